Context: an optimization exercise on an open-source flow, tuned for small area. The choices shown serve that exercise and are no tape-out recipe. At most, simulation tests tie the RTL to the original design; equivalence was not proved. Order is by start time. A run may have started before the one above it ended, and the first run may already hold edits. Not every run is shown, and edits may drop behaviour that the tests do not exercise. The RTL of run 1 was laid out without a check of its function. Power and IR drop assume default switching activity.

## flow/config.mk

```make
export PLATFORM = sky130hd
export DESIGN_NAME = sauria_sa_top
export DESIGN_NICKNAME = sauria_sa_top
export VERILOG_FILES = /design/flow/design.v
export SDC_FILE = /design/flow/constraint.sdc
export NUM_CORES = 4
export LEC_CHECK = 0
export CAP_MARGIN = 20
export CORE_MARGIN = 2
export CORE_UTILIZATION = 40
export PLACE_DENSITY = 0.6
export SLEW_MARGIN = 20
```

## flow/constraint.sdc

```tcl
create_clock -name core_clock -period 8.0 [get_ports {i_clk}]
set_input_delay 1.6000 -clock core_clock [delete_from_list [all_inputs] [get_ports {i_clk}]]
set_output_delay 1.6000 -clock core_clock [all_outputs]
set_load 0.01 [all_outputs]
```

## flow/design.v

```verilog
module FA 
(
  input logic   A,
  input logic   B,
  input logic   Cin, 
  output logic  S,
  output logic  Co
);
  assign S = A ^ B ^ Cin;
  assign Co = (Cin & A) | (Cin & B) |(A & B);
endmodule 
module HA
(
  input logic   A,
  input logic   B,
  output logic  S,
  output logic  Co
);
  assign S = A ^ B;
  assign Co = A & B;
endmodule
module mul_8x8_signed_bw
#(
  parameter MAC_IN_WIDTH = 8,                            
  parameter MAC_OUT_WIDTH = MAC_IN_WIDTH*2,              
  parameter N_LEVELS = 5,                                
  parameter N_PP = MAC_IN_WIDTH,                         
  parameter N_BIT_APPR = 8,                              
  parameter N_BIT_RES = MAC_OUT_WIDTH-4,                 
  parameter N_BIT_RES_MIN = MAC_OUT_WIDTH - N_BIT_RES,  
  parameter [N_LEVELS*32-1:0] n_rows = {32'd2,32'd3,32'd4,32'd6,32'd8},     
  parameter [(N_LEVELS-1)*32-1:0] col_start = {32'd2,32'd3,32'd4,32'd6},    
  parameter [(N_LEVELS-1)*32-1:0] col_end = {32'd13,32'd12,32'd11,32'd9}    
)(
	input logic 				i_clk,
  input logic         i_en_ff,
	input logic					i_rstn,
  input logic [MAC_IN_WIDTH-1 : 0]          a,
  input logic [MAC_IN_WIDTH-1 : 0]          b,
  input logic [N_BIT_RES-1 : 0]             res_mask,    
  input logic [N_BIT_APPR-1 : 0]            appr_mask,   
  output logic [MAC_OUT_WIDTH-1 : 0]        res
);
  logic [N_LEVELS-1:0][N_PP-1:0][MAC_OUT_WIDTH-1:0] q;
  logic [N_PP-1:0][MAC_IN_WIDTH-1:0] p;  
  logic [N_PP-1:0][MAC_OUT_WIDTH-1:0] p_shifted;
  for (genvar i = 0; i < MAC_IN_WIDTH; i++)
  begin : row_creation
    if (i < MAC_IN_WIDTH -1)
    begin : first_rows
      for (genvar j = 0; j < MAC_IN_WIDTH; j++)
      begin : column_creation
        if (j < MAC_IN_WIDTH -1)
          assign p[i][j] = a[j] & b[i];
        else
          assign p[i][j] = ~(a[j] & b[i]);
      end
    end
    else
    begin : last_row
      for (genvar j = 0; j < MAC_IN_WIDTH; j++)
      begin : column_creation
        if (j < MAC_IN_WIDTH -1)
          assign p[i][j] = ~(a[j] & b[i]);
        else
          assign p[i][j] = (a[j] & b[i]);
      end
    end
  end
  for (genvar i = 0; i < n_rows[(0)*32 +: 32]; i++)
  begin : shift_left_rows
    for (genvar j = 0; j < MAC_IN_WIDTH; j++)
    begin : shift_left_el
      if (((j+i) >= (N_BIT_RES_MIN)) && ((j+i) < N_BIT_APPR) && i!=0)     
        assign p_shifted[i][j+i] = p[i][j] & res_mask[j+i-N_BIT_RES_MIN] & appr_mask[j+i];
      else if (((j+i) >= (N_BIT_RES_MIN)) && ((j+i) < N_BIT_APPR) && i==0)     
        assign p_shifted[i][j+i] = ((~(appr_mask[j+i]) | p[i][j]) & res_mask[j+i-N_BIT_RES_MIN]);
      else if (j+i < N_BIT_RES_MIN && ((j!=3 && j!=2) || i!=0))
        assign p_shifted[i][j+i] = p[i][j] & appr_mask[j+i]; 
      else if (j+i < N_BIT_RES_MIN && (j==3 || j==2) && i==0)
        assign p_shifted[i][j+i] = (~(appr_mask[j+i])|p[i][j]); 
      else if (j+i >= N_BIT_APPR)  
      begin : apply_res_mask
        assign p_shifted[i][j+i] = p[i][j] & res_mask[j+i-N_BIT_RES_MIN];
      end
    end
  end
  assign p_shifted[0][MAC_IN_WIDTH] = 1 & res_mask[MAC_IN_WIDTH-N_BIT_RES_MIN];  
  assign p_shifted [N_PP-1][MAC_OUT_WIDTH-1] = 1 & res_mask[N_BIT_RES-1];  
  for (genvar i = 0; i < n_rows[(0)*32 +: 32]; i++)
  begin : rows_level_0
    for (genvar j = 0; j < MAC_OUT_WIDTH; j++)
    begin : columns_level_0
      if (j <= MAC_IN_WIDTH)
      begin : copy_unchanged
        assign q[0][i][j] = p_shifted[i][j];
      end
      else if ( j < MAC_OUT_WIDTH -1)
      begin : raise_columns
        if (i+j-(MAC_IN_WIDTH-1) <= (MAC_IN_WIDTH-1) )    
          assign q[0][i][j] = p_shifted[i+j-(MAC_IN_WIDTH-1)][j];
      end
      else  
      begin : raise_last_column
        if (i==0)
          assign q[0][i][j] = p_shifted[(MAC_IN_WIDTH-1)][j];   
      end
    end
  end
  for (genvar level = 0; level < N_LEVELS-1; level++) 
  begin
    for (genvar i = 0; i < n_rows[(level+1)*32 +: 32]; i++)  
    begin : rows_iteration_right_side
      for (genvar j = 0; j < col_start[(level)*32 +: 32]; j++)
      begin : dots_rside
        if (j >= i)    
          assign q[level+1][i][j] = q[level][i][j];
      end
    end
    for (genvar j = col_end[(level)*32 +: 32]+1; j < MAC_OUT_WIDTH; j++)
    begin : dots_lside
      for (genvar i = 0; i < MAC_OUT_WIDTH-1-j ; i++)
      begin : rows_iteration_left_side
        if (j != col_end[(level)*32 +: 32]+1)
          assign q[level+1][i][j] = q[level][i][j];
        else
          assign q[level+1][i+1][j] = q[level][i][j];  
      end
    end
    assign q[level+1][0][MAC_OUT_WIDTH-1] = q[level][0][MAC_OUT_WIDTH-1];
    for (genvar i = 0; i < n_rows[(level)*32 +: 32]; i++)
    begin : rows_selection_ha_fa
      if(i%3 == 0 && i+1 < n_rows[(level)*32 +: 32] && i+2 < n_rows[(0)*32 +: 32])   
      begin : ha_right  
        HA ha_li_right (
                          .A      (q[level][i][col_start[(level)*32 +: 32]+(i/3)]), 
                          .B      (q[level][i+1][col_start[(level)*32 +: 32]+(i/3)]),
                          .S      (q[level+1][i-i/3][col_start[(level)*32 +: 32]+(i/3)]),
                          .Co     (q[level+1][i+1-i/3][col_start[(level)*32 +: 32]+(i/3)+1]) 
        ); 
      end
      if(i%3 == 0 && i+2< n_rows[(level)*32 +: 32])   
      begin : fa_central_rows
        for (genvar j = col_start[(level)*32 +: 32]; j<= col_end[(level)*32 +: 32];j++)
        begin : fa_central_cols
          if ( j >= col_start[(level)*32 +: 32]+(i/3)+1 && j <= col_end[(level)*32 +: 32]-(i/3) ) 
          begin 
            if (j == col_end[(level)*32 +: 32]-(i/3))
            begin : fa_left_side  
              FA fa_li_left (
                                .A      (q[level][i][j]),
                                .B      (q[level][i+1][j]),
                                .Cin    (q[level][i+2][j]),
                                .S      (q[level+1][i-i/3][j]),
                                .Co     (q[level+1][i-i/3][j+1])
              );
            end
            else   
            begin : all_fas_central
              FA fa_li_right (
                                .A      (q[level][i][j]),
                                .B      (q[level][i+1][j]),
                                .Cin    (q[level][i+2][j]),
                                .S      (q[level+1][i-i/3][j]),
                                .Co     (q[level+1][i+1-i/3][j+1])
              );
            end
          end
        end
      end
      if (level!=3) 
      begin
        for (genvar j=col_start[(level)*32 +: 32]; j< col_start[(level)*32 +: 32]+3-level;j++)         
        begin : central_dots_right
          if (i >= 3*(j-col_start[(level)*32 +: 32])+2 && i <= j-col_start[(level)*32 +: 32]+ n_rows[(level)*32 +: 32]-2+level)    
            assign q[level+1][i-(j-col_start[(level)*32 +: 32]+1)][j] = q[level][i][j]; 
        end
      end
      if (level == 0 || level == 1)
      begin : central_dots_left
        for (genvar j = col_end[(level)*32 +: 32]-1+level; j<col_end[(level)*32 +: 32]+1; j++) 
        begin : central_dots_left_cols
          if (i >= 3 + 3*(col_end[(level)*32 +: 32]-j) && i <= 3*(col_end[(level)*32 +: 32]-j)+n_rows[(level)*32 +: 32]-3)  
            assign q[level+1][i-2*(col_end[(level)*32 +: 32]-j)][j] = q[level][i][j];  
        end
      end 
    end   
    if (level == 3)
      assign q[level+1][1][col_start[(level)*32 +: 32]] = q[level][2][col_start[(level)*32 +: 32]];
    if (level == 2)    
    begin : level2_central_dots
      for(genvar j = col_start[(level)*32 +: 32]+1; j<col_end[(level)*32 +: 32]+1;j++)
      begin : central_dots_l2l3
        assign q[level+1][2][j] = q[level][3][j];
      end
    end 
  end  
  logic [MAC_OUT_WIDTH-1:0] res_tmp_1;
  logic [MAC_OUT_WIDTH-1:0] res_tmp_2;
  logic sign_res;
  assign res_tmp_2[0] = q[N_LEVELS-1][0][0];
  assign q[N_LEVELS-1][1][MAC_OUT_WIDTH-1] = 0;   
  assign res_tmp_1[MAC_OUT_WIDTH-1:1] = q[N_LEVELS-1][0][MAC_OUT_WIDTH-1:1] + q[N_LEVELS-1][1][MAC_OUT_WIDTH-1:1];
  assign res_tmp_2 [MAC_OUT_WIDTH-N_BIT_RES-1:1] = res_tmp_1 [MAC_OUT_WIDTH-N_BIT_RES-1:1];
  assign sign_res = (a[MAC_IN_WIDTH-1] ^ b[MAC_IN_WIDTH-1]);
  assign res_tmp_2 [MAC_OUT_WIDTH-1 : MAC_OUT_WIDTH-N_BIT_RES] = (sign_res == 0) ? (res_mask & res_tmp_1[MAC_OUT_WIDTH-1 : MAC_OUT_WIDTH-N_BIT_RES]) :
                                                            (~(res_mask) | res_tmp_1[MAC_OUT_WIDTH-1 : MAC_OUT_WIDTH-N_BIT_RES] );
  assign res = (a!='0 && b!='0) ? res_tmp_2 : '0;  
endmodule
module multiplier_generic #(
    parameter MUL_TYPE = 0,
    parameter STAGES = 0,
    parameter SIGNED = 0,
    parameter M_APPROX = 0,
    parameter MM_APPROX = 0,
    parameter IA_W = 16,
    parameter IB_W = 16,
    parameter MULT_RES_MASK_W = 12,
    parameter MULT_APPR_MASK_W = 8,
    localparam MUL_W = IA_W+IB_W
)(
	input logic 				i_clk,
    input logic                 i_en_ff,
	input logic					i_rstn,
    input  logic [IA_W-1:0]   	i_a,
	input  logic [IB_W-1:0]		i_b,
    input logic [MULT_RES_MASK_W-1:0]   i_mult_res_mask,
    input logic [MULT_APPR_MASK_W-1:0]  i_mult_appr_mask,
	output logic [MUL_W-1:0]  	o_prod
);
generate
    if (MUL_TYPE == 10) begin
        mul_8x8_signed_bw multiplier_i
                (.i_clk		(i_clk),
                .i_rstn		(i_rstn),
                .i_en_ff    (i_en_ff),
                .a		    (i_a),
                .b		    (i_b),
                .res_mask   (i_mult_res_mask),
                .appr_mask  (i_mult_appr_mask),
                .res		(o_prod));              
    end
endgenerate
endmodule
module adder_ideal #(
    parameter IP_W = 16,
    parameter OC_W = 16
)(
    input  logic [IP_W-1:0]   	i_p,	     
	input  logic [OC_W-1:0]		i_c,	     
    input  logic                i_carry,     
	output logic [OC_W-1:0]     o_c 	         
);
logic signed                carry;
logic signed [IP_W-1:0]     p;
logic signed [OC_W-1:0]     c, sum;
assign carry = i_carry;
assign p = i_p;
assign c = i_c;
assign sum = p + c + carry;
assign o_c = sum;
endmodule
module adder_generic #(
    parameter ADD_TYPE = 0,
    parameter A_APPROX = 0,
    parameter AA_APPROX = 0,
    parameter IP_W = 16,
    parameter OC_W = 16
)(
    input  logic [IP_W-1:0]   	i_p,
    input  logic [OC_W-1:0]		i_c,
    input  logic                i_carry,
	output logic [OC_W-1:0]  	o_c 	 
);
generate
    if (ADD_TYPE == 0) begin
        adder_ideal #(
                .IP_W(IP_W),
                .OC_W(OC_W)
            ) adder_i
                (.i_p		(i_p),
                .i_c		(i_c),
                .i_carry    (i_carry),
                .o_c		(o_c));
    end
endgenerate
endmodule
module zero_det_neg #(
    parameter IA_W = 16,
    parameter IB_W = 16,
    parameter TH_W = 2
)(
    input  logic [IA_W-1:0]   	i_a,	 
	input  logic [IB_W-1:0]		i_b,	 
	input  logic [TH_W-1:0]		i_thres,         
	output  logic               o_zero_det 	     
);
logic exact_zero_det, neg_det_a, neg_det_b, neg_det;
localparam dec_bits = 2**TH_W -1;
logic [dec_bits-1:0] thres_dec;
logic [IA_W-1:1] a_neg_inputs_p, a_neg_inputs_n;     
logic [IB_W-1:1] b_neg_inputs_p, b_neg_inputs_n;
localparam a_exp_bit_max = 14;
localparam a_exp_bit_min = 10;
localparam b_exp_bit_max = 14;
localparam b_exp_bit_min = 10;
logic [a_exp_bit_max:a_exp_bit_min+1] a_exp_inputs;      
logic [b_exp_bit_max:b_exp_bit_min+1] b_exp_inputs;
always_comb begin
    if ((i_a == 0) || (i_b == 0)) begin
        exact_zero_det = 1;
    end else begin
        exact_zero_det = 0;
    end
end
    always_comb begin
        for (integer b=0; b<dec_bits; b=b+1) begin
            if (b<i_thres) begin
                thres_dec[b] = 1;
            end else begin
                thres_dec[b] = 0;
            end
        end
    end
        always_comb begin
            if (i_thres==0) begin
                a_neg_inputs_p = '1;
                a_neg_inputs_n = '0;
                b_neg_inputs_p = '1;
                b_neg_inputs_n = '0;
            end else begin
                for (integer ba=1; ba<IA_W; ba=ba+1) begin
                    if(ba<dec_bits) begin
                        if (thres_dec[ba]) begin
                            a_neg_inputs_p[ba] = 0;            
                            a_neg_inputs_n[ba] = 1;            
                        end else begin
                            a_neg_inputs_p[ba] = i_a[ba];
                            a_neg_inputs_n[ba] = i_a[ba];
                        end
                    end else begin
                        a_neg_inputs_p[ba] = i_a[ba];
                        a_neg_inputs_n[ba] = i_a[ba];
                    end
                end
                for (integer bb=1; bb<IB_W; bb=bb+1) begin
                    if(bb<dec_bits) begin
                        if (thres_dec[bb]) begin
                            b_neg_inputs_p[bb] = 0;            
                            b_neg_inputs_n[bb] = 1;            
                        end else begin
                            b_neg_inputs_p[bb] = i_b[bb];
                            b_neg_inputs_n[bb] = i_b[bb];
                        end
                    end else begin
                        b_neg_inputs_p[bb] = i_b[bb];
                        b_neg_inputs_n[bb] = i_b[bb];
                    end
                end
            end
            neg_det_a = (a_neg_inputs_p=='0) || (a_neg_inputs_n=='1);
            neg_det_b = (b_neg_inputs_p=='0) || (b_neg_inputs_n=='1);
            neg_det = neg_det_a & neg_det_b;
        end
    assign o_zero_det = exact_zero_det | neg_det;
endmodule
module sa_processing_element #(
    parameter ARITHMETIC = 0,
	parameter MUL_TYPE = 0,         
	parameter M_APPROX = 0,
	parameter MM_APPROX = 0,
	parameter ADD_TYPE = 0,         
	parameter A_APPROX = 0,       	
	parameter AA_APPROX = 0,  
    parameter IA_W = 16,
    parameter IB_W = 16,
    parameter OC_W = 48,
    parameter TH_W = 2,
    parameter MULT_RES_MASK_W = 12,
    parameter MULT_APPR_MASK_W = 8, 
	parameter STAGES_MUL = 2,
    parameter INTERMEDIATE_PIPELINE_STAGE = 1,
    parameter ZERO_GATING_MULT = 1,
    parameter ZERO_GATING_ADD = 1,
    parameter ZD_LOOKAHEAD = 1,
    parameter EXTRA_CSREG = 0
)(
	input logic 				i_clk,
	input logic					i_rstn,
    input  logic [IA_W-1:0]   	i_a,	 
	input  logic [IB_W-1:0]		i_b,	 
	input  logic [OC_W-1:0] 	i_c,	 
    input logic                 i_reg_clear,     
	input logic					i_cell_en,       
	input logic					i_cell_sc_en,    
    input logic					i_pipeline_en,   
    input logic					i_cswitch,       
    input logic					i_cscan_en,      
    input logic [TH_W-1:0]      i_thres,         
    input logic [MULT_RES_MASK_W-1:0]   i_mult_res_mask,      
    input logic [MULT_APPR_MASK_W-1:0]  i_mult_appr_mask,     
	output  logic               o_cswitch, 	 
    output  logic               o_cell_en, 	 
	output  logic [IA_W-1:0]  	o_a, 	 
    output  logic [IB_W-1:0]  	o_b, 	 
	output  logic [OC_W-1:0]  	o_c 	 
);
localparam ZERO_DETECTOR = ZERO_GATING_MULT | ZERO_GATING_ADD;
localparam MUL_W = (ARITHMETIC == 0)? (IA_W + IB_W) : OC_W;
logic pipeline_ff_en;
logic [IA_W-1:0] a_q;
logic [IB_W-1:0] b_q;
logic            cswitch_q;
logic            cell_en_q;
logic            cswitch_q_ext;
logic               mul_mux_sel;
logic [MUL_W-1:0]   mul_d, mul_q, mul_q_zd;
logic [OC_W-1:0]    mac_d, mac_q, mac_q_mux, mac_q_zd;
logic                   zero_det_d, zero_det_q0, zero_det_q1;
logic                   zd_lookahead;
logic                   acc_read_en;
logic [STAGES_MUL:0]    zero_det_q_shim;     
logic [IA_W-1:0]        a_zd_q;
logic [IB_W-1:0]        b_zd_q;
logic [OC_W-1:0]        mhold_q;
logic [OC_W-1:0]        mac_sc_d, mac_sc_q;
logic                   sc_reg_en;
assign pipeline_ff_en = i_cell_en & i_pipeline_en;
generate
    if (ARITHMETIC == 0) begin
        multiplier_generic #(
                .MUL_TYPE(MUL_TYPE),
                .M_APPROX(M_APPROX),
                .MM_APPROX(MM_APPROX),
                .SIGNED(1'b1),
                .STAGES(STAGES_MUL),
                .IA_W(IA_W),
                .IB_W(IB_W),
                .MULT_RES_MASK_W(MULT_RES_MASK_W),
                .MULT_APPR_MASK_W(MULT_APPR_MASK_W)
            ) multiplier_i
                (.i_clk		(i_clk),
                .i_rstn		(i_rstn && (!i_reg_clear)),
                .i_en_ff    (pipeline_ff_en),
                .i_a		(a_zd_q),
                .i_b		(b_zd_q),
                .i_mult_res_mask    (i_mult_res_mask),
                .i_mult_appr_mask   (i_mult_appr_mask),
                .o_prod		(mul_d));
        adder_generic #(
                .ADD_TYPE(ADD_TYPE),
                .A_APPROX(A_APPROX),
                .AA_APPROX(AA_APPROX),
                .IP_W(MUL_W),
                .OC_W(OC_W)
            ) adder_i
                (.i_p		(mul_q_zd),
                .i_c		(mac_q_zd),
                .i_carry    (1'b0),
                .o_c		(mac_d));
    end
endgenerate
generate
    if(EXTRA_CSREG == 1) begin
        always_ff @(posedge i_clk or negedge i_rstn) begin : prop_reg
            if(~i_rstn) begin
                cswitch_q_ext <= 0;
            end else begin
                if (i_reg_clear) begin
                    cswitch_q_ext <= 0;
                end else if(pipeline_ff_en) begin
                    cswitch_q_ext <= i_cswitch;
                end
            end
        end
    end else begin
        assign cswitch_q_ext = i_cswitch;
    end
endgenerate
generate
    if(ZERO_DETECTOR == 1) begin
        zero_det_neg #(
            .IA_W(IA_W),
            .IB_W(IB_W),
            .TH_W(TH_W)
        ) zero_det_neg_i
        (.i_a		    (i_a),
            .i_b		    (i_b),
            .i_thres	    (i_thres),
            .o_zero_det		(zero_det_d));
        always_ff @(posedge i_clk or negedge i_rstn) begin : zd_reg0
            if(~i_rstn) begin
                zero_det_q0 <= 0;
            end else begin
                if (i_reg_clear) begin
                    zero_det_q0 <= 0;
                end else if(pipeline_ff_en) begin
                    zero_det_q0 <= zero_det_d;
                end
            end
        end
    end
endgenerate
generate
    if(ZERO_GATING_MULT == 1) begin
        always_ff @(posedge i_clk or negedge i_rstn) begin : sil_reg
            if(~i_rstn) begin
                a_zd_q <= 0;
                b_zd_q <= 0;
            end else begin
                if (i_reg_clear) begin
                    a_zd_q <= 0;
                    b_zd_q <= 0;
                end else if ((pipeline_ff_en) && !(zero_det_d)) begin
                    a_zd_q <= i_a;
                    b_zd_q <= i_b;
                end
            end
        end
    end else begin
        assign a_zd_q = i_a;
        assign b_zd_q = i_b;
    end
endgenerate
genvar k;
generate
    if(ZERO_DETECTOR == 1) begin
        if (STAGES_MUL>0) begin
            for (k=1; k<STAGES_MUL+1; k=k+1) begin
                always_ff @(posedge i_clk or negedge i_rstn) begin : buff_reg
                    if(~i_rstn) begin
                        zero_det_q_shim[k] <= 0;
                    end else begin
                        if (i_reg_clear) begin
                            zero_det_q_shim[k] <= 0;
                        end else if(pipeline_ff_en) begin
                            if (k==1) begin
                                zero_det_q_shim[1] <= zero_det_q0;
                            end else begin
                                zero_det_q_shim[k] <= zero_det_q_shim[k-1];
                            end
                        end
                    end
                end
            end
        end else begin
            assign zero_det_q_shim[0] = zero_det_q0;
        end
    end
endgenerate
generate
    if(INTERMEDIATE_PIPELINE_STAGE == 1) begin
        if (ARITHMETIC == 0) begin
            always_ff @(posedge i_clk or negedge i_rstn) begin : mul_reg
                if(~i_rstn) begin
                    mul_q <= 0;
                end else begin
                    if (i_reg_clear) begin
                        mul_q <= 0;
                    end else if(pipeline_ff_en) begin
                        mul_q <= mul_d;
                    end
                end
            end
        end
        if(ZERO_DETECTOR == 1) begin
            always_ff @(posedge i_clk or negedge i_rstn) begin : zd_reg1
                if(~i_rstn) begin
                    zero_det_q1 <= 0;
                end else begin
                    if (i_reg_clear) begin
                        zero_det_q1 <= 0;
                    end else if(pipeline_ff_en) begin
                        zero_det_q1 <= zero_det_q_shim[STAGES_MUL];
                    end
                end
            end
        end
    end else begin
        assign mul_q = mul_d;
        assign zero_det_q1 = zero_det_q_shim[STAGES_MUL];
    end
endgenerate
generate
    if(ZERO_DETECTOR == 1) begin
        assign mul_mux_sel = zero_det_q1 && cswitch_q_ext;
        if (ARITHMETIC == 0) begin
            assign mul_q_zd = (mul_mux_sel) ? 0 : mul_q;
        end
        assign acc_read_en = pipeline_ff_en & (cswitch_q_ext | (~zero_det_q1));
    end else begin
        assign mul_q_zd = mul_q;
        assign acc_read_en = pipeline_ff_en;
    end
endgenerate
generate
    if(ZERO_GATING_ADD == 1) begin
        if(ZD_LOOKAHEAD == 1) begin
            if(INTERMEDIATE_PIPELINE_STAGE == 1) begin
                assign zd_lookahead = zero_det_q_shim[STAGES_MUL];
            end else begin
                if (STAGES_MUL>0) begin
                    assign zd_lookahead = zero_det_q_shim[STAGES_MUL-1];
                end else begin
                    assign zd_lookahead = zero_det_d;
                end
            end
        end else begin
            assign zd_lookahead = 1;
        end
        always_ff @(posedge i_clk or negedge i_rstn) begin : mhold_reg
            if(~i_rstn) begin
                mhold_q <= 0;
            end else begin
                if (i_reg_clear) begin
                    mhold_q <= 0;
                end else if(zd_lookahead) begin
                    mhold_q <= mac_q_zd;
                end
            end
        end
        assign mac_q_zd = (zero_det_q1 && (!cswitch_q_ext)) ? mhold_q : mac_q_mux;
    end else begin
        assign mac_q_zd = mac_q_mux;
    end
endgenerate
always_ff @(posedge i_clk or negedge i_rstn) begin : acc_reg
	if(~i_rstn) begin
		mac_q <= 0;
	end else begin
        if (i_reg_clear) begin
            mac_q <= 0;
        end else if(acc_read_en) begin
		    mac_q <= mac_d;
        end
	end
end
assign mac_q_mux = (cswitch_q_ext) ? mac_sc_q : mac_q;
assign sc_reg_en = (i_cscan_en | cswitch_q_ext ) & i_pipeline_en;
assign mac_sc_d = (cswitch_q_ext) ? mac_q : i_c;
always_ff @(posedge i_clk or negedge i_rstn) begin : sc_reg
	if(~i_rstn) begin
		mac_sc_q <= 0;
	end else begin
        if (i_reg_clear) begin
            mac_sc_q <= 0;
        end else if(sc_reg_en) begin
		    mac_sc_q <= mac_sc_d;
        end
	end
end
always_ff @(posedge i_clk or negedge i_rstn) begin : prop_reg
	if(~i_rstn) begin
		a_q <= 0;
		b_q <= 0;
        cswitch_q <= 0;
	end else begin
        if (i_reg_clear) begin
            a_q <= 0;
            b_q <= 0;
            cswitch_q <= 0;
        end else if(pipeline_ff_en) begin
		    a_q <= i_a;
		    b_q <= i_b;
            cswitch_q <= i_cswitch;
        end
	end
end
always_ff @(posedge i_clk or negedge i_rstn) begin : cell_en_reg
	if(~i_rstn) begin
		cell_en_q <= 0;
	end else begin
        if (i_reg_clear) begin
            cell_en_q <= 0;
        end else if(i_cell_sc_en) begin
		    cell_en_q <= i_cell_en;
        end
	end
end
assign o_a = a_q;
assign o_b = b_q;
assign o_c = mac_sc_q;
assign o_cswitch = cswitch_q;
assign o_cell_en = cell_en_q;
endmodule
module sa_array #(
    parameter ARITHMETIC = 0,
	parameter MUL_TYPE = 0,         
	parameter M_APPROX = 0,
	parameter MM_APPROX = 0,
	parameter ADD_TYPE = 0,         
	parameter A_APPROX = 0,       	
	parameter AA_APPROX = 0,  
    parameter X = 3,
    parameter Y = 3,
    parameter IA_W = 16,
    parameter IB_W = 16,
    parameter OC_W = 48,
    parameter TH_W = 2,
    parameter MULT_RES_MASK_W = 12,
    parameter MULT_APPR_MASK_W = 8,
	parameter STAGES_MUL = 2,
    parameter INTERMEDIATE_PIPELINE_STAGE = 1,
    parameter ZERO_GATING_MULT = 1,
    parameter ZERO_GATING_ADD = 1,
    parameter ZD_LOOKAHEAD = 1,
    parameter EXTRA_CSREG = 0
)(
	input logic 				        i_clk,
	input logic					        i_rstn,
    input  logic [0:Y-1][IA_W-1:0]      i_a_arr,	         
	input  logic [0:X-1][IB_W-1:0]	    i_b_arr,	         
	input  logic [0:Y-1][OC_W-1:0] 	    i_c_arr,	         
    input logic                         i_reg_clear,         
    input logic					        i_pipeline_en,       
    input logic	[0:X-1]				    i_cswitch_arr,       
    input logic					        i_cscan_en,          
    input logic [TH_W-1:0]              i_thres,             
    input logic [MULT_RES_MASK_W-1:0]   i_mult_res_mask,      
    input logic [MULT_APPR_MASK_W-1:0]  i_mult_appr_mask,     
	output  logic [0:Y-1][OC_W-1:0]  	o_c_arr              
);
logic [0:Y-1][0:X][IA_W-1:0]   	mat_A;
logic [0:Y][0:X-1][IB_W-1:0]	mat_B;
logic [0:Y-1][0:X][OC_W-1:0]	mat_C;
logic [0:Y][0:X-1]              mat_cswitch;
logic [0:Y][0:X-1]              mat_cell_en;
genvar jj;
    generate
        for (jj=0; jj < Y; jj++) begin : y_ios
            assign mat_A[jj][0] = i_a_arr[jj];       
            assign mat_C[jj][X] = i_c_arr[jj];       
            assign o_c_arr[jj] = mat_C[jj][0];       
        end
    endgenerate
genvar ii;
    generate
        for (ii=0; ii < X; ii++) begin : x_ios
            assign mat_B[0][ii] = i_b_arr[ii];                   
            assign mat_cswitch[0][ii] = i_cswitch_arr[ii];       
        end
    endgenerate
genvar i,j;
    generate
        for (j=0; j < Y; j++) begin : y_axis
			for (i=0; i < X; i++) begin : x_axis
                sa_processing_element #(
                    .ARITHMETIC(ARITHMETIC),
                    .MUL_TYPE(MUL_TYPE),
                    .M_APPROX(M_APPROX),
                    .MM_APPROX(MM_APPROX),
                    .ADD_TYPE(ADD_TYPE),
                    .A_APPROX(A_APPROX),
                    .AA_APPROX(AA_APPROX),
                    .IA_W(IA_W),
                    .IB_W(IB_W),
                    .OC_W(OC_W),
                    .TH_W(TH_W),
                    .MULT_RES_MASK_W(MULT_RES_MASK_W),
                    .MULT_APPR_MASK_W(MULT_APPR_MASK_W),
                    .STAGES_MUL(STAGES_MUL),
                    .INTERMEDIATE_PIPELINE_STAGE(INTERMEDIATE_PIPELINE_STAGE),
                    .ZERO_GATING_MULT(ZERO_GATING_MULT),
                    .ZERO_GATING_ADD(ZERO_GATING_ADD),
                    .ZD_LOOKAHEAD(ZD_LOOKAHEAD),
                    .EXTRA_CSREG(EXTRA_CSREG)
                ) sa_processing_element_i (
                    .i_clk		    (i_clk),
                    .i_rstn		    (i_rstn),
                    .i_a		    (mat_A[j][i]),          
                    .i_b		    (mat_B[j][i]),
                    .i_c		    (mat_C[j][i+1]),         
                    .i_thres        (i_thres),
                    .i_mult_res_mask    (i_mult_res_mask),
                    .i_mult_appr_mask   (i_mult_appr_mask), 
                    .i_reg_clear    (i_reg_clear),
                    .i_cell_en		(1'b1),                  
                    .i_cell_sc_en   (1'b1),                  
                    .i_pipeline_en	(i_pipeline_en),
                    .i_cswitch		(mat_cswitch[j][i]),
                    .i_cscan_en		(i_cscan_en),
                    .o_cswitch		(mat_cswitch[j+1][i]),   
                    .o_cell_en		(),                      
                    .o_a		    (mat_A[j][i+1]),         
                    .o_b		    (mat_B[j+1][i]),         
                    .o_c		    (mat_C[j][i]));          
            end
        end
    endgenerate
endmodule
module sauria_sa_top #(
    parameter X = 4,
    parameter Y = 4,
    parameter IA_W = 8,
    parameter IB_W = 8,
    parameter OC_W = 32,
    parameter TH_W = 2,
    parameter MULT_RES_MASK_W = 12,
    parameter MULT_APPR_MASK_W = 8
)(
    input  logic                        i_clk,
    input  logic                        i_rstn,
    input  logic [Y*IA_W-1:0]           i_a_arr,         
    input  logic [X*IB_W-1:0]           i_b_arr,         
    input  logic [Y*OC_W-1:0]           i_c_arr,         
    input  logic                        i_reg_clear,
    input  logic                        i_pipeline_en,
    input  logic [X-1:0]                i_cswitch_arr,   
    input  logic                        i_cscan_en,
    input  logic [TH_W-1:0]             i_thres,
    input  logic [MULT_RES_MASK_W-1:0]  i_mult_res_mask,
    input  logic [MULT_APPR_MASK_W-1:0] i_mult_appr_mask,
    output logic [Y*OC_W-1:0]           o_c_arr          
);
logic [0:Y-1][IA_W-1:0] a_arr;
logic [0:X-1][IB_W-1:0] b_arr;
logic [0:Y-1][OC_W-1:0] c_arr, oc_arr;
logic [0:X-1]           cswitch_arr;
genvar j, i;
generate
    for (j = 0; j < Y; j++) begin : rows
        assign a_arr[j] = i_a_arr[j*IA_W +: IA_W];
        assign c_arr[j] = i_c_arr[j*OC_W +: OC_W];
        assign o_c_arr[j*OC_W +: OC_W] = oc_arr[j];
    end
    for (i = 0; i < X; i++) begin : cols
        assign b_arr[i] = i_b_arr[i*IB_W +: IB_W];
        assign cswitch_arr[i] = i_cswitch_arr[i];
    end
endgenerate
sa_array #(
    .ARITHMETIC(0),
    .MUL_TYPE(10),
    .M_APPROX(0),
    .MM_APPROX(0),
    .ADD_TYPE(0),
    .A_APPROX(0),
    .AA_APPROX(0),
    .X(X),
    .Y(Y),
    .IA_W(IA_W),
    .IB_W(IB_W),
    .OC_W(OC_W),
    .TH_W(TH_W),
    .MULT_RES_MASK_W(MULT_RES_MASK_W),
    .MULT_APPR_MASK_W(MULT_APPR_MASK_W),
    .STAGES_MUL(0),
    .INTERMEDIATE_PIPELINE_STAGE(1),
    .ZERO_GATING_MULT(1),
    .ZERO_GATING_ADD(0),
    .ZD_LOOKAHEAD(1),
    .EXTRA_CSREG(1)
) sa_array_i (
    .i_clk            (i_clk),
    .i_rstn           (i_rstn),
    .i_a_arr          (a_arr),
    .i_b_arr          (b_arr),
    .i_c_arr          (c_arr),
    .i_reg_clear      (i_reg_clear),
    .i_pipeline_en    (i_pipeline_en),
    .i_cswitch_arr    (cswitch_arr),
    .i_cscan_en       (i_cscan_en),
    .i_thres          (i_thres),
    .i_mult_res_mask  (i_mult_res_mask),
    .i_mult_appr_mask (i_mult_appr_mask),
    .o_c_arr          (oc_arr)
);
endmodule
```

## flow/run.sh

```bash
#!/bin/bash
# synth_recipe.tcl (not shown) runs the flow's synth.tcl, then flattens the netlist and writes it again
# the make line also repeats each setting of config.mk as NAME=value (left out here)
make -C /OpenROAD-flow-scripts/flow DESIGN_CONFIG=/design/flow/config.mk WORK_HOME=/design/flow/orfs CLKGATE_MAP_FILE= SYNTH_SCRIPT=/design/flow/synth_recipe.tcl finish
```

==> results of run 1 <==
## cell type report
| cell class | count | area (um^2) |
|---|---|---|
| multi-input combinational | 11930 | 88120 |
| timing repair buffer | 511 | 4933 |
| antenna | 46 | 115.1 |
| clock inverter | 84 | 960.9 |
| sequential | 1776 | 44500 |
| tap | 4620 | 5781 |
| fill | 34540 | 197300 |
| clock buffer | 304 | 6276 |
| inverter | 1023 | 3841 |
## state kept, by name, indices dropped and copies added, names as in the netlist, named ones only
signal / flops
sa_array_i.y_axis.x_axis.sa_processing_element_i.mac_sc_q: 512
sa_array_i.y_axis.x_axis.sa_processing_element_i.a_q: 96
sa_array_i.y_axis.x_axis.sa_processing_element_i.b_zd_q: 128
sa_array_i.y_axis.x_axis.sa_processing_element_i.mul_q: 256
sa_array_i.y_axis.x_axis.sa_processing_element_i.zero_det_q1: 16
sa_array_i.y_axis.x_axis.sa_processing_element_i.a_zd_q: 128
sa_array_i.y_axis.x_axis.sa_processing_element_i.zero_det_q0: 16
sa_array_i.y_axis.x_axis.sa_processing_element_i.mac_q: 512
sa_array_i.y_axis.x_axis.sa_processing_element_i.b_q: 96
## cells by family after synthesis
group,share of synthesized area
simple gates,0.1593
mux,0.1062
xor+xnor,0.03744
fa+ha+maj,0.1578
compound gates,0.1619
flops,0.3151
buf+inv,0.06224
## stage by stage
| step | util | hold WS (ns) | setup slack [ns] |
|---|---|---|---|
| CTS | 0.4387 | 0.4764 | 2.049 |
| floorplan | - | 0.4418 | 1.781 |
| global route | 0.4391 | 0.4965 | 1.676 |
| detailed placement | 0.4182 | 0.4629 | 1.075 |
| finish | 0.4392 | 0.4687 | 1.961 |
| global placement | 0.4181 | 0.4542 | 1.095 |
## path summary, 6_finish.rpt
| check | startpoint | endpoint | cells past startpoint |
|---|---|---|---|
| max | i_mult_res_mask[3] | flip-flop | 19 |
| min | flip-flop | flip-flop | 2 |
| max reg2reg | flip-flop | flip-flop | 17 |
| min reg2reg | flip-flop | flip-flop | 2 |
| max in group asynchronous | i_rstn | async pin | 3 |
| min in group asynchronous | i_rstn | async pin | 1 |
## metal layers
metal / track usage / part of all wire
met1: 0.3304 / 0.44
met2: 0.3919 / 0.46
met3: 0.03189 / 0.054
met5: 0 / 0.00025
met4: 0.09451 / 0.040
## critical path, stage by stage
cell	delay (ns)
buf_2	0.45
and2_4	0.58
buf_12	0.33
and3_1	0.21
fa_1	0.41
inv_1	0.08
fa_1	0.44
fa_1	0.41
fa_1	0.36
inv_1	0.07
ha_1	0.28
and2_1	0.21
a31oi_1	0.14
o21ai_1	0.12
o41ai_1	0.51
o21ai_1	0.17
xor2_1	0.16
mux2i_1	0.14
o21ai_1	0.08
## Yosys cell counts, types with 104 or more instances
cell type  count  area share
clkbuf_1     885       0.024
inv_1       1005       0.027
buf_1        108      0.0029
nand2b_1     104      0.0046
and2_1       300       0.013
a21oi_1      892       0.032
and3_1       555       0.025
xnor2_1      303       0.019
buf_4        136      0.0072
mux2i_1      933       0.066
nor2_1       689       0.018
a21o_1       285       0.015
xor2_1       300       0.019
o31ai_1      568       0.030
fa_1         592       0.084
nand2_1     2322       0.062
nand3_1      330       0.012
o21ai_0      595       0.021
ha_1         832       0.074
mux2_2       501       0.040
a31oi_1      131      0.0058
nor3_1       192      0.0068
o21ai_1      381       0.014
dfrtp_1     1776        0.32
## power breakdown
group,internal (mW),switching (mW)
clock network,5.89,4.28
logic,1.16,2.05
registers,9.26,0.469
total,16.3,6.80
## layout by cell type (no fill, tap or decap), types with 62 or more instances in the layout
| cell type | instances |
|---|---|
| o21a_1 | 78 |
| clkbuf_16 | 216 |
| a22o_1 | 73 |
| mux2_2 | 501 |
| fa_1 | 592 |
| o21ai_0 | 595 |
| and2_1 | 296 |
| nor4_1 | 81 |
| nor2b_1 | 101 |
| a32o_1 | 62 |
| a31oi_1 | 131 |
| ha_1 | 832 |
| a21boi_0 | 87 |
| xnor2_1 | 303 |
| a21o_1 | 285 |
| nand2_1 | 2320 |
| and3_1 | 555 |
| dfrtp_1 | 1760 |
| o31ai_1 | 568 |
| xor2_1 | 300 |
| inv_1 | 1003 |
| nand2b_1 | 103 |
| buf_4 | 146 |
| o21bai_1 | 65 |
| mux2i_1 | 933 |
| nand3_1 | 330 |
| nor3_1 | 190 |
| o21ai_1 | 381 |
| nor2_1 | 672 |
| a21oi_1 | 875 |
| clkdlybuf4s50_1 | 326 |
==> out/qor.yml, run 1 <==
outcome:
  outcome: "timing/DRC/antenna clean"
floorplan:
  fp.dieW_um: 597.8
  row_count: 218
  fp.dieH_um: 597.8
  core_mm2: 0.3519
  fp.dieArea_mm2: 0.3574
  boundaryPins: 351
  initial_core_util: 0.4008
critical_path:
  cp.required_ns: 8.78
  r2r_setup_slack_ns: 2.96
  path_class: "in -> reg"
  crit_arrival_ns: 6.81
  cp-start-kind: "primary input"
  worstPathMaxFanout: 47
  endpoint_kind: "flip-flop"
sta:
  hold_viol_final: 0
  fin_tns_setup_ns: 0
  fin_crit_sh: 0.7549
  timing.final.crit_period_ns: 6.039
  fmax_mhz: 165.6
  setup_viol: 0
  worst_pin_slew_ns: 1.169
  slew_headroom: 0.2207
  rsz0062_at_grt: "no"
  finClkSkew_ns: 0.07946
  slew_viol_final: 0
power:
  p_per_area_mw_per_mm2: 149.6
  p_total_mw: 23.11
  peakVddDrop_mv: 0.1900
  leakage_nw: 72.46
clock_network:
  numClockSinks: 1776
  post_cts_buffers: 0
  clockBufferDepth: 4
  post_cts_resized: 0
  cts-hold-fix-buffers: 0
  root_buffer: "clkbuf_16"
  tritoncts: "built"
  path_clk_slew_ns: 0.06
  htreeDepth: 4
  cts_buffers: 215
  clock_latency_ns: 0.94
global_routing:
  grt_max_degree: 166
  grt_pass1_vias: 111600
  antenna_found_initial: 62
  globalRouteTotalUtil: 0.2429
  grt_overflow: 0
  grt_pass1_wl_um: 685100
placed_design:
  hpwl_um: 316200
  gp_congestion: 0.9119
  dpl_cell_area_mm2: 0.1471
  dp.cells: 19850
  numPortBuffers: 350
synthesis:
  netlist_instances: 15890
  synth_warnings: 2
  synthArstFlopShare: 1.000
  seq_area_frac_synth: 0.3151
  synth_edf_count: 0
  synth_area_mm2: 0.1410
  syn_area_per_cell_um2: 8.876
  ys_seq_elements: 1776
  synth_ff_type: "dfrtp_1"
  synth_cell_type_count: 101
final_layout:
  stdcell_area_mm2: 0.1545
  drive_gt1_frac: 0.07457
  nets: 17100
  layoutNonFillerInstCount: 20290
  area_growth_pct: 9.562
detailed_routing:
  wirelength_um: 440100
  drcViolationCount: 0
  antenna_left: 0
  drtIter0Drc: 9332
  wire_per_inst_um: 21.69
  firstDrtPassIters: 8
  via_per_inst: 5.633
  vias: 114300
flow_run:
  drv_cap: 0
hold_path:
  min_path_type: "reg -> reg"
==> inputs of run 2 (changes only) <==
==> flow/design.v (replaced) <==
module FA 
(
  input logic   A,
  input logic   B,
  input logic   Cin, 
  output logic  S,
  output logic  Co
);
  assign S = A ^ B ^ Cin;
  assign Co = (Cin & A) | (Cin & B) |(A & B);
endmodule 
module HA
(
  input logic   A,
  input logic   B,
  output logic  S,
  output logic  Co
);
  assign S = A ^ B;
  assign Co = A & B;
endmodule
module mul_8x8_signed_bw (
  input  logic [7:0]  a,
  input  logic [7:0]  b,
  input  logic [11:0] R,    
  input  logic [7:0]  P,    
  output logic [15:0] s,
  output logic [15:0] c
);
  logic pp_0_0;
  assign pp_0_0 = (a[0] & b[0]) & P[0];
  logic pp_0_1;
  assign pp_0_1 = (a[1] & b[0]) & P[1];
  logic pp_0_2;
  assign pp_0_2 = ~P[2] | (a[2] & b[0]);
  logic pp_0_3;
  assign pp_0_3 = ~P[3] | (a[3] & b[0]);
  logic pp_0_4;
  assign pp_0_4 = (~P[4] | (a[4] & b[0])) & R[0];
  logic pp_0_5;
  assign pp_0_5 = (~P[5] | (a[5] & b[0])) & R[1];
  logic pp_0_6;
  assign pp_0_6 = (~P[6] | (a[6] & b[0])) & R[2];
  logic pp_0_7;
  assign pp_0_7 = (~P[7] | ~(a[7] & b[0])) & R[3];
  logic pp_1_0;
  assign pp_1_0 = (a[0] & b[1]) & P[1];
  logic pp_1_1;
  assign pp_1_1 = (a[1] & b[1]) & P[2];
  logic pp_1_2;
  assign pp_1_2 = (a[2] & b[1]) & P[3];
  logic pp_1_3;
  assign pp_1_3 = (a[3] & b[1]) & R[0] & P[4];
  logic pp_1_4;
  assign pp_1_4 = (a[4] & b[1]) & R[1] & P[5];
  logic pp_1_5;
  assign pp_1_5 = (a[5] & b[1]) & R[2] & P[6];
  logic pp_1_6;
  assign pp_1_6 = (a[6] & b[1]) & R[3] & P[7];
  logic pp_1_7;
  assign pp_1_7 = ~(a[7] & b[1]) & R[4];
  logic pp_2_0;
  assign pp_2_0 = (a[0] & b[2]) & P[2];
  logic pp_2_1;
  assign pp_2_1 = (a[1] & b[2]) & P[3];
  logic pp_2_2;
  assign pp_2_2 = (a[2] & b[2]) & R[0] & P[4];
  logic pp_2_3;
  assign pp_2_3 = (a[3] & b[2]) & R[1] & P[5];
  logic pp_2_4;
  assign pp_2_4 = (a[4] & b[2]) & R[2] & P[6];
  logic pp_2_5;
  assign pp_2_5 = (a[5] & b[2]) & R[3] & P[7];
  logic pp_2_6;
  assign pp_2_6 = (a[6] & b[2]) & R[4];
  logic pp_2_7;
  assign pp_2_7 = ~(a[7] & b[2]) & R[5];
  logic pp_3_0;
  assign pp_3_0 = (a[0] & b[3]) & P[3];
  logic pp_3_1;
  assign pp_3_1 = (a[1] & b[3]) & R[0] & P[4];
  logic pp_3_2;
  assign pp_3_2 = (a[2] & b[3]) & R[1] & P[5];
  logic pp_3_3;
  assign pp_3_3 = (a[3] & b[3]) & R[2] & P[6];
  logic pp_3_4;
  assign pp_3_4 = (a[4] & b[3]) & R[3] & P[7];
  logic pp_3_5;
  assign pp_3_5 = (a[5] & b[3]) & R[4];
  logic pp_3_6;
  assign pp_3_6 = (a[6] & b[3]) & R[5];
  logic pp_3_7;
  assign pp_3_7 = ~(a[7] & b[3]) & R[6];
  logic pp_4_0;
  assign pp_4_0 = (a[0] & b[4]) & R[0] & P[4];
  logic pp_4_1;
  assign pp_4_1 = (a[1] & b[4]) & R[1] & P[5];
  logic pp_4_2;
  assign pp_4_2 = (a[2] & b[4]) & R[2] & P[6];
  logic pp_4_3;
  assign pp_4_3 = (a[3] & b[4]) & R[3] & P[7];
  logic pp_4_4;
  assign pp_4_4 = (a[4] & b[4]) & R[4];
  logic pp_4_5;
  assign pp_4_5 = (a[5] & b[4]) & R[5];
  logic pp_4_6;
  assign pp_4_6 = (a[6] & b[4]) & R[6];
  logic pp_4_7;
  assign pp_4_7 = ~(a[7] & b[4]) & R[7];
  logic pp_5_0;
  assign pp_5_0 = (a[0] & b[5]) & R[1] & P[5];
  logic pp_5_1;
  assign pp_5_1 = (a[1] & b[5]) & R[2] & P[6];
  logic pp_5_2;
  assign pp_5_2 = (a[2] & b[5]) & R[3] & P[7];
  logic pp_5_3;
  assign pp_5_3 = (a[3] & b[5]) & R[4];
  logic pp_5_4;
  assign pp_5_4 = (a[4] & b[5]) & R[5];
  logic pp_5_5;
  assign pp_5_5 = (a[5] & b[5]) & R[6];
  logic pp_5_6;
  assign pp_5_6 = (a[6] & b[5]) & R[7];
  logic pp_5_7;
  assign pp_5_7 = ~(a[7] & b[5]) & R[8];
  logic pp_6_0;
  assign pp_6_0 = (a[0] & b[6]) & R[2] & P[6];
  logic pp_6_1;
  assign pp_6_1 = (a[1] & b[6]) & R[3] & P[7];
  logic pp_6_2;
  assign pp_6_2 = (a[2] & b[6]) & R[4];
  logic pp_6_3;
  assign pp_6_3 = (a[3] & b[6]) & R[5];
  logic pp_6_4;
  assign pp_6_4 = (a[4] & b[6]) & R[6];
  logic pp_6_5;
  assign pp_6_5 = (a[5] & b[6]) & R[7];
  logic pp_6_6;
  assign pp_6_6 = (a[6] & b[6]) & R[8];
  logic pp_6_7;
  assign pp_6_7 = ~(a[7] & b[6]) & R[9];
  logic pp_7_0;
  assign pp_7_0 = ~(a[0] & b[7]) & R[3] & P[7];
  logic pp_7_1;
  assign pp_7_1 = ~(a[1] & b[7]) & R[4];
  logic pp_7_2;
  assign pp_7_2 = ~(a[2] & b[7]) & R[5];
  logic pp_7_3;
  assign pp_7_3 = ~(a[3] & b[7]) & R[6];
  logic pp_7_4;
  assign pp_7_4 = ~(a[4] & b[7]) & R[7];
  logic pp_7_5;
  assign pp_7_5 = ~(a[5] & b[7]) & R[8];
  logic pp_7_6;
  assign pp_7_6 = ~(a[6] & b[7]) & R[9];
  logic pp_7_7;
  assign pp_7_7 = (a[7] & b[7]) & R[10];
  logic fs0, fc0;
  logic fs1, fc1;
  logic fs2, fc2;
  logic fs3, fc3;
  logic fs4, fc4;
  logic fs5, fc5;
  logic fs6, fc6;
  logic fs7, fc7;
  logic fs8, fc8;
  logic fs9, fc9;
  logic fs10, fc10;
  logic fs11, fc11;
  logic fs12, fc12;
  logic fs13, fc13;
  logic fs14, fc14;
  logic fs15, fc15;
  logic fs16, fc16;
  logic fs17, fc17;
  logic fs18, fc18;
  logic fs19, fc19;
  logic fs20, fc20;
  logic fs21, fc21;
  logic fs22, fc22;
  logic fs23, fc23;
  logic fs24, fc24;
  logic fs25, fc25;
  logic fs26, fc26;
  logic fs27, fc27;
  logic fs28, fc28;
  logic fs29, fc29;
  logic fs30, fc30;
  logic fs31, fc31;
  logic fs32, fc32;
  logic fs33, fc33;
  logic fs34, fc34;
  logic fs35, fc35;
  logic fs36, fc36;
  logic fs37, fc37;
  logic fs38, fc38;
  logic fs39, fc39;
  logic fs40, fc40;
  logic fs41, fc41;
  HA ha0 (.A(pp_0_6), .B(pp_1_5), .S(fs0), .Co(fc0));
  FA fa1 (.A(pp_0_7), .B(pp_1_6), .Cin(pp_2_5), .S(fs1), .Co(fc1));
  HA ha2 (.A(pp_3_4), .B(pp_4_3), .S(fs2), .Co(fc2));
  FA fa3 (.A(pp_1_7), .B(pp_2_6), .Cin(pp_3_5), .S(fs3), .Co(fc3));
  FA fa4 (.A(pp_4_4), .B(pp_5_3), .Cin(pp_6_2), .S(fs4), .Co(fc4));
  FA fa5 (.A(pp_2_7), .B(pp_3_6), .Cin(pp_4_5), .S(fs5), .Co(fc5));
  HA ha6 (.A(pp_0_4), .B(pp_1_3), .S(fs6), .Co(fc6));
  FA fa7 (.A(pp_0_5), .B(pp_1_4), .Cin(pp_2_3), .S(fs7), .Co(fc7));
  HA ha8 (.A(pp_3_2), .B(pp_4_1), .S(fs8), .Co(fc8));
  FA fa9 (.A(fs0), .B(pp_2_4), .Cin(pp_3_3), .S(fs9), .Co(fc9));
  FA fa10 (.A(pp_4_2), .B(pp_5_1), .Cin(pp_6_0), .S(fs10), .Co(fc10));
  FA fa11 (.A(fc0), .B(fs1), .Cin(fs2), .S(fs11), .Co(fc11));
  FA fa12 (.A(pp_5_2), .B(pp_6_1), .Cin(pp_7_0), .S(fs12), .Co(fc12));
  FA fa13 (.A(fc1), .B(fc2), .Cin(fs3), .S(fs13), .Co(fc13));
  FA fa14 (.A(fs4), .B(pp_7_1), .Cin(R[4]), .S(fs14), .Co(fc14));
  FA fa15 (.A(fc3), .B(fc4), .Cin(fs5), .S(fs15), .Co(fc15));
  FA fa16 (.A(pp_5_4), .B(pp_6_3), .Cin(pp_7_2), .S(fs16), .Co(fc16));
  FA fa17 (.A(fc5), .B(pp_3_7), .Cin(pp_4_6), .S(fs17), .Co(fc17));
  FA fa18 (.A(pp_5_5), .B(pp_6_4), .Cin(pp_7_3), .S(fs18), .Co(fc18));
  FA fa19 (.A(pp_4_7), .B(pp_5_6), .Cin(pp_6_5), .S(fs19), .Co(fc19));
  HA ha20 (.A(pp_0_3), .B(pp_1_2), .S(fs20), .Co(fc20));
  FA fa21 (.A(fs6), .B(pp_2_2), .Cin(pp_3_1), .S(fs21), .Co(fc21));
  FA fa22 (.A(fc6), .B(fs7), .Cin(fs8), .S(fs22), .Co(fc22));
  FA fa23 (.A(fc7), .B(fc8), .Cin(fs9), .S(fs23), .Co(fc23));
  FA fa24 (.A(fc9), .B(fc10), .Cin(fs11), .S(fs24), .Co(fc24));
  FA fa25 (.A(fc11), .B(fc12), .Cin(fs13), .S(fs25), .Co(fc25));
  FA fa26 (.A(fc13), .B(fc14), .Cin(fs15), .S(fs26), .Co(fc26));
  FA fa27 (.A(fc15), .B(fc16), .Cin(fs17), .S(fs27), .Co(fc27));
  FA fa28 (.A(fc17), .B(fc18), .Cin(fs19), .S(fs28), .Co(fc28));
  FA fa29 (.A(fc19), .B(pp_5_7), .Cin(pp_6_6), .S(fs29), .Co(fc29));
  HA ha30 (.A(pp_0_2), .B(pp_1_1), .S(fs30), .Co(fc30));
  FA fa31 (.A(fs20), .B(pp_2_1), .Cin(pp_3_0), .S(fs31), .Co(fc31));
  FA fa32 (.A(fc20), .B(fs21), .Cin(pp_4_0), .S(fs32), .Co(fc32));
  FA fa33 (.A(fc21), .B(fs22), .Cin(pp_5_0), .S(fs33), .Co(fc33));
  FA fa34 (.A(fc22), .B(fs23), .Cin(fs10), .S(fs34), .Co(fc34));
  FA fa35 (.A(fc23), .B(fs24), .Cin(fs12), .S(fs35), .Co(fc35));
  FA fa36 (.A(fc24), .B(fs25), .Cin(fs14), .S(fs36), .Co(fc36));
  FA fa37 (.A(fc25), .B(fs26), .Cin(fs16), .S(fs37), .Co(fc37));
  FA fa38 (.A(fc26), .B(fs27), .Cin(fs18), .S(fs38), .Co(fc38));
  FA fa39 (.A(fc27), .B(fs28), .Cin(pp_7_4), .S(fs39), .Co(fc39));
  FA fa40 (.A(fc28), .B(fs29), .Cin(pp_7_5), .S(fs40), .Co(fc40));
  FA fa41 (.A(fc29), .B(pp_6_7), .Cin(pp_7_6), .S(fs41), .Co(fc41));
  assign s[0] = pp_0_0;
  assign c[0] = 1'b0;
  assign s[1] = pp_0_1;
  assign c[1] = pp_1_0;
  assign s[2] = fs30;
  assign c[2] = pp_2_0;
  assign s[3] = fc30;
  assign c[3] = fs31;
  assign s[4] = fc31;
  assign c[4] = fs32;
  assign s[5] = fc32;
  assign c[5] = fs33;
  assign s[6] = fc33;
  assign c[6] = fs34;
  assign s[7] = fc34;
  assign c[7] = fs35;
  assign s[8] = fc35;
  assign c[8] = fs36;
  assign s[9] = fc36;
  assign c[9] = fs37;
  assign s[10] = fc37;
  assign c[10] = fs38;
  assign s[11] = fc38;
  assign c[11] = fs39;
  assign s[12] = fc39;
  assign c[12] = fs40;
  assign s[13] = fc40;
  assign c[13] = fs41;
  assign s[14] = fc41;
  assign c[14] = pp_7_7;
  assign s[15] = R[11];
  assign c[15] = 1'b0;
endmodule
module multiplier_generic (
    input  logic [7:0]  i_a,
    input  logic [7:0]  i_b,
    input  logic [11:0] i_mult_res_mask,
    input  logic [7:0]  i_mult_appr_mask,
    output logic [15:0] o_prod
);
logic [15:0] s, c, t;
logic        sign_res;
mul_8x8_signed_bw tree_i (
    .a (i_a),
    .b (i_b),
    .R (i_mult_res_mask),
    .P (i_mult_appr_mask),
    .s (s),
    .c (c)
);
adder_ideal #(.W(16)) cpa_i (.i_p(s), .i_c(c), .o_c(t));
assign sign_res = i_a[7] ^ i_b[7];
assign o_prod[3:0]  = t[3:0];
assign o_prod[15:4] = (i_mult_res_mask & t[15:4]) | (~i_mult_res_mask & {12{sign_res}});
endmodule
module adder_ideal #(
    parameter W = 16
)(
    input  logic [W-1:0] i_p,
    input  logic [W-1:0] i_c,
    output logic [W-1:0] o_c
);
assign o_c = i_p + i_c;
endmodule
module adder_generic (
    input  logic [15:0] i_p,
    input  logic [31:0] i_c,
    output logic [31:0] o_c
);
assign o_c = i_c + {{16{i_p[15]}}, i_p};
endmodule
module zero_det_neg (
    input  logic [7:0] i_a,
    input  logic [7:0] i_b,
    input  logic [1:0] i_thres,
    output logic       o_zero_det
);
logic a_s3, a_s2, a_s1, b_s3, b_s2, b_s1, neg_det;
assign a_s3 = (i_a[7:3] == 5'b00000) | (i_a[7:3] == 5'b11111);
assign a_s2 = a_s3 & (i_a[2] == i_a[3]);
assign a_s1 = a_s2 & (i_a[1] == i_a[2]);
assign b_s3 = (i_b[7:3] == 5'b00000) | (i_b[7:3] == 5'b11111);
assign b_s2 = b_s3 & (i_b[2] == i_b[3]);
assign b_s1 = b_s2 & (i_b[1] == i_b[2]);
always_comb begin
    case (i_thres)
        2'd1:    neg_det = a_s1 & b_s1;
        2'd2:    neg_det = a_s2 & b_s2;
        2'd3:    neg_det = a_s3 & b_s3;
        default: neg_det = 1'b0;
    endcase
end
assign o_zero_det = (i_a == 8'd0) | (i_b == 8'd0) | neg_det;
endmodule
module sa_processing_element #(
    parameter PRIM_A  = 0,   
    parameter PRIM_B  = 0,   
    parameter PRIM_C  = 0,   
    parameter TRUE_SC = 0    
)(
    input  logic        i_clk,
    input  logic        i_rstn,
    input  logic        i_z,
    input  logic        i_clear,
    input  logic        i_en,
    input  logic        i_cscan_en,
    input  logic [7:0]  i_a,
    input  logic [7:0]  i_b,
    input  logic        i_cswitch,
    input  logic [31:0] i_c,
    input  logic [11:0] i_mult_res_mask,
    input  logic [7:0]  i_mult_appr_mask,
    input  logic [1:0]  i_thres,
    output logic [7:0]  o_a,
    output logic [7:0]  o_b,
    output logic        o_cswitch,
    output logic [31:0] o_c
);
logic [7:0]  a_q, b_q;
logic        cswitch_q;
logic [31:0] mac_q, mac_sc_q;
logic [15:0] mul_q;
logic        nz, ld_a, ld_b, hold;
logic        zero_det, ld_mul, add_en, cswitch_eff;
logic        sel_sc, sel_mac, sc_mac, sc_in, sc_hold;
logic [15:0] prod, addend;
logic [31:0] acc_in, mac_d, sc_d;
assign nz   = ~i_z;
assign ld_a = i_en & ((PRIM_A != 0) | nz);
assign ld_b = i_en & ((PRIM_B != 0) | nz);
assign hold = ~i_en & nz;
always_ff @(posedge i_clk) begin
    a_q       <= ({8{ld_a}} & i_a) | ({8{hold}} & a_q);
    b_q       <= ({8{ld_b}} & i_b) | ({8{hold}} & b_q);
    cswitch_q <= (ld_b & i_cswitch) | (hold & cswitch_q);
end
zero_det_neg zero_det_neg_i (
    .i_a        (a_q),
    .i_b        (b_q),
    .i_thres    (i_thres),
    .o_zero_det (zero_det)
);
multiplier_generic multiplier_i (
    .i_a              (a_q),
    .i_b              (b_q),
    .i_mult_res_mask  (i_mult_res_mask),
    .i_mult_appr_mask (i_mult_appr_mask),
    .o_prod           (prod)
);
assign ld_mul = i_en & nz & ~zero_det;
always_ff @(posedge i_clk) begin
    mul_q <= ({16{ld_mul}} & prod) | ({16{hold}} & mul_q);
end
assign cswitch_eff = cswitch_q & nz;
assign add_en      = i_en & nz;
assign addend      = {16{add_en}} & mul_q;
assign sel_sc  = i_en & cswitch_eff;
assign sel_mac = nz & ~sel_sc;
assign acc_in  = ({32{sel_sc}} & mac_sc_q) | ({32{sel_mac}} & mac_q);
adder_generic adder_i (
    .i_p (addend),
    .i_c (acc_in),
    .o_c (mac_d)
);
always_ff @(posedge i_clk) begin
    mac_q <= mac_d;
end
assign sc_mac  = i_en & cswitch_eff;
assign sc_in   = i_en & ~cswitch_eff & i_cscan_en & ((PRIM_C != 0) | nz);
assign sc_hold = nz & ~(i_en & (cswitch_eff | i_cscan_en));
assign sc_d    = ({32{sc_mac}} & mac_q) | ({32{sc_in}} & i_c) | ({32{sc_hold}} & mac_sc_q);
generate
    if (TRUE_SC != 0) begin : g_true_sc
        always_ff @(posedge i_clk or negedge i_rstn) begin
            if (~i_rstn) begin
                mac_sc_q <= '0;
            end else begin
                mac_sc_q <= {32{~i_clear}} & sc_d;
            end
        end
    end else begin : g_raw_sc
        always_ff @(posedge i_clk) begin
            mac_sc_q <= sc_d;
        end
    end
endgenerate
assign o_a       = a_q;
assign o_b       = b_q;
assign o_cswitch = cswitch_q;
assign o_c       = mac_sc_q;
endmodule
module sa_array #(
    parameter X = 4,
    parameter Y = 4
)(
    input  logic                 i_clk,
    input  logic                 i_rstn,
    input  logic [0:Y-1][7:0]    i_a_arr,
    input  logic [0:X-1][7:0]    i_b_arr,
    input  logic [0:Y-1][31:0]   i_c_arr,
    input  logic                 i_reg_clear,
    input  logic                 i_pipeline_en,
    input  logic [0:X-1]         i_cswitch_arr,
    input  logic                 i_cscan_en,
    input  logic [1:0]           i_thres,
    input  logic [11:0]          i_mult_res_mask,
    input  logic [7:0]           i_mult_appr_mask,
    output logic [0:Y-1][31:0]   o_c_arr
);
logic z_q;
always_ff @(posedge i_clk or negedge i_rstn) begin
    if (~i_rstn) begin
        z_q <= 1'b1;
    end else begin
        z_q <= i_reg_clear;
    end
end
logic [1:0]  thres_q;
always_ff @(posedge i_clk) begin
    if (i_pipeline_en) begin
        thres_q <= i_thres;
    end
end
logic [0:Y-1][0:X][7:0]    mat_a;
logic [0:Y][0:X-1][7:0]    mat_b;
logic [0:Y-1][0:X][31:0]   mat_c;
logic [0:Y][0:X-1]         mat_cswitch;
genvar i, j;
generate
    for (j = 0; j < Y; j++) begin : y_ios
        assign mat_a[j][0] = i_a_arr[j];
        assign mat_c[j][X] = i_c_arr[j];
        assign o_c_arr[j]  = mat_c[j][0];
    end
    for (i = 0; i < X; i++) begin : x_ios
        assign mat_b[0][i]       = i_b_arr[i];
        assign mat_cswitch[0][i] = i_cswitch_arr[i];
    end
    for (j = 0; j < Y; j++) begin : y_axis
        for (i = 0; i < X; i++) begin : x_axis
            sa_processing_element #(
                .PRIM_A  (i == 0),
                .PRIM_B  (j == 0),
                .PRIM_C  (i == X-1),
                .TRUE_SC (i == 0)
            ) sa_processing_element_i (
                .i_clk            (i_clk),
                .i_rstn           (i_rstn),
                .i_z              (z_q),
                .i_clear          (i_reg_clear),
                .i_en             (i_pipeline_en),
                .i_cscan_en       (i_cscan_en),
                .i_a              (mat_a[j][i]),
                .i_b              (mat_b[j][i]),
                .i_cswitch        (mat_cswitch[j][i]),
                .i_c              (mat_c[j][i+1]),
                .i_mult_res_mask  (i_mult_res_mask),
                .i_mult_appr_mask (i_mult_appr_mask),
                .i_thres          (thres_q),
                .o_a              (mat_a[j][i+1]),
                .o_b              (mat_b[j+1][i]),
                .o_cswitch        (mat_cswitch[j+1][i]),
                .o_c              (mat_c[j][i])
            );
        end
    end
endgenerate
endmodule
module sauria_sa_top #(
    parameter X = 4,
    parameter Y = 4,
    parameter IA_W = 8,
    parameter IB_W = 8,
    parameter OC_W = 32,
    parameter TH_W = 2,
    parameter MULT_RES_MASK_W = 12,
    parameter MULT_APPR_MASK_W = 8
)(
    input  logic                        i_clk,
    input  logic                        i_rstn,
    input  logic [Y*IA_W-1:0]           i_a_arr,         
    input  logic [X*IB_W-1:0]           i_b_arr,         
    input  logic [Y*OC_W-1:0]           i_c_arr,         
    input  logic                        i_reg_clear,
    input  logic                        i_pipeline_en,
    input  logic [X-1:0]                i_cswitch_arr,   
    input  logic                        i_cscan_en,
    input  logic [TH_W-1:0]             i_thres,
    input  logic [MULT_RES_MASK_W-1:0]  i_mult_res_mask,
    input  logic [MULT_APPR_MASK_W-1:0] i_mult_appr_mask,
    output logic [Y*OC_W-1:0]           o_c_arr          
);
logic [0:Y-1][IA_W-1:0] a_arr;
logic [0:X-1][IB_W-1:0] b_arr;
logic [0:Y-1][OC_W-1:0] c_arr, oc_arr;
logic [0:X-1]           cswitch_arr;
genvar j, i;
generate
    for (j = 0; j < Y; j++) begin : rows
        assign a_arr[j] = i_a_arr[j*IA_W +: IA_W];
        assign c_arr[j] = i_c_arr[j*OC_W +: OC_W];
        assign o_c_arr[j*OC_W +: OC_W] = oc_arr[j];
    end
    for (i = 0; i < X; i++) begin : cols
        assign b_arr[i] = i_b_arr[i*IB_W +: IB_W];
        assign cswitch_arr[i] = i_cswitch_arr[i];
    end
endgenerate
sa_array #(
    .X(X),
    .Y(Y)
) sa_array_i (
    .i_clk            (i_clk),
    .i_rstn           (i_rstn),
    .i_a_arr          (a_arr),
    .i_b_arr          (b_arr),
    .i_c_arr          (c_arr),
    .i_reg_clear      (i_reg_clear),
    .i_pipeline_en    (i_pipeline_en),
    .i_cswitch_arr    (cswitch_arr),
    .i_cscan_en       (i_cscan_en),
    .i_thres          (i_thres),
    .i_mult_res_mask  (i_mult_res_mask),
    .i_mult_appr_mask (i_mult_appr_mask),
    .o_c_arr          (oc_arr)
);
endmodule
==> run 2 against run 1 <==
  * Still clean on timing, DRC and antenna
  * Flip-flop and latch count is 221 lower
  * Clock-buffer cell count is 31 lower
  * Synthesized cell count is 12% lower
  * Routed wire length is 15% lower
  * Sequential share of layout area is 3.9 points lower
  * Combinational power is 12% lower
  * Clock skew is 0.012 ns higher
  * Utilization is 0.41 points higher
  * Register-to-register slack worse by 0.20 ns
  * Highest routed layer unchanged
==> out/qor.yml, run 2 <==
critical_path:
  path_class: "in -> reg"
  slowest_stage: "and2_4"
  path_delay_family: "adder cells"
  crit_arrival_ns: 6.96  # +0.15 ns
  cp.depth: 16  # -3
  cp.required_ns: 8.77  # about the same
  cp_num_buf_inv: 2  # -2
  worstPathMaxFanout: 51  # +8.5%
  max_stage_delay_ns: 0.64  # +0.06 ns
  path_common_cell: "fa_1"
  worst-r2r-cell-count: 13  # -4
  endpoint_kind: "flip-flop"
  cp-start-kind: "primary input"
  path_cells: "buf_2 > and2_4 > buf_4 > and3_1 > fa_1 > fa_1 > fa_1 > fa_1 > ha_1 > or3_1 > o21ai_0 > a21oi_1 > a31oi_1 > o21ai_0 > or3_1 > nand3_1"
global_routing:
  grt_max_degree: 150  # -9.6%
  grt_pass1_vias: 94220  # -16%
  antenna_found_initial: 28  # -55%
  grt_overflow: 0  # unchanged
  grt_pass1_wl_um: 570700  # -17%
  globalRouteTotalUtil: 0.2460  # +0.003169
sta:
  slew_viol_final: 0  # unchanged
  hold_viol_final: 0  # unchanged
  finClkSkew_ns: 0.09140  # +0.01194 ns
  rsz0062_at_grt: "no"
  timing.final.crit_period_ns: 6.190  # +0.1502 ns
  fin_crit_sh: 0.7737  # +0.01877
  worst_pin_slew_ns: 1.117  # -0.05239 ns
  fmax_mhz: 161.6  # -2.4%
  setup_viol: 0  # unchanged
  fin_tns_setup_ns: 0  # unchanged
  slew_headroom: 0.2510  # +0.03033
clock_network:
  clockBufferDepth: 4  # unchanged
  numClockSinks: 1555  # -12%
  root_buffer: "clkbuf_16"
  tritoncts: "built"
  cts_buffers: 190  # -12%
  post_cts_buffers: 0  # unchanged
  clock_latency_ns: 0.91  # -0.03 ns
  htreeDepth: 4  # unchanged
  cts-hold-fix-buffers: 0  # unchanged
  path_clk_slew_ns: 0.06  # about the same
  post_cts_resized: 0  # unchanged
final_layout:
  layout_common_cells: "nand2_1, dfxtp_1, inv_1, ha_1, a21oi_1"
  area_growth_pct: 10.19
  layout_commonest_cell: "nand2_1"
  nets: 15270  # -11%
  drive_gt1_frac: 0.04590  # -0.02866
  top_regs: "sa_array_i.y_axis.x_axis.sa_processing_element_i.mac_q: 512 flops, sa_array_i.y_axis.x_axis.sa_processing_element_i.mac_sc_q: 512 flops, sa_array_i.y_axis.x_axis.sa_processing_element_i.mul_q: 256 flops"
detailed_routing:
  drtIter0Drc: 9503  # +1.8%
  vias: 99360  # -13%
  firstDrtPassIters: 10  # +2
  drcViolationCount: 0  # unchanged
  wirelength_um: 372100  # -15%
  via_per_inst: 5.672  # +0.69%
  antenna_left: 0  # unchanged
  wire_per_inst_um: 21.24  # -2.1%
synthesis:
  syn_area_per_cell_um2: 8.337  # -6.1%
  ys_top_cells_by_count: "nand2_1, dfxtp_1, inv_1"
  synth_edf_count: 2  # +2
  synth_area_leaders: "dfxtp_1, fa_1, ha_1"
  netlist_instances: 13920  # -12%
  synth_ff_type: "dfxtp_1"
  synth.top_cell.area_share: 0.2457  # -0.06936
  synth_area_mm2: 0.1160  # -18%
  yosysMostFrequentCell: "nand2_1"
  seq_area_frac_synth: 0.2741  # -0.04100
  post-synth-top-area-cell: "dfxtp_1"
  ys_seq_elements: 1555  # -12%
  synth_warnings: 8  # +6
  synth_cell_type_count: 100  # -0.99%
  synthArstFlopShare: 0.08296  # -0.9170
floorplan:
  fp.dieW_um: 542.5  # -9.2%
  fp.dieArea_mm2: 0.2943  # -18%
  core_mm2: 0.2884  # -18%
  fp.dieH_um: 542.5  # -9.2%
  initial_core_util: 0.4023  # +0.001402
  row_count: 197  # -9.6%
  boundaryPins: 351  # unchanged
placed_design:
  numPortBuffers: 350  # unchanged
  hpwl_um: 268600  # -15%
  gp_congestion: 0.9083  # -0.39%
power:
  p_total_mw: 20.05  # -13%
  peakVddDrop_mv: 0.1876  # -1.3%
  p_per_area_mw_per_mm2: 156.8  # +4.9%
  leakage_nw: 60.73  # -16%
outcome:
  outcome: "timing/DRC/antenna clean"
flow_run:
  drv_cap: 0  # unchanged
hold_path:
  min_path_type: "reg -> reg"
  min_path_cells: 2  # unchanged
==> run 2: cell types whose count changed in the layout (fill, tap and decap cells not counted), sizes merged, moves of 159 or more <==
cell    before   now
o21ai      977   761
dfrtp     1776   128
mux2i      933   332
a222oi       0   256
o31ai      571    41
dfxtp        0  1424
xnor2      303   462
a21oi      894   724
nand2     2322  1783
mux2       501     0
a22o        73   321
a22oi        9   270
==> run 2: worst min-delay path: cells and delay by family (launching register included) <==
family	cells	cell delay (ns)
AO/OA/AOI/OAI	1	0.05
flip-flops	1	0.31
AND/OR/NAND/NOR	1	0.05
==> run 2: per-stage QoR <==
stage          worst slack, ns  std cells  instance area [um^2]    util  hold WS (ns)
5_1_grt                  1.644      17520                127800  0.4432        0.4077
6_report                 1.810      17520                127800  0.4432        0.3665
4_1_cts                  1.901      17510                127800  0.4431        0.3740
3_3_place_gp             1.032      17160                121500  0.4213        0.4156
2_1_floorplan            1.234      13920                116000       -        0.4073
3_5_place_dp             1.004      17160                121500  0.4213        0.4248
==> run 2: cells by family (layout without fill, tap and decap cells) <==
group / Yosys count / after routing / synth area share
XOR/XNOR: 670 / 670 / 0.05059
AO/OA/AOI/OAI: 3429 / 3429 / 0.2023
adder cells (fa/ha/maj): 1472 / 1472 / 0.1971
buffers and inverters: 2202 / 2011 / 0.07540
AND/OR/NAND/NOR: 4255 / 4255 / 0.1719
flip-flops: 1555 / 1555 / 0.2741
other: 0 / 13 / 0
multiplexers: 332 / 332 / 0.02865
==> run 2: area by class of cell <==
class / instances / area (um^2)
fill: 28600 / 160600
multi-input combinational: 10160 / 75750
sequential: 1555 / 31800
clock buffer: 273 / 5502
timing repair buffer: 529 / 4927
tap: 3781 / 4731
inverter: 1140 / 4288
clock inverter: 69 / 793.3
antenna: 13 / 32.53
==> run 2: final timing paths <==
kind / to / slack (ns) / start
setup reg to reg: flip-flop / 2.76 / sa_array_i.z_q
max in group asynchronous: async pin / 5.92 / i_rstn
hold / removal: flip-flop / 0.37 / flip-flop
hold reg to reg: flip-flop / 0.37 / flip-flop
setup / recovery: flip-flop / 1.81 / i_mult_res_mask[3]
min in group asynchronous: async pin / 0.75 / i_rstn
==> run 2: per-layer routing <==
| layer | wire, um | global-route usage | vias up |
|---|---|---|---|
| li1 | - | - | 47720 |
| met1 | 170300 | 0.3484 | 47980 |
| met4 | 12140 | 0.07609 | 10 |
| met5 | 48 | 0 | - |
| met3 | 24910 | 0.03077 | 587 |
| met2 | 164600 | 0.3878 | 3063 |
==> run 2: power by group <==
part | internal [mW] | switching, mW | total, mW | leakage, nW
combinational | 1.10 | 1.71 | 2.81 | 44.3
clock | 5.20 | 3.60 | 8.80 | 3.07
sequential | 8.02 | 0.415 | 8.44 | 13.4
==> inputs of run 3 (changes only) <==
--- a/flow/design.v
+++ b/flow/design.v
@@ -26,2 +26,4 @@
   input  logic [7:0]  P,    
+  input  logic [7:4]  RP,   
+  input  logic [7:4]  RnP,  
   output logic [15:0] s,
@@ -38,9 +40,9 @@
   logic pp_0_4;
-  assign pp_0_4 = (~P[4] | (a[4] & b[0])) & R[0];
+  assign pp_0_4 = RnP[4] | ((a[4] & b[0]) & R[0]);
   logic pp_0_5;
-  assign pp_0_5 = (~P[5] | (a[5] & b[0])) & R[1];
+  assign pp_0_5 = RnP[5] | ((a[5] & b[0]) & R[1]);
   logic pp_0_6;
-  assign pp_0_6 = (~P[6] | (a[6] & b[0])) & R[2];
+  assign pp_0_6 = RnP[6] | ((a[6] & b[0]) & R[2]);
   logic pp_0_7;
-  assign pp_0_7 = (~P[7] | ~(a[7] & b[0])) & R[3];
+  assign pp_0_7 = RnP[7] | (~(a[7] & b[0]) & R[3]);
   logic pp_1_0;
@@ -52,9 +54,9 @@
   logic pp_1_3;
-  assign pp_1_3 = (a[3] & b[1]) & R[0] & P[4];
+  assign pp_1_3 = (a[3] & b[1]) & RP[4];
   logic pp_1_4;
-  assign pp_1_4 = (a[4] & b[1]) & R[1] & P[5];
+  assign pp_1_4 = (a[4] & b[1]) & RP[5];
   logic pp_1_5;
-  assign pp_1_5 = (a[5] & b[1]) & R[2] & P[6];
+  assign pp_1_5 = (a[5] & b[1]) & RP[6];
   logic pp_1_6;
-  assign pp_1_6 = (a[6] & b[1]) & R[3] & P[7];
+  assign pp_1_6 = (a[6] & b[1]) & RP[7];
   logic pp_1_7;
@@ -66,9 +68,9 @@
   logic pp_2_2;
-  assign pp_2_2 = (a[2] & b[2]) & R[0] & P[4];
+  assign pp_2_2 = (a[2] & b[2]) & RP[4];
   logic pp_2_3;
-  assign pp_2_3 = (a[3] & b[2]) & R[1] & P[5];
+  assign pp_2_3 = (a[3] & b[2]) & RP[5];
   logic pp_2_4;
-  assign pp_2_4 = (a[4] & b[2]) & R[2] & P[6];
+  assign pp_2_4 = (a[4] & b[2]) & RP[6];
   logic pp_2_5;
-  assign pp_2_5 = (a[5] & b[2]) & R[3] & P[7];
+  assign pp_2_5 = (a[5] & b[2]) & RP[7];
   logic pp_2_6;
@@ -80,9 +82,9 @@
   logic pp_3_1;
-  assign pp_3_1 = (a[1] & b[3]) & R[0] & P[4];
+  assign pp_3_1 = (a[1] & b[3]) & RP[4];
   logic pp_3_2;
-  assign pp_3_2 = (a[2] & b[3]) & R[1] & P[5];
+  assign pp_3_2 = (a[2] & b[3]) & RP[5];
   logic pp_3_3;
-  assign pp_3_3 = (a[3] & b[3]) & R[2] & P[6];
+  assign pp_3_3 = (a[3] & b[3]) & RP[6];
   logic pp_3_4;
-  assign pp_3_4 = (a[4] & b[3]) & R[3] & P[7];
+  assign pp_3_4 = (a[4] & b[3]) & RP[7];
   logic pp_3_5;
@@ -94,9 +96,9 @@
   logic pp_4_0;
-  assign pp_4_0 = (a[0] & b[4]) & R[0] & P[4];
+  assign pp_4_0 = (a[0] & b[4]) & RP[4];
   logic pp_4_1;
-  assign pp_4_1 = (a[1] & b[4]) & R[1] & P[5];
+  assign pp_4_1 = (a[1] & b[4]) & RP[5];
   logic pp_4_2;
-  assign pp_4_2 = (a[2] & b[4]) & R[2] & P[6];
+  assign pp_4_2 = (a[2] & b[4]) & RP[6];
   logic pp_4_3;
-  assign pp_4_3 = (a[3] & b[4]) & R[3] & P[7];
+  assign pp_4_3 = (a[3] & b[4]) & RP[7];
   logic pp_4_4;
@@ -110,7 +112,7 @@
   logic pp_5_0;
-  assign pp_5_0 = (a[0] & b[5]) & R[1] & P[5];
+  assign pp_5_0 = (a[0] & b[5]) & RP[5];
   logic pp_5_1;
-  assign pp_5_1 = (a[1] & b[5]) & R[2] & P[6];
+  assign pp_5_1 = (a[1] & b[5]) & RP[6];
   logic pp_5_2;
-  assign pp_5_2 = (a[2] & b[5]) & R[3] & P[7];
+  assign pp_5_2 = (a[2] & b[5]) & RP[7];
   logic pp_5_3;
@@ -126,5 +128,5 @@
   logic pp_6_0;
-  assign pp_6_0 = (a[0] & b[6]) & R[2] & P[6];
+  assign pp_6_0 = (a[0] & b[6]) & RP[6];
   logic pp_6_1;
-  assign pp_6_1 = (a[1] & b[6]) & R[3] & P[7];
+  assign pp_6_1 = (a[1] & b[6]) & RP[7];
   logic pp_6_2;
@@ -142,3 +144,3 @@
   logic pp_7_0;
-  assign pp_7_0 = ~(a[0] & b[7]) & R[3] & P[7];
+  assign pp_7_0 = ~(a[0] & b[7]) & RP[7];
   logic pp_7_1;
@@ -279,2 +281,4 @@
     input  logic [7:0]  i_mult_appr_mask,
+    input  logic [7:4]  i_rp,        
+    input  logic [7:4]  i_rnp,       
     output logic [15:0] o_prod
@@ -288,2 +292,4 @@
     .P (i_mult_appr_mask),
+    .RP  (i_rp),
+    .RnP (i_rnp),
     .s (s),
@@ -291,3 +297,3 @@
 );
-adder_ideal #(.W(16)) cpa_i (.i_p(s), .i_c(c), .o_c(t));
+adder_ideal #(.W(16), .BLK(8)) cpa_i (.i_p(s), .i_c(c), .i_ci(1'b0), .o_c(t), .o_co());
 assign sign_res = i_a[7] ^ i_b[7];
@@ -297,3 +303,4 @@
 module adder_ideal #(
-    parameter W = 16
+    parameter W   = 16,
+    parameter BLK = 5
 )(
@@ -301,7 +308,40 @@
     input  logic [W-1:0] i_c,
-    output logic [W-1:0] o_c
-);
-assign o_c = i_p + i_c;
+    input  logic         i_ci,
+    output logic [W-1:0] o_c,
+    output logic         o_co
+);
+localparam NB = (W + BLK - 1) / BLK;
+logic [NB:0] bc;     
+assign bc[0] = i_ci;
+genvar k, n;
+generate
+    for (n = 0; n < NB; n++) begin : blk
+        localparam LO = n * BLK;
+        localparam HI = ((n + 1) * BLK < W) ? (n + 1) * BLK : W;
+        if (n == 0) begin : first
+            logic [HI-LO:0] cy;
+            assign cy[0] = bc[0];
+            for (k = LO; k < HI; k++) begin : bits
+                FA fa_i (.A(i_p[k]), .B(i_c[k]), .Cin(cy[k-LO]), .S(o_c[k]), .Co(cy[k-LO+1]));
+            end
+            assign bc[1] = cy[HI-LO];
+        end else begin : sel
+            logic [HI-LO:0] cy0, cy1;
+            logic [HI-LO-1:0] s0, s1;
+            assign cy0[0] = 1'b0;
+            assign cy1[0] = 1'b1;
+            for (k = LO; k < HI; k++) begin : bits
+                FA fa0_i (.A(i_p[k]), .B(i_c[k]), .Cin(cy0[k-LO]), .S(s0[k-LO]), .Co(cy0[k-LO+1]));
+                FA fa1_i (.A(i_p[k]), .B(i_c[k]), .Cin(cy1[k-LO]), .S(s1[k-LO]), .Co(cy1[k-LO+1]));
+            end
+            assign o_c[HI-1:LO] = bc[n] ? s1 : s0;
+            assign bc[n+1] = bc[n] ? cy1[HI-LO] : cy0[HI-LO];
+        end
+    end
+endgenerate
+assign o_co = bc[NB];
 endmodule
-module adder_generic (
+module adder_generic #(
+    parameter BLK = 8
+)(
     input  logic [15:0] i_p,
@@ -310,3 +350,23 @@
 );
-assign o_c = i_c + {{16{i_p[15]}}, i_p};
+logic        c16, inc, dec;
+logic [16:0] all1, all0;
+adder_ideal #(.W(16), .BLK(BLK)) lo_i (
+    .i_p  (i_p),
+    .i_c  (i_c[15:0]),
+    .i_ci (1'b0),
+    .o_c  (o_c[15:0]),
+    .o_co (c16)
+);
+assign inc = c16 & ~i_p[15];
+assign dec = ~c16 & i_p[15];
+assign all1[0] = 1'b1;
+assign all0[0] = 1'b1;
+genvar k;
+generate
+    for (k = 0; k < 16; k++) begin : hi
+        assign all1[k+1] = all1[k] & i_c[16+k];
+        assign all0[k+1] = all0[k] & ~i_c[16+k];
+        assign o_c[16+k] = i_c[16+k] ^ ((inc & all1[k]) | (dec & all0[k]));
+    end
+endgenerate
 endmodule
@@ -353,2 +413,4 @@
     input  logic [7:0]  i_mult_appr_mask,
+    input  logic [7:4]  i_rp,
+    input  logic [7:4]  i_rnp,
     input  logic [1:0]  i_thres,
@@ -388,2 +450,4 @@
     .i_mult_appr_mask (i_mult_appr_mask),
+    .i_rp             (i_rp),
+    .i_rnp            (i_rnp),
     .o_prod           (prod)
@@ -464,2 +528,5 @@
 end
+logic [7:4] rp, rnp;
+assign rp  = i_mult_res_mask[3:0] & i_mult_appr_mask[7:4];
+assign rnp = i_mult_res_mask[3:0] & ~i_mult_appr_mask[7:4];
 logic [0:Y-1][0:X][7:0]    mat_a;
@@ -499,2 +566,4 @@
                 .i_mult_appr_mask (i_mult_appr_mask),
+                .i_rp             (rp),
+                .i_rnp            (rnp),
                 .i_thres          (thres_q),
==> flow/flow/run.sh (new file) <==
#!/bin/bash
# The standard layout (standard.sh, standard synthesis unchanged),
# with the smallest buffer on the ports, yosys/abc buffers removed instead of
# an early timing repair on the unplaced netlist, and a clock tree of
# mid-size buffers without dummy loads. make's full output goes to
# standard.log.
set -euo pipefail
bash standard.sh finish \
  "REMOVE_ABC_BUFFERS=1" \
  "BUFFER_PORTS_ARGS=-buffer_cell sky130_fd_sc_hd__buf_1" \
  "CTS_ARGS=-sink_clustering_enable -repair_clock_nets -dont_use_dummy_load -buf_list sky130_fd_sc_hd__clkbuf_8 -sink_clustering_size 20 -sink_clustering_max_diameter 50" \
  > standard.log 2>&1
==> flow/standard.sh (new file) <==
#!/bin/bash
# synth_recipe.tcl (not shown) runs the flow's synth.tcl, then flattens the netlist and writes it again
# the make line also repeats each setting of config.mk as NAME=value (left out here)
make -C /OpenROAD-flow-scripts/flow DESIGN_CONFIG=/design/flow/config.mk WORK_HOME=/design/flow/orfs CLKGATE_MAP_FILE= SYNTH_SCRIPT=/design/flow/synth_recipe.tcl "${@:-finish}"
removed: flow/run.sh
==> run 3 against run 2 <==
  * Still clean on timing, DRC and antenna
  * Worst setup slack worse by 1.5 ns
  * Clock skew is 0.055 ns higher
  * Total power is 19% lower
  * Critical path depth is 11 higher
  * Fmax is 20% lower
  * Combinational power is 4% lower
  * Synthesized area is 6.7% lower
  * Critical path type unchanged
==> out/qor.yml, run 3 <==
synthesis:
  synth_cell_type_count: 97  # -3.0%
  syn_area_per_cell_um2: 8.731  # +4.7%
  ys_seq_elements: 1555  # unchanged
  ys_top_cells_by_count: "nand2_1, dfxtp_1, inv_1"
  netlist_instances: 12390  # -11%
  synth_ff_type: "dfxtp_1"
  synth.top_cell.area_share: 0.2634  # +0.01769
  seq_area_frac_synth: 0.2938  # +0.01973
  synth_edf_count: 2  # unchanged
  synth_area_leaders: "dfxtp_1, fa_1, ha_1"
  post-synth-top-area-cell: "dfxtp_1"
  synthArstFlopShare: 0.08296  # unchanged
  yosysMostFrequentCell: "nand2_1"
  synth_area_mm2: 0.1082  # -6.7%
  synth_warnings: 8  # unchanged
final_layout:
  layout_commonest_cell: "nand2_1"
  area_growth_pct: 7.372
  nets: 13760  # -9.9%
  drive_gt1_frac: 0.07953  # +0.03363
  layout_common_cells: "nand2_1, dfxtp_1, inv_1, fa_1, and3_1"
  top_regs: "sa_array_i.y_axis.x_axis.sa_processing_element_i.mac_q: 512 flops, sa_array_i.y_axis.x_axis.sa_processing_element_i.mac_sc_q: 512 flops, sa_array_i.y_axis.x_axis.sa_processing_element_i.mul_q: 256 flops"
  layoutNonFillerInstCount: 15830  # -9.7%
power:
  p_int_mw: 11.19  # -22%
  peakVddDrop_mv: 0.1626  # -13%
  p_sw_frac: 0.3095  # +0.02387
  clkPwrFrac: 0.312  # -0.127
  p_sw_mw: 5.016  # -12%
  p_per_area_mw_per_mm2: 139.5  # -11%
  combPwrFrac: 0.167  # +0.027
  leakage_nw: 52.66  # -13%
  seqPwrFrac: 0.520  # +0.099
sta:
  fin_crit_sh: 0.9616  # +0.1879
  fmax_mhz: 130.0  # -20%
  worst_pin_slew_ns: 1.092  # -0.02419 ns
  final.setup.worst_slack_ns: 0.3073  # -1.503 ns
  timing.final.crit_period_ns: 7.693  # +1.503 ns
  slew_headroom: 0.2718  # +0.02073
  setup_viol: 0  # unchanged
  rsz0062_at_grt: "yes"
  finClkSkew_ns: 0.1466  # +0.05515 ns
  slew_viol_final: 0  # unchanged
  hold_viol_final: 0  # unchanged
detailed_routing:
  antenna_left: 0  # unchanged
  wirelength_um: 350000  # -5.9%
  firstDrtPassIters: 11  # +1
  drtIter0Drc: 8785  # -7.6%
  drcViolationCount: 0  # unchanged
  via_per_inst: 5.646  # -0.45%
  wire_per_inst_um: 22.12  # +4.1%
  vias: 89360  # -10%
critical_path:
  cp.required_ns: 8.90  # +0.13 ns
  path_delay_family: "adder cells"
  path_class: "in -> reg"
  crit_arrival_ns: 8.59  # +1.63 ns
  slowest_stage: "or3b_2"
  endpoint_kind: "flip-flop"
  path_common_cell: "fa_1"
  max_stage_delay_ns: 0.52  # -0.12 ns
  worstPathMaxFanout: 6  # -88%
  r2r_setup_slack_ns: 0.31  # -2.45 ns
  cp-start-kind: "primary input"
  cp_num_buf_inv: 5  # +3
clock_network:
  htreeDepth: 4  # unchanged
  path_clk_slew_ns: 0.06  # about the same
  numClockSinks: 1555  # unchanged
  cts_buffers: 199  # +4.7%
  clockBufferDepth: 3  # -1
  tritoncts: "built"
  cts-hold-fix-buffers: 0  # unchanged
  root_buffer: "clkbuf_8"
  clock_latency_ns: 1.04  # +0.13 ns
global_routing:
  globalRouteTotalUtil: 0.2489  # +0.002887
  grt_overflow: 0  # unchanged
  antenna_found_initial: 15  # -46%
  grt_pass1_vias: 85550  # -9.2%
  grt_pass1_wl_um: 533500  # -6.5%
  grt_max_degree: 144  # -4.0%
hold_path:
  min_path_type: "reg -> reg"
floorplan:
  fp.dieH_um: 524.1  # -3.4%
  core_mm2: 0.2686  # -6.9%
  fp.dieArea_mm2: 0.2747  # -6.7%
  fp.dieW_um: 524.1  # -3.4%
  row_count: 190  # -3.6%
  boundaryPins: 351  # unchanged
  initial_core_util: 0.4028  # +0.0005848
placed_design:
  numPortBuffers: 350  # unchanged
  hpwl_um: 251400  # -6.4%
  gp_congestion: 0.9087  # about the same
  dp.cells: 15610  # -9.0%
  pre_cts_slack_ns: -1.073  # -2.077 ns
outcome:
  outcome: "timing/DRC/antenna clean"
flow_run:
  drv_cap: 0  # unchanged
run 3: cell types whose count changed in the layout (fill, tap and decap cells not counted), moves of 192 or more:
cell,change
buf_1,+327
a21oi_1,-259
clkbuf_16,-192
clkdlybuf4s50_1,-330
o21ai_0,-355
buf_4,+230
nand2_1,-255
ha_1,-386
a21o_1,-248
run 3: power by group through the flow:
stage	Combinational (mW)	Clock (mW)	Sequential, mW
after global placement	2.65	0	8.59
final	2.71	5.06	8.43
after global routing	2.99	5.49	8.45
after CTS	2.68	5.21	8.42
after floorplan	1.61	0	8.40
after detailed placement	2.66	0	8.59
run 3: timing repair:
item / in CTS / in global routing
pin swaps: 1 / 28
gates resized for setup: 2 / 83
setup endpoints to repair: 4 / 111
setup buffers: 0 / 13
cloned: 0 / 2
run 3: kinds of logic after synthesis:
logic type / count (synthesis) / synth area share
AOI/OAI and AO/OA: 2559 / 0.1715
muxes: 385 / 0.03567
and+or+nand+nor: 3760 / 0.1690
DFF: 1555 / 0.2938
buffers and inverters: 2329 / 0.08674
adders and majority gates: 1264 / 0.1994
xor gates and xnor gates: 542 / 0.04387
run 3: worst register-to-register path, cell delays in order (launching register included):
cell and delay (ns):
dfstp_4 0.73, buf_4 0.17, and3b_2 0.23, o21ai_0 0.17, ha_1 0.20, fa_1 0.18
inv_1 0.06, fa_1 0.45, fa_1 0.47, fa_2 0.41, fa_1 0.46, fa_1 0.48
fa_2 0.44, mux2i_1 0.15, o41a_1 0.41, o21ai_2 0.18, a31oi_1 0.13, o21bai_1 0.21
a21o_1 0.14, ha_1 0.18, or3b_4 0.39, or4_4 0.55, or4_4 0.56, o31ai_2 0.25
xnor2_1 0.09
run 3: per-layer routing:
metal  global-route usage  share of wire  routed length (um)
met2               0.3920           0.45              156300
met4              0.08913          0.039               13480
met3              0.03918          0.068               23940
met5                    0        0.00020                  69
met1               0.3446           0.45              156200
run 3: cell type report:
class / count / area (um^2)
inverter: 1216 / 4572
timing repair buffer: 792 / 5094
multi-input combinational: 8510 / 67540
sequential: 1555 / 31800
tap: 3552 / 4444
antenna: 2 / 5.005
fill: 26790 / 152400
clock buffer: 199 / 2739
run 3: path summary, 6_finish.rpt:
check,startpoint,endpoint,cells after the start
hold / removal,flip-flop,flip-flop,2
setup reg to reg,sa_array_i.z_q,flip-flop,24
max in group asynchronous,i_rstn,async pin,2
setup / recovery,i_pipeline_en,flip-flop,27
min in group asynchronous,i_rstn,async pin,1
hold reg to reg,flip-flop,flip-flop,2
run 3: metrics by stage:
stage / hold WS, ns / power (mW) / cell area [um^2] / TNS [ns] / utilization
final: 0.3759 / 16.20 / 116200 / 0 / 0.4325
after global routing: 0.4024 / 16.93 / 116200 / -0.1550 / 0.4325
after CTS: 0.3629 / 16.31 / 115700 / 0 / 0.4308
after detailed placement: 0.4204 / 11.25 / 113000 / -135.42 / 0.4206
after global placement: 0.4202 / 11.24 / 113000 / -111.32 / 0.4206
after floorplan: 0.4060 / 10.01 / 103400 / - / -
==> inputs of run 4 (changes only) <==
==> flow/run.sh (new file) <==
#!/bin/bash
# synth_recipe.tcl (not shown) runs the flow's synth.tcl, then flattens the netlist and writes it again
# the make line also repeats each setting of config.mk as NAME=value (left out here)
make -C /OpenROAD-flow-scripts/flow DESIGN_CONFIG=/design/flow/config.mk WORK_HOME=/design/flow/orfs CLKGATE_MAP_FILE= SYNTH_SCRIPT=/design/flow/synth_recipe.tcl finish
--- a/flow/config.mk
+++ b/flow/config.mk
@@ -9,4 +9,7 @@
 export CORE_MARGIN = 2
-export CORE_UTILIZATION = 40
-export PLACE_DENSITY = 0.6
+export CORE_UTILIZATION = 50
+export CTS_BUF_LIST = sky130_fd_sc_hd__clkbuf_8
+export CTS_CLUSTER_DIAMETER = 40
+export CTS_CLUSTER_SIZE = 16
+export PLACE_DENSITY = 0.65
 export SLEW_MARGIN = 20
removed: flow/flow/run.sh
removed: flow/standard.sh
==> run 4 against run 3 <==
  * Total power up 27%
  * Highest routed layer unchanged
  * Routed wire length grew 3.0%
  * Global-route usage up 7.0 points
  * Via count increased by 4.4%
  * Critical path type is now reg -> reg
  * Flip-flop and latch count unchanged
  * Fmax up 2.9%
  * Clock-buffer cell count up 145
  * Clock skew fell by 0.058 ns
  * Still clean on timing, DRC and antenna
  * First-iteration DRC count up 16%
==> out/qor.yml, run 4 <==
synthesis:
  synthXorXnorAreaFrac: 0.04387  # unchanged
  synth.top_cell.area_share: 0.2634  # unchanged
  post-synth-top-area-cell: "dfxtp_1"
  synth_cell_type_count: 97  # unchanged
  yosysMostFrequentCell: "nand2_1"
  netlist_instances: 12390  # unchanged
  synth_warnings: 8  # unchanged
  synth_area_mm2: 0.1082  # unchanged
  yosys.area_share.simple: 0.1690  # unchanged
  synth_top_family_by_area: "adder cells"
  synth_area_leaders: "dfxtp_1, fa_1, ha_1"
  synth-compound-area-share: 0.1715  # unchanged
  synth.area.mux_share: 0.03567  # unchanged
  synth_edf_count: 2  # unchanged
  yosys.area_share.adder: 0.1994  # unchanged
  syn_area_per_cell_um2: 8.731  # unchanged
  synthArstFlopShare: 0.08296  # unchanged
  ys_seq_elements: 1555  # unchanged
  seq_area_frac_synth: 0.2938  # unchanged
  synth_ff_type: "dfxtp_1"
  ys_top_cells_by_count: "nand2_1, dfxtp_1, inv_1"
critical_path:
  crit_arrival_ns: 8.39  # -0.20 ns
  slowest_stage: "dfstp_4"
  r2r-start: "sa_array_i.z_q"
  cp.required_ns: 8.91  # about the same
  worstPathMaxFanout: 28  # +22
  cp-start-kind: "flip-flop"
  endpoint_kind: "flip-flop"
  max_stage_delay_ns: 0.96  # +0.44 ns
  path_common_cell: "fa_2"
  path_class: "reg -> reg"
  r2r_setup_slack_ns: 0.53  # +0.22 ns
  worst-r2r-cell-count: 25  # +4.2%
sta:
  worst_pin_slew_ns: 1.209  # +0.1165 ns
  fmax_mhz: 133.8  # +2.9%
  fin_tns_setup_ns: 0  # unchanged
  timing.final.crit_period_ns: 7.474  # -0.2187 ns
  rsz0062_at_grt: "no"
  final.setup.worst_slack_ns: 0.5261  # +0.2187 ns
  slew_headroom: 0.1932  # -0.07854
  slew_viol_final: 0  # unchanged
  hold_viol_final: 0  # unchanged
  fin_crit_sh: 0.9342  # -0.02734
  setup_viol: 0  # unchanged
  whs_ns: 0.4195  # +0.04356 ns
  finClkSkew_ns: 0.08812  # -0.05843 ns
final_layout:
  fillers: 19120  # -29%
  area_growth_pct: 12.23
  post-route-util: 0.5654  # +0.1328
  top_regs: "sa_array_i.y_axis.x_axis.sa_processing_element_i.mac_q: 512 flops, sa_array_i.y_axis.x_axis.sa_processing_element_i.mac_sc_q: 512 flops, sa_array_i.y_axis.x_axis.sa_processing_element_i.mul_q: 256 flops"
  layout_commonest_cell: "nand2_1"
  nets: 13800  # +0.27%
  layout_common_cells: "nand2_1, dfxtp_1, inv_1, fa_1, and3_1"
  drive_gt1_frac: 0.1063  # +0.02674
outcome:
  outcome: "timing/DRC/antenna clean"
hold_path:
  min_path_type: "reg -> reg"
  min_path_cells: 2  # unchanged
detailed_routing:
  firstDrtPassIters: 9  # -2
  wirelength_um: 360400  # +3.0%
  drtIter0Drc: 10230  # +16%
  wire_per_inst_um: 23.42  # +5.9%
  via_per_inst: 6.060  # +7.3%
  vias: 93260  # +4.4%
  drcViolationCount: 0  # unchanged
  antenna_left: 0  # unchanged
clock_network:
  root_buffer: "clkbuf_8"
  cts_buffers: 305  # +53%
  clockBufferDepth: 4  # +1
  clock_latency_ns: 1.08  # +0.04 ns
  htreeDepth: 5  # +1
  numClockSinks: 1555  # unchanged
  path_clk_slew_ns: 0.08  # +0.02 ns
  tritoncts: "built"
  post_cts_resized: 0  # -2
  cts-hold-fix-buffers: 0  # unchanged
  post_cts_buffers: 0  # unchanged
flow_run:
  drv_cap: 0  # unchanged
floorplan:
  row_count: 170  # -11%
  initial_core_util: 0.5037  # +0.1009
  core_mm2: 0.2148  # -20%
  fp.dieArea_mm2: 0.2202  # -20%
  fp.dieH_um: 469.2  # -10%
  fp.dieW_um: 469.2  # -10%
  boundaryPins: 351  # unchanged
placed_design:
  hpwl_um: 257900  # +2.6%
  pre_cts_slack_ns: -0.2936  # +0.7794 ns
  gp_congestion: 0.9313  # +2.5%
  numPortBuffers: 350  # unchanged
global_routing:
  grt_pass1_vias: 91310  # +6.7%
  antenna_found_initial: 29  # +14
  grt_overflow: 0  # unchanged
  grt_max_degree: 162  # +13%
  globalRouteTotalUtil: 0.3184  # +0.06952
  grt_pass1_wl_um: 550300  # +3.1%
power:
  p_total_mw: 20.63  # +27%
  leakage_nw: 55.45  # +5.3%
  peakVddDrop_mv: 0.2110  # +30%
  p_per_area_mw_per_mm2: 169.8  # +22%
-- run 4: cell counts after synthesis --
Identical to the previous run, type by type.
-- run 4: report_power, final --
group,total (mW),switching [mW],leakage (nW),internal [mW]
combinational,2.84,1.76,38.5,1.08
clock,9.34,4.03,3.60,5.31
sequential,8.44,0.451,13.4,7.99
total,20.6,6.25,55.5,14.4
-- run 4: cells by family (layout without fill, tap and decap cells) --
| kind of cell | after synthesis | in the layout |
|---|---|---|
| AND/OR/NAND/NOR | 3760 | 3760 |
| AO/OA/AOI/OAI | 2559 | 2559 |
| buffers and inverters | 2329 | 2478 |
| flip-flops | 1555 | 1555 |
| adder cells (fa/ha/maj) | 1264 | 1264 |
| XOR/XNOR | 542 | 542 |
| multiplexers | 385 | 385 |
| other | 0 | 8 |
-- run 4: per-layer routing --
layer | wire [um] | track usage | share of wire
met2 | 151100 | 0.4636 | 0.42
met1 | 156200 | 0.4470 | 0.43
met5 | 77 | 0 | 0.00021
met4 | 16890 | 0.1438 | 0.047
met3 | 36210 | 0.07506 | 0.10
-- run 4: stage by stage --
step	std cells	instance area [um^2]
2_1_floorplan	12390	109300
3_5_place_dp	14840	114400
4_1_cts	15380	121400
6_report	15390	121500
5_1_grt	15390	121400
3_3_place_gp	14840	114400
-- run 4: how the worst max path moves through the flow --
stage              startpoint   endpoint  slack, ns
5_1_grt        sa_array_i.z_q  flip-flop       0.20
6_report       sa_array_i.z_q  flip-flop       0.53
3_3_place_gp    i_pipeline_en  flip-flop      -0.15
3_5_place_dp    i_pipeline_en  flip-flop      -0.29
4_1_cts        sa_array_i.z_q  flip-flop       0.55
2_1_floorplan   i_pipeline_en  flip-flop      -0.19
-- run 4: worst max-delay path, delay by kind of cell, from the launching register on --
kind,cells,cell delay [ns]
buffers and inverters,2,0.34
XOR/XNOR,1,0.17
flip-flops,1,0.96
AO/OA/AOI/OAI,8,1.38
multiplexers,1,0.25
AND/OR/NAND/NOR,4,1.26
adder cells (fa/ha/maj),9,2.94
-- run 4: layout make-up --
class,count,area (um^2),share of cell area
Clock buffer,344,4735,0.03898
Sequential cell,1555,31800,0.2618
Clock inverter,195,2270,0.01869
Timing Repair Buffer,723,6538,0.05383
Multi-Input combinational cell,8510,67970,0.5596
Inverter,1216,4572,0.03764
Antenna cell,8,20.02,0.0001648
Tap cell,2838,3551,0.02924
==> inputs of run 5 (changes only) <==
--- a/flow/design.v
+++ b/flow/design.v
@@ -346,19 +346,22 @@
 )(
-    input  logic [15:0] i_p,
-    input  logic [31:0] i_c,
-    output logic [31:0] o_c
+    input  logic [15:0] i_p,       
+    input  logic [15:0] i_c_lo,    
+    output logic [15:0] o_lo,      
+    output logic        o_ps,      
+    output logic        o_pc,
+    input  logic [15:0] i_hi,      
+    input  logic        i_ps,      
+    input  logic        i_pc,
+    output logic [15:0] o_hi       
 );
-logic        c16, inc, dec;
-logic [16:0] all1, all0;
 adder_ideal #(.W(16), .BLK(BLK)) lo_i (
     .i_p  (i_p),
-    .i_c  (i_c[15:0]),
+    .i_c  (i_c_lo),
     .i_ci (1'b0),
-    .o_c  (o_c[15:0]),
-    .o_co (c16)
+    .o_c  (o_lo),
+    .o_co (o_pc)
 );
-assign inc = c16 & ~i_p[15];
-assign dec = ~c16 & i_p[15];
-assign all1[0] = 1'b1;
-assign all0[0] = 1'b1;
+assign o_ps = i_p[15];
+logic [16:0] tg;
+assign tg[0] = i_ps ^ i_pc;
 genvar k;
@@ -366,5 +369,4 @@
     for (k = 0; k < 16; k++) begin : hi
-        assign all1[k+1] = all1[k] & i_c[16+k];
-        assign all0[k+1] = all0[k] & ~i_c[16+k];
-        assign o_c[16+k] = i_c[16+k] ^ ((inc & all1[k]) | (dec & all0[k]));
+        assign tg[k+1]  = tg[k] & (i_hi[k] ^ i_ps);
+        assign o_hi[k]  = i_hi[k] ^ tg[k];
     end
@@ -423,2 +425,4 @@
 logic        cswitch_q;
+logic [15:0] mac_lo_q, mac_hi_q, mac_hi;
+logic        mac_ps_q, mac_pc_q, ps_d, pc_d;
 logic [31:0] mac_q, mac_sc_q;
@@ -429,3 +433,4 @@
 logic [15:0] prod, addend;
-logic [31:0] acc_in, mac_d, sc_d;
+logic [31:0] acc_in, sc_d;
+logic [15:0] lo_d;
 assign nz   = ~i_z;
@@ -461,2 +466,3 @@
 assign addend      = {16{add_en}} & mul_q;
+assign mac_q   = {mac_hi, mac_lo_q};
 assign sel_sc  = i_en & cswitch_eff;
@@ -465,8 +471,17 @@
 adder_generic adder_i (
-    .i_p (addend),
-    .i_c (acc_in),
-    .o_c (mac_d)
+    .i_p    (addend),
+    .i_c_lo (acc_in[15:0]),
+    .o_lo   (lo_d),
+    .o_ps   (ps_d),
+    .o_pc   (pc_d),
+    .i_hi   (mac_hi_q),
+    .i_ps   (mac_ps_q),
+    .i_pc   (mac_pc_q),
+    .o_hi   (mac_hi)
 );
 always_ff @(posedge i_clk) begin
-    mac_q <= mac_d;
+    mac_lo_q <= lo_d;
+    mac_hi_q <= acc_in[31:16];
+    mac_ps_q <= ps_d;
+    mac_pc_q <= pc_d;
 end
==> flow/flow/run.sh (new file) <==
#!/bin/bash
# The standard layout (standard.sh, standard synthesis unchanged),
# with the smallest buffer on the ports, yosys/abc buffers removed instead of
# an early timing repair on the unplaced netlist, and a clock tree of
# mid-size buffers without dummy loads. make's full output goes to
# standard.log.
set -euo pipefail
bash standard.sh finish \
  "REMOVE_ABC_BUFFERS=1" \
  "BUFFER_PORTS_ARGS=-buffer_cell sky130_fd_sc_hd__buf_1" \
  "CTS_ARGS=-sink_clustering_enable -repair_clock_nets -dont_use_dummy_load -buf_list sky130_fd_sc_hd__clkbuf_8 -sink_clustering_size 20 -sink_clustering_max_diameter 50" \
  > standard.log 2>&1
==> flow/standard.sh (new file) <==
#!/bin/bash
# synth_recipe.tcl (not shown) runs the flow's synth.tcl, then flattens the netlist and writes it again
# the make line also repeats each setting of config.mk as NAME=value (left out here)
make -C /OpenROAD-flow-scripts/flow DESIGN_CONFIG=/design/flow/config.mk WORK_HOME=/design/flow/orfs CLKGATE_MAP_FILE= SYNTH_SCRIPT=/design/flow/synth_recipe.tcl "${@:-finish}"
--- a/flow/config.mk
+++ b/flow/config.mk
@@ -9,7 +9,4 @@
 export CORE_MARGIN = 2
-export CORE_UTILIZATION = 50
-export CTS_BUF_LIST = sky130_fd_sc_hd__clkbuf_8
-export CTS_CLUSTER_DIAMETER = 40
-export CTS_CLUSTER_SIZE = 16
-export PLACE_DENSITY = 0.65
+export CORE_UTILIZATION = 40
+export PLACE_DENSITY = 0.6
 export SLEW_MARGIN = 20
removed: flow/run.sh
==> run 5 against run 4 <==
  * Utilization shrank 14 points
  * Synthesized area down 1.3%
  * Sequential share of layout area is 2.4 points higher
  * Critical path type unchanged
  * Global-route usage is 6.5 points lower
  * Largest power group is now registers
  * Still clean on timing, DRC and antenna
  * Combinational power decreased by about 10%
  * Final cell count up 0.45%
  * Clock power is 43% lower
  * Hold slack worse by 0.030 ns
  * Critical path depth is 5 lower
  * Non-clock buffer count down 132
  * Total power down 20%
==> out/qor.yml, run 5 <==
clock_network:
  tritoncts: "built"
  htreeDepth: 4  # -1
  numClockSinks: 1587  # +2.1%
  clockBufferDepth: 4  # unchanged
  post_cts_resized: 0  # unchanged
  root_buffer: "clkbuf_8"
  cts_buffers: 216  # -29%
  path_clk_slew_ns: 0.10  # +0.02 ns
  cts-hold-fix-buffers: 0  # unchanged
  post_cts_buffers: 0  # unchanged
  clock_latency_ns: 1.05  # -0.03 ns
critical_path:
  cp_num_buf_inv: 4  # +2
  worstPathMaxFanout: 56  # +100%
  path_cells: "nor2b_4 > buf_12 > buf_12 > and2_2 > buf_4 > o21ai_0 > ha_1 > fa_1 > inv_1 > fa_1 > fa_1 > fa_1 > fa_1 > fa_1 > fa_1 > mux2i_1 > o41a_1 > o21ai_0 > o211ai_1 > xnor2_1"
  cp-start-kind: "flip-flop"
  cp.required_ns: 8.85  # -0.06 ns
  path_delay_family: "adder cells"
  max_stage_delay_ns: 0.88  # -0.08 ns
  path_common_cell: "fa_1"
  crit_arrival_ns: 7.77  # -0.62 ns
  endpoint_kind: "flip-flop"
  path_class: "reg -> reg"
  slowest_stage: "dfstp_4"
floorplan:
  fp.dieW_um: 520.8  # +11%
  fp.dieArea_mm2: 0.2712  # +23%
  row_count: 189  # +11%
  core_mm2: 0.2653  # +24%
  initial_core_util: 0.4026  # -0.1011
  boundaryPins: 351  # unchanged
  fp.dieH_um: 520.8  # +11%
synthesis:
  synthArstFlopShare: 0.08129  # -0.001673
  seq_area_frac_synth: 0.3036  # +0.009817
  synth.top_cell.area_share: 0.2729  # +0.009422
  ys_top_cells_by_count: "dfxtp_1, nand2_1, inv_1"
  netlist_instances: 12170  # -1.8%
  syn_area_per_cell_um2: 8.777  # +0.53%
  yosysMostFrequentCell: "dfxtp_1"
  synth_warnings: 8  # unchanged
  synth_area_leaders: "dfxtp_1, fa_1, ha_1"
  synth_edf_count: 2  # unchanged
  post-synth-top-area-cell: "dfxtp_1"
  synth_ff_type: "dfxtp_1"
  synth_area_mm2: 0.1068  # -1.3%
  synth_cell_type_count: 81  # -16%
  ys_seq_elements: 1587  # +2.1%
power:
  leakage_nw: 49.48  # -11%
  peakVddDrop_mv: 0.1270  # -40%
  p_per_area_mw_per_mm2: 145.3  # -14%
sta:
  timing.final.crit_period_ns: 6.926  # -0.5482 ns
  final.setup.worst_slack_ns: 1.074  # +0.5482 ns
  finClkSkew_ns: 0.1480  # +0.05984 ns
  slew_headroom: 0.2657  # +0.07246
  rsz0062_at_grt: "no"
  setup_viol: 0  # unchanged
  slew_viol_final: 0  # unchanged
  worst_pin_slew_ns: 1.099  # -0.1100 ns
  fin_crit_sh: 0.8657  # -0.06852
  fmax_mhz: 144.4  # +7.9%
  hold_viol_final: 0  # unchanged
detailed_routing:
  wirelength_um: 353300  # -2.0%
  vias: 89470  # -4.1%
  drcViolationCount: 0  # unchanged
  drtIter0Drc: 9152  # -11%
  wire_per_inst_um: 22.86  # -2.4%
  firstDrtPassIters: 10  # +1
  antenna_left: 0  # unchanged
  via_per_inst: 5.788  # -4.5%
placed_design:
  numPortBuffers: 350  # unchanged
  hpwl_um: 252400  # -2.1%
  dp.cells: 15230  # +2.6%
  dpl_cell_area_mm2: 0.1104  # -3.5%
  gp_congestion: 0.9043  # -2.9%
  pre_cts_slack_ns: 0.2097  # +0.5032 ns
final_layout:
  largest_register_ffs: 512
  area_growth_pct: 6.166
  layout_commonest_cell: "dfxtp_1"
  nets: 13370  # -3.1%
  layoutNonFillerInstCount: 15460  # +0.45%
  layout_common_cells: "dfxtp_1, nand2_1, inv_1, fa_1, o21ai_0"
  largest_register: "sa_array_i.y_axis.x_axis.sa_processing_element_i.mac_sc_q"
  drive_gt1_frac: 0.05473  # -0.05154
  stdcell_area_mm2: 0.1134  # -6.6%
global_routing:
  met3_usage: 0.03811  # -0.03695
  grt_overflow: 0  # unchanged
  grt_pass1_vias: 87810  # -3.8%
  use_met1: 0.3458  # -0.1012
  grt_max_degree: 99  # -39%
  top_usage_layer: "met2"
  antenna_found_initial: 23  # -21%
  grt_pass1_wl_um: 540100  # -1.9%
  use_met2: 0.3973  # -0.06631
  globalRouteTotalUtil: 0.2535  # -0.06490
hold_path:
  min_path_type: "reg -> reg"
outcome:
  outcome: "timing/DRC/antenna clean"
flow_run:
  drv_cap: 0  # unchanged
[run 5: cell types whose count changed after synthesis, moves of 46 or more]
cell / previous run / this run
a21oi_1: 459 / 315
a222oi_1: 224 / 167
a22o_1: 288 / 334
a31o_2: 54 / 3
and4b_1: 75 / 17
buf_2: 85 / 33
inv_1: 1214 / 1106
mux2i_1: 380 / 294
nand2_1: 1527 / 1394
nand3_1: 374 / 320
o21ai_0: 367 / 673
xor2_1: 182 / 240
[run 5: where the power goes]
| group | switching [mW] | internal (mW) |
|---|---|---|
| clock network | 2.99 | 2.37 |
| logic | 1.59 | 0.969 |
| registers | 0.440 | 8.13 |
| total | 5.02 | 11.5 |
[run 5: stage by stage]
| step | util | total power [mW] | hold WS, ns | TNS, ns |
|---|---|---|---|---|
| 6_report | 0.4274 | 16.48 | 0.3900 | 0 |
| 3_3_place_gp | 0.4160 | 11.17 | 0.4187 | 0 |
| 4_1_cts | 0.4273 | 16.61 | 0.3803 | 0 |
| 3_5_place_dp | 0.4161 | 11.24 | 0.4210 | 0 |
| 2_1_floorplan | - | 10.08 | 0.4071 | -6408.13 |
| 5_1_grt | 0.4274 | 17.22 | 0.3817 | 0 |
[run 5: layer usage]
metal	vias to the layer above	routed length [um]
li1	40840	-
met1	44290	152300
met2	3588	158000
met4	22	16590
met5	-	124
met3	726	26300
[run 5: logic make-up (layout without fill, tap and decap cells)]
family	after synthesis	count (layout)	synth area share
AOI/OAI and AO/OA	2666	2666	0.1754
xor gates and xnor gates	590	590	0.04837
adders and majority gates	1232	1232	0.1983
buffers and inverters	2173	1915	0.08127
DFF	1587	1587	0.3036
muxes	332	332	0.03155
other	0	12	0
and+or+nand+nor	3591	3591	0.1614
[run 5: final timing paths]
path | from | endpoint | slack, ns | cells after the start
worst min register to register | flip-flop | flip-flop | 0.39 | 2
worst max-delay path | sa_array_i.z_q | flip-flop | 1.07 | 20
worst max register to register | sa_array_i.z_q | flip-flop | 1.07 | 20
worst min-delay path | flip-flop | flip-flop | 0.39 | 2
min in group asynchronous | i_rstn | async pin | 0.50 | 1
max in group asynchronous | i_rstn | async pin | 5.60 | 3
[run 5: cell type report]
type / instances / area, um^2
diodes: 12 / 30.03
well taps: 3533 / 4420
fillers: 26080 / 151900
clock buffers: 216 / 2973
multi-input cells: 8411 / 65900
inverters: 1108 / 4164
flip-flops and latches: 1587 / 32440
repair buffers: 591 / 3480
[run 5: worst min-delay path, cell delays in order (launching register included)]
cell and delay [ns]:
dfxtp_1 0.31, nand2_1 0.06, a21oi_1 0.05
==> inputs of run 6 (changes only) <==
--- a/flow/design.v
+++ b/flow/design.v
@@ -304,3 +304,3 @@
     parameter W   = 16,
-    parameter BLK = 5
+    parameter BLK = 8
 )(
@@ -327,13 +327,13 @@
             assign bc[1] = cy[HI-LO];
-        end else begin : sel
-            logic [HI-LO:0] cy0, cy1;
-            logic [HI-LO-1:0] s0, s1;
-            assign cy0[0] = 1'b0;
-            assign cy1[0] = 1'b1;
+        end else begin : inc
+            logic [HI-LO:0] cy, all1;
+            logic [HI-LO-1:0] s;
+            assign cy[0] = 1'b0;
+            assign all1[0] = 1'b1;
             for (k = LO; k < HI; k++) begin : bits
-                FA fa0_i (.A(i_p[k]), .B(i_c[k]), .Cin(cy0[k-LO]), .S(s0[k-LO]), .Co(cy0[k-LO+1]));
-                FA fa1_i (.A(i_p[k]), .B(i_c[k]), .Cin(cy1[k-LO]), .S(s1[k-LO]), .Co(cy1[k-LO+1]));
+                FA fa_i (.A(i_p[k]), .B(i_c[k]), .Cin(cy[k-LO]), .S(s[k-LO]), .Co(cy[k-LO+1]));
+                assign all1[k-LO+1] = all1[k-LO] & s[k-LO];
+                assign o_c[k] = s[k-LO] ^ (bc[n] & all1[k-LO]);
             end
-            assign o_c[HI-1:LO] = bc[n] ? s1 : s0;
-            assign bc[n+1] = bc[n] ? cy1[HI-LO] : cy0[HI-LO];
+            assign bc[n+1] = cy[HI-LO] | (bc[n] & all1[HI-LO]);
         end
==> run 6 against run 5 <==
  * Still clean on timing, DRC and antenna
  * Clock-buffer cell count down 24
  * Largest power group unchanged
  * Register-to-register slack better by 0.48 ns
  * Flip-flop and latch count stayed put
==> out/qor.yml, run 6 <==
critical_path:
  cp_num_buf_inv: 7  # +3
  crit_arrival_ns: 7.62  # -0.15 ns
  path_class: "in -> reg"
  cp.required_ns: 8.83  # -0.02 ns
  slowest_stage: "fa_1"
  path_common_cell: "fa_1"
  path_cells: "clkbuf_4 > and2_2 > buf_12 > nand3_1 > fa_1 > inv_1 > fa_1 > inv_1 > fa_1 > inv_1 > fa_1 > ha_1 > fa_1 > fa_1 > inv_1 > fa_1 > fa_1 > fa_1 > inv_1 > fa_1 > nor4bb_1 > xnor2_1 > mux2i_1 > o21ai_0"
  cp-start-kind: "primary input"
  cp.depth: 24  # +20%
  worst-r2r-cell-count: 18  # -10%
  path_delay_family: "adder cells"
  endpoint_kind: "flip-flop"
  worstPathMaxFanout: 41  # -27%
  max_stage_delay_ns: 0.55  # -0.33 ns
placed_design:
  numPortBuffers: 350  # unchanged
  gp_congestion: 0.9255  # +2.3%
  hpwl_um: 249900  # -0.99%
  dp.cells: 14390  # -5.5%
  pre_cts_slack_ns: 0.2724  # +0.06278 ns
synthesis:
  yosysMostFrequentCell: "dfxtp_1"
  synth_cell_type_count: 76  # -6.2%
  ys_top_cells_by_count: "dfxtp_1, nand2_1, inv_1"
  ys_seq_elements: 1587  # unchanged
  netlist_instances: 11460  # -5.9%
  synthArstFlopShare: 0.08129  # unchanged
  synth.top_cell.area_share: 0.2800  # +0.007153
  syn_area_per_cell_um2: 9.086  # +3.5%
  post-synth-top-area-cell: "dfxtp_1"
  synth_ff_type: "dfxtp_1"
  seq_area_frac_synth: 0.3116  # +0.007960
  synth_edf_count: 2  # unchanged
  synth_area_mm2: 0.1041  # -2.6%
  synth_area_leaders: "dfxtp_1, fa_1, nand2_1"
  synth_warnings: 8  # unchanged
detailed_routing:
  drcViolationCount: 0  # unchanged
  wire_per_inst_um: 23.63  # +3.4%
  antenna_left: 0  # unchanged
  firstDrtPassIters: 13  # +3
  vias: 84320  # -5.8%
  via_per_inst: 5.776  # -0.21%
  drtIter0Drc: 9135  # -0.19%
  wirelength_um: 345000  # -2.4%
power:
  clkPwrFrac: 0.311  # -0.014
  combPwrFrac: 0.157  # +0.002
  seqPwrFrac: 0.531  # +0.011
  p_total_mw: 16.05  # -2.6%
  peakVddDrop_mv: 0.1444  # +14%
  p_sw_frac: 0.3040  # -0.0003757
  p_sw_mw: 4.878  # -2.8%
  p_per_area_mw_per_mm2: 145.6  # +0.17%
  p_int_mw: 11.17  # -2.6%
  leakage_nw: 47.07  # -4.9%
floorplan:
  row_count: 187  # -1.1%
  initial_core_util: 0.4015  # -0.001078
  core_mm2: 0.2592  # -2.3%
  fp.dieArea_mm2: 0.2643  # -2.5%
  fp.dieH_um: 514.1  # -1.3%
  fp.dieW_um: 514.1  # -1.3%
  boundaryPins: 351  # unchanged
global_routing:
  grt_overflow: 0  # unchanged
  grt_pass1_vias: 83780  # -4.6%
  grt_pass1_wl_um: 522800  # -3.2%
  antenna_found_initial: 35  # +52%
  globalRouteTotalUtil: 0.2559  # +0.002345
  grt_max_degree: 176  # +78%
final_layout:
  largest_register: "sa_array_i.y_axis.x_axis.sa_processing_element_i.mac_sc_q"
  layout_commonest_cell: "dfxtp_1"
  post-route-util: 0.4252  # -0.002252
  drive_gt1_frac: 0.05180  # -0.002932
  nets: 12640  # -5.5%
  layout_common_cells: "dfxtp_1, nand2_1, inv_1, fa_1, o21ai_0"
  largest_register_ffs: 512  # unchanged
  area_growth_pct: 5.889
  layoutNonFillerInstCount: 14600  # -5.6%
sta:
  timing.final.crit_period_ns: 6.786  # -0.1398 ns
  whs_ns: 0.4146  # +0.02460 ns
  slew_headroom: 0.2135  # -0.05221
  hold_viol_final: 0  # unchanged
  finClkSkew_ns: 0.1502  # +0.002240 ns
  setup_viol: 0  # unchanged
  fin_crit_sh: 0.8483  # -0.01747
  final.setup.worst_slack_ns: 1.214  # +0.1398 ns
  rsz0062_at_grt: "no"
  worst_pin_slew_ns: 1.180  # +0.08098 ns
  slew_viol_final: 0  # unchanged
  fmax_mhz: 147.4  # +2.1%
clock_network:
  clockBufferDepth: 3  # -1
  htreeDepth: 4  # unchanged
  cts-hold-fix-buffers: 0  # unchanged
  numClockSinks: 1587  # unchanged
  post_cts_resized: 0  # unchanged
  cts_buffers: 192  # -11%
  root_buffer: "clkbuf_8"
  post_cts_buffers: 0  # unchanged
  tritoncts: "built"
  path_clk_slew_ns: 0.09  # about the same
  clock_latency_ns: 1.05  # about the same
flow_run:
  drv_cap: 0  # unchanged
outcome:
  outcome: "timing/DRC/antenna clean"
hold_path:
  min_path_cells: 2  # unchanged
  min_path_type: "reg -> reg"
## run 6: layout make-up
| cell class | instances | area (um^2) |
|---|---|---|
| Antenna cell | 19 | 47.55 |
| Clock buffer | 192 | 2643 |
| Fill cell | 25420 | 149000 |
| Inverter | 1092 | 4104 |
| Multi-Input combinational cell | 7728 | 63290 |
| Sequential cell | 1587 | 32440 |
| Tap cell | 3402 | 4257 |
| Timing Repair Buffer | 579 | 3445 |
## run 6: per-layer routing
| layer | global-route usage | wire (um) |
|---|---|---|
| met5 | 0 | 102 |
| met4 | 0.08991 | 11900 |
| met3 | 0.04500 | 27880 |
| met2 | 0.4066 | 157200 |
| met1 | 0.3492 | 147900 |
## run 6: cell families after synthesis
family	share of synthesized area
xor+xnor	0.04762
simple gates	0.1639
mux	0.03185
compound gates	0.1444
buf+inv	0.08212
fa+ha+maj	0.2185
flops	0.3116
## run 6: worst paths after layout
check / startpoint / endpoint / slack (ns)
max: i_mult_res_mask[3] / flip-flop / 1.21
min: flip-flop / flip-flop / 0.41
max reg2reg: sa_array_i.z_q / flip-flop / 1.55
min reg2reg: flip-flop / flip-flop / 0.41
max in group asynchronous: i_rstn / async pin / 5.98
min in group asynchronous: i_rstn / async pin / 0.52
## run 6: worst register-to-register path, delay by kind of cell, from the launching register on
kind,cells,cell delay [ns]
buffers and inverters,4,0.73
and+or+nand+nor,5,1.35
DFF,1,1.10
adders and majority gates,7,2.71
AOI/OAI and AO/OA,2,0.56
## run 6: power by group through the flow
stage          clock [mW]  combinational, mW  sequential, mW
2_1_floorplan           0               1.51            8.50
3_3_place_gp            0               2.45            8.68
3_5_place_dp            0               2.50            8.68
4_1_cts              5.13               2.51            8.51
5_1_grt              5.43               2.78            8.54
6_report             5.00               2.52            8.53
## run 6: stage by stage
stage          area [um^2]  TNS (ns)
2_1_floorplan        99650  -5916.50
3_3_place_gp        107500         0
3_5_place_dp        107500         0
4_1_cts             110100         0
5_1_grt             110200         0
6_report            110200         0
==> inputs of run 7 (changes only) <==
--- a/flow/design.v
+++ b/flow/design.v
@@ -487,5 +487,7 @@
 end
-assign sc_mac  = i_en & cswitch_eff;
-assign sc_in   = i_en & ~cswitch_eff & i_cscan_en & ((PRIM_C != 0) | nz);
-assign sc_hold = nz & ~(i_en & (cswitch_eff | i_cscan_en));
+logic sc_keep;
+assign sc_keep = (TRUE_SC == 0) | ~i_clear;
+assign sc_mac  = sc_keep & i_en & cswitch_eff;
+assign sc_in   = sc_keep & i_en & ~cswitch_eff & i_cscan_en & ((PRIM_C != 0) | nz);
+assign sc_hold = sc_keep & nz & ~(i_en & (cswitch_eff | i_cscan_en));
 assign sc_d    = ({32{sc_mac}} & mac_q) | ({32{sc_in}} & i_c) | ({32{sc_hold}} & mac_sc_q);
@@ -497,3 +499,3 @@
             end else begin
-                mac_sc_q <= {32{~i_clear}} & sc_d;
+                mac_sc_q <= sc_d;
             end
--- a/flow/config.mk
+++ b/flow/config.mk
@@ -9,4 +9,4 @@
 export CORE_MARGIN = 2
-export CORE_UTILIZATION = 40
-export PLACE_DENSITY = 0.6
+export CORE_UTILIZATION = 48
+export PLACE_DENSITY = 0.62
 export SLEW_MARGIN = 20
==> run 7 against run 6 <==
  * Clock skew shrank 0.032 ns
  * Total power fell by 0.54%
  * Utilization increased by 8.2 points
  * Synthesized cell count decreased by 1.6%
  * Hold slack better by 0.020 ns
  * Synthesized area decreased by 0.62%
  * Clock power decreased by 0.8%
  * Largest power group unchanged
  * Critical path depth fell by 6
  * First-iteration DRC count down 2.6%
  * Design area decreased by 1.4%
  * Register-to-register slack got worse by 0.08 ns
  * Fmax fell by 0.45%
==> out/qor.yml, run 7 <==
outcome:
  outcome: "timing/DRC/antenna clean"
final_layout:
  layout_commonest_cell: "dfxtp_1"
  largest_register_ffs: 512  # unchanged
  post-route-util: 0.5067  # +0.08152
  layout_common_cells: "dfxtp_1, nand2_1, inv_1, fa_1, o21ai_0"
  nets: 12450  # -1.5%
  largest_register: "sa_array_i.y_axis.x_axis.sa_processing_element_i.mac_sc_q"
  stdcell_area_mm2: 0.1086  # -1.4%
  area_growth_pct: 5.017
  fillers: 20110  # -21%
  drive_gt1_frac: 0.05187  # +0.00007188
detailed_routing:
  wirelength_um: 327000  # -5.2%
  vias: 82720  # -1.9%
  firstDrtPassIters: 12  # -1
  drtIter0Drc: 8893  # -2.6%
  antenna_left: 0  # unchanged
  wire_per_inst_um: 23.61  # -0.11%
  drcViolationCount: 0  # unchanged
  via_per_inst: 5.972  # +3.4%
global_routing:
  grt_pass1_wl_um: 497900  # -4.8%
  antenna_found_initial: 35  # unchanged
  grt_pass1_vias: 81490  # -2.7%
  grt_overflow: 0  # unchanged
  globalRouteTotalUtil: 0.2933  # +0.03739
  grt_max_degree: 180  # +2.3%
power:
  seqPwrFrac: 0.534  # +0.003
  p_sw_frac: 0.3013  # -0.002666
  leakage_nw: 47.71  # +1.4%
  p_per_area_mw_per_mm2: 146.9  # +0.91%
  clkPwrFrac: 0.311  # about the same
  p_sw_mw: 4.809  # -1.4%
  p_total_mw: 15.96  # -0.54%
  combPwrFrac: 0.156  # about the same
  peakVddDrop_mv: 0.1593  # +10%
  p_int_mw: 11.15  # -0.16%
sta:
  rsz0062_at_grt: "no"
  slew_viol_final: 0  # unchanged
  slew_headroom: 0.2229  # +0.009456
  setup_viol: 0  # unchanged
  finClkSkew_ns: 0.1180  # -0.03217 ns
  timing.final.crit_period_ns: 6.816  # +0.03038 ns
  fmax_mhz: 146.7  # -0.45%
  worst_pin_slew_ns: 1.163  # -0.01700 ns
  hold_viol_final: 0  # unchanged
  whs_ns: 0.4347  # +0.02011 ns
  fin_crit_sh: 0.8520  # +0.003798
critical_path:
  endpoint_kind: "flip-flop"
  r2r_setup_slack_ns: 1.47  # -0.08 ns
  crit_arrival_ns: 7.63  # about the same
  cp.required_ns: 8.81  # -0.02 ns
  r2r-start: "sa_array_i.z_q"
  worstPathMaxFanout: 26  # -37%
  cp-startpoint: "i_mult_res_mask[4]"
  cp-start-kind: "primary input"
  path_class: "in -> reg"
  worst-r2r-cell-count: 19  # +1
synthesis:
  syn_area_per_cell_um2: 9.174  # +0.97%
  synth_edf_count: 2  # unchanged
  synth_warnings: 8  # unchanged
  ys_top_cells_by_count: "dfxtp_1, nand2_1, inv_1"
  post-synth-top-area-cell: "dfxtp_1"
  netlist_instances: 11280  # -1.6%
  yosysMostFrequentCell: "dfxtp_1"
  synth_area_mm2: 0.1035  # -0.62%
  synthArstFlopShare: 0.08129  # unchanged
  synth_cell_type_count: 74  # -2.6%
  ys_seq_elements: 1587  # unchanged
  synth.top_cell.area_share: 0.2818  # +0.001744
  synth_ff_type: "dfxtp_1"
  seq_area_frac_synth: 0.3135  # +0.001941
  synth_area_leaders: "dfxtp_1, fa_1, nand2_1"
floorplan:
  initial_core_util: 0.4825  # +0.08097
  fp.dieArea_mm2: 0.2193  # -17%
  core_mm2: 0.2144  # -17%
  fp.dieH_um: 468.3  # -8.9%
  row_count: 170  # -9.1%
  fp.dieW_um: 468.3  # -8.9%
  boundaryPins: 351  # unchanged
clock_network:
  numClockSinks: 1587  # unchanged
  htreeDepth: 4  # unchanged
  tritoncts: "built"
  post_cts_buffers: 0  # unchanged
  clockBufferDepth: 3  # unchanged
  cts_buffers: 191  # -0.52%
  clock_latency_ns: 0.99  # -0.06 ns
  root_buffer: "clkbuf_8"
  path_clk_slew_ns: 0.10  # about the same
  post_cts_resized: 0  # unchanged
  cts-hold-fix-buffers: 0  # unchanged
hold_path:
  min_path_type: "reg -> reg"
placed_design:
  dpl_cell_area_mm2: 0.1059  # -1.4%
  hpwl_um: 233400  # -6.6%
  numPortBuffers: 350  # unchanged
  gp_congestion: 0.9201  # -0.58%
flow_run:
  drv_cap: 0  # unchanged
-- run 7: final cells by class --
type,count,area (um^2),share of cell area
Multi-Input combinational cell,7481,62370,0.5741
Sequential cell,1587,32440,0.2986
Inverter,1182,4439,0.04086
Tap cell,2838,3551,0.03268
Timing Repair Buffer,548,3152,0.02901
Clock buffer,191,2629,0.02420
Antenna cell,23,57.56,0.0005298
-- run 7: through the flow --
stage	std cells	worst slack, ns	TNS (ns)
after floorplan	10250	-6.829	-6017.98
after global placement	13630	0.3011	0
after detailed placement	13640	0.2567	0
after CTS	13830	1.313	0
after global routing	13840	0.9317	0
final	13850	1.184	0
-- run 7: power groups by stage --
stage	clock (mW)	sequential (mW)	combinational, mW
after floorplan	0	8.50	1.51
after global placement	0	8.67	2.39
after detailed placement	0	8.68	2.45
after CTS	5.09	8.50	2.46
after global routing	5.38	8.53	2.74
final	4.96	8.52	2.48
-- run 7: worst min-delay path by stage --
stage	from	endpoint	slack, ns	cells after the start
final	flip-flop	flip-flop	0.43	2
after global routing	flip-flop	flip-flop	0.46	2
after CTS	flip-flop	flip-flop	0.42	2
after detailed placement	flip-flop	flip-flop	0.43	2
after global placement	flip-flop	flip-flop	0.43	2
after floorplan	flip-flop	flip-flop	0.42	2
-- run 7: kinds of logic after synthesis --
group,after synthesis,synth area share
AND/OR/NAND/NOR,3158,0.1558
buffers and inverters,2209,0.08524
AO/OA/AOI/OAI,2190,0.1448
flip-flops,1587,0.3135
adder cells (fa/ha/maj),1232,0.2198
XOR/XNOR,569,0.04817
multiplexers,332,0.03256
-- run 7: per-layer routing --
| metal | GRT usage | wire (um) | vias to the layer above |
|---|---|---|---|
| li1 | - | - | 37220 |
| met1 | 0.4067 | 140800 | 41570 |
| met2 | 0.4599 | 147400 | 3307 |
| met3 | 0.04913 | 26040 | 615 |
| met4 | 0.1076 | 12590 | 10 |
| met5 | 0 | 59 | - |
-- run 7: worst max-delay path: stages --
cell	delay, ns
clkbuf_4	0.25
buf_4	0.36
a21boi_0	0.35
fa_1	0.48
fa_1	0.51
fa_1	0.43
fa_1	0.52
ha_1	0.17
fa_1	0.22
fa_1	0.18
inv_1	0.06
fa_1	0.44
fa_1	0.46
fa_1	0.52
nor4_1	0.53
a21oi_1	0.18
nor3_1	0.24
o21ai_0	0.10
==> inputs of run 8 (changes only) <==
--- a/flow/design.v
+++ b/flow/design.v
@@ -297,3 +297,3 @@
 );
-adder_ideal #(.W(16), .BLK(8)) cpa_i (.i_p(s), .i_c(c), .i_ci(1'b0), .o_c(t), .o_co());
+adder_ideal #(.W(16), .BLK(10)) cpa_i (.i_p(s), .i_c(c), .i_ci(1'b0), .o_c(t), .o_co());
 assign sign_res = i_a[7] ^ i_b[7];
@@ -344,3 +344,3 @@
 module adder_generic #(
-    parameter BLK = 8
+    parameter BLK = 10
 )(
==> run 8 against run 7 <==
  * Sequential power about the same
  * Clock-buffer cell count stayed put
  * Clock power about the same
  * Routed wire length fell by 1.9%
  * Design area is 0.51% lower
  * Global-route usage shrank 0.41 points
  * Hold slack worse by 0.038 ns
  * Still clean
==> out/qor.yml, run 8 <==
synthesis:
  yosysMostFrequentCell: "dfxtp_1"
  ys_top_cells_by_count: "dfxtp_1, inv_1, nand2_1"
  synth_cell_type_count: 78  # +5.4%
  yosys.area_share.adder: 0.2210  # +0.001208
  synth_area_mm2: 0.1029  # -0.55%
  synthXorXnorAreaFrac: 0.04137  # -0.006801
  syn_area_per_cell_um2: 9.267  # +1.0%
  seq_area_frac_synth: 0.3153  # +0.001723
  synth-compound-area-share: 0.1558  # +0.01099
  synth_top_family_by_area: "adder cells"
  ys_seq_elements: 1587  # unchanged
  post-synth-top-area-cell: "dfxtp_1"
  synth_ff_type: "dfxtp_1"
  netlist_instances: 11100  # -1.5%
  synth.top_cell.area_share: 0.2833  # +0.001549
  yosys.area_share.simple: 0.1462  # -0.009675
  synth.area.mux_share: 0.02943  # -0.003129
  synth_warnings: 8  # unchanged
  synth_edf_count: 2  # unchanged
  synth_area_leaders: "dfxtp_1, fa_1, inv_1"
  synthArstFlopShare: 0.08129  # unchanged
final_layout:
  area_growth_pct: 5.054  # about the same
  largest_register_ffs: 512  # unchanged
  layout_common_cells: "dfxtp_1, inv_1, nand2_1, fa_1, and3_1"
  post-route-util: 0.5086  # +0.001906
  largest_register: "sa_array_i.y_axis.x_axis.sa_processing_element_i.mac_sc_q"
  nets: 12280  # -1.3%
  layout_commonest_cell: "dfxtp_1"
  regArea_mm2: 0.03244  # unchanged
  multiInputGateArea_mm2: 0.06123  # -1.8%
  drive_gt1_frac: 0.05201  # +0.0001392
  fillers: 19740  # -1.8%
clock_network:
  numClockSinks: 1587  # unchanged
  cts_buffers: 191  # unchanged
  path_clk_slew_ns: 0.09  # about the same
  root_buffer: "clkbuf_8"
  post_cts_buffers: 0  # unchanged
  clock_latency_ns: 1.02  # +0.03 ns
  cts-hold-fix-buffers: 0  # unchanged
  post_cts_resized: 0  # unchanged
  tritoncts: "built"
  htreeDepth: 4  # unchanged
  clockBufferDepth: 3  # unchanged
critical_path:
  cp-start-kind: "flip-flop"
  worst-r2r-cell-count: 20  # +1
  cp.required_ns: 8.89  # +0.08 ns
  path_class: "reg -> reg"
  r2r_setup_slack_ns: 0.88  # -0.59 ns
  crit_arrival_ns: 8.01  # +0.38 ns
  r2r-start: "sa_array_i.z_q"
  worstPathMaxFanout: 25  # -3.8%
  endpoint_kind: "flip-flop"
detailed_routing:
  antenna_left: 0  # unchanged
  wire_per_inst_um: 23.47  # -0.59%
  top_layer: "met5"
  drcViolationCount: 0  # unchanged
  wl_met3_um: 25500  # -2.1%
  drtIter0Drc: 8723  # -1.9%
  via_per_inst: 5.970  # about the same
  firstDrtPassIters: 15  # +3
  wirelength_um: 320600  # -1.9%
  wl_met2_um: 146500  # -0.62%
  met1Wirelength_um: 134700  # -4.3%
  vias: 81560  # -1.4%
global_routing:
  grt_pass1_vias: 80620  # -1.1%
  antenna_found_initial: 22  # -37%
  globalRouteTotalUtil: 0.2891  # -0.004137
  grt_max_degree: 106  # -41%
  grt_overflow: 0  # unchanged
  grt_pass1_wl_um: 489600  # -1.7%
floorplan:
  initial_core_util: 0.4842  # +0.001643
  fp.dieH_um: 467.0  # -0.27%
  fp.dieW_um: 467.0  # -0.27%
  core_mm2: 0.2125  # -0.88%
  boundaryPins: 351  # unchanged
  row_count: 169  # -0.59%
  fp.dieArea_mm2: 0.2181  # -0.54%
sta:
  slew_headroom: 0.3031  # +0.08021
  fmax_mhz: 140.5  # -4.2%
  fin_crit_sh: 0.8894  # +0.03733
  hold_viol_final: 0  # unchanged
  worst_pin_slew_ns: 1.045  # -0.1175 ns
  timing.final.crit_period_ns: 7.115  # +0.2987 ns
  fin_tns_setup_ns: 0  # unchanged
  rsz0062_at_grt: "no"
  slew_viol_final: 0  # unchanged
  setup_viol: 0  # unchanged
  finClkSkew_ns: 0.1109  # -0.007160 ns
placed_design:
  numPortBuffers: 350  # unchanged
  gp_congestion: 0.8962  # -2.6%
  hpwl_um: 227500  # -2.5%
power:
  leakage_nw: 47.22  # -1.0%
  peakVddDrop_mv: 0.2061  # +29%
  p_per_area_mw_per_mm2: 146.4  # -0.34%
outcome:
  outcome: "timing/DRC/antenna clean"
hold_path:
  min_path_type: "reg -> reg"
  min_path_cells: 2  # unchanged
flow_run:
  drv_cap: 0  # unchanged
[run 8: metrics by stage]
stage | setup WS (ns) | power (mW) | cells | hold slack, ns | area, um^2
2_1_floorplan | -7.991 | 9.930 | 10070 | 0.4167 | 98450
3_3_place_gp | 0.001430 | 10.95 | 13460 | 0.4385 | 105400
4_1_cts | 0.9032 | 15.93 | 13650 | 0.4046 | 108000
3_5_place_dp | -0.06803 | 11.02 | 13460 | 0.4409 | 105400
5_1_grt | 0.5571 | 16.52 | 13650 | 0.4097 | 108100
6_report | 0.8850 | 15.82 | 13660 | 0.3962 | 108100
[run 8: report_power, final]
group | switching (mW) | internal, mW | leakage (nW) | total (mW)
registers | 0.401 | 8.13 | 13.6 | 8.53
clock network | 2.85 | 2.09 | 1.37 | 4.94
logic | 1.45 | 0.900 | 32.2 | 2.35
total | 4.70 | 11.1 | 47.2 | 15.8
[run 8: worst max-delay path by stage]
| stage | start | end | slack, ns | cells after the start |
|---|---|---|---|---|
| after CTS | sa_array_i.z_q | flip-flop | 0.90 | 20 |
| after global placement | i_pipeline_en | flip-flop | 0.001 | 21 |
| final | sa_array_i.z_q | flip-flop | 0.88 | 20 |
| after global routing | sa_array_i.z_q | flip-flop | 0.56 | 20 |
| after floorplan | sa_array_i.z_q | flip-flop | -7.99 | 18 |
| after detailed placement | i_pipeline_en | flip-flop | -0.07 | 21 |
[run 8: kinds of logic after synthesis]
| family | Yosys count |
|---|---|
| buffers and inverters | 2340 |
| and+or+nand+nor | 2911 |
| adders and majority gates | 1232 |
| muxes | 301 |
| AOI/OAI and AO/OA | 2246 |
| DFF | 1587 |
| xor gates and xnor gates | 486 |
[run 8: routing by layer]
metal  vias to the layer above  track usage
met2                      3217       0.4570
met3                       634      0.04866
li1                      36830            -
met5                         -            0
met4                         6       0.1184
met1                     40880       0.3930
[run 8: final cells by class]
| class | instances | area share |
|---|---|---|
| flip-flops and latches | 1587 | 0.3001 |
| clock buffers | 191 | 0.02432 |
| diodes | 17 | 0.0003936 |
| inverters | 1311 | 0.04557 |
| repair buffers | 560 | 0.03046 |
| well taps | 2821 | 0.03266 |
| multi-input cells | 7176 | 0.5665 |
[run 8: critical path: stages (launching register included)]
cell and delay, ns:
dfstp_4 1.03, nor2b_4 0.34, buf_12 0.27, and2_2 0.22, buf_4 0.20, o21ai_0 0.19
ha_1 0.22, fa_1 0.18, inv_1 0.05, fa_1 0.45, fa_1 0.46, fa_1 0.47
fa_1 0.47, fa_1 0.48, fa_1 0.47, fa_1 0.43, inv_1 0.09, fa_1 0.26
nand4_1 0.17, or3_1 0.38, xor2_1 0.15
==> inputs of run 9 (changes only) <==
--- a/flow/design.v
+++ b/flow/design.v
@@ -297,3 +297,3 @@
 );
-adder_ideal #(.W(16), .BLK(10)) cpa_i (.i_p(s), .i_c(c), .i_ci(1'b0), .o_c(t), .o_co());
+adder_ideal #(.W(16), .BLK(8)) cpa_i (.i_p(s), .i_c(c), .i_ci(1'b0), .o_c(t), .o_co());
 assign sign_res = i_a[7] ^ i_b[7];
@@ -344,3 +344,3 @@
 module adder_generic #(
-    parameter BLK = 10
+    parameter BLK = 8
 )(
--- a/flow/config.mk
+++ b/flow/config.mk
@@ -9,4 +9,4 @@
 export CORE_MARGIN = 2
-export CORE_UTILIZATION = 48
-export PLACE_DENSITY = 0.62
+export CORE_UTILIZATION = 52
+export PLACE_DENSITY = 0.66
 export SLEW_MARGIN = 20
==> run 9 against run 8 <==
  * Design area is essentially flat
  * Total power fell by 0.96%
  * Sequential power is essentially flat
  * Synthesized area increased by 0.55%
  * Critical path type is now in -> reg
  * Worst setup slack gained 0.41 ns
  * Non-clock buffer count shrank 18
  * Largest power group unchanged
==> out/qor.yml, run 9 <==
synthesis:
  synthArstFlopShare: 0.08129  # unchanged
  seq_area_frac_synth: 0.3135  # -0.001723
  synth.area.mux_share: 0.03256  # +0.003129
  post-synth-top-area-cell: "dfxtp_1"
  ys_top_cells_by_count: "dfxtp_1, nand2_1, inv_1"
  synth_ff_type: "dfxtp_1"
  synthXorXnorAreaFrac: 0.04817  # +0.006801
  ys_seq_elements: 1587  # unchanged
  synth_area_leaders: "dfxtp_1, fa_1, nand2_1"
  synth-compound-area-share: 0.1448  # -0.01099
  synth_warnings: 8  # unchanged
  netlist_instances: 11280  # +1.6%
  synth_top_family_by_area: "adder cells"
  synth_area_mm2: 0.1035  # +0.55%
  synth_cell_type_count: 74  # -5.1%
  yosys.area_share.adder: 0.2198  # -0.001208
  yosysMostFrequentCell: "dfxtp_1"
  synth.top_cell.area_share: 0.2818  # -0.001549
  synth_edf_count: 2  # unchanged
  yosys.area_share.simple: 0.1558  # +0.009675
  syn_area_per_cell_um2: 9.174  # -1.0%
clock_network:
  clockBufferDepth: 3  # unchanged
  clock_latency_ns: 1.01  # about the same
  cts_buffers: 173  # -9.4%
  post_cts_buffers: 0  # unchanged
  root_buffer: "clkbuf_8"
  tritoncts: "built"
  path_clk_slew_ns: 0.09  # about the same
  post_cts_resized: 0  # unchanged
  numClockSinks: 1587  # unchanged
  cts-hold-fix-buffers: 0  # unchanged
  htreeDepth: 4  # unchanged
power:
  peakVddDrop_mv: 0.1670  # -19%
  leakage_nw: 47.53  # +0.67%
  p_per_area_mw_per_mm2: 145.1  # -0.92%
final_layout:
  layout_commonest_cell: "dfxtp_1"
  largest_register_ffs: 512  # unchanged
  drive_gt1_frac: 0.04961  # -0.002397
  largest_register: "sa_array_i.y_axis.x_axis.sa_processing_element_i.mac_sc_q"
  nets: 12420  # +1.1%
  layout_common_cells: "dfxtp_1, nand2_1, inv_1, fa_1, o21ai_0"
  area_growth_pct: 4.441
  layoutNonFillerInstCount: 13620  # -0.34%
floorplan:
  fp.dieArea_mm2: 0.2025  # -7.1%
  fp.dieH_um: 450.0  # -3.6%
  initial_core_util: 0.5240  # +0.03987
  core_mm2: 0.1974  # -7.1%
  fp.dieW_um: 450.0  # -3.6%
  boundaryPins: 351  # unchanged
  row_count: 163  # -3.6%
global_routing:
  antenna_found_initial: 18  # -18%
  grt_pass1_vias: 82680  # +2.6%
  met3_usage: 0.05839  # +0.009726
  globalRouteTotalUtil: 0.3150  # +0.02591
  grt_max_degree: 154  # +45%
  grt_pass1_wl_um: 497700  # +1.7%
  use_met1: 0.4229  # +0.02994
  use_met2: 0.4983  # +0.04124
  top_usage_layer: "met2"
  grt_overflow: 0  # unchanged
detailed_routing:
  wire_per_inst_um: 23.83  # +1.5%
  drtIter0Drc: 9015  # +3.3%
  drcViolationCount: 0  # unchanged
  firstDrtPassIters: 14  # -1
  vias: 83110  # +1.9%
  via_per_inst: 6.104  # +2.2%
  antenna_left: 0  # unchanged
  wirelength_um: 324500  # +1.2%
sta:
  rsz0062_at_grt: "no"
  fmax_mhz: 149.1  # +6.1%
  worst_pin_slew_ns: 1.234  # +0.1883 ns
  hold_viol_final: 0  # unchanged
  fin_crit_sh: 0.8382  # -0.05122
  final.setup.worst_slack_ns: 1.295  # +0.4098 ns
  whs_ns: 0.4156  # +0.01937 ns
  timing.final.crit_period_ns: 6.705  # -0.4098 ns
  slew_headroom: 0.1776  # -0.1255
  finClkSkew_ns: 0.1096  # -0.001295 ns
  setup_viol: 0  # unchanged
  slew_viol_final: 0  # unchanged
critical_path:
  cp_num_buf_inv: 3  # -1
  path_delay_family: "adder cells"
  cp-startpoint: "i_mult_res_mask[4]"
  worstPathMaxFanout: 32  # +28%
  cp.required_ns: 8.81  # -0.08 ns
  crit_arrival_ns: 7.51  # -0.50 ns
  endpoint_kind: "flip-flop"
  cp-start-kind: "primary input"
  path_class: "in -> reg"
  slowest_stage: "nor4_1"
  path_common_cell: "fa_1"
  max_stage_delay_ns: 0.56  # -0.47 ns
  path_cells: "clkbuf_4 > buf_4 > a21boi_0 > fa_1 > fa_1 > fa_1 > fa_1 > ha_1 > fa_1 > fa_1 > inv_1 > fa_1 > fa_1 > fa_1 > nor4_1 > a21oi_1 > nor3_1 > o21ai_0"
placed_design:
  hpwl_um: 232400  # +2.1%
  gp_congestion: 0.9456  # +5.5%
  pre_cts_slack_ns: 0.3130  # +0.3810 ns
  dp.cells: 13430  # -0.17%
  numPortBuffers: 350  # unchanged
hold_path:
  min_path_type: "reg -> reg"
flow_run:
  drv_cap: 0  # unchanged
outcome:
  outcome: "timing/DRC/antenna clean"
[run 9: changes by cell type in the layout (fill, tap and decap cells not counted), moves of 32 or more]
cell | previous run | this run
o21ai_1 | 169 | 27
nand2_1 | 1014 | 1222
a22o_1 | 375 | 185
xnor2_1 | 288 | 243
a21boi_0 | 192 | 224
inv_1 | 1306 | 1181
o21ai_0 | 500 | 855
xor2_1 | 198 | 326
nor2_1 | 360 | 300
a21oi_1 | 220 | 124
[run 9: area by class of cell]
cell class / instances / area, um^2
multi-input combinational: 7481 / 62380
timing repair buffer: 542 / 3077
tap: 2640 / 3303
inverter: 1182 / 4439
sequential: 1587 / 32440
fill: 18040 / 89370
antenna: 11 / 27.53
clock buffer: 173 / 2381
[run 9: path summary, 6_finish.rpt]
kind / end / slack, ns / cells past startpoint
worst max-delay path: flip-flop / 1.29 / 18
worst min register to register: flip-flop / 0.42 / 2
max in group asynchronous: async pin / 5.91 / 2
min in group asynchronous: async pin / 0.70 / 1
worst max register to register: flip-flop / 1.68 / 17
worst min-delay path: flip-flop / 0.42 / 2
[run 9: power breakdown]
part           switching [mW]  total [mW]  internal, mW
Clock                    2.78        4.69          1.91
Combinational            1.53        2.46         0.928
Sequential              0.402        8.52          8.12
Total                    4.72        15.7          11.0
[run 9: cells by family (layout without fill, tap and decap cells)]
kind of cell	Yosys count	in the layout
simple gates	3158	3158
flops	1587	1587
mux	332	332
fa+ha+maj	1232	1232
xor+xnor	569	569
buf+inv	2209	1897
other cells	0	11
compound gates	2190	2190
[run 9: stage by stage]
| stage | TNS [ns] | total power, mW | instance area (um^2) | util |
|---|---|---|---|---|
| after global placement | 0 | 11.03 | 105600 | 0.5350 |
| after floorplan | -6017.98 | 10.01 | 99070 | - |
| final | 0 | 15.67 | 108000 | 0.5473 |
| after CTS | 0 | 15.73 | 108000 | 0.5471 |
| after detailed placement | 0 | 11.10 | 105600 | 0.5350 |
| after global routing | 0 | 16.32 | 108000 | 0.5472 |
[run 9: metal layers]
| metal | share of wire | vias to the layer above |
|---|---|---|
| li1 | - | 37200 |
| met1 | 0.41 | 41560 |
| met5 | 0.00038 | - |
| met4 | 0.046 | 18 |
| met2 | 0.46 | 3615 |
| met3 | 0.084 | 722 |
[run 9: worst register-to-register path, cell delays in order, from the launching register on]
cell	delay (ns)
dfxtp_1	0.90
nand3_1	0.22
fa_1	0.55
inv_1	0.06
fa_1	0.42
fa_1	0.51
fa_1	0.52
ha_1	0.17
fa_1	0.24
fa_1	0.19
inv_1	0.05
fa_1	0.44
fa_1	0.46
fa_1	0.52
nor4_1	0.48
a21oi_1	0.14
nor3_1	0.19
o21ai_0	0.09
==> inputs of run 10 (changes only) <==
--- a/flow/design.v
+++ b/flow/design.v
@@ -297,3 +297,3 @@
 );
-adder_ideal #(.W(16), .BLK(8)) cpa_i (.i_p(s), .i_c(c), .i_ci(1'b0), .o_c(t), .o_co());
+adder_ideal #(.W(16), .BLK(10)) cpa_i (.i_p(s), .i_c(c), .i_ci(1'b0), .o_c(t), .o_co());
 assign sign_res = i_a[7] ^ i_b[7];
@@ -344,3 +344,3 @@
 module adder_generic #(
-    parameter BLK = 8
+    parameter BLK = 10
 )(
==> run 10 against run 9 <==
  * Sequential share of layout area rose by 0.10 points
  * Sequential power barely moved
  * Routed wire length fell by 3.4%
  * Largest cell class unchanged
  * Still clean on timing, DRC and antenna
  * Total power fell by 0.31%
==> out/qor.yml, run 10 <==
floorplan:
  fp.dieH_um: 448.8  # -0.27%
  boundaryPins: 351  # unchanged
  fp.dieArea_mm2: 0.2014  # -0.54%
  initial_core_util: 0.5222  # -0.001786
  fp.dieW_um: 448.8  # -0.27%
  core_mm2: 0.1970  # -0.21%
  row_count: 163  # unchanged
final_layout:
  layout_common_cells: "dfxtp_1, inv_1, nand2_1, fa_1, and3_1"
  multiInputGateArea_mm2: 0.06122  # -1.9%
  drive_gt1_frac: 0.05131  # +0.001696
  area_growth_pct: 4.659
  fillers: 17820  # -1.2%
  regArea_mm2: 0.03244  # unchanged
  stdcell_area_mm2: 0.1077  # -0.34%
  nets: 12270  # -1.2%
  largest_register_ffs: 512  # unchanged
  post-route-util: 0.5466  # -0.0007280
  largest_register: "sa_array_i.y_axis.x_axis.sa_processing_element_i.mac_sc_q"
  layout_commonest_cell: "dfxtp_1"
synthesis:
  synth_area_leaders: "dfxtp_1, fa_1, inv_1"
  post-synth-top-area-cell: "dfxtp_1"
  yosysMostFrequentCell: "dfxtp_1"
  netlist_instances: 11100  # -1.5%
  synth_warnings: 8  # unchanged
  synth_cell_type_count: 78  # +5.4%
  synth_ff_type: "dfxtp_1"
  ys_top_cells_by_count: "dfxtp_1, inv_1, nand2_1"
  seq_area_frac_synth: 0.3153  # +0.001723
  synth_area_mm2: 0.1029  # -0.55%
  ys_seq_elements: 1587  # unchanged
  synthArstFlopShare: 0.08129  # unchanged
  syn_area_per_cell_um2: 9.267  # +1.0%
  synth_edf_count: 2  # unchanged
  synth.top_cell.area_share: 0.2833  # +0.001549
placed_design:
  numPortBuffers: 350  # unchanged
  gp_congestion: 0.9236  # -2.3%
  hpwl_um: 222200  # -4.4%
  dpl_cell_area_mm2: 0.1052  # -0.44%
detailed_routing:
  firstDrtPassIters: 13  # -1
  drcViolationCount: 0  # unchanged
  antenna_left: 0  # unchanged
  wire_per_inst_um: 23.25  # -2.4%
  via_per_inst: 6.083  # -0.33%
  vias: 81990  # -1.3%
  wirelength_um: 313300  # -3.4%
  drtIter0Drc: 8650  # -4.0%
clock_network:
  clock_latency_ns: 1.03  # +0.02 ns
  numClockSinks: 1587  # unchanged
  cts-hold-fix-buffers: 0  # unchanged
  path_clk_slew_ns: 0.10  # about the same
  htreeDepth: 4  # unchanged
  clockBufferDepth: 3  # unchanged
  cts_buffers: 179  # +3.5%
  post_cts_resized: 0  # unchanged
  tritoncts: "built"
  root_buffer: "clkbuf_8"
  post_cts_buffers: 0  # unchanged
critical_path:
  cp-start-kind: "primary input"
  slowest_stage: "nor2b_4"
  cp_num_buf_inv: 4  # +1
  endpoint_kind: "flip-flop"
  path_cells: "clkbuf_4 > nor2b_4 > buf_12 > and2_1 > a22o_1 > ha_1 > fa_1 > inv_1 > fa_1 > fa_1 > fa_1 > fa_1 > fa_1 > fa_1 > fa_1 > inv_1 > fa_1 > nand4_1 > or3_1 > xor2_1"
  path_class: "in -> reg"
  r2r-start: "sa_array_i.z_q"
  worst-r2r-cell-count: 19  # +2
  cp.required_ns: 8.86  # +0.05 ns
  crit_arrival_ns: 7.77  # +0.26 ns
  worstPathMaxFanout: 37  # +16%
  path_common_cell: "fa_1"
  r2r_setup_slack_ns: 1.27  # -0.41 ns
  max_stage_delay_ns: 0.69  # +0.13 ns
  path_delay_family: "adder cells"
flow_run:
  drv_cap: 0  # unchanged
sta:
  rsz0062_at_grt: "no"
  hold_viol_final: 0  # unchanged
  worst_pin_slew_ns: 1.067  # -0.1664 ns
  slew_viol_final: 0  # unchanged
  setup_viol: 0  # unchanged
  slew_headroom: 0.2886  # +0.1110
  fmax_mhz: 144.7  # -3.0%
  timing.final.crit_period_ns: 6.911  # +0.2055 ns
  finClkSkew_ns: 0.1081  # -0.001434 ns
  fin_crit_sh: 0.8638  # +0.02568
global_routing:
  grt_pass1_vias: 81290  # -1.7%
  grt_overflow: 0  # unchanged
  antenna_found_initial: 23  # +5
  grt_max_degree: 158  # +2.6%
  grt_pass1_wl_um: 484800  # -2.6%
  globalRouteTotalUtil: 0.3065  # -0.008532
power:
  peakVddDrop_mv: 0.1303  # -22%
  leakage_nw: 47.13  # -0.85%
  p_per_area_mw_per_mm2: 145.1  # about the same
hold_path:
  min_path_type: "reg -> reg"
  min_path_cells: 2  # unchanged
outcome:
  outcome: "timing/DRC/antenna clean"
## run 10: worst max-delay path by stage
stage / end / from / slack [ns] / depth (start not counted)
final: flip-flop / i_pipeline_en / 1.09 / 20
after global routing: flip-flop / i_pipeline_en / 0.90 / 20
after CTS: flip-flop / i_pipeline_en / 1.20 / 18
after detailed placement: flip-flop / i_pipeline_en / 0.12 / 18
after global placement: flip-flop / i_pipeline_en / 0.23 / 21
after floorplan: flip-flop / sa_array_i.z_q / -7.99 / 18
## run 10: cells by family after synthesis
logic type / Yosys count / share of synthesized area
compound gates: 2246 / 0.1558
xor+xnor: 486 / 0.04137
fa+ha+maj: 1232 / 0.2210
buf+inv: 2340 / 0.09093
flops: 1587 / 0.3153
mux: 301 / 0.02943
simple gates: 2911 / 0.1462
## run 10: tightest hold or removal path, delay by kind of cell (launching register included)
family	cells	cell delay, ns
DFF	1	0.33
AOI/OAI and AO/OA	1	0.07
buffers and inverters	1	0.05
## run 10: power by group
group          internal [mW]  switching, mW  total, mW
Clock                   1.97           2.80       4.78
Sequential              8.12          0.391       8.52
Combinational          0.892           1.44       2.33
Total                   11.0           4.64       15.6
## run 10: metal layers
layer	global-route usage	vias up	wire, um
li1	-	36820	-
met1	0.4110	40970	128100
met2	0.4796	3451	141700
met3	0.05095	741	26860
met4	0.1547	12	16550
met5	0	-	80
## run 10: area by class of cell
cell class / instances / area share
clock buffer: 179 / 0.02288
sequential: 1587 / 0.3013
multi-input combinational: 7176 / 0.5685
antenna: 21 / 0.0004880
tap: 2640 / 0.03068
inverter: 1311 / 0.04575
timing repair buffer: 564 / 0.03045
## run 10: per-stage QoR
stage	hold slack, ns	total power, mW	setup TNS (ns)	setup slack [ns]	cells
2_1_floorplan	0.4167	9.930	-7051.72	-7.991	10070
3_3_place_gp	0.4347	10.92	0	0.2254	13280
3_5_place_dp	0.4403	10.98	0	0.1241	13280
4_1_cts	0.4121	15.70	0	1.204	13460
5_1_grt	0.4591	16.32	0	0.8957	13470
6_report	0.4054	15.63	0	1.089	13480
==> inputs of run 11 (changes only) <==
--- a/flow/flow/run.sh
+++ b/flow/flow/run.sh
@@ -10,3 +10,3 @@
   "BUFFER_PORTS_ARGS=-buffer_cell sky130_fd_sc_hd__buf_1" \
-  "CTS_ARGS=-sink_clustering_enable -repair_clock_nets -dont_use_dummy_load -buf_list sky130_fd_sc_hd__clkbuf_8 -sink_clustering_size 20 -sink_clustering_max_diameter 50" \
+  "CTS_ARGS=-sink_clustering_enable -repair_clock_nets -dont_use_dummy_load -buf_list sky130_fd_sc_hd__clkbuf_8 -sink_clustering_size 18 -sink_clustering_max_diameter 45" \
   > standard.log 2>&1
--- a/flow/config.mk
+++ b/flow/config.mk
@@ -9,4 +9,4 @@
 export CORE_MARGIN = 2
-export CORE_UTILIZATION = 52
-export PLACE_DENSITY = 0.66
+export CORE_UTILIZATION = 50
+export PLACE_DENSITY = 0.64
 export SLEW_MARGIN = 20
==> run 11 against run 10 <==
  * Still clean on timing, DRC and antenna
  * Utilization decreased by 1.8 points
  * Total power increased by 3.0%
  * Global-route usage decreased by 0.92 points
  * Via count about the same
  * Synthesized cell count unchanged
  * Register-to-register slack improved by 0.05 ns
  * Combinational power about the same
  * Non-clock buffer count fell by 3
  * Sequential share of layout area shrank 0.14 points
  * Routed wire length grew 0.89%
  * Clock power increased by 9.6%
==> out/qor.yml, run 11 <==
outcome:
  outcome: "timing/DRC/antenna clean"
hold_path:
  min_path_cells: 2  # unchanged
  min_path_type: "reg -> reg"
global_routing:
  grt_pass1_wl_um: 486600  # +0.36%
  antenna_found_initial: 17  # -26%
  globalRouteTotalUtil: 0.2973  # -0.009244
  grt_pass1_vias: 82260  # +1.2%
  grt_overflow: 0  # unchanged
  grt_max_degree: 100  # -37%
critical_path:
  cp.required_ns: 8.86  # about the same
  crit_arrival_ns: 7.76  # about the same
  r2r_setup_slack_ns: 1.32  # +0.05 ns
  cp-startpoint: "i_pipeline_en"
  worst-r2r-cell-count: 19  # unchanged
  path_class: "in -> reg"
  cp-start-kind: "primary input"
  worstPathMaxFanout: 31  # -16%
  r2r-start: "sa_array_i.z_q"
  endpoint_kind: "flip-flop"
final_layout:
  multiInputGateArea_mm2: 0.06122  # about the same
  regArea_mm2: 0.03244  # unchanged
  drive_gt1_frac: 0.05420  # +0.002890
  post-route-util: 0.5288  # -0.01775
  nets: 12310  # +0.26%
  area_growth_pct: 5.152
  largest_register: "sa_array_i.y_axis.x_axis.sa_processing_element_i.mac_sc_q"
  layout_common_cells: "dfxtp_1, inv_1, nand2_1, fa_1, and3_1"
  fillers: 18620  # +4.5%
  layout_commonest_cell: "dfxtp_1"
  largest_register_ffs: 512  # unchanged
floorplan:
  initial_core_util: 0.5029  # -0.01933
  fp.dieW_um: 457.6  # +2.0%
  fp.dieH_um: 457.6  # +2.0%
  boundaryPins: 351  # unchanged
  row_count: 166  # +1.8%
  core_mm2: 0.2046  # +3.8%
  fp.dieArea_mm2: 0.2094  # +4.0%
sta:
  slew_headroom: 0.2531  # -0.03547
  whs_ns: 0.4164  # +0.01098 ns
  rsz0062_at_grt: "no"
  hold_viol_final: 0  # unchanged
  timing.final.crit_period_ns: 6.899  # -0.01193 ns
  slew_viol_final: 0  # unchanged
  worst_pin_slew_ns: 1.120  # +0.05320 ns
  setup_viol: 0  # unchanged
  fmax_mhz: 145.0  # +0.17%
  fin_crit_sh: 0.8624  # -0.001491
  finClkSkew_ns: 0.1059  # -0.002219 ns
clock_network:
  clockBufferDepth: 3  # unchanged
  htreeDepth: 4  # unchanged
  root_buffer: "clkbuf_8"
  post_cts_buffers: 0  # unchanged
  numClockSinks: 1587  # unchanged
  path_clk_slew_ns: 0.08  # -0.02 ns
  cts-hold-fix-buffers: 0  # unchanged
  cts_buffers: 214  # +20%
  tritoncts: "built"
  clock_latency_ns: 1.02  # about the same
  post_cts_resized: 0  # unchanged
detailed_routing:
  via_per_inst: 6.054  # -0.48%
  vias: 82040  # +0.062%
  wire_per_inst_um: 23.33  # +0.35%
  drcViolationCount: 0  # unchanged
  wirelength_um: 316100  # +0.89%
  antenna_left: 0  # unchanged
  firstDrtPassIters: 14  # +1
  drtIter0Drc: 8678  # +0.32%
synthesis:
  seq_area_frac_synth: 0.3153  # unchanged
  netlist_instances: 11100  # unchanged
  ys_top_cells_by_count: "dfxtp_1, inv_1, nand2_1"
  yosysMostFrequentCell: "dfxtp_1"
  synth_ff_type: "dfxtp_1"
  synth_edf_count: 2  # unchanged
  synth_area_mm2: 0.1029  # unchanged
  post-synth-top-area-cell: "dfxtp_1"
  synth_warnings: 8  # unchanged
  synth.top_cell.area_share: 0.2833  # unchanged
  syn_area_per_cell_um2: 9.267  # unchanged
  synth_cell_type_count: 78  # unchanged
  synth_area_leaders: "dfxtp_1, fa_1, inv_1"
  ys_seq_elements: 1587  # unchanged
  synthArstFlopShare: 0.08129  # unchanged
placed_design:
  numPortBuffers: 350  # unchanged
  gp_congestion: 0.9150  # -0.93%
  hpwl_um: 224200  # +0.92%
flow_run:
  drv_cap: 0  # unchanged
power:
  peakVddDrop_mv: 0.1887  # +45%
  p_per_area_mw_per_mm2: 148.8  # +2.5%
  leakage_nw: 47.37  # +0.50%
run 11: cell counts after synthesis:
No cell type changed its count.
run 11: stage by stage:
stage	power [mW]	instance area, um^2	std cells	setup TNS, ns	setup slack (ns)
global placement	10.92	105200	13320	0	0.1340
finish	16.10	108200	13550	0	1.101
global route	16.78	108200	13540	0	0.8435
CTS	16.18	108200	13540	0	1.173
floorplan	9.930	98450	10070	-7051.72	-7.991
detailed placement	10.98	105200	13320	0	0.1137
run 11: worst max path at each step:
stage | to | cells after the start | slack, ns
after floorplan | flip-flop | 18 | -7.99
after global routing | flip-flop | 21 | 0.84
after detailed placement | flip-flop | 18 | 0.11
final | flip-flop | 20 | 1.10
after global placement | flip-flop | 21 | 0.13
after CTS | flip-flop | 21 | 1.17
run 11: cell type report:
class | count | share of cell area
inverter | 1311 | 0.04553
multi-input combinational | 7176 | 0.5659
antenna | 14 | 0.0003238
clock buffer | 214 | 0.02722
timing repair buffer | 561 | 0.03009
tap | 2688 | 0.03109
sequential | 1587 | 0.2999
run 11: cell families after synthesis:
| logic type | share of synthesized area |
|---|---|
| compound gates | 0.1558 |
| simple gates | 0.1462 |
| buf+inv | 0.09093 |
| flops | 0.3153 |
| xor+xnor | 0.04137 |
| mux | 0.02943 |
| fa+ha+maj | 0.2210 |
run 11: worst max-delay path, stage by stage:
cell      delay (ns)
clkbuf_4        0.14
nor2b_4         0.70
buf_12          0.27
and2_1          0.22
a22o_1          0.16
ha_1            0.16
fa_1            0.17
inv_1           0.06
fa_1            0.45
fa_1            0.46
fa_1            0.46
fa_1            0.47
fa_1            0.48
fa_1            0.46
fa_1            0.43
inv_1           0.09
fa_1            0.22
nand4_1         0.16
or3_1           0.39
xor2_1          0.17
run 11: routing by layer:
metal	global-route usage	share of wire	wire, um
met3	0.04740	0.080	25380
met1	0.3906	0.41	128600
met4	0.1443	0.051	16020
met5	0	0.00015	47
met2	0.4782	0.46	146100
run 11: report_power, final:
group	leakage, nW	switching, mW	internal (mW)
Clock	1.54	2.91	2.33
Combinational	32.2	1.45	0.896
Sequential	13.6	0.382	8.13

port drivers added, routing unchanged:
No port has a modelled driver above. Below, the same layouts with a new extraction and two added sets of constraints. Step 1 (the two cells are an assumption about what drives the block):
set clk [get_ports {i_clk}]
set_driving_cell -lib_cell sky130_fd_sc_hd__clkbuf_16 $clk
set_driving_cell -lib_cell sky130_fd_sc_hd__buf_2 [delete_from_list [all_inputs] $clk]
Step 2 times the ports against the registers' clock, not the clock port: input delays grow and output delays shrink by t, the midpoint of the rising clock arrivals with the driver on. Slacks: ideal / step 1 / step 2; pairs: ideal / step 1.
run | t (ns) | setup slack, ns | latest minus earliest clock arrival (ns) | worst data-port slew with drivers (ns) | cell pins on the clock port's net
run 1 | 1.018 | 1.961 / 1.945 / 0.927 | 0.101 / 0.102 | 0.29 | 1
run 2 | 0.962 | 1.810 / 1.854 / 0.892 | 0.099 / 0.100 | 0.15 | 1
run 3 | 1.062 | 0.307 / 0.315 / -0.695 | 0.154 / 0.154 | 0.13 | 1
run 4 | 1.126 | 0.526 / 0.526 / -0.336 | 0.090 / 0.090 | 0.18 | 1
run 5 | 1.070 | 1.074 / 1.074 / 0.201 | 0.168 / 0.167 | 0.15 | 1
run 6 | 1.069 | 1.214 / 1.136 / 0.067 | 0.165 / 0.166 | 0.19 | 1
run 7 | 1.037 | 1.184 / 1.240 / 0.203 | 0.165 / 0.164 | 0.14 | 1
run 8 | 1.050 | 0.885 / 0.885 / -0.086 | 0.111 / 0.111 | 0.23 | 1
run 9 | 1.022 | 1.295 / 1.274 / 0.252 | 0.150 / 0.150 | 0.15 | 1
run 10 | 1.066 | 1.089 / 1.132 / 0.067 | 0.123 / 0.123 | 0.14 | 1
run 11 | 1.044 | 1.101 / 1.121 / 0.077 | 0.123 / 0.123 | 0.16 | 1
Met with ideal ports but missed after step 2: setup timing in run 3, run 4 and run 8. The setup slack of run 6, which loses most, moves by -0.078 ns with the drivers and by -1.147 ns with both steps.
